What follows belongs to an exercise in optimizing a design on an open flow for small area; a production flow would make more cautious choices.
RTL that was checked went through simulation tests only; none was proved equivalent to the original.
The runs stand in the order in which they began. Some may have run side by side, so a run need not build on the results above it, and the first need not be the original design.
Some runs may be left out. An edit can pass the tests and still lose a function that they never use.
Function not checked in runs 2 to 4: the RTL went through the layout flow alone.
Power figures rest on the tool's default switching activity, not on a simulated workload.

==> flow/config.mk <==
export PLATFORM = sky130hd
export DESIGN_NAME = conv
export DESIGN_NICKNAME = conv
export VERILOG_FILES = /design/flow/design.v
export SDC_FILE = /design/flow/constraint.sdc
export NUM_CORES = 4
export LEC_CHECK = 0
export CAP_MARGIN = 20
export CORE_MARGIN = 2
export CORE_UTILIZATION = 40
export SLEW_MARGIN = 20
==> flow/constraint.sdc <==
create_clock -name core_clock -period 12.0 [get_ports {clk_i}]
set_input_delay 2.4000 -clock core_clock [delete_from_list [all_inputs] [get_ports {clk_i}]]
set_output_delay 2.4000 -clock core_clock [all_outputs]
set_load 0.01 [all_outputs]
==> flow/design.v <==
module conv(clk_i, rst, Rm, Rn, max_index, done);
    input  clk_i, rst;
    input  [15:0] Rm, Rn;
    output reg [3:0] max_index;
    output reg done;
    wire       IN  = Rn[0];
    wire [6:0] Wen = Rn[7:1];
    wire       wr  = ~IN & (|Wen);
    reg [6:0] c80;               
    reg [3:0] c9;                
    always @(posedge clk_i) begin
        if (rst) begin
            c80 <= 7'd0;
            c9  <= 4'd0;
        end else begin
            c80 <= (c80 == 7'd79) ? 7'd0 : c80 + 7'd1;
            c9  <= (c9 == 4'd8) ? 4'd0 : c9 + 4'd1;
        end
    end
    wire pol = c80[0];
    wire [7:0] rlo = Rm[7:0] ^ {8{pol}};
    wire [7:0] rhi = Rm[15:8] ^ {8{pol}};
    reg [215:0] w1;              
    integer i;
    always @(posedge clk_i) begin
        for (i = 1; i <= 14; i = i + 1)
            if (wr && Wen == i) begin
                w1[16*i-16 +: 8] <= Rm[7:0];
                if (i < 14) w1[16*i-8 +: 8] <= Rm[15:8];
            end
    end
    reg  [1:0] bl, bh, ol, oh;
    reg  [3:0] nl, nh;
    reg        okl, okh;
    reg  [6:0] xl, xh;
    always @* begin
        xl = {Wen, 1'b0} - 7'd29;            
        xh = {Wen, 1'b0} - 7'd28;            
        okl = wr && Wen >= 7'd15 && Wen <= 7'd41;
        okh = wr && Wen >= 7'd14 && Wen <= 7'd40;
        ol = (xl >= 7'd27) ? 2'd1 : 2'd0;
        oh = (xh >= 7'd27) ? 2'd1 : 2'd0;
        if (xl >= 7'd27) xl = xl - 7'd27;
        if (xh >= 7'd27) xh = xh - 7'd27;
        nl = 4'd0; bl = 2'd0; nh = 4'd0; bh = 2'd0;
        case (xl[4:0])
            5'd0:  begin nl = 4'd0; bl = 2'd0; end   5'd1:  begin nl = 4'd1; bl = 2'd0; end
            5'd2:  begin nl = 4'd2; bl = 2'd0; end   5'd3:  begin nl = 4'd0; bl = 2'd1; end
            5'd4:  begin nl = 4'd1; bl = 2'd1; end   5'd5:  begin nl = 4'd2; bl = 2'd1; end
            5'd6:  begin nl = 4'd0; bl = 2'd2; end   5'd7:  begin nl = 4'd1; bl = 2'd2; end
            5'd8:  begin nl = 4'd2; bl = 2'd2; end   5'd9:  begin nl = 4'd3; bl = 2'd0; end
            5'd10: begin nl = 4'd4; bl = 2'd0; end   5'd11: begin nl = 4'd5; bl = 2'd0; end
            5'd12: begin nl = 4'd3; bl = 2'd1; end   5'd13: begin nl = 4'd4; bl = 2'd1; end
            5'd14: begin nl = 4'd5; bl = 2'd1; end   5'd15: begin nl = 4'd3; bl = 2'd2; end
            5'd16: begin nl = 4'd4; bl = 2'd2; end   5'd17: begin nl = 4'd5; bl = 2'd2; end
            5'd18: begin nl = 4'd6; bl = 2'd0; end   5'd19: begin nl = 4'd7; bl = 2'd0; end
            5'd20: begin nl = 4'd8; bl = 2'd0; end   5'd21: begin nl = 4'd6; bl = 2'd1; end
            5'd22: begin nl = 4'd7; bl = 2'd1; end   5'd23: begin nl = 4'd8; bl = 2'd1; end
            5'd24: begin nl = 4'd6; bl = 2'd2; end   5'd25: begin nl = 4'd7; bl = 2'd2; end
            default: begin nl = 4'd8; bl = 2'd2; end
        endcase
        case (xh[4:0])
            5'd0:  begin nh = 4'd0; bh = 2'd0; end   5'd1:  begin nh = 4'd1; bh = 2'd0; end
            5'd2:  begin nh = 4'd2; bh = 2'd0; end   5'd3:  begin nh = 4'd0; bh = 2'd1; end
            5'd4:  begin nh = 4'd1; bh = 2'd1; end   5'd5:  begin nh = 4'd2; bh = 2'd1; end
            5'd6:  begin nh = 4'd0; bh = 2'd2; end   5'd7:  begin nh = 4'd1; bh = 2'd2; end
            5'd8:  begin nh = 4'd2; bh = 2'd2; end   5'd9:  begin nh = 4'd3; bh = 2'd0; end
            5'd10: begin nh = 4'd4; bh = 2'd0; end   5'd11: begin nh = 4'd5; bh = 2'd0; end
            5'd12: begin nh = 4'd3; bh = 2'd1; end   5'd13: begin nh = 4'd4; bh = 2'd1; end
            5'd14: begin nh = 4'd5; bh = 2'd1; end   5'd15: begin nh = 4'd3; bh = 2'd2; end
            5'd16: begin nh = 4'd4; bh = 2'd2; end   5'd17: begin nh = 4'd5; bh = 2'd2; end
            5'd18: begin nh = 4'd6; bh = 2'd0; end   5'd19: begin nh = 4'd7; bh = 2'd0; end
            5'd20: begin nh = 4'd8; bh = 2'd0; end   5'd21: begin nh = 4'd6; bh = 2'd1; end
            5'd22: begin nh = 4'd7; bh = 2'd1; end   5'd23: begin nh = 4'd8; bh = 2'd1; end
            5'd24: begin nh = 4'd6; bh = 2'd2; end   5'd25: begin nh = 4'd7; bh = 2'd2; end
            default: begin nh = 4'd8; bh = 2'd2; end
        endcase
    end
    wire [4:0] yl = {1'b0, nl} + 5'd8 - {1'b0, c9};
    wire [4:0] yh = {1'b0, nh} + 5'd8 - {1'b0, c9};
    wire [3:0] pl = (yl >= 5'd9) ? yl[3:0] - 4'd9 : yl[3:0];
    wire [3:0] ph = (yh >= 5'd9) ? yh[3:0] - 4'd9 : yh[3:0];
    wire [15:0]  h2 [0:2];       
    genvar gb, gp, go;
    generate
        for (gb = 0; gb < 3; gb = gb + 1) begin : g_r2
            reg [143:0] r;       
            for (gp = 0; gp < 9; gp = gp + 1) begin : g_p
                for (go = 0; go < 2; go = go + 1) begin : g_o
                    wire el = okl && bl == gb && ol == go && pl == gp;
                    wire eh = okh && bh == gb && oh == go && ph == gp;
                    wire hd = ~(el | eh);
                    always @(posedge clk_i)
                        r[16*gp + 8*go +: 8] <= ~((rlo & {8{el}}) | (rhi & {8{eh}}) |
                                                  (r[(16*gp + 16*1 + 8*go) % 144 +: 8] & {8{hd}}));
                end
            end
            assign h2[gb] = r[15:0] ^ {16{pol}};
        end
    endgenerate
    wire       wr3   = wr && Wen >= 7'd41;
    wire       hiok3 = Wen <= 7'd80;
    wire       look3 = Wen >= 7'd42;
    wire [8:0] y3    = {1'b0, Wen, 1'b0} + 9'd429 - {2'b0, c80};   
    wire [6:0] p3h   = y3[8] ? y3[6:0] + 7'd80 : y3[6:0];          
    wire [7:0] d3e   = pol ? rhi : rlo;                            
    wire [7:0] d3o   = pol ? rlo : rhi;
    reg  [639:0] r3;
    genvar gq;
    generate
        for (gq = 0; gq < 80; gq = gq + 1) begin : g_r3
            wire we = wr3 && ((p3h == gq && hiok3) || (p3h == (gq + 1) % 80 && look3));
            wire hd = ~we;
            always @(posedge clk_i)
                r3[8*gq +: 8] <= ~((((gq % 2) == 0 ? d3e : d3o) & {8{we}}) |
                                   (r3[(8*gq + 8) % 640 +: 8] & {8{hd}}));
        end
    endgenerate
    wire signed [7:0] w3 = r3[7:0] ^ {8{pol}};
    reg [3:0] kcnt;              
    reg [6:0] gin;               
    wire      last_beat = IN && kcnt == 4'd8;
    wire      grp = last_beat && gin != 7'd72;
    always @(posedge clk_i) begin
        if (rst) begin
            kcnt <= 4'd0;
            gin  <= 7'd0;
        end else if (IN) begin
            kcnt <= (kcnt == 4'd8) ? 4'd0 : kcnt + 4'd1;
            if (grp) gin <= gin + 7'd1;
        end
    end
    reg [71:0] sr;               
    reg [80:0] pb;               
    integer k;
    always @(posedge clk_i) begin
        if (IN) sr <= {sr[62:0], Rm[8:0]};
    end
    always @(posedge clk_i) begin
        if (grp) begin
            pb[80:72] <= Rm[8:0];
            for (k = 0; k < 8; k = k + 1) pb[9*k +: 9] <= sr[9*(7-k) +: 9];
        end else begin
            for (k = 0; k < 9; k = k + 1) pb[9*k +: 9] <= pb[9*k +: 9] >> 1;
        end
    end
    wire [8:0] win;              
    genvar gk, gf;
    generate
        for (gk = 0; gk < 9; gk = gk + 1) begin : g_win
            assign win[gk] = pb[9*gk];
        end
    endgenerate
    reg [3:0] c1;                
    always @(posedge clk_i) begin
        if (rst) c1 <= 4'd0;
        else if (grp) c1 <= 4'd1;
        else if (c1 == 4'd9) c1 <= 4'd0;
        else if (c1 != 4'd0) c1 <= c1 + 4'd1;
    end
    wire [17:0] mxv1;            
    generate
        for (gf = 0; gf < 3; gf = gf + 1) begin : g_c1
            reg signed [11:0] s;
            reg signed [7:0]  tm;
            reg signed [5:0]  mx;
            integer t;
            always @* begin
                s = 12'sd0;
                for (t = 0; t < 9; t = t + 1) begin
                    tm = w1[8*(9*gf+t) +: 8] & {8{win[t]}};
                    s = s + tm;
                end
            end
            wire signed [5:0] v = s[11:6];
            always @(posedge clk_i) begin
                if (c1 != 4'd0 && (c1 == 4'd1 || v > mx)) mx <= v;
            end
            assign mxv1[6*gf +: 6] = mx;
        end
    endgenerate
    reg [4:0] c2;                
    reg [1:0] b;
    reg [2:0] rho;
    reg [1:0] rm3;               
    reg [1:0] blk;
    reg       fin;
    reg       zf;                
    always @(posedge clk_i) begin
        if (rst) begin
            c2 <= 5'd0; b <= 2'd0; rho <= 3'd0; rm3 <= 2'd0; blk <= 2'd0; fin <= 1'b0;
        end else begin
            if (c1 == 4'd9) c2 <= 5'd1;
            else if (c2 == 5'd17) c2 <= 5'd0;
            else if (c2 != 5'd0) c2 <= c2 + 5'd1;
            if (c2 == 5'd17) begin
                if (b == 2'd2) begin
                    b <= 2'd0;
                    rm3 <= (rm3 == 2'd2) ? 2'd0 : rm3 + 2'd1;
                    if (rho == 3'd5) begin
                        rho <= 3'd0;
                        blk <= blk + 2'd1;
                        if (blk == 2'd3) fin <= 1'b1;
                    end else
                        rho <= rho + 3'd1;
                end else
                    b <= b + 2'd1;
            end
        end
    end
    wire       mac = c2 >= 5'd1 && c2 <= 5'd9;
    reg  [1:0] ch, a;            
    always @* begin
        case (c9)
            4'd0: begin ch = 2'd0; a = 2'd0; end
            4'd1: begin ch = 2'd0; a = 2'd1; end
            4'd2: begin ch = 2'd0; a = 2'd2; end
            4'd3: begin ch = 2'd1; a = 2'd0; end
            4'd4: begin ch = 2'd1; a = 2'd1; end
            4'd5: begin ch = 2'd1; a = 2'd2; end
            4'd6: begin ch = 2'd2; a = 2'd0; end
            4'd7: begin ch = 2'd2; a = 2'd1; end
            default: begin ch = 2'd2; a = 2'd2; end
        endcase
    end
    always @(posedge clk_i) begin
        if (c1 == 4'd9) zf <= 1'b1;
        else if (mac && a == 2'd0) zf <= 1'b0;
    end
    wire signed [5:0] pin = (ch == 2'd0) ? mxv1[5:0] : (ch == 2'd1) ? mxv1[11:6] : mxv1[17:12];
    wire [15:0] wh = (b == 2'd0) ? h2[0] : (b == 2'd1) ? h2[1] : h2[2];
    wire signed [7:0] w2a = wh[7:0];
    wire signed [7:0] w2b = wh[15:8];
    wire signed [13:0] pa  = pin * w2a;
    wire signed [13:0] pbp = pin * w2b;
    reg signed [16:0] ps0a, ps0b, ps1a, ps1b, ps2a, ps2b;
    wire [1:0] dm  = mac ? a : 2'd2;
    wire [1:0] sl  = (rm3 >= dm) ? rm3 - dm : rm3 + 2'd3 - dm;
    wire signed [16:0] psa = (sl == 2'd0) ? ps0a : (sl == 2'd1) ? ps1a : ps2a;
    wire signed [16:0] psb = (sl == 2'd0) ? ps0b : (sl == 2'd1) ? ps1b : ps2b;
    wire init = b == 2'd0 && a == 2'd0 && zf;
    wire signed [16:0] suma = (init ? 17'sd0 : psa) + pa;
    wire signed [16:0] sumb = (init ? 17'sd0 : psb) + pbp;
    always @(posedge clk_i) begin
        if (mac && sl == 2'd0) begin ps0a <= suma; ps0b <= sumb; end
        if (mac && sl == 2'd1) begin ps1a <= suma; ps1b <= sumb; end
        if (mac && sl == 2'd2) begin ps2a <= suma; ps2b <= sumb; end
    end
    reg [111:0] q;
    wire signed [13:0] q0 = q[13:0];
    wire [2:0] qe    = c80[2:0];
    wire       qupd  = c2 >= 5'd10 && b == 2'd2 && rho >= 3'd2;
    wire [2:0] j     = rho - 3'd2;
    wire       tv    = (qe[1] ? blk != 2'd0 : blk != 2'd3) &&
                       (qe[0] ? j != 3'd0 : j != 3'd3);
    wire signed [9:0] c2v = qe[2] ? psb[16:7] : psa[16:7];
    wire       qfirst = qupd && blk == 2'd0 && rho == 3'd2;
    wire signed [13:0] qsum = (qfirst ? 14'sd0 : q0) + ((qupd && tv) ? c2v : 10'sd0);
    always @(posedge clk_i) q <= {qsum, q[111:14]};
    reg [1:0] st3;               
    reg signed [23:0] acc3;
    reg signed [16:0] mxv;
    wire signed [16:0] sc3 = acc3[23:7];
    wire signed [21:0] p3 = q0 * w3;
    wire [3:0] fcur = c80[6:3];
    wire       cmp3 = (st3 == 2'd1 && qe == 3'd0 && fcur != 4'd0) || st3 == 2'd2;
    wire [3:0] fidx = (st3 == 2'd2) ? 4'd9 : fcur - 4'd1;
    always @(posedge clk_i) begin
        if (rst) begin
            st3 <= 2'd0; done <= 1'b0;
        end else begin
            if (st3 == 2'd0 && fin && c80 == 7'd79) st3 <= 2'd1;
            if (st3 == 2'd1 && c80 == 7'd79) st3 <= 2'd2;
            if (st3 == 2'd2) begin st3 <= 2'd3; done <= 1'b1; end
        end
    end
    always @(posedge clk_i) begin
        if (st3 == 2'd1) acc3 <= (qe == 3'd0 ? 24'sd0 : acc3) + p3;
        if (cmp3 && (fidx == 4'd0 || sc3 > mxv)) begin
            mxv <= sc3;
            max_index <= fidx;
        end
    end
endmodule
==> flow/run.sh <==
#!/bin/bash
# synth_recipe.tcl (not shown) runs the flow's synth.tcl, then flattens the netlist and writes it again
# the make line also repeats each setting of config.mk as NAME=value (left out here)
make -C /OpenROAD-flow-scripts/flow DESIGN_CONFIG=/design/flow/config.mk WORK_HOME=/design/flow/orfs CLKGATE_MAP_FILE= SYNTH_SCRIPT=/design/flow/synth_recipe.tcl finish
==> results of run 1 <==
-- kinds of logic after synthesis --
group,after synthesis,synth area share
and+or+nand+nor,1431,0.08492
muxes,808,0.1038
buffers and inverters,839,0.04090
xor gates and xnor gates,193,0.02159
AOI/OAI and AO/OA,961,0.09761
DFF,1767,0.5041
adders and majority gates,689,0.1471
-- worst max-delay path: stages --
cell	delay [ps]
clkdlybuf4s50_1	770
buf_4	380
ha_1	530
nor2b_1	200
a32oi_1	310
o22ai_2	200
nand2b_1	300
ha_1	450
nor3_1	290
nor3_1	90
a31oi_1	360
ha_1	310
ha_1	220
fa_1	610
or4b_1	500
a32o_1	270
or2_1	330
or3_4	380
a21oi_4	430
nand2_1	600
nor2_1	640
a22o_1	240
a21oi_1	40
-- path summary, 6_finish.rpt --
path	startpoint	endpoint	slack [ps]	cells after the start
worst max-delay path	Rn[1]	g_r2[0].r[87]	1820	23
worst min-delay path	q[48]	q[34]	320	0
worst max register to register	c2[1]	ps0a[16]	4000	30
worst min register to register	q[48]	q[34]	320	0
-- final cells by class --
type / instances / area [µm²] / share of cell area
diodes: 7 / 17.52 / 0.0001962
clock buffers: 254 / 5291 / 0.05927
clock inverters: 89 / 1177 / 0.01319
inverters: 520 / 1952 / 0.02186
multi-input cells: 4082 / 36500 / 0.4089
flip-flops and latches: 1767 / 39910 / 0.4471
well taps: 2640 / 3303 / 0.03700
repair buffers: 139 / 1114 / 0.01247
-- cells in the final DEF, fill, tap and decap left out, types with 59 or more instances in the layout --
cell,Yosys,layout
dfxtp_1,1314,1313
mux2i_1,716,715
inv_1,518,517
nor2_1,491,489
edfxtp_1,453,453
fa_1,403,403
nand2_1,395,395
a222oi_1,339,339
ha_1,286,286
and2_1,229,229
clkbuf_16,0,187
a21oi_1,151,142
xnor2_1,130,130
buf_4,1,109
mux2_2,90,90
o21ai_0,89,87
o22ai_1,59,59
-- through the flow --
step                      instance area (µm²)  setup slack (ps)
after floorplan                         79170              3572
after global placement                  82730              1339
after detailed placement                82740              1229
after CTS                               89210              2112
after global routing                    89260              1571
final                                   89270              1822
-- routing by layer --
metal	vias to the layer above	track usage
met1	25820	0.2801
met2	1958	0.3209
met4	0	0.08228
met3	464	0.03848
met5	-	0
li1	23700	-
-- power by group through the flow --
stage,clock [mW],combinational [mW],sequential [mW]
CTS,6.11,4.49,8.36
global route,6.35,4.98,8.47
floorplan,0,3.19,8.18
detailed placement,0,4.46,8.46
global placement,0,4.34,8.48
finish,6.00,4.53,8.39
-- sequential cells by signal, summed over array words and instances, names as in the netlist, 18 cells and up, named ones only --
signal	cells
w1	216
acc3	24
r3	640
pb	81
q	112
sr	72
g_r2.r	432
g_c1.mx	18
-- synthesized netlist by cell type (all sizes together), types with 23 or more instances --
master and number:
a211oi 43, a21o 37, a21oi 155, a221oi 54, a222oi 339, a31oi 24, and2 229, buf 88
clkbuf 231, dfxtp 1314, edfxtp 453, fa 403, ha 286, inv 520, mux2 90, mux2i 718
nand2 396, nand2b 43, nand3 49, nor2 534, nor2b 23, nor3 45, o21ai 100, o22ai 83
or2 23, xnor2 131, xor2 62
==> flow_summary.ini, run 1 <==
[clocking]
cts_buffer_depth = 3
clkTransAtPathRegs_ps = 60
cts.sinks = 1767
cts_tree = built
cts-buffers-inserted = 183
cts-root-buf = clkbuf_16
cts_max_level = 4
holdBufCountCts = 0
clk_latency_ps = 840
post_cts_buffers = 0
cts_resized = 0

[sta]
fmax_ghz = 0.09825
slew_viol_final = 0
rsz0062_at_grt = false
fin_worst_skew_ps = 35.25
min_period_over_period = 0.8481
fin_crit_ps = 10180
maxSlewHeadroom = 0.3016
fin_setup_tns_ps = 0
worst_pin_slew_ps = 1046
worst_hold_slack_ps = 315.7
finalSetupViolCount = 0
hold_viol_final = 0

[drt]
via_per_inst = 5.469
post_drt_wl_per_cell_um = 22.08
drt-pass1-iter-count = 12
routed_wl_um = 209700
drcViolationCount = 0
drt_iter0_drc = 6775
vias = 51940
wl_met3_um = 15430
dr.max_layer_used = met4
postRouteAntennaNets = 0
met1Wirelength_um = 91870
dr_wl_met2_um = 94080

[placement]
dp.cells = 9148
portBuffers = 30
hpwl_um = 136600
place.gp.congestion = 0.8968

[logic_synthesis]
syn_inst = 6688
syn_area_um2 = 79170
async_reset_ff_frac = 0
ys_seq_area_frac = 0.5041
synth_edf_count = 453
ys_ff_latch = 1767
synthTopCellsByArea = dfxtp_1 33%, edfxtp_1 17%, fa_1 10%
synth_cell_types = 96
yosys.area.top_type = dfxtp_1
yosys_warnings = 1
netlist.area_leader.share = 0.3323
synth_ff_type = dfxtp_1
mappedNetlistNets = 7411
avgSynthCellArea_um2 = 11.84

[power_and_ir_drop]
p_comb_frac = 0.239
finalPower_mw = 18.92
p_sw_frac = 0.3088
seq_power_share = 0.443
p_int_mw = 13.08
switchingPower_mw = 5.842
powerDensity_nw_per_um2 = 211.9
peakVddDrop_mv = 0.1576
clkPwrFrac = 0.317
p_leak_nw = 34.30

[finish]
final_nets = 7416
areaGrowthSynthToFinish_pct = 12.76
utilization = 0.4531
fill_cells = 17950
drive_gt1_frac = 0.09853
final_cell_count_no_fill = 9498

[status]
status = timing/DRC/antenna clean

[global_route]
grt_antenna_before_repair = 8
grt_pass1_vias = 52820
grt_usage = 0.2051
globalRouteOverflowTotal = 0
grt_pass1_wl_um = 319800
grt_max_degree = 120

[die]
ios = 39
die_height_um = 448.9
start_util = 0.4018
rows = 163
core_um2 = 197000
fp.dieArea_um2 = 201500
dieWidth_um = 448.9

[setup_path]
required_ps = 12710
crit_arrival_ps = 10890
start_kind = input pin
path_class = input pin to flop
end_kind = flop
cp_max_fo = 23

[worst_hold_path]
hp-class = flop to flop

[run]
drv_cap = 0
==> run 2: changes to the inputs <==
--- a/flow/design.v
+++ b/flow/design.v
@@ -160,18 +160,213 @@
     end
     wire [17:0] mxv1;            
+    wire [35:0] s1;              
+    wire t0_1, t0_2; assign {t0_2, t0_1} = (w1[0] & win[0]) + (w1[8] & win[1]) + (w1[16] & win[2]);
+    wire t0_3, t0_4; assign {t0_4, t0_3} = (w1[24] & win[3]) + (w1[32] & win[4]) + (w1[40] & win[5]);
+    wire t0_5, t0_6; assign {t0_6, t0_5} = (w1[48] & win[6]) + (w1[56] & win[7]) + (w1[64] & win[8]);
+    wire t0_7, t0_8; assign {t0_8, t0_7} = (w1[1] & win[0]) + (w1[9] & win[1]) + (w1[17] & win[2]);
+    wire t0_9, t0_10; assign {t0_10, t0_9} = (w1[25] & win[3]) + (w1[33] & win[4]) + (w1[41] & win[5]);
+    wire t0_11, t0_12; assign {t0_12, t0_11} = (w1[49] & win[6]) + (w1[57] & win[7]) + (w1[65] & win[8]);
+    wire t0_13, t0_14; assign {t0_14, t0_13} = (w1[2] & win[0]) + (w1[10] & win[1]) + (w1[18] & win[2]);
+    wire t0_15, t0_16; assign {t0_16, t0_15} = (w1[26] & win[3]) + (w1[34] & win[4]) + (w1[42] & win[5]);
+    wire t0_17, t0_18; assign {t0_18, t0_17} = (w1[50] & win[6]) + (w1[58] & win[7]) + (w1[66] & win[8]);
+    wire t0_19, t0_20; assign {t0_20, t0_19} = (w1[3] & win[0]) + (w1[11] & win[1]) + (w1[19] & win[2]);
+    wire t0_21, t0_22; assign {t0_22, t0_21} = (w1[27] & win[3]) + (w1[35] & win[4]) + (w1[43] & win[5]);
+    wire t0_23, t0_24; assign {t0_24, t0_23} = (w1[51] & win[6]) + (w1[59] & win[7]) + (w1[67] & win[8]);
+    wire t0_25, t0_26; assign {t0_26, t0_25} = (w1[4] & win[0]) + (w1[12] & win[1]) + (w1[20] & win[2]);
+    wire t0_27, t0_28; assign {t0_28, t0_27} = (w1[28] & win[3]) + (w1[36] & win[4]) + (w1[44] & win[5]);
+    wire t0_29, t0_30; assign {t0_30, t0_29} = (w1[52] & win[6]) + (w1[60] & win[7]) + (w1[68] & win[8]);
+    wire t0_31, t0_32; assign {t0_32, t0_31} = (w1[5] & win[0]) + (w1[13] & win[1]) + (w1[21] & win[2]);
+    wire t0_33, t0_34; assign {t0_34, t0_33} = (w1[29] & win[3]) + (w1[37] & win[4]) + (w1[45] & win[5]);
+    wire t0_35, t0_36; assign {t0_36, t0_35} = (w1[53] & win[6]) + (w1[61] & win[7]) + (w1[69] & win[8]);
+    wire t0_37, t0_38; assign {t0_38, t0_37} = (w1[6] & win[0]) + (w1[14] & win[1]) + (w1[22] & win[2]);
+    wire t0_39, t0_40; assign {t0_40, t0_39} = (w1[30] & win[3]) + (w1[38] & win[4]) + (w1[46] & win[5]);
+    wire t0_41, t0_42; assign {t0_42, t0_41} = (w1[54] & win[6]) + (w1[62] & win[7]) + (w1[70] & win[8]);
+    wire t0_43, t0_44; assign {t0_44, t0_43} = !(w1[7] & win[0]) + !(w1[15] & win[1]) + !(w1[23] & win[2]);
+    wire t0_45, t0_46; assign {t0_46, t0_45} = !(w1[31] & win[3]) + !(w1[39] & win[4]) + !(w1[47] & win[5]);
+    wire t0_47, t0_48; assign {t0_48, t0_47} = !(w1[55] & win[6]) + !(w1[63] & win[7]) + !(w1[71] & win[8]);
+    wire t0_49, t0_50; assign {t0_50, t0_49} = t0_1 + t0_3 + t0_5;
+    wire t0_51, t0_52; assign {t0_52, t0_51} = t0_2 + t0_4 + t0_6;
+    wire t0_53, t0_54; assign {t0_54, t0_53} = t0_7 + t0_9 + t0_11;
+    wire t0_55, t0_56; assign {t0_56, t0_55} = t0_8 + t0_10 + t0_12;
+    wire t0_57, t0_58; assign {t0_58, t0_57} = t0_13 + t0_15 + t0_17;
+    wire t0_59, t0_60; assign {t0_60, t0_59} = t0_14 + t0_16 + t0_18;
+    wire t0_61, t0_62; assign {t0_62, t0_61} = t0_19 + t0_21 + t0_23;
+    wire t0_63, t0_64; assign {t0_64, t0_63} = t0_20 + t0_22 + t0_24;
+    wire t0_65, t0_66; assign {t0_66, t0_65} = t0_25 + t0_27 + t0_29;
+    wire t0_67, t0_68; assign {t0_68, t0_67} = t0_26 + t0_28 + t0_30;
+    wire t0_69, t0_70; assign {t0_70, t0_69} = t0_31 + t0_33 + t0_35;
+    wire t0_71, t0_72; assign {t0_72, t0_71} = t0_32 + t0_34 + t0_36;
+    wire t0_73, t0_74; assign {t0_74, t0_73} = t0_37 + t0_39 + t0_41;
+    wire t0_75, t0_76; assign {t0_76, t0_75} = t0_38 + t0_40 + t0_42;
+    wire t0_77, t0_78; assign {t0_78, t0_77} = t0_43 + t0_45 + t0_47;
+    wire t0_79, t0_80; assign {t0_80, t0_79} = t0_44 + t0_46 + t0_48;
+    wire t0_81, t0_82; assign {t0_82, t0_81} = t0_50 + t0_51 + t0_53;
+    wire t0_83, t0_84; assign {t0_84, t0_83} = t0_52 + t0_54 + t0_55;
+    wire t0_85, t0_86; assign {t0_86, t0_85} = t0_56 + t0_58 + t0_59;
+    wire t0_87, t0_88; assign {t0_88, t0_87} = t0_60 + t0_62 + t0_63;
+    wire t0_89, t0_90; assign {t0_90, t0_89} = t0_64 + t0_66 + t0_67;
+    wire t0_91, t0_92; assign {t0_92, t0_91} = t0_68 + t0_70 + t0_71;
+    wire t0_93, t0_94; assign {t0_94, t0_93} = t0_72 + t0_74 + t0_75;
+    wire t0_95, t0_96; assign {t0_96, t0_95} = t0_76 + t0_78 + t0_79;
+    wire t0_97, t0_98; assign {t0_98, t0_97} = t0_82 + t0_83 + t0_57;
+    wire t0_99, t0_100; assign {t0_100, t0_99} = t0_84 + t0_85 + t0_61;
+    wire t0_101, t0_102; assign {t0_102, t0_101} = t0_86 + t0_87 + t0_65;
+    wire t0_103, t0_104; assign {t0_104, t0_103} = t0_88 + t0_89 + t0_69;
+    wire t0_105, t0_106; assign {t0_106, t0_105} = t0_90 + t0_91 + t0_73;
+    wire t0_107, t0_108; assign {t0_108, t0_107} = t0_92 + t0_93 + t0_77;
+    wire t0_109, t0_110; assign {t0_110, t0_109} = t0_94 + t0_95 + 1'b1;
+    wire t0_111, t0_112; assign {t0_112, t0_111} = t0_96 + t0_80 + 1'b1;
+    wire t0_113, t0_114; assign {t0_114, t0_113} = t0_106 + t0_107 + 1'b1;
+    wire t0_115, t0_116; assign {t0_116, t0_115} = t0_114 + t0_108 + t0_109;
+    wire t0_117, t0_118; assign {t0_118, t0_117} = t0_116 + t0_110 + t0_111;
+    wire t0_119, t0_120; assign {t0_120, t0_119} = t0_98 + t0_99;
+    wire t0_121, t0_122; assign {t0_122, t0_121} = t0_100 + t0_101 + t0_120;
+    wire t0_123, t0_124; assign {t0_124, t0_123} = t0_102 + t0_103 + t0_122;
+    wire t0_125, t0_126; assign {t0_126, t0_125} = t0_104 + t0_105 + t0_124;
+    wire t0_127, t0_128; assign {t0_128, t0_127} = t0_113 + t0_126;
+    wire t0_129, t0_130; assign {t0_130, t0_129} = t0_115 + t0_128;
+    wire t0_131, t0_132; assign {t0_132, t0_131} = t0_117 + t0_130;
+    wire t0_133, t0_134; assign {t0_134, t0_133} = t0_118 + t0_112 + t0_132;
+    assign s1[11:0] = {(1'b1 ^ t0_134), t0_133, t0_131, t0_129, t0_127, t0_125, t0_123, t0_121, t0_119, t0_97, t0_81, t0_49};
+    wire t1_1, t1_2; assign {t1_2, t1_1} = (w1[72] & win[0]) + (w1[80] & win[1]) + (w1[88] & win[2]);
+    wire t1_3, t1_4; assign {t1_4, t1_3} = (w1[96] & win[3]) + (w1[104] & win[4]) + (w1[112] & win[5]);
+    wire t1_5, t1_6; assign {t1_6, t1_5} = (w1[120] & win[6]) + (w1[128] & win[7]) + (w1[136] & win[8]);
+    wire t1_7, t1_8; assign {t1_8, t1_7} = (w1[73] & win[0]) + (w1[81] & win[1]) + (w1[89] & win[2]);
+    wire t1_9, t1_10; assign {t1_10, t1_9} = (w1[97] & win[3]) + (w1[105] & win[4]) + (w1[113] & win[5]);
+    wire t1_11, t1_12; assign {t1_12, t1_11} = (w1[121] & win[6]) + (w1[129] & win[7]) + (w1[137] & win[8]);
+    wire t1_13, t1_14; assign {t1_14, t1_13} = (w1[74] & win[0]) + (w1[82] & win[1]) + (w1[90] & win[2]);
+    wire t1_15, t1_16; assign {t1_16, t1_15} = (w1[98] & win[3]) + (w1[106] & win[4]) + (w1[114] & win[5]);
+    wire t1_17, t1_18; assign {t1_18, t1_17} = (w1[122] & win[6]) + (w1[130] & win[7]) + (w1[138] & win[8]);
+    wire t1_19, t1_20; assign {t1_20, t1_19} = (w1[75] & win[0]) + (w1[83] & win[1]) + (w1[91] & win[2]);
+    wire t1_21, t1_22; assign {t1_22, t1_21} = (w1[99] & win[3]) + (w1[107] & win[4]) + (w1[115] & win[5]);
+    wire t1_23, t1_24; assign {t1_24, t1_23} = (w1[123] & win[6]) + (w1[131] & win[7]) + (w1[139] & win[8]);
+    wire t1_25, t1_26; assign {t1_26, t1_25} = (w1[76] & win[0]) + (w1[84] & win[1]) + (w1[92] & win[2]);
+    wire t1_27, t1_28; assign {t1_28, t1_27} = (w1[100] & win[3]) + (w1[108] & win[4]) + (w1[116] & win[5]);
+    wire t1_29, t1_30; assign {t1_30, t1_29} = (w1[124] & win[6]) + (w1[132] & win[7]) + (w1[140] & win[8]);
+    wire t1_31, t1_32; assign {t1_32, t1_31} = (w1[77] & win[0]) + (w1[85] & win[1]) + (w1[93] & win[2]);
+    wire t1_33, t1_34; assign {t1_34, t1_33} = (w1[101] & win[3]) + (w1[109] & win[4]) + (w1[117] & win[5]);
+    wire t1_35, t1_36; assign {t1_36, t1_35} = (w1[125] & win[6]) + (w1[133] & win[7]) + (w1[141] & win[8]);
+    wire t1_37, t1_38; assign {t1_38, t1_37} = (w1[78] & win[0]) + (w1[86] & win[1]) + (w1[94] & win[2]);
+    wire t1_39, t1_40; assign {t1_40, t1_39} = (w1[102] & win[3]) + (w1[110] & win[4]) + (w1[118] & win[5]);
+    wire t1_41, t1_42; assign {t1_42, t1_41} = (w1[126] & win[6]) + (w1[134] & win[7]) + (w1[142] & win[8]);
+    wire t1_43, t1_44; assign {t1_44, t1_43} = !(w1[79] & win[0]) + !(w1[87] & win[1]) + !(w1[95] & win[2]);
+    wire t1_45, t1_46; assign {t1_46, t1_45} = !(w1[103] & win[3]) + !(w1[111] & win[4]) + !(w1[119] & win[5]);
+    wire t1_47, t1_48; assign {t1_48, t1_47} = !(w1[127] & win[6]) + !(w1[135] & win[7]) + !(w1[143] & win[8]);
+    wire t1_49, t1_50; assign {t1_50, t1_49} = t1_1 + t1_3 + t1_5;
+    wire t1_51, t1_52; assign {t1_52, t1_51} = t1_2 + t1_4 + t1_6;
+    wire t1_53, t1_54; assign {t1_54, t1_53} = t1_7 + t1_9 + t1_11;
+    wire t1_55, t1_56; assign {t1_56, t1_55} = t1_8 + t1_10 + t1_12;
+    wire t1_57, t1_58; assign {t1_58, t1_57} = t1_13 + t1_15 + t1_17;
+    wire t1_59, t1_60; assign {t1_60, t1_59} = t1_14 + t1_16 + t1_18;
+    wire t1_61, t1_62; assign {t1_62, t1_61} = t1_19 + t1_21 + t1_23;
+    wire t1_63, t1_64; assign {t1_64, t1_63} = t1_20 + t1_22 + t1_24;
+    wire t1_65, t1_66; assign {t1_66, t1_65} = t1_25 + t1_27 + t1_29;
+    wire t1_67, t1_68; assign {t1_68, t1_67} = t1_26 + t1_28 + t1_30;
+    wire t1_69, t1_70; assign {t1_70, t1_69} = t1_31 + t1_33 + t1_35;
+    wire t1_71, t1_72; assign {t1_72, t1_71} = t1_32 + t1_34 + t1_36;
+    wire t1_73, t1_74; assign {t1_74, t1_73} = t1_37 + t1_39 + t1_41;
+    wire t1_75, t1_76; assign {t1_76, t1_75} = t1_38 + t1_40 + t1_42;
+    wire t1_77, t1_78; assign {t1_78, t1_77} = t1_43 + t1_45 + t1_47;
+    wire t1_79, t1_80; assign {t1_80, t1_79} = t1_44 + t1_46 + t1_48;
+    wire t1_81, t1_82; assign {t1_82, t1_81} = t1_50 + t1_51 + t1_53;
+    wire t1_83, t1_84; assign {t1_84, t1_83} = t1_52 + t1_54 + t1_55;
+    wire t1_85, t1_86; assign {t1_86, t1_85} = t1_56 + t1_58 + t1_59;
+    wire t1_87, t1_88; assign {t1_88, t1_87} = t1_60 + t1_62 + t1_63;
+    wire t1_89, t1_90; assign {t1_90, t1_89} = t1_64 + t1_66 + t1_67;
+    wire t1_91, t1_92; assign {t1_92, t1_91} = t1_68 + t1_70 + t1_71;
+    wire t1_93, t1_94; assign {t1_94, t1_93} = t1_72 + t1_74 + t1_75;
+    wire t1_95, t1_96; assign {t1_96, t1_95} = t1_76 + t1_78 + t1_79;
+    wire t1_97, t1_98; assign {t1_98, t1_97} = t1_82 + t1_83 + t1_57;
+    wire t1_99, t1_100; assign {t1_100, t1_99} = t1_84 + t1_85 + t1_61;
+    wire t1_101, t1_102; assign {t1_102, t1_101} = t1_86 + t1_87 + t1_65;
+    wire t1_103, t1_104; assign {t1_104, t1_103} = t1_88 + t1_89 + t1_69;
+    wire t1_105, t1_106; assign {t1_106, t1_105} = t1_90 + t1_91 + t1_73;
+    wire t1_107, t1_108; assign {t1_108, t1_107} = t1_92 + t1_93 + t1_77;
+    wire t1_109, t1_110; assign {t1_110, t1_109} = t1_94 + t1_95 + 1'b1;
+    wire t1_111, t1_112; assign {t1_112, t1_111} = t1_96 + t1_80 + 1'b1;
+    wire t1_113, t1_114; assign {t1_114, t1_113} = t1_106 + t1_107 + 1'b1;
+    wire t1_115, t1_116; assign {t1_116, t1_115} = t1_114 + t1_108 + t1_109;
+    wire t1_117, t1_118; assign {t1_118, t1_117} = t1_116 + t1_110 + t1_111;
+    wire t1_119, t1_120; assign {t1_120, t1_119} = t1_98 + t1_99;
+    wire t1_121, t1_122; assign {t1_122, t1_121} = t1_100 + t1_101 + t1_120;
+    wire t1_123, t1_124; assign {t1_124, t1_123} = t1_102 + t1_103 + t1_122;
+    wire t1_125, t1_126; assign {t1_126, t1_125} = t1_104 + t1_105 + t1_124;
+    wire t1_127, t1_128; assign {t1_128, t1_127} = t1_113 + t1_126;
+    wire t1_129, t1_130; assign {t1_130, t1_129} = t1_115 + t1_128;
+    wire t1_131, t1_132; assign {t1_132, t1_131} = t1_117 + t1_130;
+    wire t1_133, t1_134; assign {t1_134, t1_133} = t1_118 + t1_112 + t1_132;
+    assign s1[23:12] = {(1'b1 ^ t1_134), t1_133, t1_131, t1_129, t1_127, t1_125, t1_123, t1_121, t1_119, t1_97, t1_81, t1_49};
+    wire t2_1, t2_2; assign {t2_2, t2_1} = (w1[144] & win[0]) + (w1[152] & win[1]) + (w1[160] & win[2]);
+    wire t2_3, t2_4; assign {t2_4, t2_3} = (w1[168] & win[3]) + (w1[176] & win[4]) + (w1[184] & win[5]);
+    wire t2_5, t2_6; assign {t2_6, t2_5} = (w1[192] & win[6]) + (w1[200] & win[7]) + (w1[208] & win[8]);
+    wire t2_7, t2_8; assign {t2_8, t2_7} = (w1[145] & win[0]) + (w1[153] & win[1]) + (w1[161] & win[2]);
+    wire t2_9, t2_10; assign {t2_10, t2_9} = (w1[169] & win[3]) + (w1[177] & win[4]) + (w1[185] & win[5]);
+    wire t2_11, t2_12; assign {t2_12, t2_11} = (w1[193] & win[6]) + (w1[201] & win[7]) + (w1[209] & win[8]);
+    wire t2_13, t2_14; assign {t2_14, t2_13} = (w1[146] & win[0]) + (w1[154] & win[1]) + (w1[162] & win[2]);
+    wire t2_15, t2_16; assign {t2_16, t2_15} = (w1[170] & win[3]) + (w1[178] & win[4]) + (w1[186] & win[5]);
+    wire t2_17, t2_18; assign {t2_18, t2_17} = (w1[194] & win[6]) + (w1[202] & win[7]) + (w1[210] & win[8]);
+    wire t2_19, t2_20; assign {t2_20, t2_19} = (w1[147] & win[0]) + (w1[155] & win[1]) + (w1[163] & win[2]);
+    wire t2_21, t2_22; assign {t2_22, t2_21} = (w1[171] & win[3]) + (w1[179] & win[4]) + (w1[187] & win[5]);
+    wire t2_23, t2_24; assign {t2_24, t2_23} = (w1[195] & win[6]) + (w1[203] & win[7]) + (w1[211] & win[8]);
+    wire t2_25, t2_26; assign {t2_26, t2_25} = (w1[148] & win[0]) + (w1[156] & win[1]) + (w1[164] & win[2]);
+    wire t2_27, t2_28; assign {t2_28, t2_27} = (w1[172] & win[3]) + (w1[180] & win[4]) + (w1[188] & win[5]);
+    wire t2_29, t2_30; assign {t2_30, t2_29} = (w1[196] & win[6]) + (w1[204] & win[7]) + (w1[212] & win[8]);
+    wire t2_31, t2_32; assign {t2_32, t2_31} = (w1[149] & win[0]) + (w1[157] & win[1]) + (w1[165] & win[2]);
+    wire t2_33, t2_34; assign {t2_34, t2_33} = (w1[173] & win[3]) + (w1[181] & win[4]) + (w1[189] & win[5]);
+    wire t2_35, t2_36; assign {t2_36, t2_35} = (w1[197] & win[6]) + (w1[205] & win[7]) + (w1[213] & win[8]);
+    wire t2_37, t2_38; assign {t2_38, t2_37} = (w1[150] & win[0]) + (w1[158] & win[1]) + (w1[166] & win[2]);
+    wire t2_39, t2_40; assign {t2_40, t2_39} = (w1[174] & win[3]) + (w1[182] & win[4]) + (w1[190] & win[5]);
+    wire t2_41, t2_42; assign {t2_42, t2_41} = (w1[198] & win[6]) + (w1[206] & win[7]) + (w1[214] & win[8]);
+    wire t2_43, t2_44; assign {t2_44, t2_43} = !(w1[151] & win[0]) + !(w1[159] & win[1]) + !(w1[167] & win[2]);
+    wire t2_45, t2_46; assign {t2_46, t2_45} = !(w1[175] & win[3]) + !(w1[183] & win[4]) + !(w1[191] & win[5]);
+    wire t2_47, t2_48; assign {t2_48, t2_47} = !(w1[199] & win[6]) + !(w1[207] & win[7]) + !(w1[215] & win[8]);
+    wire t2_49, t2_50; assign {t2_50, t2_49} = t2_1 + t2_3 + t2_5;
+    wire t2_51, t2_52; assign {t2_52, t2_51} = t2_2 + t2_4 + t2_6;
+    wire t2_53, t2_54; assign {t2_54, t2_53} = t2_7 + t2_9 + t2_11;
+    wire t2_55, t2_56; assign {t2_56, t2_55} = t2_8 + t2_10 + t2_12;
+    wire t2_57, t2_58; assign {t2_58, t2_57} = t2_13 + t2_15 + t2_17;
+    wire t2_59, t2_60; assign {t2_60, t2_59} = t2_14 + t2_16 + t2_18;
+    wire t2_61, t2_62; assign {t2_62, t2_61} = t2_19 + t2_21 + t2_23;
+    wire t2_63, t2_64; assign {t2_64, t2_63} = t2_20 + t2_22 + t2_24;
+    wire t2_65, t2_66; assign {t2_66, t2_65} = t2_25 + t2_27 + t2_29;
+    wire t2_67, t2_68; assign {t2_68, t2_67} = t2_26 + t2_28 + t2_30;
+    wire t2_69, t2_70; assign {t2_70, t2_69} = t2_31 + t2_33 + t2_35;
+    wire t2_71, t2_72; assign {t2_72, t2_71} = t2_32 + t2_34 + t2_36;
+    wire t2_73, t2_74; assign {t2_74, t2_73} = t2_37 + t2_39 + t2_41;
+    wire t2_75, t2_76; assign {t2_76, t2_75} = t2_38 + t2_40 + t2_42;
+    wire t2_77, t2_78; assign {t2_78, t2_77} = t2_43 + t2_45 + t2_47;
+    wire t2_79, t2_80; assign {t2_80, t2_79} = t2_44 + t2_46 + t2_48;
+    wire t2_81, t2_82; assign {t2_82, t2_81} = t2_50 + t2_51 + t2_53;
+    wire t2_83, t2_84; assign {t2_84, t2_83} = t2_52 + t2_54 + t2_55;
+    wire t2_85, t2_86; assign {t2_86, t2_85} = t2_56 + t2_58 + t2_59;
+    wire t2_87, t2_88; assign {t2_88, t2_87} = t2_60 + t2_62 + t2_63;
+    wire t2_89, t2_90; assign {t2_90, t2_89} = t2_64 + t2_66 + t2_67;
+    wire t2_91, t2_92; assign {t2_92, t2_91} = t2_68 + t2_70 + t2_71;
+    wire t2_93, t2_94; assign {t2_94, t2_93} = t2_72 + t2_74 + t2_75;
+    wire t2_95, t2_96; assign {t2_96, t2_95} = t2_76 + t2_78 + t2_79;
+    wire t2_97, t2_98; assign {t2_98, t2_97} = t2_82 + t2_83 + t2_57;
+    wire t2_99, t2_100; assign {t2_100, t2_99} = t2_84 + t2_85 + t2_61;
+    wire t2_101, t2_102; assign {t2_102, t2_101} = t2_86 + t2_87 + t2_65;
+    wire t2_103, t2_104; assign {t2_104, t2_103} = t2_88 + t2_89 + t2_69;
+    wire t2_105, t2_106; assign {t2_106, t2_105} = t2_90 + t2_91 + t2_73;
+    wire t2_107, t2_108; assign {t2_108, t2_107} = t2_92 + t2_93 + t2_77;
+    wire t2_109, t2_110; assign {t2_110, t2_109} = t2_94 + t2_95 + 1'b1;
+    wire t2_111, t2_112; assign {t2_112, t2_111} = t2_96 + t2_80 + 1'b1;
+    wire t2_113, t2_114; assign {t2_114, t2_113} = t2_106 + t2_107 + 1'b1;
+    wire t2_115, t2_116; assign {t2_116, t2_115} = t2_114 + t2_108 + t2_109;
+    wire t2_117, t2_118; assign {t2_118, t2_117} = t2_116 + t2_110 + t2_111;
+    wire t2_119, t2_120; assign {t2_120, t2_119} = t2_98 + t2_99;
+    wire t2_121, t2_122; assign {t2_122, t2_121} = t2_100 + t2_101 + t2_120;
+    wire t2_123, t2_124; assign {t2_124, t2_123} = t2_102 + t2_103 + t2_122;
+    wire t2_125, t2_126; assign {t2_126, t2_125} = t2_104 + t2_105 + t2_124;
+    wire t2_127, t2_128; assign {t2_128, t2_127} = t2_113 + t2_126;
+    wire t2_129, t2_130; assign {t2_130, t2_129} = t2_115 + t2_128;
+    wire t2_131, t2_132; assign {t2_132, t2_131} = t2_117 + t2_130;
+    wire t2_133, t2_134; assign {t2_134, t2_133} = t2_118 + t2_112 + t2_132;
+    assign s1[35:24] = {(1'b1 ^ t2_134), t2_133, t2_131, t2_129, t2_127, t2_125, t2_123, t2_121, t2_119, t2_97, t2_81, t2_49};
     generate
         for (gf = 0; gf < 3; gf = gf + 1) begin : g_c1
-            reg signed [11:0] s;
-            reg signed [7:0]  tm;
             reg signed [5:0]  mx;
-            integer t;
-            always @* begin
-                s = 12'sd0;
-                for (t = 0; t < 9; t = t + 1) begin
-                    tm = w1[8*(9*gf+t) +: 8] & {8{win[t]}};
-                    s = s + tm;
-                end
-            end
-            wire signed [5:0] v = s[11:6];
+            wire signed [5:0] v = s1[12*gf+6 +: 6];
             always @(posedge clk_i) begin
                 if (c1 != 4'd0 && (c1 == 4'd1 || v > mx)) mx <= v;
@@ -232,6 +427,4 @@
     wire signed [7:0] w2a = wh[7:0];
     wire signed [7:0] w2b = wh[15:8];
-    wire signed [13:0] pa  = pin * w2a;
-    wire signed [13:0] pbp = pin * w2b;
     reg signed [16:0] ps0a, ps0b, ps1a, ps1b, ps2a, ps2b;
     wire [1:0] dm  = mac ? a : 2'd2;
@@ -240,6 +433,131 @@
     wire signed [16:0] psb = (sl == 2'd0) ? ps0b : (sl == 2'd1) ? ps1b : ps2b;
     wire init = b == 2'd0 && a == 2'd0 && zf;
-    wire signed [16:0] suma = (init ? 17'sd0 : psa) + pa;
-    wire signed [16:0] sumb = (init ? 17'sd0 : psb) + pbp;
+    wire [16:0] psag = psa & {17{~init}};
+    wire [16:0] psbg = psb & {17{~init}};
+    wire [16:0] suma, sumb;      
+    wire ma_1, ma_2; assign {ma_2, ma_1} = (pin[0] & w2a[1]) + (pin[1] & w2a[0]) + psag[1];
+    wire ma_3, ma_4; assign {ma_4, ma_3} = (pin[0] & w2a[2]) + (pin[1] & w2a[1]) + (pin[2] & w2a[0]);
+    wire ma_5, ma_6; assign {ma_6, ma_5} = (pin[0] & w2a[3]) + (pin[1] & w2a[2]) + (pin[2] & w2a[1]);
+    wire ma_7, ma_8; assign {ma_8, ma_7} = (pin[0] & w2a[4]) + (pin[1] & w2a[3]) + (pin[2] & w2a[2]);
+    wire ma_9, ma_10; assign {ma_10, ma_9} = (pin[3] & w2a[1]) + (pin[4] & w2a[0]) + psag[4];
+    wire ma_11, ma_12; assign {ma_12, ma_11} = (pin[0] & w2a[5]) + (pin[1] & w2a[4]) + (pin[2] & w2a[3]);
+    wire ma_13, ma_14; assign {ma_14, ma_13} = (pin[3] & w2a[2]) + (pin[4] & w2a[1]) + !(pin[5] & w2a[0]);
+    wire ma_15, ma_16; assign {ma_16, ma_15} = (pin[0] & w2a[6]) + (pin[1] & w2a[5]) + (pin[2] & w2a[4]);
+    wire ma_17, ma_18; assign {ma_18, ma_17} = (pin[3] & w2a[3]) + (pin[4] & w2a[2]) + !(pin[5] & w2a[1]);
+    wire ma_19, ma_20; assign {ma_20, ma_19} = !(pin[0] & w2a[7]) + (pin[1] & w2a[6]) + (pin[2] & w2a[5]);
+    wire ma_21, ma_22; assign {ma_22, ma_21} = (pin[3] & w2a[4]) + (pin[4] & w2a[3]) + !(pin[5] & w2a[2]);
+    wire ma_23, ma_24; assign {ma_24, ma_23} = !(pin[1] & w2a[7]) + (pin[2] & w2a[6]) + (pin[3] & w2a[5]);
+    wire ma_25, ma_26; assign {ma_26, ma_25} = (pin[4] & w2a[4]) + !(pin[5] & w2a[3]) + psag[8];
+    wire ma_27, ma_28; assign {ma_28, ma_27} = !(pin[2] & w2a[7]) + (pin[3] & w2a[6]) + (pin[4] & w2a[5]);
+    wire ma_29, ma_30; assign {ma_30, ma_29} = !(pin[3] & w2a[7]) + (pin[4] & w2a[6]) + !(pin[5] & w2a[5]);
+    wire ma_31, ma_32; assign {ma_32, ma_31} = !(pin[4] & w2a[7]) + !(pin[5] & w2a[6]) + psag[11];
+    wire ma_33, ma_34; assign {ma_34, ma_33} = ma_2 + ma_3 + psag[2];
+    wire ma_35, ma_36; assign {ma_36, ma_35} = ma_4 + ma_5 + (pin[3] & w2a[0]);
+    wire ma_37, ma_38; assign {ma_38, ma_37} = ma_6 + ma_7 + ma_9;
+    wire ma_39, ma_40; assign {ma_40, ma_39} = ma_8 + ma_10 + ma_11;
+    wire ma_41, ma_42; assign {ma_42, ma_41} = ma_13 + psag[5] + 1'b1;
+    wire ma_43, ma_44; assign {ma_44, ma_43} = ma_12 + ma_14 + ma_15;
+    wire ma_45, ma_46; assign {ma_46, ma_45} = ma_16 + ma_18 + ma_19;
+    wire ma_47, ma_48; assign {ma_48, ma_47} = ma_21 + psag[7] + 1'b1;
+    wire ma_49, ma_50; assign {ma_50, ma_49} = ma_20 + ma_22 + ma_23;
+    wire ma_51, ma_52; assign {ma_52, ma_51} = ma_24 + ma_26 + ma_27;
+    wire ma_53, ma_54; assign {ma_54, ma_53} = ma_28 + ma_29 + psag[10];
+    wire ma_55, ma_56; assign {ma_56, ma_55} = ma_32 + (pin[5] & w2a[7]) + psag[12];
+    wire ma_57, ma_58; assign {ma_58, ma_57} = ma_34 + ma_35 + psag[3];
+    wire ma_59, ma_60; assign {ma_60, ma_59} = ma_38 + ma_39 + ma_41;
+    wire ma_61, ma_62; assign {ma_62, ma_61} = ma_40 + ma_42 + ma_43;
+    wire ma_63, ma_64; assign {ma_64, ma_63} = ma_44 + ma_45 + ma_47;
+    wire ma_65, ma_66; assign {ma_66, ma_65} = ma_46 + ma_48 + ma_49;
+    wire ma_67, ma_68; assign {ma_68, ma_67} = ma_50 + ma_51 + !(pin[5] & w2a[4]);
+    wire ma_69, ma_70; assign {ma_70, ma_69} = ma_54 + ma_30 + ma_31;
+    wire ma_71, ma_72; assign {ma_72, ma_71} = ma_56 + psag[13] + 1'b1;
+    wire ma_73, ma_74; assign {ma_74, ma_73} = ma_58 + ma_36 + ma_37;
+    wire ma_75, ma_76; assign {ma_76, ma_75} = ma_60 + ma_61 + ma_17;
+    wire ma_77, ma_78; assign {ma_78, ma_77} = ma_64 + ma_65 + ma_25;
+    wire ma_79, ma_80; assign {ma_80, ma_79} = ma_66 + ma_67 + psag[9];
+    wire ma_81, ma_82; assign {ma_82, ma_81} = ma_68 + ma_52 + ma_53;
+    wire ma_83, ma_84; assign {ma_84, ma_83} = ma_72 + psag[14] + 1'b1;
+    wire ma_85, ma_86; assign {ma_86, ma_85} = ma_76 + ma_62 + ma_63;
+    wire ma_87, ma_88; assign {ma_88, ma_87} = ma_84 + psag[15] + 1'b1;
+    wire ma_89, ma_90; assign {ma_90, ma_89} = ma_88 + psag[16] + 1'b1;
+    wire ma_91, ma_92; assign {ma_92, ma_91} = (pin[0] & w2a[0]) + psag[0];
+    wire ma_93, ma_94; assign {ma_94, ma_93} = ma_1 + ma_92;
+    wire ma_95, ma_96; assign {ma_96, ma_95} = ma_33 + ma_94;
+    wire ma_97, ma_98; assign {ma_98, ma_97} = ma_57 + ma_96;
+    wire ma_99, ma_100; assign {ma_100, ma_99} = ma_73 + ma_98;
+    wire ma_101, ma_102; assign {ma_102, ma_101} = ma_74 + ma_59 + ma_100;
+    wire ma_103, ma_104; assign {ma_104, ma_103} = ma_75 + psag[6] + ma_102;
+    wire ma_105, ma_106; assign {ma_106, ma_105} = ma_85 + ma_104;
+    wire ma_107, ma_108; assign {ma_108, ma_107} = ma_86 + ma_77 + ma_106;
+    wire ma_109, ma_110; assign {ma_110, ma_109} = ma_78 + ma_79 + ma_108;
+    wire ma_111, ma_112; assign {ma_112, ma_111} = ma_80 + ma_81 + ma_110;
+    wire ma_113, ma_114; assign {ma_114, ma_113} = ma_82 + ma_69 + ma_112;
+    wire ma_115, ma_116; assign {ma_116, ma_115} = ma_70 + ma_55 + ma_114;
+    wire ma_117, ma_118; assign {ma_118, ma_117} = ma_71 + ma_116;
+    wire ma_119, ma_120; assign {ma_120, ma_119} = ma_83 + ma_118;
+    wire ma_121, ma_122; assign {ma_122, ma_121} = ma_87 + ma_120;
+    assign suma = {(ma_89 ^ ma_122), ma_121, ma_119, ma_117, ma_115, ma_113, ma_111, ma_109, ma_107, ma_105, ma_103, ma_101, ma_99, ma_97, ma_95, ma_93, ma_91};
+    wire mb_1, mb_2; assign {mb_2, mb_1} = (pin[0] & w2b[1]) + (pin[1] & w2b[0]) + psbg[1];
+    wire mb_3, mb_4; assign {mb_4, mb_3} = (pin[0] & w2b[2]) + (pin[1] & w2b[1]) + (pin[2] & w2b[0]);
+    wire mb_5, mb_6; assign {mb_6, mb_5} = (pin[0] & w2b[3]) + (pin[1] & w2b[2]) + (pin[2] & w2b[1]);
+    wire mb_7, mb_8; assign {mb_8, mb_7} = (pin[0] & w2b[4]) + (pin[1] & w2b[3]) + (pin[2] & w2b[2]);
+    wire mb_9, mb_10; assign {mb_10, mb_9} = (pin[3] & w2b[1]) + (pin[4] & w2b[0]) + psbg[4];
+    wire mb_11, mb_12; assign {mb_12, mb_11} = (pin[0] & w2b[5]) + (pin[1] & w2b[4]) + (pin[2] & w2b[3]);
+    wire mb_13, mb_14; assign {mb_14, mb_13} = (pin[3] & w2b[2]) + (pin[4] & w2b[1]) + !(pin[5] & w2b[0]);
+    wire mb_15, mb_16; assign {mb_16, mb_15} = (pin[0] & w2b[6]) + (pin[1] & w2b[5]) + (pin[2] & w2b[4]);
+    wire mb_17, mb_18; assign {mb_18, mb_17} = (pin[3] & w2b[3]) + (pin[4] & w2b[2]) + !(pin[5] & w2b[1]);
+    wire mb_19, mb_20; assign {mb_20, mb_19} = !(pin[0] & w2b[7]) + (pin[1] & w2b[6]) + (pin[2] & w2b[5]);
+    wire mb_21, mb_22; assign {mb_22, mb_21} = (pin[3] & w2b[4]) + (pin[4] & w2b[3]) + !(pin[5] & w2b[2]);
+    wire mb_23, mb_24; assign {mb_24, mb_23} = !(pin[1] & w2b[7]) + (pin[2] & w2b[6]) + (pin[3] & w2b[5]);
+    wire mb_25, mb_26; assign {mb_26, mb_25} = (pin[4] & w2b[4]) + !(pin[5] & w2b[3]) + psbg[8];
+    wire mb_27, mb_28; assign {mb_28, mb_27} = !(pin[2] & w2b[7]) + (pin[3] & w2b[6]) + (pin[4] & w2b[5]);
+    wire mb_29, mb_30; assign {mb_30, mb_29} = !(pin[3] & w2b[7]) + (pin[4] & w2b[6]) + !(pin[5] & w2b[5]);
+    wire mb_31, mb_32; assign {mb_32, mb_31} = !(pin[4] & w2b[7]) + !(pin[5] & w2b[6]) + psbg[11];
+    wire mb_33, mb_34; assign {mb_34, mb_33} = mb_2 + mb_3 + psbg[2];
+    wire mb_35, mb_36; assign {mb_36, mb_35} = mb_4 + mb_5 + (pin[3] & w2b[0]);
+    wire mb_37, mb_38; assign {mb_38, mb_37} = mb_6 + mb_7 + mb_9;
+    wire mb_39, mb_40; assign {mb_40, mb_39} = mb_8 + mb_10 + mb_11;
+    wire mb_41, mb_42; assign {mb_42, mb_41} = mb_13 + psbg[5] + 1'b1;
+    wire mb_43, mb_44; assign {mb_44, mb_43} = mb_12 + mb_14 + mb_15;
+    wire mb_45, mb_46; assign {mb_46, mb_45} = mb_16 + mb_18 + mb_19;
+    wire mb_47, mb_48; assign {mb_48, mb_47} = mb_21 + psbg[7] + 1'b1;
+    wire mb_49, mb_50; assign {mb_50, mb_49} = mb_20 + mb_22 + mb_23;
+    wire mb_51, mb_52; assign {mb_52, mb_51} = mb_24 + mb_26 + mb_27;
+    wire mb_53, mb_54; assign {mb_54, mb_53} = mb_28 + mb_29 + psbg[10];
+    wire mb_55, mb_56; assign {mb_56, mb_55} = mb_32 + (pin[5] & w2b[7]) + psbg[12];
+    wire mb_57, mb_58; assign {mb_58, mb_57} = mb_34 + mb_35 + psbg[3];
+    wire mb_59, mb_60; assign {mb_60, mb_59} = mb_38 + mb_39 + mb_41;
+    wire mb_61, mb_62; assign {mb_62, mb_61} = mb_40 + mb_42 + mb_43;
+    wire mb_63, mb_64; assign {mb_64, mb_63} = mb_44 + mb_45 + mb_47;
+    wire mb_65, mb_66; assign {mb_66, mb_65} = mb_46 + mb_48 + mb_49;
+    wire mb_67, mb_68; assign {mb_68, mb_67} = mb_50 + mb_51 + !(pin[5] & w2b[4]);
+    wire mb_69, mb_70; assign {mb_70, mb_69} = mb_54 + mb_30 + mb_31;
+    wire mb_71, mb_72; assign {mb_72, mb_71} = mb_56 + psbg[13] + 1'b1;
+    wire mb_73, mb_74; assign {mb_74, mb_73} = mb_58 + mb_36 + mb_37;
+    wire mb_75, mb_76; assign {mb_76, mb_75} = mb_60 + mb_61 + mb_17;
+    wire mb_77, mb_78; assign {mb_78, mb_77} = mb_64 + mb_65 + mb_25;
+    wire mb_79, mb_80; assign {mb_80, mb_79} = mb_66 + mb_67 + psbg[9];
+    wire mb_81, mb_82; assign {mb_82, mb_81} = mb_68 + mb_52 + mb_53;
+    wire mb_83, mb_84; assign {mb_84, mb_83} = mb_72 + psbg[14] + 1'b1;
+    wire mb_85, mb_86; assign {mb_86, mb_85} = mb_76 + mb_62 + mb_63;
+    wire mb_87, mb_88; assign {mb_88, mb_87} = mb_84 + psbg[15] + 1'b1;
+    wire mb_89, mb_90; assign {mb_90, mb_89} = mb_88 + psbg[16] + 1'b1;
+    wire mb_91, mb_92; assign {mb_92, mb_91} = (pin[0] & w2b[0]) + psbg[0];
+    wire mb_93, mb_94; assign {mb_94, mb_93} = mb_1 + mb_92;
+    wire mb_95, mb_96; assign {mb_96, mb_95} = mb_33 + mb_94;
+    wire mb_97, mb_98; assign {mb_98, mb_97} = mb_57 + mb_96;
+    wire mb_99, mb_100; assign {mb_100, mb_99} = mb_73 + mb_98;
+    wire mb_101, mb_102; assign {mb_102, mb_101} = mb_74 + mb_59 + mb_100;
+    wire mb_103, mb_104; assign {mb_104, mb_103} = mb_75 + psbg[6] + mb_102;
+    wire mb_105, mb_106; assign {mb_106, mb_105} = mb_85 + mb_104;
+    wire mb_107, mb_108; assign {mb_108, mb_107} = mb_86 + mb_77 + mb_106;
+    wire mb_109, mb_110; assign {mb_110, mb_109} = mb_78 + mb_79 + mb_108;
+    wire mb_111, mb_112; assign {mb_112, mb_111} = mb_80 + mb_81 + mb_110;
+    wire mb_113, mb_114; assign {mb_114, mb_113} = mb_82 + mb_69 + mb_112;
+    wire mb_115, mb_116; assign {mb_116, mb_115} = mb_70 + mb_55 + mb_114;
+    wire mb_117, mb_118; assign {mb_118, mb_117} = mb_71 + mb_116;
+    wire mb_119, mb_120; assign {mb_120, mb_119} = mb_83 + mb_118;
+    wire mb_121, mb_122; assign {mb_122, mb_121} = mb_87 + mb_120;
+    assign sumb = {(mb_89 ^ mb_122), mb_121, mb_119, mb_117, mb_115, mb_113, mb_111, mb_109, mb_107, mb_105, mb_103, mb_101, mb_99, mb_97, mb_95, mb_93, mb_91};
     always @(posedge clk_i) begin
         if (mac && sl == 2'd0) begin ps0a <= suma; ps0b <= sumb; end
@@ -256,5 +574,26 @@
     wire signed [9:0] c2v = qe[2] ? psb[16:7] : psa[16:7];
     wire       qfirst = qupd && blk == 2'd0 && rho == 3'd2;
-    wire signed [13:0] qsum = (qfirst ? 14'sd0 : q0) + ((qupd && tv) ? c2v : 10'sd0);
+    wire [13:0] q0g = q0 & {14{~qfirst}};
+    wire [9:0]  c2g = c2v & {10{qupd && tv}};
+    wire [13:0] qsum;            
+    wire qa_1, qa_2; assign {qa_2, qa_1} = q0g[9] + !c2g[9] + 1'b1;
+    wire qa_3, qa_4; assign {qa_4, qa_3} = qa_2 + q0g[10] + 1'b1;
+    wire qa_5, qa_6; assign {qa_6, qa_5} = qa_4 + q0g[11] + 1'b1;
+    wire qa_7, qa_8; assign {qa_8, qa_7} = qa_6 + q0g[12] + 1'b1;
+    wire qa_9, qa_10; assign {qa_10, qa_9} = qa_8 + q0g[13] + 1'b1;
+    wire qa_11, qa_12; assign {qa_12, qa_11} = q0g[0] + c2g[0];
+    wire qa_13, qa_14; assign {qa_14, qa_13} = q0g[1] + c2g[1] + qa_12;
+    wire qa_15, qa_16; assign {qa_16, qa_15} = q0g[2] + c2g[2] + qa_14;
+    wire qa_17, qa_18; assign {qa_18, qa_17} = q0g[3] + c2g[3] + qa_16;
+    wire qa_19, qa_20; assign {qa_20, qa_19} = q0g[4] + c2g[4] + qa_18;
+    wire qa_21, qa_22; assign {qa_22, qa_21} = q0g[5] + c2g[5] + qa_20;
+    wire qa_23, qa_24; assign {qa_24, qa_23} = q0g[6] + c2g[6] + qa_22;
+    wire qa_25, qa_26; assign {qa_26, qa_25} = q0g[7] + c2g[7] + qa_24;
+    wire qa_27, qa_28; assign {qa_28, qa_27} = q0g[8] + c2g[8] + qa_26;
+    wire qa_29, qa_30; assign {qa_30, qa_29} = qa_1 + qa_28;
+    wire qa_31, qa_32; assign {qa_32, qa_31} = qa_3 + qa_30;
+    wire qa_33, qa_34; assign {qa_34, qa_33} = qa_5 + qa_32;
+    wire qa_35, qa_36; assign {qa_36, qa_35} = qa_7 + qa_34;
+    assign qsum = {(qa_9 ^ qa_36), qa_35, qa_33, qa_31, qa_29, qa_27, qa_25, qa_23, qa_21, qa_19, qa_17, qa_15, qa_13, qa_11};
     always @(posedge clk_i) q <= {qsum, q[111:14]};
     reg [1:0] st3;               
@@ -262,5 +601,109 @@
     reg signed [16:0] mxv;
     wire signed [16:0] sc3 = acc3[23:7];
-    wire signed [21:0] p3 = q0 * w3;
+    wire [23:0] acc3g = acc3 & {24{qe != 3'd0}};
+    wire [23:0] acc3n;           
+    wire m3_1, m3_2; assign {m3_2, m3_1} = (q0[0] & w3[1]) + (q0[1] & w3[0]) + acc3g[1];
+    wire m3_3, m3_4; assign {m3_4, m3_3} = (q0[0] & w3[2]) + (q0[1] & w3[1]) + (q0[2] & w3[0]);
+    wire m3_5, m3_6; assign {m3_6, m3_5} = (q0[0] & w3[3]) + (q0[1] & w3[2]) + (q0[2] & w3[1]);
+    wire m3_7, m3_8; assign {m3_8, m3_7} = (q0[0] & w3[4]) + (q0[1] & w3[3]) + (q0[2] & w3[2]);
+    wire m3_9, m3_10; assign {m3_10, m3_9} = (q0[3] & w3[1]) + (q0[4] & w3[0]) + acc3g[4];
+    wire m3_11, m3_12; assign {m3_12, m3_11} = (q0[0] & w3[5]) + (q0[1] & w3[4]) + (q0[2] & w3[3]);
+    wire m3_13, m3_14; assign {m3_14, m3_13} = (q0[3] & w3[2]) + (q0[4] & w3[1]) + (q0[5] & w3[0]);
+    wire m3_15, m3_16; assign {m3_16, m3_15} = (q0[0] & w3[6]) + (q0[1] & w3[5]) + (q0[2] & w3[4]);
+    wire m3_17, m3_18; assign {m3_18, m3_17} = (q0[3] & w3[3]) + (q0[4] & w3[2]) + (q0[5] & w3[1]);
+    wire m3_19, m3_20; assign {m3_20, m3_19} = !(q0[0] & w3[7]) + (q0[1] & w3[6]) + (q0[2] & w3[5]);
+    wire m3_21, m3_22; assign {m3_22, m3_21} = (q0[3] & w3[4]) + (q0[4] & w3[3]) + (q0[5] & w3[2]);
+    wire m3_23, m3_24; assign {m3_24, m3_23} = (q0[6] & w3[1]) + (q0[7] & w3[0]) + acc3g[7];
+    wire m3_25, m3_26; assign {m3_26, m3_25} = !(q0[1] & w3[7]) + (q0[2] & w3[6]) + (q0[3] & w3[5]);
+    wire m3_27, m3_28; assign {m3_28, m3_27} = (q0[4] & w3[4]) + (q0[5] & w3[3]) + (q0[6] & w3[2]);
+    wire m3_29, m3_30; assign {m3_30, m3_29} = (q0[7] & w3[1]) + (q0[8] & w3[0]) + acc3g[8];
+    wire m3_31, m3_32; assign {m3_32, m3_31} = !(q0[2] & w3[7]) + (q0[3] & w3[6]) + (q0[4] & w3[5]);
+    wire m3_33, m3_34; assign {m3_34, m3_33} = (q0[5] & w3[4]) + (q0[6] & w3[3]) + (q0[7] & w3[2]);
+    wire m3_35, m3_36; assign {m3_36, m3_35} = (q0[8] & w3[1]) + (q0[9] & w3[0]) + acc3g[9];
+    wire m3_37, m3_38; assign {m3_38, m3_37} = !(q0[3] & w3[7]) + (q0[4] & w3[6]) + (q0[5] & w3[5]);
+    wire m3_39, m3_40; assign {m3_40, m3_39} = (q0[6] & w3[4]) + (q0[7] & w3[3]) + (q0[8] & w3[2]);
+    wire m3_41, m3_42; assign {m3_42, m3_41} = (q0[9] & w3[1]) + (q0[10] & w3[0]) + acc3g[10];
+    wire m3_43, m3_44; assign {m3_44, m3_43} = !(q0[4] & w3[7]) + (q0[5] & w3[6]) + (q0[6] & w3[5]);
+    wire m3_45, m3_46; assign {m3_46, m3_45} = (q0[7] & w3[4]) + (q0[8] & w3[3]) + (q0[9] & w3[2]);
+    wire m3_47, m3_48; assign {m3_48, m3_47} = (q0[10] & w3[1]) + (q0[11] & w3[0]) + acc3g[11];
+    wire m3_49, m3_50; assign {m3_50, m3_49} = !(q0[5] & w3[7]) + (q0[6] & w3[6]) + (q0[7] & w3[5]);
+    wire m3_51, m3_52; assign {m3_52, m3_51} = (q0[8] & w3[4]) + (q0[9] & w3[3]) + (q0[10] & w3[2]);
+    wire m3_53, m3_54; assign {m3_54, m3_53} = (q0[11] & w3[1]) + (q0[12] & w3[0]) + acc3g[12];
+    wire m3_55, m3_56; assign {m3_56, m3_55} = !(q0[6] & w3[7]) + (q0[7] & w3[6]) + (q0[8] & w3[5]);
+    wire m3_57, m3_58; assign {m3_58, m3_57} = (q0[9] & w3[4]) + (q0[10] & w3[3]) + (q0[11] & w3[2]);
+    wire m3_59, m3_60; assign {m3_60, m3_59} = (q0[12] & w3[1]) + !(q0[13] & w3[0]) + acc3g[13];
+    wire m3_61, m3_62; assign {m3_62, m3_61} = !(q0[7] & w3[7]) + (q0[8] & w3[6]) + (q0[9] & w3[5]);
+    wire m3_63, m3_64; assign {m3_64, m3_63} = (q0[10] & w3[4]) + (q0[11] & w3[3]) + (q0[12] & w3[2]);
+    wire m3_65, m3_66; assign {m3_66, m3_65} = !(q0[8] & w3[7]) + (q0[9] & w3[6]) + (q0[10] & w3[5]);
+    wire m3_67, m3_68; assign {m3_68, m3_67} = (q0[11] & w3[4]) + (q0[12] & w3[3]) + !(q0[13] & w3[2]);
+    wire m3_69, m3_70; assign {m3_70, m3_69} = !(q0[9] & w3[7]) + (q0[10] & w3[6]) + (q0[11] & w3[5]);
+    wire m3_71, m3_72; assign {m3_72, m3_71} = (q0[12] & w3[4]) + !(q0[13] & w3[3]) + acc3g[16];
+    wire m3_73, m3_74; assign {m3_74, m3_73} = !(q0[10] & w3[7]) + (q0[11] & w3[6]) + (q0[12] & w3[5]);
+    wire m3_75, m3_76; assign {m3_76, m3_75} = !(q0[11] & w3[7]) + (q0[12] & w3[6]) + !(q0[13] & w3[5]);
+    wire m3_77, m3_78; assign {m3_78, m3_77} = !(q0[12] & w3[7]) + !(q0[13] & w3[6]) + acc3g[19];
+    wire m3_79, m3_80; assign {m3_80, m3_79} = m3_2 + m3_3 + acc3g[2];
+    wire m3_81, m3_82; assign {m3_82, m3_81} = m3_4 + m3_5 + (q0[3] & w3[0]);
+    wire m3_83, m3_84; assign {m3_84, m3_83} = m3_6 + m3_7 + m3_9;
+    wire m3_85, m3_86; assign {m3_86, m3_85} = m3_8 + m3_10 + m3_11;
+    wire m3_87, m3_88; assign {m3_88, m3_87} = m3_12 + m3_14 + m3_15;
+    wire m3_89, m3_90; assign {m3_90, m3_89} = m3_17 + (q0[6] & w3[0]) + acc3g[6];
+    wire m3_91, m3_92; assign {m3_92, m3_91} = m3_16 + m3_18 + m3_19;
+    wire m3_93, m3_94; assign {m3_94, m3_93} = m3_21 + m3_23 + 1'b1;
+    wire m3_95, m3_96; assign {m3_96, m3_95} = m3_20 + m3_22 + m3_24;
+    wire m3_97, m3_98; assign {m3_98, m3_97} = m3_25 + m3_27 + m3_29;
+    wire m3_99, m3_100; assign {m3_100, m3_99} = m3_26 + m3_28 + m3_30;
+    wire m3_101, m3_102; assign {m3_102, m3_101} = m3_31 + m3_33 + m3_35;
+    wire m3_103, m3_104; assign {m3_104, m3_103} = m3_32 + m3_34 + m3_36;
+    wire m3_105, m3_106; assign {m3_106, m3_105} = m3_37 + m3_39 + m3_41;
+    wire m3_107, m3_108; assign {m3_108, m3_107} = m3_38 + m3_40 + m3_42;
+    wire m3_109, m3_110; assign {m3_110, m3_109} = m3_43 + m3_45 + m3_47;
+    wire m3_111, m3_112; assign {m3_112, m3_111} = m3_44 + m3_46 + m3_48;
+    wire m3_113, m3_114; assign {m3_114, m3_113} = m3_49 + m3_51 + m3_53;
+    wire m3_115, m3_116; assign {m3_116, m3_115} = m3_50 + m3_52 + m3_54;
+    wire m3_117, m3_118; assign {m3_118, m3_117} = m3_55 + m3_57 + m3_59;
+    wire m3_119, m3_120; assign {m3_120, m3_119} = m3_56 + m3_58 + m3_60;
+    wire m3_121, m3_122; assign {m3_122, m3_121} = m3_61 + m3_63 + !(q0[13] & w3[1]);
+    wire m3_123, m3_124; assign {m3_124, m3_123} = m3_62 + m3_64 + m3_65;
+    wire m3_125, m3_126; assign {m3_126, m3_125} = m3_66 + m3_68 + m3_69;
+    wire m3_127, m3_128; assign {m3_128, m3_127} = m3_70 + m3_72 + m3_73;
+    wire m3_129, m3_130; assign {m3_130, m3_129} = m3_74 + m3_75 + acc3g[18];
+    wire m3_131, m3_132; assign {m3_132, m3_131} = m3_78 + (q0[13] & w3[7]) + acc3g[20];
+    wire m3_133, m3_134; assign {m3_134, m3_133} = m3_80 + m3_81 + acc3g[3];
+    wire m3_135, m3_136; assign {m3_136, m3_135} = m3_84 + m3_85 + m3_13;
+    wire m3_137, m3_138; assign {m3_138, m3_137} = m3_86 + m3_87 + m3_89;
+    wire m3_139, m3_140; assign {m3_140, m3_139} = m3_88 + m3_90 + m3_91;
+    wire m3_141, m3_142; assign {m3_142, m3_141} = m3_92 + m3_94 + m3_95;
+    wire m3_143, m3_144; assign {m3_144, m3_143} = m3_96 + m3_98 + m3_99;
+    wire m3_145, m3_146; assign {m3_146, m3_145} = m3_100 + m3_102 + m3_103;
+    wire m3_147, m3_148; assign {m3_148, m3_147} = m3_104 + m3_106 + m3_107;
+    wire m3_149, m3_150; assign {m3_150, m3_149} = m3_108 + m3_110 + m3_111;
+    wire m3_151, m3_152; assign {m3_152, m3_151} = m3_112 + m3_114 + m3_115;
+    wire m3_153, m3_154; assign {m3_154, m3_153} = m3_116 + m3_118 + m3_119;
+    wire m3_155, m3_156; assign {m3_156, m3_155} = m3_120 + m3_122 + m3_123;
+    wire m3_157, m3_158; assign {m3_158, m3_157} = m3_124 + m3_125 + m3_71;
+    wire m3_159, m3_160; assign {m3_160, m3_159} = m3_126 + m3_127 + !(q0[13] & w3[4]);
+    wire m3_161, m3_162; assign {m3_162, m3_161} = m3_130 + m3_76 + m3_77;
+    wire m3_163, m3_164; assign {m3_164, m3_163} = m3_132 + acc3g[21] + 1'b1;
+    wire m3_165, m3_166; assign {m3_166, m3_165} = m3_134 + m3_82 + m3_83;
+    wire m3_167, m3_168; assign {m3_168, m3_167} = m3_138 + m3_139 + m3_93;
+    wire m3_169, m3_170; assign {m3_170, m3_169} = m3_140 + m3_141 + m3_97;
+    wire m3_171, m3_172; assign {m3_172, m3_171} = m3_142 + m3_143 + m3_101;
+    wire m3_173, m3_174; assign {m3_174, m3_173} = m3_144 + m3_145 + m3_105;
+    wire m3_175, m3_176; assign {m3_176, m3_175} = m3_146 + m3_147 + m3_109;
+    wire m3_177, m3_178; assign {m3_178, m3_177} = m3_148 + m3_149 + m3_113;
+    wire m3_179, m3_180; assign {m3_180, m3_179} = m3_150 + m3_151 + m3_117;
+    wire m3_181, m3_182; assign {m3_182, m3_181} = m3_152 + m3_153 + m3_121;
+    wire m3_183, m3_184; assign {m3_184, m3_183} = m3_154 + m3_155 + m3_67;
+    wire m3_185, m3_186; assign {m3_186, m3_185} = m3_158 + m3_159 + acc3g[17];
+    wire m3_187, m3_188; assign {m3_188, m3_187} = m3_160 + m3_128 + m3_129;
+    wire m3_189, m3_190; assign {m3_190, m3_189} = m3_164 + acc3g[22] + 1'b1;
+    wire m3_191, m3_192; assign {m3_192, m3_191} = m3_166 + m3_135 + acc3g[5];
+    wire m3_193, m3_194; assign {m3_194, m3_193} = m3_178 + m3_179 + 1'b1;
+    wire m3_195, m3_196; assign {m3_196, m3_195} = m3_180 + m3_181 + acc3g[14];
+    wire m3_197, m3_198; assign {m3_198, m3_197} = m3_182 + m3_183 + acc3g[15];
+    wire m3_199, m3_200; assign {m3_200, m3_199} = m3_184 + m3_156 + m3_157;
+    wire m3_201, m3_202; assign {m3_202, m3_201} = m3_190 + acc3g[23] + 1'b1;
+    wire m3_203, m3_204; assign {m3_204, m3_203} = m3_192 + m3_136 + m3_137;
+    assign acc3n = {m3_201, m3_189, m3_163, m3_162, m3_188, m3_186, m3_200, m3_198, m3_196, m3_194, m3_193, m3_176, m3_174, m3_172, m3_170, m3_168, m3_204, m3_203, m3_191, m3_165, m3_133, m3_79, m3_1, (q0[0] & w3[0])} + {1'b0, 1'b0, 1'b0, m3_131, m3_161, m3_187, m3_185, m3_199, m3_197, m3_195, 1'b0, m3_177, m3_175, m3_173, m3_171, m3_169, m3_167, 1'b0, 1'b0, 1'b0, 1'b0, 1'b0, 1'b0, acc3g[0]};
     wire [3:0] fcur = c80[6:3];
     wire       cmp3 = (st3 == 2'd1 && qe == 3'd0 && fcur != 4'd0) || st3 == 2'd2;
@@ -276,5 +719,5 @@
     end
     always @(posedge clk_i) begin
-        if (st3 == 2'd1) acc3 <= (qe == 3'd0 ? 24'sd0 : acc3) + p3;
+        acc3 <= acc3n;
         if (cmp3 && (fidx == 4'd0 || sc3 > mxv)) begin
             mxv <= sc3;
--- a/flow/config.mk
+++ b/flow/config.mk
@@ -6,6 +6,6 @@
 export NUM_CORES = 4
 export LEC_CHECK = 0
-export CAP_MARGIN = 20
+export CAP_MARGIN = 30
 export CORE_MARGIN = 2
-export CORE_UTILIZATION = 40
+export CORE_UTILIZATION = 65
 export SLEW_MARGIN = 20
==> flow_summary.ini, run 2 <==
[die]
rows = 126
ios = 39
dieWidth_um = 347.9
core_um2 = 117600
start_util = 0.6536
fp.dieArea_um2 = 121000
die_height_um = 347.9

[clocking]
cts-buffers-inserted = 174
holdBufCountCts = 0
cts_tree = built
cts_buffer_depth = 3
cts_max_level = 4
clk_latency_ps = 820
clkTransAtPathRegs_ps = 70
post_cts_buffers = 0
cts_resized = 0
cts-root-buf = clkbuf_16
cts.sinks = 1767

[drt]
vias = 48830
drt_iter0_drc = 4062
via_per_inst = 5.967
postRouteAntennaNets = 0
drt-pass1-iter-count = 8
post_drt_wl_per_cell_um = 22.03
drcViolationCount = 0
routed_wl_um = 180200

[sta]
finalSetupViolCount = 0
hold_viol_final = 0
maxSlewHeadroom = 0.2620
worst_pin_slew_ps = 1107
min_period_over_period = 0.8129
fin_crit_ps = 9755
rsz0062_at_grt = false
fmax_ghz = 0.1025
fin_worst_skew_ps = 33.07
slew_viol_final = 0
fin_setup_tns_ps = 0
setup_ws_ps = 2245

[setup_path]
path_class = flop to flop
start_kind = flop
crit_arrival_ps = 10370
worstSetupPathDepth = 33
cp_max_fo = 30
slowest_delay_ps = 720
slowest_stage = o21ai_0
end_kind = flop
r2r_cells = 33
critPathTopFamily = adder cells
reg2reg_from = c2[1]
path_buf_inv = 7
regToRegSetupSlack_ps = 2240
timing.rr.end = ps0a[16]
required_ps = 12610
cp_common_cell = fa_1

[finish]
fill_cells = 8226
areaGrowthSynthToFinish_pct = 10.77
final_common_cell = dfxtp_1
final_cell_count_no_fill = 8182
drive_gt1_frac = 0.1062
largest_register_ffs = 640
utilization = 0.7240
registers.top_by_ff_count = r3
fin_area_um2 = 85150
reg_top3 = r3: 640 flops, g_r2.r: 432 flops, w1: 216 flops
layout_common_cells = 1,337 x dfxtp_1, 712 x mux2i_1, 573 x nor2_1, 447 x inv_1, 429 x edfxtp_1
final_nets = 7108

[logic_synthesis]
syn_inst = 6497
yosys.area.top_type = dfxtp_1
avgSynthCellArea_um2 = 11.83
ys_ff_latch = 1767
synth_cell_types = 102
synth_ff_type = dfxtp_1
ys_seq_area_frac = 0.5160
yosysMostFrequentCell = dfxtp_1
syn_area_um2 = 76870
synth_edf_count = 429
mappedNetlistNets = 7100
yosys_warnings = 1
netlist.area_leader.share = 0.3484
synthTopCellsByArea = dfxtp_1 35%, edfxtp_1 17%, fa_1 9.5%
synth_common_cells = 1,338 x dfxtp_1, 713 x mux2i_1, 574 x nor2_1
async_reset_ff_frac = 0

[placement]
dp_slack_ps = 1742
place.gp.congestion = 0.9571
portBuffers = 30
place_area_um2 = 79160
hpwl_um = 114200
dp.cells = 7856

[power_and_ir_drop]
peakVddDrop_mv = 0.1644
p_leak_nw = 33.51
powerDensity_nw_per_um2 = 209.1

[global_route]
globalRouteOverflowTotal = 0
grt_use_met3 = 0.05536
grt_max_degree = 60
met1_usage = 0.4182
grt_pass1_wl_um = 282900
grt-busiest-layer = met2
met2_usage = 0.4795
grt_pass1_vias = 49230
grt_usage = 0.3008
grt_antenna_before_repair = 9

[run]
drv_cap = 0

[worst_hold_path]
hp-class = flop to flop
hold_depth = 0
holdPathEnd = q[4]
min_from = q[18]

[status]
status = timing/DRC/antenna clean
==> run 2: changes by cell type after synthesis, sizes merged, moves of 51 or more <==
cell / change
a222oi: -339
a221oi: +289
and2: +109
nand2: -96
a22o: +87
ha: -83
a21oi: +82
inv: -72
nor2: +65
xnor2: -51
==> run 2: power breakdown <==
group / internal [mW] / leakage [nW] / switching [mW] / total, mW
sequential: 7.84 / 15.7 / 0.453 / 8.29
combinational: 1.50 / 14.9 / 2.49 / 3.99
clock: 3.20 / 2.90 / 2.33 / 5.53
==> run 2: final cells by class <==
cell class / instances / area, µm² / share of cell area
Clock buffer: 261 / 5214 / 0.06123
Clock inverter: 55 / 683.2 / 0.008023
Tap cell: 1536 / 1922 / 0.02257
Timing Repair Buffer: 153 / 1300 / 0.01527
Multi-Input combinational cell: 3960 / 34670 / 0.4072
Inverter: 449 / 1685 / 0.01979
Antenna cell: 1 / 2.502 / 0.00002939
Sequential cell: 1767 / 39670 / 0.4659
==> run 2: worst reg2reg max path: cells and delay by family (launching register included) <==
kind | cells | cell delay [ps]
AOI/OAI and AO/OA | 3 | 1200
xor gates and xnor gates | 2 | 400
adders and majority gates | 19 | 6090
buffers and inverters | 7 | 450
DFF | 1 | 450
muxes | 1 | 700
and+or+nand+nor | 1 | 290
==> run 2: how the worst max path moves through the flow <==
stage,slack (ps),endpoint,from
3_5_place_dp,1740,g_r2[0].r[141],Rn[3]
4_1_cts,2210,ps0a[16],c2[1]
2_1_floorplan,2760,ps0b[16],c2[1]
5_1_grt,1720,ps0a[16],c2[1]
6_report,2240,ps0a[16],c2[1]
3_3_place_gp,1860,g_r2[1].r[107],Rn[2]
==> run 2: per-layer routing <==
metal / part of all wire / vias to the layer above
li1: - / 22570
met5: 0.00022 / -
met4: 0.030 / 6
met3: 0.071 / 386
met2: 0.46 / 1673
met1: 0.44 / 24190
==> run 2: through the flow <==
step | power [mW] | hold WS, ps
2_1_floorplan | 10.98 | 309.6
3_3_place_gp | 12.13 | 309.7
3_5_place_dp | 12.31 | 312.1
4_1_cts | 17.84 | 318.1
5_1_grt | 18.65 | 328.7
6_report | 17.80 | 319.3
==> run 2: logic make-up (layout without fill, tap and decap cells) <==
kind of cell / Yosys count / after routing / synth area share
AOI/OAI and AO/OA: 969 / 969 / 0.1016
xor gates and xnor gates: 133 / 133 / 0.01525
adders and majority gates: 570 / 570 / 0.1285
buffers and inverters: 770 / 918 / 0.03937
DFF: 1767 / 1767 / 0.5160
muxes: 793 / 793 / 0.1046
other: 0 / 1 / 0
and+or+nand+nor: 1495 / 1495 / 0.09460
==> run 3: changes to the inputs <==
--- a/flow/design.v
+++ b/flow/design.v
@@ -118,16 +118,12 @@
     endgenerate
     wire signed [7:0] w3 = r3[7:0] ^ {8{pol}};
+    reg       fin;               
     reg [3:0] kcnt;              
-    reg [6:0] gin;               
-    wire      last_beat = IN && kcnt == 4'd8;
-    wire      grp = last_beat && gin != 7'd72;
+    wire      grp = IN && kcnt == 4'd8 && !fin;
     always @(posedge clk_i) begin
-        if (rst) begin
+        if (rst)
             kcnt <= 4'd0;
-            gin  <= 7'd0;
-        end else if (IN) begin
+        else if (IN)
             kcnt <= (kcnt == 4'd8) ? 4'd0 : kcnt + 4'd1;
-            if (grp) gin <= gin + 7'd1;
-        end
     end
     reg [71:0] sr;               
@@ -380,5 +376,4 @@
     reg [1:0] rm3;               
     reg [1:0] blk;
-    reg       fin;
     reg       zf;                
     always @(posedge clk_i) begin
--- a/flow/config.mk
+++ b/flow/config.mk
@@ -9,3 +9,4 @@
 export CORE_MARGIN = 2
 export CORE_UTILIZATION = 65
+export CTS_BUF_LIST = sky130_fd_sc_hd__clkbuf_4
 export SLEW_MARGIN = 20
==> flow_summary.ini, run 3 <==
[logic_synthesis]
yosys.area.top_type = dfxtp_1
netlist.area_leader.share = 0.3549
avgSynthCellArea_um2 = 11.79
yosys_warnings = 1
synth_ff_type = dfxtp_1
yosysMostFrequentCell = dfxtp_1
synth_edf_count = 429
mappedNetlistNets = 6971
syn_inst = 6368
ys_ff_latch = 1760
synth_cell_types = 85
syn_area_um2 = 75080
async_reset_ff_frac = 0
synthTopCellsByArea = dfxtp_1 35%, edfxtp_1 17%, fa_1 9.8%
synth_common_cells = 1,331 x dfxtp_1, 707 x mux2i_1, 529 x nor2_1
ys_seq_area_frac = 0.5265

[sta]
slew_viol_final = 0
maxSlewHeadroom = 0.1254
min_period_over_period = 0.8245
worst_pin_slew_ps = 1312
fmax_ghz = 0.1011
fin_crit_ps = 9894
fin_worst_skew_ps = 111.5
worst_hold_slack_ps = 292.1
finalSetupViolCount = 0
hold_viol_final = 0
rsz0062_at_grt = false
fin_setup_tns_ps = 0

[placement]
place.gp.congestion = 0.9259
hpwl_um = 116600
place_area_um2 = 77580
portBuffers = 30
dp.cells = 7725

[global_route]
grt_usage = 0.3185
grt_max_degree = 80
grt_pass1_wl_um = 288600
grt_pass1_vias = 50990
grt_antenna_before_repair = 9
globalRouteOverflowTotal = 0

[clocking]
cts-buffers-inserted = 440
clk_latency_ps = 1300
post_cts_buffers = 0
cts_tree = built
holdBufCountCts = 0
cts_max_level = 5
cts-root-buf = clkbuf_4
cts_buffer_depth = 4
cts.sinks = 1760
clkTransAtPathRegs_ps = 80
cts_resized = 0

[setup_path]
timing.rr.end = ps2b[16]
cp_common_cell = fa_1
cp-startpoint = c2[1]
reg2reg_from = c2[1]
slowest_stage = mux2_2
end_kind = flop
critPathTopFamily = adder cells
start_kind = flop
regToRegSetupSlack_ps = 2110
path_buf_inv = 7
slowest_delay_ps = 640
cp_max_fo = 30
crit_arrival_ps = 10870
path_class = flop to flop
required_ps = 12980
r2r_cells = 36

[finish]
fin_area_um2 = 83020
registers.top_by_ff_count = r3
areaGrowthSynthToFinish_pct = 10.57
drive_gt1_frac = 0.1452
largest_register_ffs = 640
final_cell_count_no_fill = 8498
multiInputGateArea_um2 = 32950
final_nets = 7272
fill_cells = 8296
final_common_cell = dfxtp_1
reg_top3 = r3: 640 flops, g_r2.r: 432 flops, w1: 216 flops
area.sequential_um2 = 39530
layout_common_cells = 1,328 x dfxtp_1, 706 x mux2i_1, 636 x clkbuf_4, 518 x nor2_1, 449 x inv_1

[drt]
routed_wl_um = 186500
drt_iter0_drc = 4846
post_drt_wl_per_cell_um = 21.94
drcViolationCount = 0
drt-pass1-iter-count = 10
postRouteAntennaNets = 0
via_per_inst = 5.898
vias = 50120

[die]
core_um2 = 114500
ios = 39
die_height_um = 343.9
dieWidth_um = 343.9
rows = 124
start_util = 0.6557
fp.dieArea_um2 = 118200

[power_and_ir_drop]
finalPower_mw = 22.22
peakVddDrop_mv = 0.4467
switchingPower_mw = 7.628
powerDensity_nw_per_um2 = 267.7
clkPwrFrac = 0.214
p_leak_nw = 33.34
p_sw_frac = 0.3433
seq_power_share = 0.427
p_comb_frac = 0.359
p_int_mw = 14.59

[run]
drv_cap = 0

[worst_hold_path]
min_from = q[17]
holdPathEnd = q[3]
hold_depth = 0
hp-class = flop to flop

[status]
status = timing/DRC/antenna clean
==> run 3: cell count changes after synthesis, sizes merged, moves of 25 or more <==
cell and change:
clkbuf +34, a21oi -25, nor2 -67, a221oi -75, a211oi -41, o22ai +65
buf -30, nor3 +34, a22o -96, a222oi +61
==> run 3: power groups by stage <==
stage | sequential, mW | combinational [mW] | clock (mW)
final | 9.49 | 7.98 | 4.75
after floorplan | 9.37 | 5.63 | 0
after detailed placement | 9.58 | 7.93 | 0
after global placement | 9.58 | 7.51 | 0
after global routing | 9.58 | 9.09 | 5.16
after CTS | 9.47 | 7.99 | 4.86
==> run 3: worst register-to-register path: cells and delay by family (launching register included) <==
family                     cells  cell delay [ps]
adders and majority gates     19             6000
AOI/OAI and AO/OA              4              860
and+or+nand+nor                3              920
xor gates and xnor gates       2              300
buffers and inverters          7              510
DFF                            1              380
muxes                          1              640
==> run 3: how the worst max path moves through the flow <==
stage / end / slack [ps] / cells past startpoint
6_report: ps2b[16] / 2110 / 36
5_1_grt: ps0b[16] / 1560 / 35
4_1_cts: ps1b[16] / 2080 / 36
3_5_place_dp: g_r2[2].r[52] / 1150 / 26
3_3_place_gp: g_r2[2].r[54] / 1320 / 26
2_1_floorplan: ps0a[16] / 2620 / 40
==> run 3: cell type report <==
cell class | instances | area share
Timing Repair Buffer | 184 | 0.01992
Inverter | 452 | 0.02044
Clock inverter | 119 | 0.006059
Tap cell | 1512 | 0.02279
Sequential cell | 1760 | 0.4762
Multi-Input combinational cell | 3831 | 0.3969
Antenna cell | 4 | 0.0001206
Clock buffer | 636 | 0.05751
==> run 3: through the flow <==
step                setup slack, ps  utilization
floorplan                      2623            -
global placement               1322       0.6747
detailed placement             1152       0.6775
CTS                            2077       0.7236
global route                   1564       0.7250
finish                         2106       0.7250
==> run 3: cells by family (layout without fill, tap and decap cells) <==
family          after synthesis  after routing  share of synthesized area
flops                      1760           1760                     0.5265
compound gates              897            897                    0.08719
buf+inv                     777           1391                    0.03936
other cells                   0              4                          0
xor+xnor                    124            124                    0.01447
simple gates               1453           1453                    0.09468
fa+ha+maj                   570            570                     0.1316
mux                         787            787                     0.1063
==> run 3: per-layer routing <==
| metal | global-route usage | vias to the layer above | part of all wire |
|---|---|---|---|
| met2 | 0.5132 | 2118 | 0.47 |
| met4 | 0.1427 | 0 | 0.038 |
| met3 | 0.06836 | 510 | 0.078 |
| met5 | 0 | - | 0 |
| met1 | 0.4159 | 24460 | 0.41 |
| li1 | - | 23030 | - |
==> run 4: changes to the inputs <==
--- a/flow/design.v
+++ b/flow/design.v
@@ -127,17 +127,14 @@
             kcnt <= (kcnt == 4'd8) ? 4'd0 : kcnt + 4'd1;
     end
-    reg [71:0] sr;               
-    reg [80:0] pb;               
-    integer k;
+    reg [80:0] A;                
+    reg        par;
+    reg        first;            
+    integer r, cc;
     always @(posedge clk_i) begin
-        if (IN) sr <= {sr[62:0], Rm[8:0]};
-    end
-    always @(posedge clk_i) begin
-        if (grp) begin
-            pb[80:72] <= Rm[8:0];
-            for (k = 0; k < 8; k = k + 1) pb[9*k +: 9] <= sr[9*(7-k) +: 9];
-        end else begin
-            for (k = 0; k < 9; k = k + 1) pb[9*k +: 9] <= pb[9*k +: 9] >> 1;
-        end
+        if (IN)
+            for (r = 0; r < 9; r = r + 1)
+                for (cc = 0; cc < 9; cc = cc + 1)
+                    if (par) A[9*r+cc] <= (r == 8) ? Rm[cc] : A[9*(r+1)+cc];
+                    else     A[9*r+cc] <= (cc == 8) ? Rm[r] : A[9*r+cc+1];
     end
     wire [8:0] win;              
@@ -145,13 +142,14 @@
     generate
         for (gk = 0; gk < 9; gk = gk + 1) begin : g_win
-            assign win[gk] = pb[9*gk];
+            assign win[gk] = par ? A[gk] : A[9*gk];
         end
     endgenerate
-    reg [3:0] c1;                
+    wire trig = grp && !first;
     always @(posedge clk_i) begin
-        if (rst) c1 <= 4'd0;
-        else if (grp) c1 <= 4'd1;
-        else if (c1 == 4'd9) c1 <= 4'd0;
-        else if (c1 != 4'd0) c1 <= c1 + 4'd1;
+        if (rst) begin
+            par <= 1'b0; first <= 1'b1;
+        end else if (grp) begin
+            par <= ~par; first <= 1'b0;
+        end
     end
     wire [17:0] mxv1;            
@@ -363,10 +361,12 @@
     generate
         for (gf = 0; gf < 3; gf = gf + 1) begin : g_c1
-            reg signed [5:0]  mx;
+            reg signed [5:0]  mx, mxc;
             wire signed [5:0] v = s1[12*gf+6 +: 6];
+            wire signed [5:0] mn = (kcnt == 4'd0 || v > mx) ? v : mx;
             always @(posedge clk_i) begin
-                if (c1 != 4'd0 && (c1 == 4'd1 || v > mx)) mx <= v;
+                if (IN) mx <= mn;
+                if (trig) mxc <= mn;
             end
-            assign mxv1[6*gf +: 6] = mx;
+            assign mxv1[6*gf +: 6] = mxc;
         end
     endgenerate
@@ -381,5 +381,5 @@
             c2 <= 5'd0; b <= 2'd0; rho <= 3'd0; rm3 <= 2'd0; blk <= 2'd0; fin <= 1'b0;
         end else begin
-            if (c1 == 4'd9) c2 <= 5'd1;
+            if (trig) c2 <= 5'd1;
             else if (c2 == 5'd17) c2 <= 5'd0;
             else if (c2 != 5'd0) c2 <= c2 + 5'd1;
@@ -415,5 +415,5 @@
     end
     always @(posedge clk_i) begin
-        if (c1 == 4'd9) zf <= 1'b1;
+        if (trig) zf <= 1'b1;
         else if (mac && a == 2'd0) zf <= 1'b0;
     end
--- a/flow/config.mk
+++ b/flow/config.mk
@@ -9,4 +9,5 @@
 export CORE_MARGIN = 2
 export CORE_UTILIZATION = 65
-export CTS_BUF_LIST = sky130_fd_sc_hd__clkbuf_4
+export CTS_CLUSTER_DIAMETER = 100
+export CTS_CLUSTER_SIZE = 26
 export SLEW_MARGIN = 20
==> flow_summary.ini, run 4 <==
[logic_synthesis]
ys_seq_area_frac = 0.5137
netlist.area_leader.share = 0.3318
synth_ff_type = dfxtp_1
yosys_warnings = 1
syn_inst = 6542
avgSynthCellArea_um2 = 11.51
synth_edf_count = 456
yosysMostFrequentCell = dfxtp_1
yosys.area.top_type = dfxtp_1
syn_area_um2 = 75290
synth_cell_types = 108
synthTopCellsByArea = dfxtp_1 33%, edfxtp_1 18%, fa_1 9.7%
synth_common_cells = 1,248 x dfxtp_1, 642 x mux2i_1, 602 x nor2_1
mappedNetlistNets = 7139
ys_ff_latch = 1704
async_reset_ff_frac = 0

[setup_path]
slowest_delay_ps = 950
crit_arrival_ps = 10540
slowest_stage = o2bb2a_1
cp_max_fo = 25
start_kind = input pin
required_ps = 12600
end_kind = flop
path_class = input pin to flop

[finish]
layout_common_cells = 1,246 x dfxtp_1, 627 x mux2i_1, 598 x nor2_1, 470 x inv_1, 456 x edfxtp_1
final_common_cell = dfxtp_1
reg_top3 = r3: 640 flops, g_r2.r: 432 flops, w1: 216 flops
areaGrowthSynthToFinish_pct = 6.345
largest_register_ffs = 640
drive_gt1_frac = 0.08006
utilization = 0.6983
fin_area_um2 = 80070
final_nets = 7057
registers.top_by_ff_count = r3

[sta]
fin_worst_skew_ps = 33.65
fin_crit_ps = 9942
hold_viol_final = 0
fmax_ghz = 0.1006
maxSlewHeadroom = 0.2891
worst_pin_slew_ps = 1061
finalSetupViolCount = 0
worst_hold_slack_ps = 324.9
fin_setup_tns_ps = 0
slew_viol_final = 0
min_period_over_period = 0.8285
rsz0062_at_grt = false

[power_and_ir_drop]
finalPower_mw = 18.76
p_leak_nw = 31.22
powerDensity_nw_per_um2 = 234.3
peakVddDrop_mv = 0.3903

[drt]
postRouteAntennaNets = 0
vias = 48430
drt-pass1-iter-count = 6
post_drt_wl_per_cell_um = 22.59
via_per_inst = 6.046
drt_iter0_drc = 4681
routed_wl_um = 180900
drcViolationCount = 0

[clocking]
cts.sinks = 1704
cts-buffers-inserted = 76
cts_buffer_depth = 3
holdBufCountCts = 0
clk_latency_ps = 720
post_cts_buffers = 0
clkTransAtPathRegs_ps = 100
cts_resized = 0
cts_max_level = 3
cts_tree = built
cts-root-buf = clkbuf_16

[die]
start_util = 0.6567
core_um2 = 114700
rows = 124
fp.dieArea_um2 = 118600
dieWidth_um = 344.3
ios = 39
die_height_um = 344.3

[placement]
portBuffers = 30
place_area_um2 = 77770
place.gp.congestion = 0.8890
hpwl_um = 117300

[worst_hold_path]
hp-class = flop to flop

[run]
drv_cap = 0

[global_route]
grt_max_degree = 61
grt_usage = 0.3079
grt_antenna_before_repair = 7
globalRouteOverflowTotal = 0
grt_pass1_wl_um = 280000
grt_pass1_vias = 47520

[status]
status = timing/DRC/antenna clean
-- run 4: per-stage QoR --
| stage | instances | setup WS [ps] |
|---|---|---|
| after CTS | 7994 | 2230 |
| after global routing | 8007 | 1521 |
| after floorplan | 6542 | 2628 |
| after detailed placement | 7881 | 1591 |
| after global placement | 7873 | 1845 |
| final | 8009 | 2059 |
-- run 4: layout make-up --
cell class,count,area [µm²]
inverters,473,1775
multi-input cells,4035,34120
diodes,2,5.005
fillers,8380,34590
clock buffers,105,2011
repair buffers,170,1435
clock inverters,8,145.1
well taps,1512,1892
flip-flops and latches,1704,38680
-- run 4: power breakdown --
group	total (mW)	internal, mW	switching (mW)
Combinational	6.86	2.81	4.06
Clock	2.99	1.21	1.78
Sequential	8.91	8.39	0.520
-- run 4: cell families after synthesis --
group                      after synthesis  share of synthesized area
muxes                                  743                     0.1005
AOI/OAI and AO/OA                      987                    0.09200
xor gates and xnor gates               113                    0.01344
DFF                                   1704                     0.5137
buffers and inverters                  803                    0.04150
adders and majority gates              564                     0.1302
and+or+nand+nor                       1628                     0.1087
-- run 4: worst max-delay path, delay by kind of cell --
family	cells	cell delay (ps)
simple gates	11	1950
fa+ha+maj	6	2260
buf+inv	6	1390
compound gates	6	2530
-- run 4: final timing paths --
path	end	cells past startpoint	slack, ps	startpoint
max	g_r2[0].r[86]	29	2060	Rn[2]
min	q[1]	0	320	q[15]
max reg2reg	ps1a[16]	36	2280	c2[1]
min reg2reg	q[1]	0	320	q[15]
-- run 4: metal layers --
| layer | GRT usage | vias to the layer above | wire length, µm |
|---|---|---|---|
| li1 | - | 22410 | - |
| met1 | 0.4543 | 23830 | 81070 |
| met2 | 0.4711 | 1845 | 79590 |
| met3 | 0.04530 | 336 | 14330 |
| met4 | 0.09837 | 2 | 5909 |
| met5 | 0 | - | 7 |
==> run 5: changes to the inputs <==
--- a/flow/design.v
+++ b/flow/design.v
@@ -96,5 +96,5 @@
                 end
             end
-            assign h2[gb] = r[15:0] ^ {16{pol}};
+            assign h2[gb] = r[15:0];
         end
     endgenerate
@@ -365,5 +365,5 @@
             wire signed [5:0] mn = (kcnt == 4'd0 || v > mx) ? v : mx;
             always @(posedge clk_i) begin
-                if (IN) mx <= mn;
+                mx <= mn;
                 if (trig) mxc <= mn;
             end
@@ -371,5 +371,6 @@
         end
     endgenerate
-    reg [4:0] c2;                
+    reg [4:0] c2;
+    reg [3:0] qc;
     reg [1:0] b;
     reg [2:0] rho;
@@ -377,12 +378,17 @@
     reg [1:0] blk;
     reg       zf;                
+    reg       ret2, jz2, j32, b02, b32, last2;   
     always @(posedge clk_i) begin
         if (rst) begin
-            c2 <= 5'd0; b <= 2'd0; rho <= 3'd0; rm3 <= 2'd0; blk <= 2'd0; fin <= 1'b0;
+            c2 <= 5'd0; qc <= 4'd0; b <= 2'd0; rho <= 3'd0; rm3 <= 2'd0; blk <= 2'd0; fin <= 1'b0;
         end else begin
             if (trig) c2 <= 5'd1;
-            else if (c2 == 5'd17) c2 <= 5'd0;
+            else if (c2 == 5'd18) c2 <= 5'd0;
             else if (c2 != 5'd0) c2 <= c2 + 5'd1;
-            if (c2 == 5'd17) begin
+            if (c2 == 5'd18) qc <= 4'd1;
+            else if (qc == 4'd8) qc <= 4'd0;
+            else if (qc != 4'd0) qc <= qc + 4'd1;
+            if (qc == 4'd8 && last2) fin <= 1'b1;
+            if (c2 == 5'd18) begin
                 if (b == 2'd2) begin
                     b <= 2'd0;
@@ -391,5 +397,4 @@
                         rho <= 3'd0;
                         blk <= blk + 2'd1;
-                        if (blk == 2'd3) fin <= 1'b1;
                     end else
                         rho <= rho + 3'd1;
@@ -399,5 +404,15 @@
         end
     end
-    wire       mac = c2 >= 5'd1 && c2 <= 5'd9;
+    wire       ret = b == 2'd2 && rho >= 3'd2;   
+    wire [2:0] j   = rho - 3'd2;
+    always @(posedge clk_i) begin
+        if (c2 == 5'd18) begin
+            ret2 <= ret; jz2 <= j == 3'd0; j32 <= j == 3'd3;
+            b02 <= blk == 2'd0; b32 <= blk == 2'd3;
+            last2 <= blk == 2'd3 && rho == 3'd5 && b == 2'd2;
+        end
+    end
+    wire       lapa = c2 >= 5'd1 && c2 <= 5'd9;
+    wire       lapb = c2 >= 5'd10;
     reg  [1:0] ch, a;            
     always @* begin
@@ -415,66 +430,66 @@
     end
     always @(posedge clk_i) begin
-        if (trig) zf <= 1'b1;
-        else if (mac && a == 2'd0) zf <= 1'b0;
+        if (trig || c2 == 5'd9) zf <= 1'b1;
+        else if ((lapa || lapb) && a == 2'd0) zf <= 1'b0;
     end
     wire signed [5:0] pin = (ch == 2'd0) ? mxv1[5:0] : (ch == 2'd1) ? mxv1[11:6] : mxv1[17:12];
-    wire [15:0] wh = (b == 2'd0) ? h2[0] : (b == 2'd1) ? h2[1] : h2[2];
-    wire signed [7:0] w2a = wh[7:0];
-    wire signed [7:0] w2b = wh[15:8];
+    wire [15:0] whr = (b == 2'd0) ? h2[0] : (b == 2'd1) ? h2[1] : h2[2];
+    wire [7:0]  w2 = (lapb ? whr[15:8] : whr[7:0]) ^ {8{pol}};
     reg signed [16:0] ps0a, ps0b, ps1a, ps1b, ps2a, ps2b;
-    wire [1:0] dm  = mac ? a : 2'd2;
-    wire [1:0] sl  = (rm3 >= dm) ? rm3 - dm : rm3 + 2'd3 - dm;
-    wire signed [16:0] psa = (sl == 2'd0) ? ps0a : (sl == 2'd1) ? ps1a : ps2a;
-    wire signed [16:0] psb = (sl == 2'd0) ? ps0b : (sl == 2'd1) ? ps1b : ps2b;
+    wire [1:0] slm = (rm3 >= a) ? rm3 - a : rm3 + 2'd3 - a;       
+    wire [1:0] slr = (rm3 == 2'd2) ? 2'd0 : rm3 + 2'd1;           
+    wire [1:0] sla = lapa ? slm : slr;
+    wire [1:0] slb = lapb ? slm : rm3;    
+    wire signed [16:0] psa = (sla == 2'd0) ? ps0a : (sla == 2'd1) ? ps1a : ps2a;
+    wire signed [16:0] psb = (slb == 2'd0) ? ps0b : (slb == 2'd1) ? ps1b : ps2b;
     wire init = b == 2'd0 && a == 2'd0 && zf;
-    wire [16:0] psag = psa & {17{~init}};
-    wire [16:0] psbg = psb & {17{~init}};
-    wire [16:0] suma, sumb;      
-    wire ma_1, ma_2; assign {ma_2, ma_1} = (pin[0] & w2a[1]) + (pin[1] & w2a[0]) + psag[1];
-    wire ma_3, ma_4; assign {ma_4, ma_3} = (pin[0] & w2a[2]) + (pin[1] & w2a[1]) + (pin[2] & w2a[0]);
-    wire ma_5, ma_6; assign {ma_6, ma_5} = (pin[0] & w2a[3]) + (pin[1] & w2a[2]) + (pin[2] & w2a[1]);
-    wire ma_7, ma_8; assign {ma_8, ma_7} = (pin[0] & w2a[4]) + (pin[1] & w2a[3]) + (pin[2] & w2a[2]);
-    wire ma_9, ma_10; assign {ma_10, ma_9} = (pin[3] & w2a[1]) + (pin[4] & w2a[0]) + psag[4];
-    wire ma_11, ma_12; assign {ma_12, ma_11} = (pin[0] & w2a[5]) + (pin[1] & w2a[4]) + (pin[2] & w2a[3]);
-    wire ma_13, ma_14; assign {ma_14, ma_13} = (pin[3] & w2a[2]) + (pin[4] & w2a[1]) + !(pin[5] & w2a[0]);
-    wire ma_15, ma_16; assign {ma_16, ma_15} = (pin[0] & w2a[6]) + (pin[1] & w2a[5]) + (pin[2] & w2a[4]);
-    wire ma_17, ma_18; assign {ma_18, ma_17} = (pin[3] & w2a[3]) + (pin[4] & w2a[2]) + !(pin[5] & w2a[1]);
-    wire ma_19, ma_20; assign {ma_20, ma_19} = !(pin[0] & w2a[7]) + (pin[1] & w2a[6]) + (pin[2] & w2a[5]);
-    wire ma_21, ma_22; assign {ma_22, ma_21} = (pin[3] & w2a[4]) + (pin[4] & w2a[3]) + !(pin[5] & w2a[2]);
-    wire ma_23, ma_24; assign {ma_24, ma_23} = !(pin[1] & w2a[7]) + (pin[2] & w2a[6]) + (pin[3] & w2a[5]);
-    wire ma_25, ma_26; assign {ma_26, ma_25} = (pin[4] & w2a[4]) + !(pin[5] & w2a[3]) + psag[8];
-    wire ma_27, ma_28; assign {ma_28, ma_27} = !(pin[2] & w2a[7]) + (pin[3] & w2a[6]) + (pin[4] & w2a[5]);
-    wire ma_29, ma_30; assign {ma_30, ma_29} = !(pin[3] & w2a[7]) + (pin[4] & w2a[6]) + !(pin[5] & w2a[5]);
-    wire ma_31, ma_32; assign {ma_32, ma_31} = !(pin[4] & w2a[7]) + !(pin[5] & w2a[6]) + psag[11];
-    wire ma_33, ma_34; assign {ma_34, ma_33} = ma_2 + ma_3 + psag[2];
-    wire ma_35, ma_36; assign {ma_36, ma_35} = ma_4 + ma_5 + (pin[3] & w2a[0]);
+    wire [16:0] psg = (lapb ? psb : psa) & {17{~init}};
+    wire [16:0] sum2;            
+    wire ma_1, ma_2; assign {ma_2, ma_1} = (pin[0] & w2[1]) + (pin[1] & w2[0]) + psg[1];
+    wire ma_3, ma_4; assign {ma_4, ma_3} = (pin[0] & w2[2]) + (pin[1] & w2[1]) + (pin[2] & w2[0]);
+    wire ma_5, ma_6; assign {ma_6, ma_5} = (pin[0] & w2[3]) + (pin[1] & w2[2]) + (pin[2] & w2[1]);
+    wire ma_7, ma_8; assign {ma_8, ma_7} = (pin[0] & w2[4]) + (pin[1] & w2[3]) + (pin[2] & w2[2]);
+    wire ma_9, ma_10; assign {ma_10, ma_9} = (pin[3] & w2[1]) + (pin[4] & w2[0]) + psg[4];
+    wire ma_11, ma_12; assign {ma_12, ma_11} = (pin[0] & w2[5]) + (pin[1] & w2[4]) + (pin[2] & w2[3]);
+    wire ma_13, ma_14; assign {ma_14, ma_13} = (pin[3] & w2[2]) + (pin[4] & w2[1]) + !(pin[5] & w2[0]);
+    wire ma_15, ma_16; assign {ma_16, ma_15} = (pin[0] & w2[6]) + (pin[1] & w2[5]) + (pin[2] & w2[4]);
+    wire ma_17, ma_18; assign {ma_18, ma_17} = (pin[3] & w2[3]) + (pin[4] & w2[2]) + !(pin[5] & w2[1]);
+    wire ma_19, ma_20; assign {ma_20, ma_19} = !(pin[0] & w2[7]) + (pin[1] & w2[6]) + (pin[2] & w2[5]);
+    wire ma_21, ma_22; assign {ma_22, ma_21} = (pin[3] & w2[4]) + (pin[4] & w2[3]) + !(pin[5] & w2[2]);
+    wire ma_23, ma_24; assign {ma_24, ma_23} = !(pin[1] & w2[7]) + (pin[2] & w2[6]) + (pin[3] & w2[5]);
+    wire ma_25, ma_26; assign {ma_26, ma_25} = (pin[4] & w2[4]) + !(pin[5] & w2[3]) + psg[8];
+    wire ma_27, ma_28; assign {ma_28, ma_27} = !(pin[2] & w2[7]) + (pin[3] & w2[6]) + (pin[4] & w2[5]);
+    wire ma_29, ma_30; assign {ma_30, ma_29} = !(pin[3] & w2[7]) + (pin[4] & w2[6]) + !(pin[5] & w2[5]);
+    wire ma_31, ma_32; assign {ma_32, ma_31} = !(pin[4] & w2[7]) + !(pin[5] & w2[6]) + psg[11];
+    wire ma_33, ma_34; assign {ma_34, ma_33} = ma_2 + ma_3 + psg[2];
+    wire ma_35, ma_36; assign {ma_36, ma_35} = ma_4 + ma_5 + (pin[3] & w2[0]);
     wire ma_37, ma_38; assign {ma_38, ma_37} = ma_6 + ma_7 + ma_9;
     wire ma_39, ma_40; assign {ma_40, ma_39} = ma_8 + ma_10 + ma_11;
-    wire ma_41, ma_42; assign {ma_42, ma_41} = ma_13 + psag[5] + 1'b1;
+    wire ma_41, ma_42; assign {ma_42, ma_41} = ma_13 + psg[5] + 1'b1;
     wire ma_43, ma_44; assign {ma_44, ma_43} = ma_12 + ma_14 + ma_15;
     wire ma_45, ma_46; assign {ma_46, ma_45} = ma_16 + ma_18 + ma_19;
-    wire ma_47, ma_48; assign {ma_48, ma_47} = ma_21 + psag[7] + 1'b1;
+    wire ma_47, ma_48; assign {ma_48, ma_47} = ma_21 + psg[7] + 1'b1;
     wire ma_49, ma_50; assign {ma_50, ma_49} = ma_20 + ma_22 + ma_23;
     wire ma_51, ma_52; assign {ma_52, ma_51} = ma_24 + ma_26 + ma_27;
-    wire ma_53, ma_54; assign {ma_54, ma_53} = ma_28 + ma_29 + psag[10];
-    wire ma_55, ma_56; assign {ma_56, ma_55} = ma_32 + (pin[5] & w2a[7]) + psag[12];
-    wire ma_57, ma_58; assign {ma_58, ma_57} = ma_34 + ma_35 + psag[3];
+    wire ma_53, ma_54; assign {ma_54, ma_53} = ma_28 + ma_29 + psg[10];
+    wire ma_55, ma_56; assign {ma_56, ma_55} = ma_32 + (pin[5] & w2[7]) + psg[12];
+    wire ma_57, ma_58; assign {ma_58, ma_57} = ma_34 + ma_35 + psg[3];
     wire ma_59, ma_60; assign {ma_60, ma_59} = ma_38 + ma_39 + ma_41;
     wire ma_61, ma_62; assign {ma_62, ma_61} = ma_40 + ma_42 + ma_43;
     wire ma_63, ma_64; assign {ma_64, ma_63} = ma_44 + ma_45 + ma_47;
     wire ma_65, ma_66; assign {ma_66, ma_65} = ma_46 + ma_48 + ma_49;
-    wire ma_67, ma_68; assign {ma_68, ma_67} = ma_50 + ma_51 + !(pin[5] & w2a[4]);
+    wire ma_67, ma_68; assign {ma_68, ma_67} = ma_50 + ma_51 + !(pin[5] & w2[4]);
     wire ma_69, ma_70; assign {ma_70, ma_69} = ma_54 + ma_30 + ma_31;
-    wire ma_71, ma_72; assign {ma_72, ma_71} = ma_56 + psag[13] + 1'b1;
+    wire ma_71, ma_72; assign {ma_72, ma_71} = ma_56 + psg[13] + 1'b1;
     wire ma_73, ma_74; assign {ma_74, ma_73} = ma_58 + ma_36 + ma_37;
     wire ma_75, ma_76; assign {ma_76, ma_75} = ma_60 + ma_61 + ma_17;
     wire ma_77, ma_78; assign {ma_78, ma_77} = ma_64 + ma_65 + ma_25;
-    wire ma_79, ma_80; assign {ma_80, ma_79} = ma_66 + ma_67 + psag[9];
+    wire ma_79, ma_80; assign {ma_80, ma_79} = ma_66 + ma_67 + psg[9];
     wire ma_81, ma_82; assign {ma_82, ma_81} = ma_68 + ma_52 + ma_53;
-    wire ma_83, ma_84; assign {ma_84, ma_83} = ma_72 + psag[14] + 1'b1;
+    wire ma_83, ma_84; assign {ma_84, ma_83} = ma_72 + psg[14] + 1'b1;
     wire ma_85, ma_86; assign {ma_86, ma_85} = ma_76 + ma_62 + ma_63;
-    wire ma_87, ma_88; assign {ma_88, ma_87} = ma_84 + psag[15] + 1'b1;
-    wire ma_89, ma_90; assign {ma_90, ma_89} = ma_88 + psag[16] + 1'b1;
-    wire ma_91, ma_92; assign {ma_92, ma_91} = (pin[0] & w2a[0]) + psag[0];
+    wire ma_87, ma_88; assign {ma_88, ma_87} = ma_84 + psg[15] + 1'b1;
+    wire ma_89, ma_90; assign {ma_90, ma_89} = ma_88 + psg[16] + 1'b1;
+    wire ma_91, ma_92; assign {ma_92, ma_91} = (pin[0] & w2[0]) + psg[0];
     wire ma_93, ma_94; assign {ma_94, ma_93} = ma_1 + ma_92;
     wire ma_95, ma_96; assign {ma_96, ma_95} = ma_33 + ma_94;
@@ -482,5 +497,5 @@
     wire ma_99, ma_100; assign {ma_100, ma_99} = ma_73 + ma_98;
     wire ma_101, ma_102; assign {ma_102, ma_101} = ma_74 + ma_59 + ma_100;
-    wire ma_103, ma_104; assign {ma_104, ma_103} = ma_75 + psag[6] + ma_102;
+    wire ma_103, ma_104; assign {ma_104, ma_103} = ma_75 + psg[6] + ma_102;
     wire ma_105, ma_106; assign {ma_106, ma_105} = ma_85 + ma_104;
     wire ma_107, ma_108; assign {ma_108, ma_107} = ma_86 + ma_77 + ma_106;
@@ -492,83 +507,27 @@
     wire ma_119, ma_120; assign {ma_120, ma_119} = ma_83 + ma_118;
     wire ma_121, ma_122; assign {ma_122, ma_121} = ma_87 + ma_120;
-    assign suma = {(ma_89 ^ ma_122), ma_121, ma_119, ma_117, ma_115, ma_113, ma_111, ma_109, ma_107, ma_105, ma_103, ma_101, ma_99, ma_97, ma_95, ma_93, ma_91};
-    wire mb_1, mb_2; assign {mb_2, mb_1} = (pin[0] & w2b[1]) + (pin[1] & w2b[0]) + psbg[1];
-    wire mb_3, mb_4; assign {mb_4, mb_3} = (pin[0] & w2b[2]) + (pin[1] & w2b[1]) + (pin[2] & w2b[0]);
-    wire mb_5, mb_6; assign {mb_6, mb_5} = (pin[0] & w2b[3]) + (pin[1] & w2b[2]) + (pin[2] & w2b[1]);
-    wire mb_7, mb_8; assign {mb_8, mb_7} = (pin[0] & w2b[4]) + (pin[1] & w2b[3]) + (pin[2] & w2b[2]);
-    wire mb_9, mb_10; assign {mb_10, mb_9} = (pin[3] & w2b[1]) + (pin[4] & w2b[0]) + psbg[4];
-    wire mb_11, mb_12; assign {mb_12, mb_11} = (pin[0] & w2b[5]) + (pin[1] & w2b[4]) + (pin[2] & w2b[3]);
-    wire mb_13, mb_14; assign {mb_14, mb_13} = (pin[3] & w2b[2]) + (pin[4] & w2b[1]) + !(pin[5] & w2b[0]);
-    wire mb_15, mb_16; assign {mb_16, mb_15} = (pin[0] & w2b[6]) + (pin[1] & w2b[5]) + (pin[2] & w2b[4]);
-    wire mb_17, mb_18; assign {mb_18, mb_17} = (pin[3] & w2b[3]) + (pin[4] & w2b[2]) + !(pin[5] & w2b[1]);
-    wire mb_19, mb_20; assign {mb_20, mb_19} = !(pin[0] & w2b[7]) + (pin[1] & w2b[6]) + (pin[2] & w2b[5]);
-    wire mb_21, mb_22; assign {mb_22, mb_21} = (pin[3] & w2b[4]) + (pin[4] & w2b[3]) + !(pin[5] & w2b[2]);
-    wire mb_23, mb_24; assign {mb_24, mb_23} = !(pin[1] & w2b[7]) + (pin[2] & w2b[6]) + (pin[3] & w2b[5]);
-    wire mb_25, mb_26; assign {mb_26, mb_25} = (pin[4] & w2b[4]) + !(pin[5] & w2b[3]) + psbg[8];
-    wire mb_27, mb_28; assign {mb_28, mb_27} = !(pin[2] & w2b[7]) + (pin[3] & w2b[6]) + (pin[4] & w2b[5]);
-    wire mb_29, mb_30; assign {mb_30, mb_29} = !(pin[3] & w2b[7]) + (pin[4] & w2b[6]) + !(pin[5] & w2b[5]);
-    wire mb_31, mb_32; assign {mb_32, mb_31} = !(pin[4] & w2b[7]) + !(pin[5] & w2b[6]) + psbg[11];
-    wire mb_33, mb_34; assign {mb_34, mb_33} = mb_2 + mb_3 + psbg[2];
-    wire mb_35, mb_36; assign {mb_36, mb_35} = mb_4 + mb_5 + (pin[3] & w2b[0]);
-    wire mb_37, mb_38; assign {mb_38, mb_37} = mb_6 + mb_7 + mb_9;
-    wire mb_39, mb_40; assign {mb_40, mb_39} = mb_8 + mb_10 + mb_11;
-    wire mb_41, mb_42; assign {mb_42, mb_41} = mb_13 + psbg[5] + 1'b1;
-    wire mb_43, mb_44; assign {mb_44, mb_43} = mb_12 + mb_14 + mb_15;
-    wire mb_45, mb_46; assign {mb_46, mb_45} = mb_16 + mb_18 + mb_19;
-    wire mb_47, mb_48; assign {mb_48, mb_47} = mb_21 + psbg[7] + 1'b1;
-    wire mb_49, mb_50; assign {mb_50, mb_49} = mb_20 + mb_22 + mb_23;
-    wire mb_51, mb_52; assign {mb_52, mb_51} = mb_24 + mb_26 + mb_27;
-    wire mb_53, mb_54; assign {mb_54, mb_53} = mb_28 + mb_29 + psbg[10];
-    wire mb_55, mb_56; assign {mb_56, mb_55} = mb_32 + (pin[5] & w2b[7]) + psbg[12];
-    wire mb_57, mb_58; assign {mb_58, mb_57} = mb_34 + mb_35 + psbg[3];
-    wire mb_59, mb_60; assign {mb_60, mb_59} = mb_38 + mb_39 + mb_41;
-    wire mb_61, mb_62; assign {mb_62, mb_61} = mb_40 + mb_42 + mb_43;
-    wire mb_63, mb_64; assign {mb_64, mb_63} = mb_44 + mb_45 + mb_47;
-    wire mb_65, mb_66; assign {mb_66, mb_65} = mb_46 + mb_48 + mb_49;
-    wire mb_67, mb_68; assign {mb_68, mb_67} = mb_50 + mb_51 + !(pin[5] & w2b[4]);
-    wire mb_69, mb_70; assign {mb_70, mb_69} = mb_54 + mb_30 + mb_31;
-    wire mb_71, mb_72; assign {mb_72, mb_71} = mb_56 + psbg[13] + 1'b1;
-    wire mb_73, mb_74; assign {mb_74, mb_73} = mb_58 + mb_36 + mb_37;
-    wire mb_75, mb_76; assign {mb_76, mb_75} = mb_60 + mb_61 + mb_17;
-    wire mb_77, mb_78; assign {mb_78, mb_77} = mb_64 + mb_65 + mb_25;
-    wire mb_79, mb_80; assign {mb_80, mb_79} = mb_66 + mb_67 + psbg[9];
-    wire mb_81, mb_82; assign {mb_82, mb_81} = mb_68 + mb_52 + mb_53;
-    wire mb_83, mb_84; assign {mb_84, mb_83} = mb_72 + psbg[14] + 1'b1;
-    wire mb_85, mb_86; assign {mb_86, mb_85} = mb_76 + mb_62 + mb_63;
-    wire mb_87, mb_88; assign {mb_88, mb_87} = mb_84 + psbg[15] + 1'b1;
-    wire mb_89, mb_90; assign {mb_90, mb_89} = mb_88 + psbg[16] + 1'b1;
-    wire mb_91, mb_92; assign {mb_92, mb_91} = (pin[0] & w2b[0]) + psbg[0];
-    wire mb_93, mb_94; assign {mb_94, mb_93} = mb_1 + mb_92;
-    wire mb_95, mb_96; assign {mb_96, mb_95} = mb_33 + mb_94;
-    wire mb_97, mb_98; assign {mb_98, mb_97} = mb_57 + mb_96;
-    wire mb_99, mb_100; assign {mb_100, mb_99} = mb_73 + mb_98;
-    wire mb_101, mb_102; assign {mb_102, mb_101} = mb_74 + mb_59 + mb_100;
-    wire mb_103, mb_104; assign {mb_104, mb_103} = mb_75 + psbg[6] + mb_102;
-    wire mb_105, mb_106; assign {mb_106, mb_105} = mb_85 + mb_104;
-    wire mb_107, mb_108; assign {mb_108, mb_107} = mb_86 + mb_77 + mb_106;
-    wire mb_109, mb_110; assign {mb_110, mb_109} = mb_78 + mb_79 + mb_108;
-    wire mb_111, mb_112; assign {mb_112, mb_111} = mb_80 + mb_81 + mb_110;
-    wire mb_113, mb_114; assign {mb_114, mb_113} = mb_82 + mb_69 + mb_112;
-    wire mb_115, mb_116; assign {mb_116, mb_115} = mb_70 + mb_55 + mb_114;
-    wire mb_117, mb_118; assign {mb_118, mb_117} = mb_71 + mb_116;
-    wire mb_119, mb_120; assign {mb_120, mb_119} = mb_83 + mb_118;
-    wire mb_121, mb_122; assign {mb_122, mb_121} = mb_87 + mb_120;
-    assign sumb = {(mb_89 ^ mb_122), mb_121, mb_119, mb_117, mb_115, mb_113, mb_111, mb_109, mb_107, mb_105, mb_103, mb_101, mb_99, mb_97, mb_95, mb_93, mb_91};
+    assign sum2 = {(ma_89 ^ ma_122), ma_121, ma_119, ma_117, ma_115, ma_113, ma_111, ma_109, ma_107, ma_105, ma_103, ma_101, ma_99, ma_97, ma_95, ma_93, ma_91};
     always @(posedge clk_i) begin
-        if (mac && sl == 2'd0) begin ps0a <= suma; ps0b <= sumb; end
-        if (mac && sl == 2'd1) begin ps1a <= suma; ps1b <= sumb; end
-        if (mac && sl == 2'd2) begin ps2a <= suma; ps2b <= sumb; end
+        if (lapa && slm == 2'd0) ps0a <= sum2;
+        if (lapa && slm == 2'd1) ps1a <= sum2;
+        if (lapa && slm == 2'd2) ps2a <= sum2;
+        if (lapb && slm == 2'd0) ps0b <= sum2;
+        if (lapb && slm == 2'd1) ps1b <= sum2;
+        if (lapb && slm == 2'd2) ps2b <= sum2;
     end
     reg [111:0] q;
     wire signed [13:0] q0 = q[13:0];
     wire [2:0] qe    = c80[2:0];
-    wire       qupd  = c2 >= 5'd10 && b == 2'd2 && rho >= 3'd2;
-    wire [2:0] j     = rho - 3'd2;
-    wire       tv    = (qe[1] ? blk != 2'd0 : blk != 2'd3) &&
-                       (qe[0] ? j != 3'd0 : j != 3'd3);
-    wire signed [9:0] c2v = qe[2] ? psb[16:7] : psa[16:7];
-    wire       qfirst = qupd && blk == 2'd0 && rho == 3'd2;
+    wire       q1    = lapb && c2 != 5'd18 && ret && !qe[2];    
+    wire       q2    = qc != 4'd0 && ret2 && qe[2];             
+    wire       jz    = q2 ? jz2 : j == 3'd0;
+    wire       j3    = q2 ? j32 : j == 3'd3;
+    wire       b0    = q2 ? b02 : blk == 2'd0;
+    wire       b3    = q2 ? b32 : blk == 2'd3;
+    wire       tv    = (qe[1] ? !b0 : !b3) && (qe[0] ? !jz : !j3);
+    wire signed [9:0] c2v = q2 ? psb[16:7] : psa[16:7];
+    wire       qfirst = (q1 || q2) && b0 && jz;
     wire [13:0] q0g = q0 & {14{~qfirst}};
-    wire [9:0]  c2g = c2v & {10{qupd && tv}};
+    wire [9:0]  c2g = c2v & {10{(q1 || q2) && tv}};
     wire [13:0] qsum;            
     wire qa_1, qa_2; assign {qa_2, qa_1} = q0g[9] + !c2g[9] + 1'b1;
==> flow_summary.ini, run 5 <==
[status]
status = timing/DRC/antenna clean

[power_and_ir_drop]
clkPwrFrac = 0.174
seq_power_share = 0.491
powerDensity_nw_per_um2 = 216.5
p_sw_frac = 0.3380
p_leak_nw = 30.82
finalPower_mw = 17.06
p_comb_frac = 0.335
switchingPower_mw = 5.765
peakVddDrop_mv = 0.2218
p_int_mw = 11.29

[die]
die_height_um = 341.2
fp.dieArea_um2 = 116400
rows = 123
ios = 39
core_um2 = 112700
start_util = 0.6561
dieWidth_um = 341.2

[sta]
fmax_ghz = 0.09463
fin_crit_ps = 10570
fin_worst_skew_ps = 37.79
maxSlewHeadroom = 0.2702
worst_pin_slew_ps = 1095
min_period_over_period = 0.8806
hold_viol_final = 0
fin_setup_tns_ps = 0
rsz0062_at_grt = false
finalSetupViolCount = 0
slew_viol_final = 0

[global_route]
globalRouteOverflowTotal = 0
grt_usage = 0.3100
grt_max_degree = 147
grt_antenna_before_repair = 5
grt_pass1_wl_um = 279100
grt_pass1_vias = 47420

[drt]
via_per_inst = 6.183
dr.max_layer_used = met5
dr_wl_met2_um = 81530
met1Wirelength_um = 77350
postRouteAntennaNets = 0
drt-pass1-iter-count = 14
post_drt_wl_per_cell_um = 23.47
drt_iter0_drc = 5957
drcViolationCount = 0
wl_met3_um = 14890
vias = 47530
routed_wl_um = 180400

[logic_synthesis]
yosys.area.top_type = dfxtp_1
netlist.area_leader.share = 0.3440
synth_ff_type = dfxtp_1
mappedNetlistNets = 6751
syn_area_um2 = 73910
avgSynthCellArea_um2 = 11.90
synthTopCellsByArea = dfxtp_1 34%, edfxtp_1 18%, mux2i_1 9.6%
syn_inst = 6210
ys_ff_latch = 1714
yosys_warnings = 1
async_reset_ff_frac = 0
synth_common_cells = 1,270 x dfxtp_1, 709 x mux2i_1, 463 x nor2_1
ys_seq_area_frac = 0.5244
synth_cell_types = 91
yosysMostFrequentCell = dfxtp_1
synth_edf_count = 444

[setup_path]
r2r_cells = 35
path_class = input pin to flop
required_ps = 12570
end_kind = flop
crit_arrival_ps = 11140
start_kind = input pin
slowest_delay_ps = 910
cp_max_fo = 17
crit_chain = clkdlybuf4s50_1 > inv_1 > ha_1 > inv_2 > o311ai_1 > a21o_1 > inv_2 > xnor2_1 > o21ai_0 > or3_1 > and2_1 > ha_1 > inv_1 > fa_1 > nand2_1 > o21a_1 > o21ai_0 > xor2_1 > nand2_1 > nor3_2 > a21oi_1 > a222oi_1
slowest_stage = clkdlybuf4s50_1

[finish]
registers.top_by_ff_count = r3
final_common_cell = dfxtp_1
drive_gt1_frac = 0.07873
reg_top3 = r3: 640 flops, g_r2.r: 432 flops, w1: 216 flops
largest_register_ffs = 640
areaGrowthSynthToFinish_pct = 6.573
layout_common_cells = 1,268 x dfxtp_1, 696 x mux2i_1, 462 x nor2_1, 444 x edfxtp_1, 398 x inv_1
final_nets = 6697

[clocking]
post_cts_buffers = 0
cts_tree = built
cts-buffers-inserted = 76
cts-root-buf = clkbuf_16
holdBufCountCts = 0
cts_resized = 0
cts.sinks = 1714
cts_buffer_depth = 3
cts_max_level = 3
clk_latency_ps = 730
clkTransAtPathRegs_ps = 100

[placement]
portBuffers = 30
hpwl_um = 120300
place.gp.congestion = 0.9638

[worst_hold_path]
hp-class = flop to flop
hold_depth = 0

[run]
drv_cap = 0
-- run 5: cell types whose count changed after synthesis, sizes merged, moves of 68 or more --
cell / before / now
a221oi: 333 / 102
nand2: 341 / 272
a22o: 3 / 86
a222oi: 0 / 201
inv: 473 / 403
nor2: 624 / 463
mux2i: 642 / 710
-- run 5: critical path: cells and delay by family --
| family | cells | cell delay, ps |
|---|---|---|
| compound gates | 7 | 2390 |
| xor+xnor | 2 | 900 |
| fa+ha+maj | 3 | 1730 |
| buf+inv | 5 | 1850 |
| simple gates | 5 | 1850 |
-- run 5: cell families (layout without fill, tap and decap cells) --
family / count (synthesis) / count (layout) / synth area share
simple gates: 1376 / 1376 / 0.09209
buf+inv: 714 / 690 / 0.03712
mux: 846 / 846 / 0.1186
compound gates: 938 / 938 / 0.09583
other cells: 0 / 1 / 0
flops: 1714 / 1714 / 0.5244
fa+ha+maj: 509 / 509 / 0.1186
xor+xnor: 113 / 113 / 0.01339
-- run 5: layout make-up --
cell class | count | area, µm²
repair buffers | 178 | 1506
diodes | 1 | 2.502
fillers | 8208 | 33890
inverters | 404 | 1516
well taps | 1500 | 1877
clock inverters | 11 | 153.9
multi-input cells | 3782 | 32970
flip-flops and latches | 1714 | 38760
clock buffers | 97 | 1981
-- run 5: final timing paths --
path	startpoint	slack (ps)	endpoint
setup / recovery	Rn[3]	1430	g_r2[1].r[103]
hold / removal	q[109]	330	q[95]
setup reg to reg	c9[3]	2180	ps0b[16]
hold reg to reg	q[109]	330	q[95]
-- run 5: power by group through the flow --
| stage | clock [mW] | combinational (mW) | sequential [mW] |
|---|---|---|---|
| 3_5_place_dp | 0 | 5.62 | 8.47 |
| 3_3_place_gp | 0 | 5.45 | 8.46 |
| 2_1_floorplan | 0 | 4.14 | 8.20 |
| 6_report | 2.97 | 5.71 | 8.38 |
| 5_1_grt | 3.21 | 6.38 | 8.47 |
| 4_1_cts | 3.02 | 5.67 | 8.35 |
-- run 5: metrics by stage --
step / instance area (µm²) / hold slack (ps) / instances / util / setup WS [ps]
2_1_floorplan: 73910 / 309.6 / 6210 / - / 2915
3_3_place_gp: 76400 / 309.8 / 7556 / 0.6782 / 1218
3_5_place_dp: 76470 / 312.1 / 7562 / 0.6788 / 1020
4_1_cts: 78600 / 332.0 / 7670 / 0.6977 / 1714
5_1_grt: 78770 / 337.9 / 7686 / 0.6992 / 1012
6_report: 78770 / 332.6 / 7687 / 0.6992 / 1432
-- run 5: layer usage --
layer / GRT usage / vias to the layer above
li1: - / 21770
met1: 0.4403 / 23280
met2: 0.4867 / 2069
met3: 0.05117 / 413
met4: 0.1058 / 4
met5: 0 / -
==> run 6: changes to the inputs <==
--- a/flow/config.mk
+++ b/flow/config.mk
@@ -9,5 +9,5 @@
 export CORE_MARGIN = 2
 export CORE_UTILIZATION = 65
-export CTS_CLUSTER_DIAMETER = 100
-export CTS_CLUSTER_SIZE = 26
+export CTS_CLUSTER_DIAMETER = 90
+export CTS_CLUSTER_SIZE = 30
 export SLEW_MARGIN = 20
==> flow_summary.ini, run 6 <==
[sta]
finalSetupViolCount = 0
hold_viol_final = 0
maxSlewHeadroom = 0.2563
fin_worst_skew_ps = 41.79
setup_ws_ps = 1458
fin_setup_tns_ps = 0
rsz0062_at_grt = false
fmax_ghz = 0.09486
worst_pin_slew_ps = 1115
slew_viol_final = 0
fin_crit_ps = 10540
min_period_over_period = 0.8785

[drt]
dr_wl_met2_um = 81250
drt_iter0_drc = 5907
drt-pass1-iter-count = 13
dr.max_layer_used = met5
wl_met3_um = 15060
met1Wirelength_um = 77160
routed_wl_um = 180000
postRouteAntennaNets = 0
vias = 47550
post_drt_wl_per_cell_um = 23.43
via_per_inst = 6.190
drcViolationCount = 0

[placement]
place.gp.congestion = 0.9638
dp_slack_ps = 1020
hpwl_um = 120300
portBuffers = 30

[clocking]
cts_tree = built
cts-buffers-inserted = 70
cts_buffer_depth = 3
cts_max_level = 3
cts.sinks = 1714
cts_resized = 0
clkTransAtPathRegs_ps = 110
cts-root-buf = clkbuf_16
holdBufCountCts = 0
post_cts_buffers = 0
clk_latency_ps = 720

[global_route]
grt_usage = 0.3092
grt_antenna_before_repair = 7
grt_max_degree = 147
globalRouteOverflowTotal = 0
grt_pass1_wl_um = 278500
grt_pass1_vias = 47300

[logic_synthesis]
synth_common_cells = 1,270 x dfxtp_1, 709 x mux2i_1, 463 x nor2_1
yosys_warnings = 1
synth-xor-area-share = 0.01339
mappedNetlistNets = 6751
synth-simple-area-share = 0.09209
ys_ff_latch = 1714
syn_area_um2 = 73910
synth-compound-area-share = 0.09583
syn_inst = 6210
netlist.area_leader.share = 0.3440
synth_top_family_by_area = adder cells
synth-adder-area-share = 0.1186
async_reset_ff_frac = 0
yosys.area.top_type = dfxtp_1
synth_cell_types = 91
ys_seq_area_frac = 0.5244
synthTopCellsByArea = dfxtp_1 34%, edfxtp_1 18%, mux2i_1 9.6%
synth.area.mux_share = 0.1186
synth_ff_type = dfxtp_1
yosysMostFrequentCell = dfxtp_1
avgSynthCellArea_um2 = 11.90
synth_edf_count = 444

[die]
start_util = 0.6561
fp.dieArea_um2 = 116400
ios = 39
rows = 123
core_um2 = 112700
dieWidth_um = 341.2
die_height_um = 341.2

[finish]
drive_gt1_frac = 0.07961
multiInputGateArea_um2 = 32970
area.sequential_um2 = 38760
final_nets = 6692
final_common_cell = dfxtp_1
registers.top_by_ff_count = r3
reg_top3 = r3: 640 flops, g_r2.r: 432 flops, w1: 216 flops
largest_register_ffs = 640
layout_common_cells = 1,268 x dfxtp_1, 696 x mux2i_1, 462 x nor2_1, 444 x edfxtp_1, 398 x inv_1
areaGrowthSynthToFinish_pct = 6.533
fill_cells = 8188

[worst_hold_path]
hp-class = flop to flop

[status]
status = timing/DRC/antenna clean

[power_and_ir_drop]
peakVddDrop_mv = 0.2225
powerDensity_nw_per_um2 = 216.0
p_leak_nw = 30.80

[setup_path]
start_kind = input pin
crit_arrival_ps = 11100
required_ps = 12560
cp_max_fo = 17
path_class = input pin to flop
end_kind = flop

[run]
drv_cap = 0
-- run 6: path summary, 6_finish.rpt --
path / startpoint / to / slack (ps) / cells after the start
setup / recovery: Rn[3] / g_r2[1].r[103] / 1460 / 22
hold / removal: q[101] / q[87] / 330 / 0
setup reg to reg: c9[3] / ps1a[16] / 2230 / 35
hold reg to reg: q[101] / q[87] / 330 / 0
-- run 6: per-layer routing --
metal / track usage / vias up
met5: 0 / -
met4: 0.1029 / 6
met3: 0.05444 / 399
met2: 0.4866 / 2095
met1: 0.4369 / 23290
li1: - / 21750
-- run 6: layout make-up --
cell class              instances  share of cell area
clock inverters                17            0.003003
repair buffers                179             0.01932
multi-input cells            3782              0.4188
well taps                    1500             0.02384
flip-flops and latches       1714              0.4923
inverters                     404             0.01926
diodes                          1          0.00003178
clock buffers                  84             0.02344
-- run 6: power breakdown --
group          switching, mW  internal [mW]
Combinational           3.42           2.28
Clock                   1.78           1.14
Sequential             0.565           7.81
-- run 6: kinds of logic after synthesis --
logic type / count (synthesis)
flip-flops: 1714
AND/OR/NAND/NOR: 1376
AO/OA/AOI/OAI: 938
multiplexers: 846
buffers and inverters: 714
adder cells (fa/ha/maj): 509
XOR/XNOR: 113
-- run 6: per-stage QoR --
stage               hold WS [ps]    util  cell area, µm²  std cells  power (mW)
global placement           309.8  0.6782           76400       7556       13.92
floorplan                  309.6       -           73910       6210       12.34
global route               335.7  0.6989           78740       7680       18.02
detailed placement         312.1  0.6788           76470       7562       14.09
finish                     330.6  0.6989           78740       7681       17.01
CTS                        333.1  0.6973           78550       7663       16.99
-- run 6: worst max-delay path, cell delays in order --
cell and delay (ps):
clkdlybuf4s50_1 900, inv_1 380, ha_1 690, inv_2 210, o311ai_1 450, a21o_1 390
inv_2 270, xnor2_1 390, o21ai_0 130, or3_1 360, and2_1 160, ha_1 300
inv_1 70, fa_1 730, nand2_1 110, o21a_1 200, o21ai_0 310, xor2_1 500
nand2_1 460, nor3_2 740, a21oi_1 320, a222oi_1 600
==> run 7: changes to the inputs <==
==> flow/design.v (replaced) <==
module conv(clk_i, rst, Rm, Rn, max_index, done);
    input  clk_i, rst;
    input  [15:0] Rm, Rn;
    output reg [3:0] max_index;
    output reg done;
    wire       IN  = Rn[0];
    wire [6:0] Wen = Rn[7:1];
    wire       wr  = ~IN & (|Wen);
    reg [6:0] c80;               
    reg [3:0] c9;                
    always @(posedge clk_i) begin
        if (rst) begin
            c80 <= 7'd0;
            c9  <= 4'd0;
        end else begin
            c80 <= (c80 == 7'd79) ? 7'd0 : c80 + 7'd1;
            c9  <= (c9 == 4'd8) ? 4'd0 : c9 + 4'd1;
        end
    end
    wire pol = c80[0];
    wire [7:0] rlo = Rm[7:0] ^ {8{pol}};
    wire [7:0] rhi = Rm[15:8] ^ {8{pol}};
    reg [215:0] w1;              
    integer i;
    always @(posedge clk_i) begin
        for (i = 1; i <= 14; i = i + 1)
            if (wr && Wen == i) begin
                w1[16*i-16 +: 8] <= Rm[7:0];
                if (i < 14) w1[16*i-8 +: 8] <= Rm[15:8];
            end
    end
    reg  [1:0] bl, bh, ol, oh;
    reg  [3:0] nl, nh;
    reg        okl, okh;
    reg  [6:0] xl, xh;
    always @* begin
        xl = {Wen, 1'b0} - 7'd29;            
        xh = {Wen, 1'b0} - 7'd28;            
        okl = wr && Wen >= 7'd15 && Wen <= 7'd41;
        okh = wr && Wen >= 7'd14 && Wen <= 7'd40;
        ol = (xl >= 7'd27) ? 2'd1 : 2'd0;
        oh = (xh >= 7'd27) ? 2'd1 : 2'd0;
        if (xl >= 7'd27) xl = xl - 7'd27;
        if (xh >= 7'd27) xh = xh - 7'd27;
        nl = 4'd0; bl = 2'd0; nh = 4'd0; bh = 2'd0;
        case (xl[4:0])
            5'd0:  begin nl = 4'd0; bl = 2'd0; end   5'd1:  begin nl = 4'd1; bl = 2'd0; end
            5'd2:  begin nl = 4'd2; bl = 2'd0; end   5'd3:  begin nl = 4'd0; bl = 2'd1; end
            5'd4:  begin nl = 4'd1; bl = 2'd1; end   5'd5:  begin nl = 4'd2; bl = 2'd1; end
            5'd6:  begin nl = 4'd0; bl = 2'd2; end   5'd7:  begin nl = 4'd1; bl = 2'd2; end
            5'd8:  begin nl = 4'd2; bl = 2'd2; end   5'd9:  begin nl = 4'd3; bl = 2'd0; end
            5'd10: begin nl = 4'd4; bl = 2'd0; end   5'd11: begin nl = 4'd5; bl = 2'd0; end
            5'd12: begin nl = 4'd3; bl = 2'd1; end   5'd13: begin nl = 4'd4; bl = 2'd1; end
            5'd14: begin nl = 4'd5; bl = 2'd1; end   5'd15: begin nl = 4'd3; bl = 2'd2; end
            5'd16: begin nl = 4'd4; bl = 2'd2; end   5'd17: begin nl = 4'd5; bl = 2'd2; end
            5'd18: begin nl = 4'd6; bl = 2'd0; end   5'd19: begin nl = 4'd7; bl = 2'd0; end
            5'd20: begin nl = 4'd8; bl = 2'd0; end   5'd21: begin nl = 4'd6; bl = 2'd1; end
            5'd22: begin nl = 4'd7; bl = 2'd1; end   5'd23: begin nl = 4'd8; bl = 2'd1; end
            5'd24: begin nl = 4'd6; bl = 2'd2; end   5'd25: begin nl = 4'd7; bl = 2'd2; end
            default: begin nl = 4'd8; bl = 2'd2; end
        endcase
        case (xh[4:0])
            5'd0:  begin nh = 4'd0; bh = 2'd0; end   5'd1:  begin nh = 4'd1; bh = 2'd0; end
            5'd2:  begin nh = 4'd2; bh = 2'd0; end   5'd3:  begin nh = 4'd0; bh = 2'd1; end
            5'd4:  begin nh = 4'd1; bh = 2'd1; end   5'd5:  begin nh = 4'd2; bh = 2'd1; end
            5'd6:  begin nh = 4'd0; bh = 2'd2; end   5'd7:  begin nh = 4'd1; bh = 2'd2; end
            5'd8:  begin nh = 4'd2; bh = 2'd2; end   5'd9:  begin nh = 4'd3; bh = 2'd0; end
            5'd10: begin nh = 4'd4; bh = 2'd0; end   5'd11: begin nh = 4'd5; bh = 2'd0; end
            5'd12: begin nh = 4'd3; bh = 2'd1; end   5'd13: begin nh = 4'd4; bh = 2'd1; end
            5'd14: begin nh = 4'd5; bh = 2'd1; end   5'd15: begin nh = 4'd3; bh = 2'd2; end
            5'd16: begin nh = 4'd4; bh = 2'd2; end   5'd17: begin nh = 4'd5; bh = 2'd2; end
            5'd18: begin nh = 4'd6; bh = 2'd0; end   5'd19: begin nh = 4'd7; bh = 2'd0; end
            5'd20: begin nh = 4'd8; bh = 2'd0; end   5'd21: begin nh = 4'd6; bh = 2'd1; end
            5'd22: begin nh = 4'd7; bh = 2'd1; end   5'd23: begin nh = 4'd8; bh = 2'd1; end
            5'd24: begin nh = 4'd6; bh = 2'd2; end   5'd25: begin nh = 4'd7; bh = 2'd2; end
            default: begin nh = 4'd8; bh = 2'd2; end
        endcase
    end
    wire [4:0] yl = {1'b0, nl} + 5'd8 - {1'b0, c9};
    wire [4:0] yh = {1'b0, nh} + 5'd8 - {1'b0, c9};
    wire [3:0] pl = (yl >= 5'd9) ? yl[3:0] - 4'd9 : yl[3:0];
    wire [3:0] ph = (yh >= 5'd9) ? yh[3:0] - 4'd9 : yh[3:0];
    wire [15:0]  h2 [0:2];       
    genvar gb, gp, go;
    generate
        for (gb = 0; gb < 3; gb = gb + 1) begin : g_r2
            reg [143:0] r;       
            for (gp = 0; gp < 9; gp = gp + 1) begin : g_p
                for (go = 0; go < 2; go = go + 1) begin : g_o
                    wire el = okl && bl == gb && ol == go && pl == gp;
                    wire eh = okh && bh == gb && oh == go && ph == gp;
                    wire hd = ~(el | eh);
                    always @(posedge clk_i)
                        r[16*gp + 8*go +: 8] <= ~((rlo & {8{el}}) | (rhi & {8{eh}}) |
                                                  (r[(16*gp + 16*1 + 8*go) % 144 +: 8] & {8{hd}}));
                end
            end
            assign h2[gb] = r[15:0];
        end
    endgenerate
    wire       wr3   = wr && Wen >= 7'd41;
    wire       hiok3 = Wen <= 7'd80;
    wire       look3 = Wen >= 7'd42;
    wire [8:0] y3    = {1'b0, Wen, 1'b0} + 9'd429 - {2'b0, c80};   
    wire [6:0] p3h   = y3[8] ? y3[6:0] + 7'd80 : y3[6:0];          
    wire [7:0] d3e   = pol ? rhi : rlo;                            
    wire [7:0] d3o   = pol ? rlo : rhi;
    reg  [639:0] r3;
    genvar gq;
    generate
        for (gq = 0; gq < 80; gq = gq + 1) begin : g_r3
            wire we = wr3 && ((p3h == gq && hiok3) || (p3h == (gq + 1) % 80 && look3));
            wire hd = ~we;
            always @(posedge clk_i)
                r3[8*gq +: 8] <= ~((((gq % 2) == 0 ? d3e : d3o) & {8{we}}) |
                                   (r3[(8*gq + 8) % 640 +: 8] & {8{hd}}));
        end
    endgenerate
    wire signed [7:0] w3 = r3[7:0] ^ {8{pol}};
    reg       fin;               
    reg [3:0] kcnt;              
    wire      grp = IN && kcnt == 4'd8 && !fin;
    always @(posedge clk_i) begin
        if (rst)
            kcnt <= 4'd0;
        else if (IN)
            kcnt <= (kcnt == 4'd8) ? 4'd0 : kcnt + 4'd1;
    end
    reg [80:0] A;                
    reg        par;
    reg        first;            
    integer r, cc;
    always @(posedge clk_i) begin
        if (IN)
            for (r = 0; r < 9; r = r + 1)
                for (cc = 0; cc < 9; cc = cc + 1)
                    if (par) A[9*r+cc] <= (r == 8) ? Rm[cc] : A[9*(r+1)+cc];
                    else     A[9*r+cc] <= (cc == 8) ? Rm[r] : A[9*r+cc+1];
    end
    wire [8:0] win;              
    genvar gk, gf;
    generate
        for (gk = 0; gk < 9; gk = gk + 1) begin : g_win
            assign win[gk] = par ? A[gk] : A[9*gk];
        end
    endgenerate
    wire trig = grp && !first;
    always @(posedge clk_i) begin
        if (rst) begin
            par <= 1'b0; first <= 1'b1;
        end else if (grp) begin
            par <= ~par; first <= 1'b0;
        end
    end
    wire [17:0] mxv1;            
    reg  [1:0] wph;              
    always @(posedge clk_i) begin
        if (rst || IN) wph <= 2'd0;
        else if (wph != 2'd2) wph <= wph + 2'd1;
    end
    wire       ph1 = wph == 2'd1;
    wire [71:0] wta = ph1 ? w1[143:72] : w1[71:0];
    wire [23:0] s1;              
    wire t0_1, t0_2; assign {t0_2, t0_1} = (wta[0] & win[0]) + (wta[8] & win[1]) + (wta[16] & win[2]);
    wire t0_3, t0_4; assign {t0_4, t0_3} = (wta[24] & win[3]) + (wta[32] & win[4]) + (wta[40] & win[5]);
    wire t0_5, t0_6; assign {t0_6, t0_5} = (wta[48] & win[6]) + (wta[56] & win[7]) + (wta[64] & win[8]);
    wire t0_7, t0_8; assign {t0_8, t0_7} = (wta[1] & win[0]) + (wta[9] & win[1]) + (wta[17] & win[2]);
    wire t0_9, t0_10; assign {t0_10, t0_9} = (wta[25] & win[3]) + (wta[33] & win[4]) + (wta[41] & win[5]);
    wire t0_11, t0_12; assign {t0_12, t0_11} = (wta[49] & win[6]) + (wta[57] & win[7]) + (wta[65] & win[8]);
    wire t0_13, t0_14; assign {t0_14, t0_13} = (wta[2] & win[0]) + (wta[10] & win[1]) + (wta[18] & win[2]);
    wire t0_15, t0_16; assign {t0_16, t0_15} = (wta[26] & win[3]) + (wta[34] & win[4]) + (wta[42] & win[5]);
    wire t0_17, t0_18; assign {t0_18, t0_17} = (wta[50] & win[6]) + (wta[58] & win[7]) + (wta[66] & win[8]);
    wire t0_19, t0_20; assign {t0_20, t0_19} = (wta[3] & win[0]) + (wta[11] & win[1]) + (wta[19] & win[2]);
    wire t0_21, t0_22; assign {t0_22, t0_21} = (wta[27] & win[3]) + (wta[35] & win[4]) + (wta[43] & win[5]);
    wire t0_23, t0_24; assign {t0_24, t0_23} = (wta[51] & win[6]) + (wta[59] & win[7]) + (wta[67] & win[8]);
    wire t0_25, t0_26; assign {t0_26, t0_25} = (wta[4] & win[0]) + (wta[12] & win[1]) + (wta[20] & win[2]);
    wire t0_27, t0_28; assign {t0_28, t0_27} = (wta[28] & win[3]) + (wta[36] & win[4]) + (wta[44] & win[5]);
    wire t0_29, t0_30; assign {t0_30, t0_29} = (wta[52] & win[6]) + (wta[60] & win[7]) + (wta[68] & win[8]);
    wire t0_31, t0_32; assign {t0_32, t0_31} = (wta[5] & win[0]) + (wta[13] & win[1]) + (wta[21] & win[2]);
    wire t0_33, t0_34; assign {t0_34, t0_33} = (wta[29] & win[3]) + (wta[37] & win[4]) + (wta[45] & win[5]);
    wire t0_35, t0_36; assign {t0_36, t0_35} = (wta[53] & win[6]) + (wta[61] & win[7]) + (wta[69] & win[8]);
    wire t0_37, t0_38; assign {t0_38, t0_37} = (wta[6] & win[0]) + (wta[14] & win[1]) + (wta[22] & win[2]);
    wire t0_39, t0_40; assign {t0_40, t0_39} = (wta[30] & win[3]) + (wta[38] & win[4]) + (wta[46] & win[5]);
    wire t0_41, t0_42; assign {t0_42, t0_41} = (wta[54] & win[6]) + (wta[62] & win[7]) + (wta[70] & win[8]);
    wire t0_43, t0_44; assign {t0_44, t0_43} = !(wta[7] & win[0]) + !(wta[15] & win[1]) + !(wta[23] & win[2]);
    wire t0_45, t0_46; assign {t0_46, t0_45} = !(wta[31] & win[3]) + !(wta[39] & win[4]) + !(wta[47] & win[5]);
    wire t0_47, t0_48; assign {t0_48, t0_47} = !(wta[55] & win[6]) + !(wta[63] & win[7]) + !(wta[71] & win[8]);
    wire t0_49, t0_50; assign {t0_50, t0_49} = t0_1 + t0_3 + t0_5;
    wire t0_51, t0_52; assign {t0_52, t0_51} = t0_2 + t0_4 + t0_6;
    wire t0_53, t0_54; assign {t0_54, t0_53} = t0_7 + t0_9 + t0_11;
    wire t0_55, t0_56; assign {t0_56, t0_55} = t0_8 + t0_10 + t0_12;
    wire t0_57, t0_58; assign {t0_58, t0_57} = t0_13 + t0_15 + t0_17;
    wire t0_59, t0_60; assign {t0_60, t0_59} = t0_14 + t0_16 + t0_18;
    wire t0_61, t0_62; assign {t0_62, t0_61} = t0_19 + t0_21 + t0_23;
    wire t0_63, t0_64; assign {t0_64, t0_63} = t0_20 + t0_22 + t0_24;
    wire t0_65, t0_66; assign {t0_66, t0_65} = t0_25 + t0_27 + t0_29;
    wire t0_67, t0_68; assign {t0_68, t0_67} = t0_26 + t0_28 + t0_30;
    wire t0_69, t0_70; assign {t0_70, t0_69} = t0_31 + t0_33 + t0_35;
    wire t0_71, t0_72; assign {t0_72, t0_71} = t0_32 + t0_34 + t0_36;
    wire t0_73, t0_74; assign {t0_74, t0_73} = t0_37 + t0_39 + t0_41;
    wire t0_75, t0_76; assign {t0_76, t0_75} = t0_38 + t0_40 + t0_42;
    wire t0_77, t0_78; assign {t0_78, t0_77} = t0_43 + t0_45 + t0_47;
    wire t0_79, t0_80; assign {t0_80, t0_79} = t0_44 + t0_46 + t0_48;
    wire t0_81, t0_82; assign {t0_82, t0_81} = t0_50 + t0_51 + t0_53;
    wire t0_83, t0_84; assign {t0_84, t0_83} = t0_52 + t0_54 + t0_55;
    wire t0_85, t0_86; assign {t0_86, t0_85} = t0_56 + t0_58 + t0_59;
    wire t0_87, t0_88; assign {t0_88, t0_87} = t0_60 + t0_62 + t0_63;
    wire t0_89, t0_90; assign {t0_90, t0_89} = t0_64 + t0_66 + t0_67;
    wire t0_91, t0_92; assign {t0_92, t0_91} = t0_68 + t0_70 + t0_71;
    wire t0_93, t0_94; assign {t0_94, t0_93} = t0_72 + t0_74 + t0_75;
    wire t0_95, t0_96; assign {t0_96, t0_95} = t0_76 + t0_78 + t0_79;
    wire t0_97, t0_98; assign {t0_98, t0_97} = t0_82 + t0_83 + t0_57;
    wire t0_99, t0_100; assign {t0_100, t0_99} = t0_84 + t0_85 + t0_61;
    wire t0_101, t0_102; assign {t0_102, t0_101} = t0_86 + t0_87 + t0_65;
    wire t0_103, t0_104; assign {t0_104, t0_103} = t0_88 + t0_89 + t0_69;
    wire t0_105, t0_106; assign {t0_106, t0_105} = t0_90 + t0_91 + t0_73;
    wire t0_107, t0_108; assign {t0_108, t0_107} = t0_92 + t0_93 + t0_77;
    wire t0_109, t0_110; assign {t0_110, t0_109} = t0_94 + t0_95 + 1'b1;
    wire t0_111, t0_112; assign {t0_112, t0_111} = t0_96 + t0_80 + 1'b1;
    wire t0_113, t0_114; assign {t0_114, t0_113} = t0_106 + t0_107 + 1'b1;
    wire t0_115, t0_116; assign {t0_116, t0_115} = t0_114 + t0_108 + t0_109;
    wire t0_117, t0_118; assign {t0_118, t0_117} = t0_116 + t0_110 + t0_111;
    wire t0_119, t0_120; assign {t0_120, t0_119} = t0_98 + t0_99;
    wire t0_121, t0_122; assign {t0_122, t0_121} = t0_100 + t0_101 + t0_120;
    wire t0_123, t0_124; assign {t0_124, t0_123} = t0_102 + t0_103 + t0_122;
    wire t0_125, t0_126; assign {t0_126, t0_125} = t0_104 + t0_105 + t0_124;
    wire t0_127, t0_128; assign {t0_128, t0_127} = t0_113 + t0_126;
    wire t0_129, t0_130; assign {t0_130, t0_129} = t0_115 + t0_128;
    wire t0_131, t0_132; assign {t0_132, t0_131} = t0_117 + t0_130;
    wire t0_133, t0_134; assign {t0_134, t0_133} = t0_118 + t0_112 + t0_132;
    assign s1[11:0] = {(1'b1 ^ t0_134), t0_133, t0_131, t0_129, t0_127, t0_125, t0_123, t0_121, t0_119, t0_97, t0_81, t0_49};
    wire t1_1, t1_2; assign {t1_2, t1_1} = (w1[144] & win[0]) + (w1[152] & win[1]) + (w1[160] & win[2]);
    wire t1_3, t1_4; assign {t1_4, t1_3} = (w1[168] & win[3]) + (w1[176] & win[4]) + (w1[184] & win[5]);
    wire t1_5, t1_6; assign {t1_6, t1_5} = (w1[192] & win[6]) + (w1[200] & win[7]) + (w1[208] & win[8]);
    wire t1_7, t1_8; assign {t1_8, t1_7} = (w1[145] & win[0]) + (w1[153] & win[1]) + (w1[161] & win[2]);
    wire t1_9, t1_10; assign {t1_10, t1_9} = (w1[169] & win[3]) + (w1[177] & win[4]) + (w1[185] & win[5]);
    wire t1_11, t1_12; assign {t1_12, t1_11} = (w1[193] & win[6]) + (w1[201] & win[7]) + (w1[209] & win[8]);
    wire t1_13, t1_14; assign {t1_14, t1_13} = (w1[146] & win[0]) + (w1[154] & win[1]) + (w1[162] & win[2]);
    wire t1_15, t1_16; assign {t1_16, t1_15} = (w1[170] & win[3]) + (w1[178] & win[4]) + (w1[186] & win[5]);
    wire t1_17, t1_18; assign {t1_18, t1_17} = (w1[194] & win[6]) + (w1[202] & win[7]) + (w1[210] & win[8]);
    wire t1_19, t1_20; assign {t1_20, t1_19} = (w1[147] & win[0]) + (w1[155] & win[1]) + (w1[163] & win[2]);
    wire t1_21, t1_22; assign {t1_22, t1_21} = (w1[171] & win[3]) + (w1[179] & win[4]) + (w1[187] & win[5]);
    wire t1_23, t1_24; assign {t1_24, t1_23} = (w1[195] & win[6]) + (w1[203] & win[7]) + (w1[211] & win[8]);
    wire t1_25, t1_26; assign {t1_26, t1_25} = (w1[148] & win[0]) + (w1[156] & win[1]) + (w1[164] & win[2]);
    wire t1_27, t1_28; assign {t1_28, t1_27} = (w1[172] & win[3]) + (w1[180] & win[4]) + (w1[188] & win[5]);
    wire t1_29, t1_30; assign {t1_30, t1_29} = (w1[196] & win[6]) + (w1[204] & win[7]) + (w1[212] & win[8]);
    wire t1_31, t1_32; assign {t1_32, t1_31} = (w1[149] & win[0]) + (w1[157] & win[1]) + (w1[165] & win[2]);
    wire t1_33, t1_34; assign {t1_34, t1_33} = (w1[173] & win[3]) + (w1[181] & win[4]) + (w1[189] & win[5]);
    wire t1_35, t1_36; assign {t1_36, t1_35} = (w1[197] & win[6]) + (w1[205] & win[7]) + (w1[213] & win[8]);
    wire t1_37, t1_38; assign {t1_38, t1_37} = (w1[150] & win[0]) + (w1[158] & win[1]) + (w1[166] & win[2]);
    wire t1_39, t1_40; assign {t1_40, t1_39} = (w1[174] & win[3]) + (w1[182] & win[4]) + (w1[190] & win[5]);
    wire t1_41, t1_42; assign {t1_42, t1_41} = (w1[198] & win[6]) + (w1[206] & win[7]) + (w1[214] & win[8]);
    wire t1_43, t1_44; assign {t1_44, t1_43} = !(w1[151] & win[0]) + !(w1[159] & win[1]) + !(w1[167] & win[2]);
    wire t1_45, t1_46; assign {t1_46, t1_45} = !(w1[175] & win[3]) + !(w1[183] & win[4]) + !(w1[191] & win[5]);
    wire t1_47, t1_48; assign {t1_48, t1_47} = !(w1[199] & win[6]) + !(w1[207] & win[7]) + !(w1[215] & win[8]);
    wire t1_49, t1_50; assign {t1_50, t1_49} = t1_1 + t1_3 + t1_5;
    wire t1_51, t1_52; assign {t1_52, t1_51} = t1_2 + t1_4 + t1_6;
    wire t1_53, t1_54; assign {t1_54, t1_53} = t1_7 + t1_9 + t1_11;
    wire t1_55, t1_56; assign {t1_56, t1_55} = t1_8 + t1_10 + t1_12;
    wire t1_57, t1_58; assign {t1_58, t1_57} = t1_13 + t1_15 + t1_17;
    wire t1_59, t1_60; assign {t1_60, t1_59} = t1_14 + t1_16 + t1_18;
    wire t1_61, t1_62; assign {t1_62, t1_61} = t1_19 + t1_21 + t1_23;
    wire t1_63, t1_64; assign {t1_64, t1_63} = t1_20 + t1_22 + t1_24;
    wire t1_65, t1_66; assign {t1_66, t1_65} = t1_25 + t1_27 + t1_29;
    wire t1_67, t1_68; assign {t1_68, t1_67} = t1_26 + t1_28 + t1_30;
    wire t1_69, t1_70; assign {t1_70, t1_69} = t1_31 + t1_33 + t1_35;
    wire t1_71, t1_72; assign {t1_72, t1_71} = t1_32 + t1_34 + t1_36;
    wire t1_73, t1_74; assign {t1_74, t1_73} = t1_37 + t1_39 + t1_41;
    wire t1_75, t1_76; assign {t1_76, t1_75} = t1_38 + t1_40 + t1_42;
    wire t1_77, t1_78; assign {t1_78, t1_77} = t1_43 + t1_45 + t1_47;
    wire t1_79, t1_80; assign {t1_80, t1_79} = t1_44 + t1_46 + t1_48;
    wire t1_81, t1_82; assign {t1_82, t1_81} = t1_50 + t1_51 + t1_53;
    wire t1_83, t1_84; assign {t1_84, t1_83} = t1_52 + t1_54 + t1_55;
    wire t1_85, t1_86; assign {t1_86, t1_85} = t1_56 + t1_58 + t1_59;
    wire t1_87, t1_88; assign {t1_88, t1_87} = t1_60 + t1_62 + t1_63;
    wire t1_89, t1_90; assign {t1_90, t1_89} = t1_64 + t1_66 + t1_67;
    wire t1_91, t1_92; assign {t1_92, t1_91} = t1_68 + t1_70 + t1_71;
    wire t1_93, t1_94; assign {t1_94, t1_93} = t1_72 + t1_74 + t1_75;
    wire t1_95, t1_96; assign {t1_96, t1_95} = t1_76 + t1_78 + t1_79;
    wire t1_97, t1_98; assign {t1_98, t1_97} = t1_82 + t1_83 + t1_57;
    wire t1_99, t1_100; assign {t1_100, t1_99} = t1_84 + t1_85 + t1_61;
    wire t1_101, t1_102; assign {t1_102, t1_101} = t1_86 + t1_87 + t1_65;
    wire t1_103, t1_104; assign {t1_104, t1_103} = t1_88 + t1_89 + t1_69;
    wire t1_105, t1_106; assign {t1_106, t1_105} = t1_90 + t1_91 + t1_73;
    wire t1_107, t1_108; assign {t1_108, t1_107} = t1_92 + t1_93 + t1_77;
    wire t1_109, t1_110; assign {t1_110, t1_109} = t1_94 + t1_95 + 1'b1;
    wire t1_111, t1_112; assign {t1_112, t1_111} = t1_96 + t1_80 + 1'b1;
    wire t1_113, t1_114; assign {t1_114, t1_113} = t1_106 + t1_107 + 1'b1;
    wire t1_115, t1_116; assign {t1_116, t1_115} = t1_114 + t1_108 + t1_109;
    wire t1_117, t1_118; assign {t1_118, t1_117} = t1_116 + t1_110 + t1_111;
    wire t1_119, t1_120; assign {t1_120, t1_119} = t1_98 + t1_99;
    wire t1_121, t1_122; assign {t1_122, t1_121} = t1_100 + t1_101 + t1_120;
    wire t1_123, t1_124; assign {t1_124, t1_123} = t1_102 + t1_103 + t1_122;
    wire t1_125, t1_126; assign {t1_126, t1_125} = t1_104 + t1_105 + t1_124;
    wire t1_127, t1_128; assign {t1_128, t1_127} = t1_113 + t1_126;
    wire t1_129, t1_130; assign {t1_130, t1_129} = t1_115 + t1_128;
    wire t1_131, t1_132; assign {t1_132, t1_131} = t1_117 + t1_130;
    wire t1_133, t1_134; assign {t1_134, t1_133} = t1_118 + t1_112 + t1_132;
    assign s1[23:12] = {(1'b1 ^ t1_134), t1_133, t1_131, t1_129, t1_127, t1_125, t1_123, t1_121, t1_119, t1_97, t1_81, t1_49};
    wire signed [5:0] va = s1[11:6], vb = s1[23:18];
    reg  signed [5:0] mx0, mx1, mx2, mxc0, mxc1, mxc2;
    wire signed [5:0] mn0 = (kcnt == 4'd0 || va > mx0) ? va : mx0;
    wire signed [5:0] mn1 = (kcnt == 4'd0 || va > mx1) ? va : mx1;
    wire signed [5:0] mn2 = (kcnt == 4'd0 || vb > mx2) ? vb : mx2;
    always @(posedge clk_i) begin
        if (!ph1) mx0 <= mn0;
        if (ph1)  mx1 <= mn1;
        mx2 <= mn2;
        if (trig) begin
            mxc0 <= mx0;
            mxc1 <= ph1 ? mn1 : mx1;
            mxc2 <= mn2;
        end
    end
    assign mxv1 = {mxc2, mxc1, mxc0};
    reg [4:0] c2;
    reg [3:0] qc;
    reg [1:0] b;
    reg [2:0] rho;
    reg [1:0] rm3;               
    reg [1:0] blk;
    reg       zf;                
    reg       ret2, jz2, j32, b02, b32, last2;   
    always @(posedge clk_i) begin
        if (rst) begin
            c2 <= 5'd0; qc <= 4'd0; b <= 2'd0; rho <= 3'd0; rm3 <= 2'd0; blk <= 2'd0; fin <= 1'b0;
        end else begin
            if (trig) c2 <= 5'd1;
            else if (c2 == 5'd18) c2 <= 5'd0;
            else if (c2 != 5'd0) c2 <= c2 + 5'd1;
            if (c2 == 5'd18) qc <= 4'd1;
            else if (qc == 4'd8) qc <= 4'd0;
            else if (qc != 4'd0) qc <= qc + 4'd1;
            if (qc == 4'd8 && last2) fin <= 1'b1;
            if (c2 == 5'd18) begin
                if (b == 2'd2) begin
                    b <= 2'd0;
                    rm3 <= (rm3 == 2'd2) ? 2'd0 : rm3 + 2'd1;
                    if (rho == 3'd5) begin
                        rho <= 3'd0;
                        blk <= blk + 2'd1;
                    end else
                        rho <= rho + 3'd1;
                end else
                    b <= b + 2'd1;
            end
        end
    end
    wire       ret = b == 2'd2 && rho >= 3'd2;   
    wire [2:0] j   = rho - 3'd2;
    always @(posedge clk_i) begin
        if (c2 == 5'd18) begin
            ret2 <= ret; jz2 <= j == 3'd0; j32 <= j == 3'd3;
            b02 <= blk == 2'd0; b32 <= blk == 2'd3;
            last2 <= blk == 2'd3 && rho == 3'd5 && b == 2'd2;
        end
    end
    wire       lapa = c2 >= 5'd1 && c2 <= 5'd9;
    wire       lapb = c2 >= 5'd10;
    reg  [1:0] ch, a;            
    always @* begin
        case (c9)
            4'd0: begin ch = 2'd0; a = 2'd0; end
            4'd1: begin ch = 2'd0; a = 2'd1; end
            4'd2: begin ch = 2'd0; a = 2'd2; end
            4'd3: begin ch = 2'd1; a = 2'd0; end
            4'd4: begin ch = 2'd1; a = 2'd1; end
            4'd5: begin ch = 2'd1; a = 2'd2; end
            4'd6: begin ch = 2'd2; a = 2'd0; end
            4'd7: begin ch = 2'd2; a = 2'd1; end
            default: begin ch = 2'd2; a = 2'd2; end
        endcase
    end
    always @(posedge clk_i) begin
        if (trig || c2 == 5'd9) zf <= 1'b1;
        else if ((lapa || lapb) && a == 2'd0) zf <= 1'b0;
    end
    wire signed [5:0] pin = (ch == 2'd0) ? mxv1[5:0] : (ch == 2'd1) ? mxv1[11:6] : mxv1[17:12];
    wire [15:0] whr = (b == 2'd0) ? h2[0] : (b == 2'd1) ? h2[1] : h2[2];
    wire [7:0]  w2 = (lapb ? whr[15:8] : whr[7:0]) ^ {8{pol}};
    reg signed [16:0] ps0a, ps0b, ps1a, ps1b, ps2a, ps2b;
    wire [1:0] slm = (rm3 >= a) ? rm3 - a : rm3 + 2'd3 - a;       
    wire [1:0] slr = (rm3 == 2'd2) ? 2'd0 : rm3 + 2'd1;           
    wire [1:0] sla = lapa ? slm : slr;
    wire [1:0] slb = lapb ? slm : rm3;    
    wire signed [16:0] psa = (sla == 2'd0) ? ps0a : (sla == 2'd1) ? ps1a : ps2a;
    wire signed [16:0] psb = (slb == 2'd0) ? ps0b : (slb == 2'd1) ? ps1b : ps2b;
    wire init = b == 2'd0 && a == 2'd0 && zf;
    wire [16:0] psg = (lapb ? psb : psa) & {17{~init}};
    wire [16:0] sum2;            
    always @(posedge clk_i) begin
        if (lapa && slm == 2'd0) ps0a <= sum2;
        if (lapa && slm == 2'd1) ps1a <= sum2;
        if (lapa && slm == 2'd2) ps2a <= sum2;
        if (lapb && slm == 2'd0) ps0b <= sum2;
        if (lapb && slm == 2'd1) ps1b <= sum2;
        if (lapb && slm == 2'd2) ps2b <= sum2;
    end
    reg [111:0] q;
    wire signed [13:0] q0 = q[13:0];
    wire [2:0] qe    = c80[2:0];
    wire       q1    = lapb && c2 != 5'd18 && ret && !qe[2];    
    wire       q2    = qc != 4'd0 && ret2 && qe[2];             
    wire       jz    = q2 ? jz2 : j == 3'd0;
    wire       j3    = q2 ? j32 : j == 3'd3;
    wire       b0    = q2 ? b02 : blk == 2'd0;
    wire       b3    = q2 ? b32 : blk == 2'd3;
    wire       tv    = (qe[1] ? !b0 : !b3) && (qe[0] ? !jz : !j3);
    wire signed [9:0] c2v = q2 ? psb[16:7] : psa[16:7];
    wire       qfirst = (q1 || q2) && b0 && jz;
    wire [13:0] q0g = q0 & {14{~qfirst}};
    wire [9:0]  c2g = c2v & {10{(q1 || q2) && tv}};
    wire [13:0] qsum;            
    wire qa_1, qa_2; assign {qa_2, qa_1} = q0g[9] + !c2g[9] + 1'b1;
    wire qa_3, qa_4; assign {qa_4, qa_3} = qa_2 + q0g[10] + 1'b1;
    wire qa_5, qa_6; assign {qa_6, qa_5} = qa_4 + q0g[11] + 1'b1;
    wire qa_7, qa_8; assign {qa_8, qa_7} = qa_6 + q0g[12] + 1'b1;
    wire qa_9, qa_10; assign {qa_10, qa_9} = qa_8 + q0g[13] + 1'b1;
    wire qa_11, qa_12; assign {qa_12, qa_11} = q0g[0] + c2g[0];
    wire qa_13, qa_14; assign {qa_14, qa_13} = q0g[1] + c2g[1] + qa_12;
    wire qa_15, qa_16; assign {qa_16, qa_15} = q0g[2] + c2g[2] + qa_14;
    wire qa_17, qa_18; assign {qa_18, qa_17} = q0g[3] + c2g[3] + qa_16;
    wire qa_19, qa_20; assign {qa_20, qa_19} = q0g[4] + c2g[4] + qa_18;
    wire qa_21, qa_22; assign {qa_22, qa_21} = q0g[5] + c2g[5] + qa_20;
    wire qa_23, qa_24; assign {qa_24, qa_23} = q0g[6] + c2g[6] + qa_22;
    wire qa_25, qa_26; assign {qa_26, qa_25} = q0g[7] + c2g[7] + qa_24;
    wire qa_27, qa_28; assign {qa_28, qa_27} = q0g[8] + c2g[8] + qa_26;
    wire qa_29, qa_30; assign {qa_30, qa_29} = qa_1 + qa_28;
    wire qa_31, qa_32; assign {qa_32, qa_31} = qa_3 + qa_30;
    wire qa_33, qa_34; assign {qa_34, qa_33} = qa_5 + qa_32;
    wire qa_35, qa_36; assign {qa_36, qa_35} = qa_7 + qa_34;
    assign qsum = {(qa_9 ^ qa_36), qa_35, qa_33, qa_31, qa_29, qa_27, qa_25, qa_23, qa_21, qa_19, qa_17, qa_15, qa_13, qa_11};
    always @(posedge clk_i) q <= {qsum, q[111:14]};
    reg [1:0] st3;               
    reg signed [23:0] acc3;
    reg signed [16:0] mxv;
    wire signed [16:0] sc3 = acc3[23:7];
    wire [23:0] acc3g = acc3 & {24{qe != 3'd0}};
    wire [13:0] mA = fin ? q0 : {{8{pin[5]}}, pin};
    wire [7:0]  mB = fin ? w3 : w2;
    wire [23:0] mC = fin ? acc3g : {{7{psg[16]}}, psg};
    wire [23:0] acc3n;           
    wire m3_1, m3_2; assign {m3_2, m3_1} = (mA[0] & mB[1]) + (mA[1] & mB[0]) + mC[1];
    wire m3_3, m3_4; assign {m3_4, m3_3} = (mA[0] & mB[2]) + (mA[1] & mB[1]) + (mA[2] & mB[0]);
    wire m3_5, m3_6; assign {m3_6, m3_5} = (mA[0] & mB[3]) + (mA[1] & mB[2]) + (mA[2] & mB[1]);
    wire m3_7, m3_8; assign {m3_8, m3_7} = (mA[0] & mB[4]) + (mA[1] & mB[3]) + (mA[2] & mB[2]);
    wire m3_9, m3_10; assign {m3_10, m3_9} = (mA[3] & mB[1]) + (mA[4] & mB[0]) + mC[4];
    wire m3_11, m3_12; assign {m3_12, m3_11} = (mA[0] & mB[5]) + (mA[1] & mB[4]) + (mA[2] & mB[3]);
    wire m3_13, m3_14; assign {m3_14, m3_13} = (mA[3] & mB[2]) + (mA[4] & mB[1]) + (mA[5] & mB[0]);
    wire m3_15, m3_16; assign {m3_16, m3_15} = (mA[0] & mB[6]) + (mA[1] & mB[5]) + (mA[2] & mB[4]);
    wire m3_17, m3_18; assign {m3_18, m3_17} = (mA[3] & mB[3]) + (mA[4] & mB[2]) + (mA[5] & mB[1]);
    wire m3_19, m3_20; assign {m3_20, m3_19} = !(mA[0] & mB[7]) + (mA[1] & mB[6]) + (mA[2] & mB[5]);
    wire m3_21, m3_22; assign {m3_22, m3_21} = (mA[3] & mB[4]) + (mA[4] & mB[3]) + (mA[5] & mB[2]);
    wire m3_23, m3_24; assign {m3_24, m3_23} = (mA[6] & mB[1]) + (mA[7] & mB[0]) + mC[7];
    wire m3_25, m3_26; assign {m3_26, m3_25} = !(mA[1] & mB[7]) + (mA[2] & mB[6]) + (mA[3] & mB[5]);
    wire m3_27, m3_28; assign {m3_28, m3_27} = (mA[4] & mB[4]) + (mA[5] & mB[3]) + (mA[6] & mB[2]);
    wire m3_29, m3_30; assign {m3_30, m3_29} = (mA[7] & mB[1]) + (mA[8] & mB[0]) + mC[8];
    wire m3_31, m3_32; assign {m3_32, m3_31} = !(mA[2] & mB[7]) + (mA[3] & mB[6]) + (mA[4] & mB[5]);
    wire m3_33, m3_34; assign {m3_34, m3_33} = (mA[5] & mB[4]) + (mA[6] & mB[3]) + (mA[7] & mB[2]);
    wire m3_35, m3_36; assign {m3_36, m3_35} = (mA[8] & mB[1]) + (mA[9] & mB[0]) + mC[9];
    wire m3_37, m3_38; assign {m3_38, m3_37} = !(mA[3] & mB[7]) + (mA[4] & mB[6]) + (mA[5] & mB[5]);
    wire m3_39, m3_40; assign {m3_40, m3_39} = (mA[6] & mB[4]) + (mA[7] & mB[3]) + (mA[8] & mB[2]);
    wire m3_41, m3_42; assign {m3_42, m3_41} = (mA[9] & mB[1]) + (mA[10] & mB[0]) + mC[10];
    wire m3_43, m3_44; assign {m3_44, m3_43} = !(mA[4] & mB[7]) + (mA[5] & mB[6]) + (mA[6] & mB[5]);
    wire m3_45, m3_46; assign {m3_46, m3_45} = (mA[7] & mB[4]) + (mA[8] & mB[3]) + (mA[9] & mB[2]);
    wire m3_47, m3_48; assign {m3_48, m3_47} = (mA[10] & mB[1]) + (mA[11] & mB[0]) + mC[11];
    wire m3_49, m3_50; assign {m3_50, m3_49} = !(mA[5] & mB[7]) + (mA[6] & mB[6]) + (mA[7] & mB[5]);
    wire m3_51, m3_52; assign {m3_52, m3_51} = (mA[8] & mB[4]) + (mA[9] & mB[3]) + (mA[10] & mB[2]);
    wire m3_53, m3_54; assign {m3_54, m3_53} = (mA[11] & mB[1]) + (mA[12] & mB[0]) + mC[12];
    wire m3_55, m3_56; assign {m3_56, m3_55} = !(mA[6] & mB[7]) + (mA[7] & mB[6]) + (mA[8] & mB[5]);
    wire m3_57, m3_58; assign {m3_58, m3_57} = (mA[9] & mB[4]) + (mA[10] & mB[3]) + (mA[11] & mB[2]);
    wire m3_59, m3_60; assign {m3_60, m3_59} = (mA[12] & mB[1]) + !(mA[13] & mB[0]) + mC[13];
    wire m3_61, m3_62; assign {m3_62, m3_61} = !(mA[7] & mB[7]) + (mA[8] & mB[6]) + (mA[9] & mB[5]);
    wire m3_63, m3_64; assign {m3_64, m3_63} = (mA[10] & mB[4]) + (mA[11] & mB[3]) + (mA[12] & mB[2]);
    wire m3_65, m3_66; assign {m3_66, m3_65} = !(mA[8] & mB[7]) + (mA[9] & mB[6]) + (mA[10] & mB[5]);
    wire m3_67, m3_68; assign {m3_68, m3_67} = (mA[11] & mB[4]) + (mA[12] & mB[3]) + !(mA[13] & mB[2]);
    wire m3_69, m3_70; assign {m3_70, m3_69} = !(mA[9] & mB[7]) + (mA[10] & mB[6]) + (mA[11] & mB[5]);
    wire m3_71, m3_72; assign {m3_72, m3_71} = (mA[12] & mB[4]) + !(mA[13] & mB[3]) + mC[16];
    wire m3_73, m3_74; assign {m3_74, m3_73} = !(mA[10] & mB[7]) + (mA[11] & mB[6]) + (mA[12] & mB[5]);
    wire m3_75, m3_76; assign {m3_76, m3_75} = !(mA[11] & mB[7]) + (mA[12] & mB[6]) + !(mA[13] & mB[5]);
    wire m3_77, m3_78; assign {m3_78, m3_77} = !(mA[12] & mB[7]) + !(mA[13] & mB[6]) + mC[19];
    wire m3_79, m3_80; assign {m3_80, m3_79} = m3_2 + m3_3 + mC[2];
    wire m3_81, m3_82; assign {m3_82, m3_81} = m3_4 + m3_5 + (mA[3] & mB[0]);
    wire m3_83, m3_84; assign {m3_84, m3_83} = m3_6 + m3_7 + m3_9;
    wire m3_85, m3_86; assign {m3_86, m3_85} = m3_8 + m3_10 + m3_11;
    wire m3_87, m3_88; assign {m3_88, m3_87} = m3_12 + m3_14 + m3_15;
    wire m3_89, m3_90; assign {m3_90, m3_89} = m3_17 + (mA[6] & mB[0]) + mC[6];
    wire m3_91, m3_92; assign {m3_92, m3_91} = m3_16 + m3_18 + m3_19;
    wire m3_93, m3_94; assign {m3_94, m3_93} = m3_21 + m3_23 + 1'b1;
    wire m3_95, m3_96; assign {m3_96, m3_95} = m3_20 + m3_22 + m3_24;
    wire m3_97, m3_98; assign {m3_98, m3_97} = m3_25 + m3_27 + m3_29;
    wire m3_99, m3_100; assign {m3_100, m3_99} = m3_26 + m3_28 + m3_30;
    wire m3_101, m3_102; assign {m3_102, m3_101} = m3_31 + m3_33 + m3_35;
    wire m3_103, m3_104; assign {m3_104, m3_103} = m3_32 + m3_34 + m3_36;
    wire m3_105, m3_106; assign {m3_106, m3_105} = m3_37 + m3_39 + m3_41;
    wire m3_107, m3_108; assign {m3_108, m3_107} = m3_38 + m3_40 + m3_42;
    wire m3_109, m3_110; assign {m3_110, m3_109} = m3_43 + m3_45 + m3_47;
    wire m3_111, m3_112; assign {m3_112, m3_111} = m3_44 + m3_46 + m3_48;
    wire m3_113, m3_114; assign {m3_114, m3_113} = m3_49 + m3_51 + m3_53;
    wire m3_115, m3_116; assign {m3_116, m3_115} = m3_50 + m3_52 + m3_54;
    wire m3_117, m3_118; assign {m3_118, m3_117} = m3_55 + m3_57 + m3_59;
    wire m3_119, m3_120; assign {m3_120, m3_119} = m3_56 + m3_58 + m3_60;
    wire m3_121, m3_122; assign {m3_122, m3_121} = m3_61 + m3_63 + !(mA[13] & mB[1]);
    wire m3_123, m3_124; assign {m3_124, m3_123} = m3_62 + m3_64 + m3_65;
    wire m3_125, m3_126; assign {m3_126, m3_125} = m3_66 + m3_68 + m3_69;
    wire m3_127, m3_128; assign {m3_128, m3_127} = m3_70 + m3_72 + m3_73;
    wire m3_129, m3_130; assign {m3_130, m3_129} = m3_74 + m3_75 + mC[18];
    wire m3_131, m3_132; assign {m3_132, m3_131} = m3_78 + (mA[13] & mB[7]) + mC[20];
    wire m3_133, m3_134; assign {m3_134, m3_133} = m3_80 + m3_81 + mC[3];
    wire m3_135, m3_136; assign {m3_136, m3_135} = m3_84 + m3_85 + m3_13;
    wire m3_137, m3_138; assign {m3_138, m3_137} = m3_86 + m3_87 + m3_89;
    wire m3_139, m3_140; assign {m3_140, m3_139} = m3_88 + m3_90 + m3_91;
    wire m3_141, m3_142; assign {m3_142, m3_141} = m3_92 + m3_94 + m3_95;
    wire m3_143, m3_144; assign {m3_144, m3_143} = m3_96 + m3_98 + m3_99;
    wire m3_145, m3_146; assign {m3_146, m3_145} = m3_100 + m3_102 + m3_103;
    wire m3_147, m3_148; assign {m3_148, m3_147} = m3_104 + m3_106 + m3_107;
    wire m3_149, m3_150; assign {m3_150, m3_149} = m3_108 + m3_110 + m3_111;
    wire m3_151, m3_152; assign {m3_152, m3_151} = m3_112 + m3_114 + m3_115;
    wire m3_153, m3_154; assign {m3_154, m3_153} = m3_116 + m3_118 + m3_119;
    wire m3_155, m3_156; assign {m3_156, m3_155} = m3_120 + m3_122 + m3_123;
    wire m3_157, m3_158; assign {m3_158, m3_157} = m3_124 + m3_125 + m3_71;
    wire m3_159, m3_160; assign {m3_160, m3_159} = m3_126 + m3_127 + !(mA[13] & mB[4]);
    wire m3_161, m3_162; assign {m3_162, m3_161} = m3_130 + m3_76 + m3_77;
    wire m3_163, m3_164; assign {m3_164, m3_163} = m3_132 + mC[21] + 1'b1;
    wire m3_165, m3_166; assign {m3_166, m3_165} = m3_134 + m3_82 + m3_83;
    wire m3_167, m3_168; assign {m3_168, m3_167} = m3_138 + m3_139 + m3_93;
    wire m3_169, m3_170; assign {m3_170, m3_169} = m3_140 + m3_141 + m3_97;
    wire m3_171, m3_172; assign {m3_172, m3_171} = m3_142 + m3_143 + m3_101;
    wire m3_173, m3_174; assign {m3_174, m3_173} = m3_144 + m3_145 + m3_105;
    wire m3_175, m3_176; assign {m3_176, m3_175} = m3_146 + m3_147 + m3_109;
    wire m3_177, m3_178; assign {m3_178, m3_177} = m3_148 + m3_149 + m3_113;
    wire m3_179, m3_180; assign {m3_180, m3_179} = m3_150 + m3_151 + m3_117;
    wire m3_181, m3_182; assign {m3_182, m3_181} = m3_152 + m3_153 + m3_121;
    wire m3_183, m3_184; assign {m3_184, m3_183} = m3_154 + m3_155 + m3_67;
    wire m3_185, m3_186; assign {m3_186, m3_185} = m3_158 + m3_159 + mC[17];
    wire m3_187, m3_188; assign {m3_188, m3_187} = m3_160 + m3_128 + m3_129;
    wire m3_189, m3_190; assign {m3_190, m3_189} = m3_164 + mC[22] + 1'b1;
    wire m3_191, m3_192; assign {m3_192, m3_191} = m3_166 + m3_135 + mC[5];
    wire m3_193, m3_194; assign {m3_194, m3_193} = m3_178 + m3_179 + 1'b1;
    wire m3_195, m3_196; assign {m3_196, m3_195} = m3_180 + m3_181 + mC[14];
    wire m3_197, m3_198; assign {m3_198, m3_197} = m3_182 + m3_183 + mC[15];
    wire m3_199, m3_200; assign {m3_200, m3_199} = m3_184 + m3_156 + m3_157;
    wire m3_201, m3_202; assign {m3_202, m3_201} = m3_190 + mC[23] + 1'b1;
    wire m3_203, m3_204; assign {m3_204, m3_203} = m3_192 + m3_136 + m3_137;
    assign acc3n = {m3_201, m3_189, m3_163, m3_162, m3_188, m3_186, m3_200, m3_198, m3_196, m3_194, m3_193, m3_176, m3_174, m3_172, m3_170, m3_168, m3_204, m3_203, m3_191, m3_165, m3_133, m3_79, m3_1, (mA[0] & mB[0])} + {1'b0, 1'b0, 1'b0, m3_131, m3_161, m3_187, m3_185, m3_199, m3_197, m3_195, 1'b0, m3_177, m3_175, m3_173, m3_171, m3_169, m3_167, 1'b0, 1'b0, 1'b0, 1'b0, 1'b0, 1'b0, mC[0]};
    assign sum2 = acc3n[16:0];
    wire [3:0] fcur = c80[6:3];
    wire       cmp3 = (st3 == 2'd1 && qe == 3'd0 && fcur != 4'd0) || st3 == 2'd2;
    wire [3:0] fidx = (st3 == 2'd2) ? 4'd9 : fcur - 4'd1;
    always @(posedge clk_i) begin
        if (rst) begin
            st3 <= 2'd0; done <= 1'b0;
        end else begin
            if (st3 == 2'd0 && fin && c80 == 7'd79) st3 <= 2'd1;
            if (st3 == 2'd1 && c80 == 7'd79) st3 <= 2'd2;
            if (st3 == 2'd2) begin st3 <= 2'd3; done <= 1'b1; end
        end
    end
    always @(posedge clk_i) begin
        acc3 <= acc3n;
        if (cmp3 && (fidx == 4'd0 || sc3 > mxv)) begin
            mxv <= sc3;
            max_index <= fidx;
        end
    end
endmodule
--- a/flow/config.mk
+++ b/flow/config.mk
@@ -9,5 +9,5 @@
 export CORE_MARGIN = 2
 export CORE_UTILIZATION = 65
-export CTS_CLUSTER_DIAMETER = 90
-export CTS_CLUSTER_SIZE = 30
+export CTS_CLUSTER_DIAMETER = 100
+export CTS_CLUSTER_SIZE = 26
 export SLEW_MARGIN = 20
==> flow_summary.ini, run 7 <==
[die]
die_height_um = 336.9
start_util = 0.6535
rows = 122
core_um2 = 110200
fp.dieArea_um2 = 113500
ios = 39
dieWidth_um = 336.9

[clocking]
holdBufCountCts = 0
cts_buffer_depth = 3
cts.sinks = 1716
cts-root-buf = clkbuf_16
cts_resized = 0
clk_latency_ps = 730
cts_max_level = 3
clkTransAtPathRegs_ps = 100
cts_tree = built
post_cts_buffers = 0
cts-buffers-inserted = 76

[global_route]
grt_antenna_before_repair = 5
grt_max_degree = 77
globalRouteOverflowTotal = 0
grt_usage = 0.3183
grt_pass1_wl_um = 275100
grt_pass1_vias = 45890

[power_and_ir_drop]
peakVddDrop_mv = 0.8704
p_leak_nw = 28.60
finalPower_mw = 19.88
powerDensity_nw_per_um2 = 259.5

[setup_path]
start_kind = input pin
slowest_stage = nor3b_2
path_class = input pin to flop
end_kind = flop
critPathCapture = g_r2[1].r[119]
reg2reg_from = par
cp-startpoint = Rn[2]
required_ps = 12610
timing.rr.end = mxc2[1]
crit_arrival_ps = 10690
slowest_delay_ps = 1030
cp_max_fo = 28
r2r_cells = 29
regToRegSetupSlack_ps = 3400
cp_common_cell = ha_1

[drt]
routed_wl_um = 181600
drt-pass1-iter-count = 10
drt_iter0_drc = 4700
vias = 46900
postRouteAntennaNets = 0
post_drt_wl_per_cell_um = 24.25
drcViolationCount = 0
via_per_inst = 6.261

[logic_synthesis]
syn_area_um2 = 72020
synthTopCellsByArea = dfxtp_1 35%, edfxtp_1 19%, mux2i_1 11%
yosysMostFrequentCell = dfxtp_1
synth_cell_types = 101
synth-adder-area-share = 0.08885
synth_common_cells = 1,266 x dfxtp_1, 760 x mux2i_1, 549 x nor2_1
synth-simple-area-share = 0.08443
netlist.area_leader.share = 0.3519
syn_inst = 6058
synth-xor-area-share = 0.01155
ys_ff_latch = 1716
mappedNetlistNets = 6472
async_reset_ff_frac = 0
yosys_warnings = 1
ys_seq_area_frac = 0.5395
synth.area.mux_share = 0.1288
synth_ff_type = dfxtp_1
avgSynthCellArea_um2 = 11.89
synth_edf_count = 450
yosys.area.top_type = dfxtp_1
synth_top_family_by_area = multiplexers
synth-compound-area-share = 0.1134

[finish]
final_nets = 6386
largest_register_ffs = 640
final_common_cell = dfxtp_1
registers.top_by_ff_count = r3
layout_common_cells = 1,264 x dfxtp_1, 759 x mux2i_1, 545 x nor2_1, 450 x edfxtp_1, 321 x nand2_1
areaGrowthSynthToFinish_pct = 6.398
reg_top3 = r3: 640 flops, g_r2.r: 432 flops, w1: 216 flops
drive_gt1_frac = 0.1034
utilization = 0.6953

[sta]
maxSlewHeadroom = 0.2354
fin_crit_ps = 10080
fin_worst_skew_ps = 43.80
finalSetupViolCount = 0
slew_viol_final = 0
rsz0062_at_grt = false
fin_setup_tns_ps = 0
worst_pin_slew_ps = 1142
hold_viol_final = 0
fmax_ghz = 0.09922
min_period_over_period = 0.8399

[worst_hold_path]
hp-class = flop to flop

[status]
status = timing/DRC/antenna clean

[placement]
portBuffers = 30
hpwl_um = 119300
place.gp.congestion = 0.9111

[run]
drv_cap = 0
[run 7: logic make-up after synthesis]
family,count (synthesis)
AND/OR/NAND/NOR,1318
AO/OA/AOI/OAI,1038
flip-flops,1716
XOR/XNOR,95
buffers and inverters,605
multiplexers,906
adder cells (fa/ha/maj),380
[run 7: worst min path at each step]
| stage | start | end | slack, ps | cells past startpoint |
|---|---|---|---|---|
| finish | q[76] | q[62] | 330 | 0 |
| global route | q[49] | q[35] | 340 | 0 |
| CTS | q[76] | q[62] | 320 | 0 |
| detailed placement | q[16] | q[2] | 310 | 0 |
| global placement | q[26] | q[12] | 310 | 0 |
| floorplan | q[14] | q[0] | 310 | 0 |
[run 7: power by group]
group / total [mW] / internal [mW] / switching [mW]
clock: 2.97 / 1.19 / 1.78
combinational: 7.93 / 2.92 / 5.01
sequential: 8.98 / 8.48 / 0.502
[run 7: per-stage QoR]
| step | hold slack, ps | cells | worst slack (ps) | cell area, µm² |
|---|---|---|---|---|
| after global routing | 335.6 | 7488 | 1482 | 76620 |
| after floorplan | 309.6 | 6058 | 3916 | 72020 |
| after detailed placement | 312.1 | 7363 | 1521 | 74320 |
| final | 326.8 | 7491 | 1921 | 76630 |
| after CTS | 320.6 | 7468 | 2252 | 76430 |
| after global placement | 309.6 | 7349 | 1640 | 74190 |
[run 7: critical path: cells and delay by family]
kind / cells / cell delay, ps
simple gates: 6 / 2180
compound gates: 9 / 2120
fa+ha+maj: 5 / 2050
buf+inv: 5 / 1270
xor+xnor: 1 / 630
[run 7: final cells by class]
class                   instances  area (µm²)
diodes                          4       10.01
clock buffers                  96        1977
clock inverters                 9       140.1
fillers                      8082       33580
inverters                     256       960.9
multi-input cells            3737       31290
flip-flops and latches       1716       38860
well taps                    1488        1862
repair buffers                185        1524
[run 7: layer usage]
| layer | vias to the layer above | global-route usage | wire, µm |
|---|---|---|---|
| met1 | 23320 | 0.4303 | 76750 |
| met5 | - | 0 | 21 |
| li1 | 21470 | - | - |
| met4 | 4 | 0.1186 | 7486 |
| met2 | 1717 | 0.5203 | 84470 |
| met3 | 397 | 0.04969 | 12920 |
==> run 8: changes to the inputs <==
--- a/flow/design.v
+++ b/flow/design.v
@@ -117,5 +117,4 @@
         end
     endgenerate
-    wire signed [7:0] w3 = r3[7:0] ^ {8{pol}};
     reg       fin;               
     reg [3:0] kcnt;              
@@ -154,10 +153,5 @@
     end
     wire [17:0] mxv1;            
-    reg  [1:0] wph;              
-    always @(posedge clk_i) begin
-        if (rst || IN) wph <= 2'd0;
-        else if (wph != 2'd2) wph <= wph + 2'd1;
-    end
-    wire       ph1 = wph == 2'd1;
+    wire       ph1 = pol;
     wire [71:0] wta = ph1 ? w1[143:72] : w1[71:0];
     wire [23:0] s1;              
@@ -308,5 +302,5 @@
         mx2 <= mn2;
         if (trig) begin
-            mxc0 <= mx0;
+            mxc0 <= ph1 ? mx0 : mn0;
             mxc1 <= ph1 ? mn1 : mx1;
             mxc2 <= mn2;
@@ -378,5 +372,5 @@
     wire signed [5:0] pin = (ch == 2'd0) ? mxv1[5:0] : (ch == 2'd1) ? mxv1[11:6] : mxv1[17:12];
     wire [15:0] whr = (b == 2'd0) ? h2[0] : (b == 2'd1) ? h2[1] : h2[2];
-    wire [7:0]  w2 = (lapb ? whr[15:8] : whr[7:0]) ^ {8{pol}};
+    wire [7:0]  w2r = lapb ? whr[15:8] : whr[7:0];
     reg signed [16:0] ps0a, ps0b, ps1a, ps1b, ps2a, ps2b;
     wire [1:0] slm = (rm3 >= a) ? rm3 - a : rm3 + 2'd3 - a;       
@@ -438,5 +432,5 @@
     wire [23:0] acc3g = acc3 & {24{qe != 3'd0}};
     wire [13:0] mA = fin ? q0 : {{8{pin[5]}}, pin};
-    wire [7:0]  mB = fin ? w3 : w2;
+    wire [7:0]  mB = (fin ? r3[7:0] : w2r) ^ {8{pol}};
     wire [23:0] mC = fin ? acc3g : {{7{psg[16]}}, psg};
     wire [23:0] acc3n;           
==> flow_summary.ini, run 8 <==
[status]
status = timing/DRC/antenna clean

[logic_synthesis]
syn_inst = 5921
avgSynthCellArea_um2 = 11.94
async_reset_ff_frac = 0
ys_ff_latch = 1714
syn_area_um2 = 70700
yosysMostFrequentCell = dfxtp_1
synth_cell_types = 85
mappedNetlistNets = 6334
synth_ff_type = dfxtp_1
yosys.area.top_type = dfxtp_1
netlist.area_leader.share = 0.3596
synth_common_cells = 1,270 x dfxtp_1, 730 x mux2i_1, 520 x nor2_1
synth_edf_count = 444
yosys_warnings = 1
ys_seq_area_frac = 0.5482
synthTopCellsByArea = dfxtp_1 36%, edfxtp_1 19%, mux2i_1 10%

[finish]
largest_register_ffs = 640
reg_top3 = r3: 640 flops, g_r2.r: 432 flops, w1: 216 flops
final_nets = 6230
final_cell_count_no_fill = 7256
registers.top_by_ff_count = r3
final_common_cell = dfxtp_1
areaGrowthSynthToFinish_pct = 6.302
multiInputGateArea_um2 = 30230
area.sequential_um2 = 38760
fill_cells = 7839
layout_common_cells = 1,268 x dfxtp_1, 727 x mux2i_1, 518 x nor2_1, 444 x edfxtp_1, 342 x nand2_1
utilization = 0.6991
drive_gt1_frac = 0.08802

[drt]
postRouteAntennaNets = 0
vias = 46460
drt_iter0_drc = 6476
drt-pass1-iter-count = 15
post_drt_wl_per_cell_um = 24.54
drcViolationCount = 0
via_per_inst = 6.404
routed_wl_um = 178000

[sta]
min_period_over_period = 0.8668
hold_viol_final = 0
maxSlewHeadroom = 0.2824
worst_hold_slack_ps = 323.9
fin_worst_skew_ps = 36.66
fin_setup_tns_ps = 0
fin_crit_ps = 10400
finalSetupViolCount = 0
rsz0062_at_grt = false
worst_pin_slew_ps = 1076
fmax_ghz = 0.09613
slew_viol_final = 0

[setup_path]
slowest_delay_ps = 970
slowest_stage = clkdlybuf4s50_1
required_ps = 12580
cp_common_cell = ha_1
crit_arrival_ps = 10980
path_class = input pin to flop
crit_chain = clkdlybuf4s50_1 > inv_2 > ha_1 > or3b_1 > a211oi_1 > a211o_1 > buf_4 > inv_2 > o221a_4 > xnor2_2 > nor2_1 > a211oi_1 > a21oi_1 > ha_1 > ha_1 > inv_1 > fa_1 > xor2_1 > o22ai_1 > o31ai_1 > nand2_1 > nor2_1 > a21oi_1 > a222oi_1
end_kind = flop
cp_max_fo = 20
start_kind = input pin
regToRegSetupSlack_ps = 3420

[die]
core_um2 = 107500
ios = 39
start_util = 0.6576
dieWidth_um = 333.8
die_height_um = 333.8
rows = 120
fp.dieArea_um2 = 111400

[global_route]
grt_usage = 0.3180
grt_pass1_wl_um = 272700
grt_pass1_vias = 45750
grt_antenna_before_repair = 8
globalRouteOverflowTotal = 0
grt_max_degree = 163

[power_and_ir_drop]
clkPwrFrac = 0.154
p_sw_frac = 0.3622
finalPower_mw = 19.17
p_int_mw = 12.23
p_leak_nw = 29.53
powerDensity_nw_per_um2 = 255.1
switchingPower_mw = 6.944
peakVddDrop_mv = 0.6874
p_comb_frac = 0.381
seq_power_share = 0.464

[placement]
hpwl_um = 117600
portBuffers = 30
place.gp.congestion = 0.9483
dp.cells = 7134

[worst_hold_path]
hp-class = flop to flop

[clocking]
holdBufCountCts = 0
cts.sinks = 1714
cts_max_level = 3
post_cts_buffers = 0
cts_resized = 0
clk_latency_ps = 710
cts_tree = built
clkTransAtPathRegs_ps = 100
cts-root-buf = clkbuf_16
cts-buffers-inserted = 76
cts_buffer_depth = 3

[run]
drv_cap = 0
==> run 8: cell types whose count changed after synthesis, moves of 29 or more <==
cell / change
a222oi_1: +217
a221oi_1: -180
o22ai_2: -51
a2bb2oi_1: +50
o22ai_1: -47
nor3_1: +45
a21oi_1: +31
mux2i_1: -30
nor2_1: -29
==> run 8: final cells by class <==
class	count	area share
sequential	1714	0.5158
multi-input combinational	3626	0.4023
tap	1403	0.02336
antenna	2	0.00006660
clock inverter	11	0.001881
clock buffer	101	0.02656
inverter	248	0.01239
timing repair buffer	151	0.01763
==> run 8: logic make-up after synthesis <==
logic type | count (synthesis) | synth area share
simple gates | 1315 | 0.08458
buf+inv | 581 | 0.03141
xor+xnor | 92 | 0.01196
compound gates | 940 | 0.1027
mux | 900 | 0.1308
fa+ha+maj | 379 | 0.09033
flops | 1714 | 0.5482
==> run 8: worst paths after layout <==
| kind | startpoint | endpoint | cells past startpoint |
|---|---|---|---|
| worst max-delay path | Rn[2] | g_r2[0].r[103] | 24 |
| worst min-delay path | q[51] | q[37] | 0 |
| worst max register to register | c80[0] | mxc0[1] | 28 |
| worst min register to register | q[51] | q[37] | 0 |
==> run 8: power by group through the flow <==
stage                     registers [mW]  logic, mW  clock network [mW]
after global routing                8.99       8.08                3.19
after CTS                           8.87       7.23                3.00
after detailed placement            8.99       7.16                   0
after global placement              8.98       6.96                   0
final                               8.90       7.31                2.96
after floorplan                     8.76       5.11                   0
==> run 8: stage by stage <==
stage / instance area (µm²) / worst slack, ps
detailed placement: 72900 / 1172
CTS: 75040 / 1879
global placement: 72700 / 1263
floorplan: 70700 / 3528
finish: 75150 / 1598
global route: 75150 / 1060
==> run 8: per-layer routing <==
layer  up-vias  GRT usage  share of wire
met5         -          0        0.00027
met4         8     0.1140          0.040
met3       435    0.05775          0.083
met2      2152     0.4993           0.45
met1     22780     0.4456           0.42
li1      21090          -              -
==> run 8: worst max-delay path, delay by kind of cell <==
family	cells	cell delay, ps
AOI/OAI and AO/OA	9	3050
xor gates and xnor gates	2	730
adders and majority gates	4	1390
buffers and inverters	5	1820
and+or+nand+nor	4	1560

## afterwards: timing with drivers on the ports
The flow's constraints put no driver on any port. The routed layouts listed below were extracted and timed again, unchanged, in two steps.
Step 1 assumes that a clkbuf_16 drives the clock port and a buf_2 every other input.
Step 2 adds t to the input delays and takes it off the output delays; t is the mean of the earliest and latest rising clock arrival at the registers after step 1. Input paths then give back, and output paths get back, about the clock's delay inside the block.
Slacks: ideal / step 1 / step 2; pairs: ideal / step 1.
run | t, ns | slack for setup (ns) | cell pins on the clock port's net
run 1 | 0.917 | 1.822 / 1.887 / 0.969 | 1
run 2 | 0.885 | 2.245 / 2.245 / 1.448 | 1
run 3 | 1.331 | 2.106 / 2.106 / 0.864 | 1
run 4 | 0.776 | 2.059 / 2.110 / 1.334 | 1
run 5 | 0.786 | 1.432 / 1.381 / 0.595 | 1
run 6 | 0.772 | 1.458 / 1.402 / 0.630 | 1
run 7 | 0.776 | 1.921 / 1.941 / 1.165 | 1
run 8 | 0.761 | 1.598 / 1.507 / 0.746 | 1
After both steps every run listed still meets setup and hold. The setup slack of run 3, which loses most, moves by 0.000 ns with the drivers and by -1.242 ns with both steps.
